Source: an optimization exercise on an open RTL-to-GDS flow (aim: small area, a short achievable clock period and few clock cycles per item). Production flows keep margins and buffers that such runs may drop.
At most, simulation tests tie the RTL to the original design; equivalence was not proved.
Order is by start time. A run may have started before the one above it ended, and the first run may already hold edits.
Not every run is shown, and edits may drop behaviour that the tests do not exercise.
No functional check of the RTL was part of runs 2, 9, 10 and 14.
The clock port is modelled as an ideal driver; clocking choices that lean on that would not hold on a real chip.

==> design.v <==
module ntt_processer (
    input clk,
    input rst,
    input start,
    input [1:0] mode,  
    input is_add_or_sub,
    input [9:0] ram_r_start_offset_A,
    input [9:0] ram_r_start_offset_B,
    input [9:0] ram_w_start_offset,
    input [95:0] ram_rdata,
    output reg last_cycle,
    output reg ram_wen,
    output [9:0] ram_raddr,
    output [9:0] ram_waddr,
    output reg [95:0] ram_wdata,
    output reg NTT_finish
);
parameter WAIT_COMMAND_AND_FRST_CYCLE = 2'd0;
parameter PROCESSING = 2'd1;
parameter LAST_CYCLE = 2'd2;
reg [1:0] st, nst;  
reg [7:0] cycle_cnt, ncnt;
reg [2:0] stage;
reg in_buf_pre_load;
reg in_buf_load;
reg bu_type;
reg [9:0] ram_r_start_offset;
reg buf_wen;
reg [95:0] BP_in_data;
reg [4:0] buf_raddr;
wire [6:0] coef_addr;
wire [4:0] ag_raddr_out, ag_waddr_out;
wire [23:0] coef_rom_out;
wire [95:0] buf_rdata, buf_wdata;
wire [95:0] BP_out_data;
reg [1:0] mode_reg;
reg is_add_or_sub_reg;
reg [9:0] ram_r_start_offset_A_reg;
reg [9:0] ram_r_start_offset_B_reg;
reg [9:0] ram_w_start_offset_reg;
addr_generator AG (
    .clk(clk),
    .rst(rst),
    .mode(start ? mode : mode_reg),
    .cycle_cnt(cycle_cnt),
    .stage(stage),
    .coef_addr(coef_addr),
    .raddr(ag_raddr_out),
    .waddr(ag_waddr_out)
);
BU_processor BP (
    .clk(clk),
    .rst(rst),
    .op_mode(start ? mode : mode_reg),  
    .stage(stage), 
    .in_buf_pre_load(in_buf_pre_load),
    .in_buf_load(in_buf_load),
    .bu_type(bu_type), 
    .in_data(BP_in_data),
    .in_coef(coef_rom_out),
    .out_data(BP_out_data)
);
twiddle_factor ROM (
    .clk(clk),
    .addr(coef_addr),
    .dout(coef_rom_out)
);
assign buf_wdata = BP_out_data; 
buf_96x32 ntt_buf (
    .clk(clk),
    .rst(rst),
    .wen(buf_wen),
    .raddr(buf_raddr),
    .waddr(ag_waddr_out),
    .din(buf_wdata),
    .dout(buf_rdata)
);
assign ram_raddr = ram_r_start_offset + ag_raddr_out;
assign ram_waddr = mode == 2'd0 || mode == 2'd1 ? ram_w_start_offset_reg + ag_waddr_out : ram_w_start_offset_reg + buf_raddr;
always @(posedge clk or posedge rst) begin
    if(rst) begin
        st <= WAIT_COMMAND_AND_FRST_CYCLE;
        cycle_cnt <= 8'd0;
    end
    else begin
        st <= nst;
        cycle_cnt <= ncnt;
    end
end
always @(*) begin
    case (st)
        WAIT_COMMAND_AND_FRST_CYCLE : begin
            stage = 3'd0;
            if(start) begin
                nst = PROCESSING;
                ncnt = cycle_cnt + 1;
            end
            else begin
                nst = st;
                ncnt = 8'd0;
            end
        end 
        PROCESSING : begin
            ncnt = cycle_cnt + 1;
            case(mode_reg)
            2'd0, 2'd1: begin
                nst = cycle_cnt == 8'd228 ? LAST_CYCLE : PROCESSING;
                stage = cycle_cnt[7:5];
            end
            2'd2: begin
                nst = cycle_cnt == 8'd138 ? LAST_CYCLE : PROCESSING;
                stage = { 1'b0, ~cycle_cnt[1], cycle_cnt[0] };  
            end
            2'd3: begin
                nst = cycle_cnt == 8'd66 ? LAST_CYCLE : PROCESSING;
                stage = { 2'b0, cycle_cnt[0] };
            end
            endcase
        end 
        LAST_CYCLE : begin
            nst = LAST_CYCLE;
            ncnt = 8'd0;
            stage = 3'd0;
        end 
        default: begin
            nst = WAIT_COMMAND_AND_FRST_CYCLE;
            stage = 3'd0;
            ncnt = 8'd0;
        end
    endcase
end
always @(*) begin
    case (st)
        WAIT_COMMAND_AND_FRST_CYCLE : begin
            in_buf_pre_load = mode == 2'd2 || mode == 2'd3;
            in_buf_load = 1'b0;
            bu_type = mode == 2'd3 ? is_add_or_sub : 1'b0;
            ram_r_start_offset = ram_r_start_offset_A;
            last_cycle = 1'b0;
            ram_wen = 1'b0;
            buf_wen = 1'b0;
            BP_in_data = ram_rdata;
            ram_wdata = 0;
            buf_raddr = 0;
            NTT_finish = 1'd0;
        end 
        PROCESSING : begin
            last_cycle = 1'b0;
            NTT_finish = 1'd0;
            case(mode_reg)
            2'd0, 2'd1: begin
                in_buf_pre_load = 1'b0;
                in_buf_load = 1'b0;
                bu_type = cycle_cnt[0];
                ram_r_start_offset = ram_r_start_offset_A_reg;
                ram_wen = cycle_cnt > 8'd197;
                buf_wen = cycle_cnt > 8'd5 && cycle_cnt <= 8'd197;
                BP_in_data = stage == 3'd0 ? ram_rdata : buf_rdata;
                ram_wdata = BP_out_data;
                buf_raddr = ag_raddr_out;
            end
            2'd2: begin
                in_buf_pre_load = cycle_cnt[1:0] == 2'd0;
                in_buf_load = cycle_cnt[1:0] == 2'd1;
                bu_type = 1'b0;
                ram_r_start_offset = cycle_cnt[0] ? ram_r_start_offset_B_reg : ram_r_start_offset_A_reg;
                ram_wen = cycle_cnt > 8'd107;
                buf_wen = cycle_cnt > 8'd12 && cycle_cnt[1:0] == 2'd3;
                BP_in_data = ram_rdata;
                ram_wdata = buf_rdata;
                buf_raddr = cycle_cnt - 8'd108;
            end
            2'd3: begin
                in_buf_pre_load = ~cycle_cnt[0];
                in_buf_load = cycle_cnt[0];
                bu_type = is_add_or_sub_reg;
                ram_r_start_offset = cycle_cnt[0] ? ram_r_start_offset_B_reg : ram_r_start_offset_A_reg;
                ram_wen = cycle_cnt > 8'd35;
                buf_wen = cycle_cnt > 8'd3 && cycle_cnt[0];
                BP_in_data = ram_rdata;
                ram_wdata = buf_rdata;
                buf_raddr = cycle_cnt - 8'd36;
            end
            endcase
        end 
        LAST_CYCLE : begin
            in_buf_pre_load = 1'b0;
            in_buf_load = 1'b0;
            bu_type = 1'b0;
            ram_r_start_offset = ram_w_start_offset_reg;
            last_cycle = 1'b1;
            ram_wen = 1'b1;
            buf_wen = 1'b0;
            BP_in_data = ram_rdata;
            ram_wdata = BP_out_data;
            buf_raddr = 5'd31;
            NTT_finish = 1'd1;
        end 
        default: begin
            in_buf_pre_load = 1'b0;
            in_buf_load = 1'b0;
            bu_type = 1'b0;
            ram_r_start_offset = ram_r_start_offset_A;
            last_cycle = 1'b0;
            ram_wen = 1'b0;
            buf_wen = 1'b0;
            BP_in_data = ram_rdata;
            ram_wdata = 0;
            buf_raddr = 0;
            NTT_finish = 1'd0;
        end
    endcase
end
always @(posedge clk or posedge rst) begin
    if(rst) begin
        mode_reg <= 0;
        is_add_or_sub_reg <= 0;
        ram_r_start_offset_A_reg <= 0;
        ram_r_start_offset_B_reg <= 0;
        ram_w_start_offset_reg <= 0;
    end
    else begin
        if(start) begin
            mode_reg <= mode;
            is_add_or_sub_reg <= is_add_or_sub;
            ram_r_start_offset_A_reg <= ram_r_start_offset_A;
            ram_r_start_offset_B_reg <= ram_r_start_offset_B;
            ram_w_start_offset_reg <= ram_w_start_offset;
        end
    end
end
endmodule
module addr_generator (
    input clk,
    input rst,
    input [1:0] mode,
    input [7:0] cycle_cnt,
    input [2:0] stage,
    output reg [6:0] coef_addr,
    output reg [4:0] raddr,
    output reg [4:0] waddr
);
reg [4:0] stage_offset;
reg [4:0] raddr_offset;
reg [6:0] coef_addr_offset;
reg [6:0] coef_addr_cnt;
wire [7:0] cycle_cnt_sub_2;
assign cycle_cnt_sub_2 = cycle_cnt - 2;
reg [4:0] waddr_shift_reg [5:0];
always @(*) begin
    case(mode)
    2'd0: begin
        case(stage)
        3'd0: stage_offset = 5'd16;
        3'd1: stage_offset = 5'd8;
        3'd2: stage_offset = 5'd4;
        3'd3: stage_offset = 5'd2;
        default: stage_offset = 5'd1;
        endcase
    end
    2'd1: begin
        case(stage)
        3'd5: stage_offset = 5'd16;
        3'd4: stage_offset = 5'd8;
        3'd3: stage_offset = 5'd4;
        3'd2: stage_offset = 5'd2;
        default: stage_offset = 5'd1;
        endcase
    end
    default: begin  
        stage_offset = 5'd0;
    end
    endcase
end
always @(*) begin
    case(mode)
    2'd0: begin
        coef_addr_offset = 7'd1 << stage;
        coef_addr_cnt = stage == 3'd6 ? {cycle_cnt[4:0], 1'b0} : (cycle_cnt[4:0] >> (3'd5-stage));
    end
    2'd1: begin
        coef_addr_offset = 7'd1 << (3'd7 - stage);
        coef_addr_cnt = stage == 3'd0 ? {cycle_cnt[4:0], 1'b0} + 6'd2 :
                        stage == 3'd1 || stage == 3'd6 ? (cycle_cnt[4:0] >> (stage-1)) + 6'd1 :
                        { (cycle_cnt[4:0] >> (stage)), 1'b0 } + (cycle_cnt[0] ? 6'd2 : 6'd1);
    end
    2'd2: begin
        coef_addr_offset = 7'd64;
        coef_addr_cnt = { cycle_cnt_sub_2[7:2], 1'b0 };
    end
    2'd3: begin
        coef_addr_offset = 7'd0;
        coef_addr_cnt = 7'd0;
    end
    endcase
end
always @(*) begin
    case(mode)
    2'd0: begin
        case(stage)
        3'd0: raddr_offset = 5'd0;
        3'd1: raddr_offset = { 1'b0, cycle_cnt[4], 3'b0 } ;  
        3'd2: raddr_offset = { 1'b0, cycle_cnt[4:3], 2'b0 } ;  
        3'd3: raddr_offset = { 1'b0, cycle_cnt[4:2], 1'b0 } ;  
        default: raddr_offset = { 1'd0, cycle_cnt[4:1] };
        endcase
    end
    2'd1: begin
        case(stage)
        3'd5: raddr_offset = 5'd0;
        3'd4: raddr_offset = { 1'b0, cycle_cnt[4], 3'b0 } ;  
        3'd3: raddr_offset = { 1'b0, cycle_cnt[4:3], 2'b0 } ;  
        3'd2: raddr_offset = { 1'b0, cycle_cnt[4:2], 1'b0 } ;  
        default: raddr_offset = { 1'd0, cycle_cnt[4:1] };
        endcase        
    end
    2'd2: begin
        raddr_offset = cycle_cnt[7:2];
    end
    2'd3: begin
        raddr_offset = cycle_cnt[6:1];
    end
    endcase
end
always @(*) begin
    case(mode)
    2'd0, 
    2'd1: begin
        raddr = raddr_offset + cycle_cnt[4:1] + (cycle_cnt[0] ? stage_offset : 5'd0);
    end
    default: begin  
        raddr = raddr_offset;
    end
    endcase
end
always @(*) begin
    case(mode)
    2'd0: begin
       coef_addr = coef_addr_offset + coef_addr_cnt;
    end
    2'd1: begin
       coef_addr = coef_addr_offset - coef_addr_cnt;
    end
    2'd2: begin
        coef_addr = coef_addr_offset + coef_addr_cnt;
    end
    2'd3: begin
        coef_addr = 0;
    end
    endcase
end
integer i;
always @(posedge clk or posedge rst) begin
    if(rst) begin
        for(i=0; i<6; i=i+1) waddr_shift_reg[i] <= 0;
    end
    else begin
        case(mode)
        2'd0, 
        2'd1: begin
        waddr_shift_reg[0] <= raddr;
        for(i=1; i<6; i=i+1) waddr_shift_reg[i] <= waddr_shift_reg[i-1];
        end
        endcase
    end
end
always @(*) begin
    case(mode)
    2'd0, 
    2'd1: begin
       waddr = waddr_shift_reg[5];
    end
    2'd2: begin
       waddr = cycle_cnt[7:2] - 3;
    end
    2'd3: begin
       waddr = cycle_cnt[7:1] - 2;
    end
    endcase
end
endmodule
module BU_processor (
    input clk,
    input rst,
    input [1:0] op_mode, 
    input [2:0] stage, 
    input in_buf_pre_load,
    input in_buf_load,
    input bu_type, 
    input [95:0] in_data,
    input [23:0] in_coef,
    output [95:0] out_data
);
integer i;
wire [11:0] in_data_split [7:0];
wire [11:0] in_coef_split [1:0];
reg [11:0] out_data_split [7:0];
wire [11:0] in_coef_split_neg [1:0];
reg [11:0] in_buf_a_pre [7:0];  
reg [11:0] in_buf_a [7:0];  
reg [11:0] in_buf_b [7:0];  
reg [11:0] out_buf [7:0];  
reg [2:0] stage_prop [8:0];  
reg type_prop [5:0];  
reg [11:0] bu_0_in_1, bu_0_in_2, bu_0_coef;
wire [1:0] bu_0_mode;
wire [11:0] bu_0_out_1, bu_0_out_2;
BU bu_0 (
    .clk(clk),
    .rst(rst),
    .u_in(bu_0_in_1),
    .t_in(bu_0_in_2),
    .coef(bu_0_coef),
    .mode(bu_0_mode),
    .U_out(bu_0_out_1),
    .T_out(bu_0_out_2)
);
reg [11:0] bu_1_in_1, bu_1_in_2, bu_1_coef;
wire [1:0] bu_1_mode;
wire [11:0] bu_1_out_1, bu_1_out_2;
BU bu_1 (
    .clk(clk),
    .rst(rst),
    .u_in(bu_1_in_1),
    .t_in(bu_1_in_2),
    .coef(bu_1_coef),
    .mode(bu_1_mode),
    .U_out(bu_1_out_1),
    .T_out(bu_1_out_2)
);
reg [11:0] bu_2_in_1, bu_2_in_2, bu_2_coef;
wire [1:0] bu_2_mode;
wire [11:0] bu_2_out_1, bu_2_out_2;
BU bu_2 (
    .clk(clk),
    .rst(rst),
    .u_in(bu_2_in_1),
    .t_in(bu_2_in_2),
    .coef(bu_2_coef),
    .mode(bu_2_mode),
    .U_out(bu_2_out_1),
    .T_out(bu_2_out_2)
);
reg [11:0] bu_3_in_1, bu_3_in_2, bu_3_coef;
wire [1:0] bu_3_mode;
wire [11:0] bu_3_out_1, bu_3_out_2;
BU bu_3 (
    .clk(clk),
    .rst(rst),
    .u_in(bu_3_in_1),
    .t_in(bu_3_in_2),
    .coef(bu_3_coef),
    .mode(bu_3_mode),
    .U_out(bu_3_out_1),
    .T_out(bu_3_out_2)
);
reg [11:0] mult_a0, mult_a1, mult_b0, mult_b1, mult_coef;
wire [11:0] mul_reduce_in_1, mul_reduce_in_2;
wire [11:0] mul_reduce_out;
mul_reduce MR (
    .clk(clk),
    .rst(rst),
    .in1(mul_reduce_in_1),
    .in2(mul_reduce_in_2),
    .res(mul_reduce_out)
);
assign mul_reduce_in_1 = op_mode == 2'd2 ? mult_a1 : 12'd0;
assign mul_reduce_in_2 = op_mode == 2'd2 ? mult_coef : 12'd0;
assign in_data_split[0] = in_data[11:00];
assign in_data_split[1] = in_data[23:12];
assign in_data_split[2] = in_data[35:24];
assign in_data_split[3] = in_data[47:36];
assign in_data_split[4] = in_data[59:48];
assign in_data_split[5] = in_data[71:60];
assign in_data_split[6] = in_data[83:72];
assign in_data_split[7] = in_data[95:84];
assign in_coef_split[0] = in_coef[11:00];
assign in_coef_split[1] = in_coef[23:12];
assign in_coef_split_neg[0] = 12'd3329 - in_coef[11:00];
assign in_coef_split_neg[1] = 12'd3329 - in_coef[23:12];
assign out_data = { out_data_split[7], out_data_split[6], out_data_split[5], out_data_split[4],
                    out_data_split[3], out_data_split[2], out_data_split[1], out_data_split[0] };
assign bu_0_mode = op_mode;
assign bu_1_mode = op_mode;
assign bu_2_mode = op_mode == 2'd2 ? 2'd0 : op_mode;
assign bu_3_mode = op_mode == 2'd2 ? 2'd0 : op_mode;
always @(*) begin
    case(op_mode)
    2'd0 : begin
        bu_0_in_1 = in_data_split[0];
        bu_0_in_2 = in_data_split[2];
        bu_1_in_1 = in_data_split[1];
        bu_1_in_2 = in_data_split[3];
        bu_2_in_1 = in_data_split[4];
        bu_2_in_2 = in_data_split[6];
        bu_3_in_1 = in_data_split[5];
        bu_3_in_2 = in_data_split[7];
        bu_0_coef = in_coef_split[0];
        bu_1_coef = in_coef_split[0];
        bu_2_coef = stage == 3'd6 ? in_coef_split[1] : in_coef_split[0];
        bu_3_coef = stage == 3'd6 ? in_coef_split[1] : in_coef_split[0];
    end
    2'd1: begin
        bu_0_in_1 = in_data_split[0];
        bu_0_in_2 = stage == 3'd0 ? in_data_split[2] : in_data_split[4];
        bu_1_in_1 = in_data_split[1];
        bu_1_in_2 = stage == 3'd0 ? in_data_split[3] : in_data_split[5];
        bu_2_in_1 = stage == 3'd0 ? in_data_split[4] : in_data_split[2];
        bu_2_in_2 = in_data_split[6];
        bu_3_in_1 = stage == 3'd0 ? in_data_split[5] : in_data_split[3];
        bu_3_in_2 = in_data_split[7];
        bu_0_coef = stage == 3'd0 ? in_coef_split_neg[1] : in_coef_split_neg[0];
        bu_1_coef = stage == 3'd0 ? in_coef_split_neg[1] : in_coef_split_neg[0];
        bu_2_coef = in_coef_split_neg[0];
        bu_3_coef = in_coef_split_neg[0];
    end
    2'd2: begin
        bu_0_in_1 = mult_b1;  
        bu_0_in_2 = mult_b0;  
        bu_0_coef = mult_a0;  
        bu_1_in_1 = mult_a0;  
        bu_1_in_2 = mult_b0;  
        bu_1_coef = mult_a1;  
        bu_2_in_1 = bu_0_out_2;  
        bu_2_in_2 = mul_reduce_out;  
        bu_2_coef = bu_0_out_1;  
        bu_3_in_1 = bu_1_out_2;  
        bu_3_in_2 = bu_0_out_1;  
        bu_3_coef = bu_1_out_1;  
    end
    default: begin  
        bu_0_in_1 = stage[0] ? in_buf_a[4] : in_buf_a[0];
        bu_0_in_2 = stage[0] ? in_buf_b[4] : in_buf_b[0];
        bu_1_in_1 = stage[0] ? in_buf_a[5] : in_buf_a[1];
        bu_1_in_2 = stage[0] ? in_buf_b[5] : in_buf_b[1];
        bu_2_in_1 = stage[0] ? in_buf_a[6] : in_buf_a[2];
        bu_2_in_2 = stage[0] ? in_buf_b[6] : in_buf_b[2];
        bu_3_in_1 = stage[0] ? in_buf_a[7] : in_buf_a[3];
        bu_3_in_2 = stage[0] ? in_buf_b[7] : in_buf_b[3];
        bu_0_coef = 12'd0;
        bu_1_coef = 12'd0;
        bu_2_coef = 12'd0;
        bu_3_coef = 12'd0;
    end
    endcase
end
always @(*) begin
    if(op_mode == 2'd2) begin
        case(stage[1:0])
        2'd0: begin
            mult_a0 = in_buf_a[0];
            mult_b0 = in_buf_b[0];
            mult_a1 = in_buf_a[1];
            mult_b1 = in_buf_b[1];
            mult_coef = in_coef_split[0];
        end
        2'd1: begin
            mult_a0 = in_buf_a[2];
            mult_b0 = in_buf_b[2];
            mult_a1 = in_buf_a[3];
            mult_b1 = in_buf_b[3];
            mult_coef = in_coef_split_neg[0];
        end
        2'd2: begin
            mult_a0 = in_buf_a[4];
            mult_b0 = in_buf_b[4];
            mult_a1 = in_buf_a[5];
            mult_b1 = in_buf_b[5];
            mult_coef = in_coef_split[1];
        end
        2'd3: begin
            mult_a0 = in_buf_a[6];
            mult_b0 = in_buf_b[6];
            mult_a1 = in_buf_a[7];
            mult_b1 = in_buf_b[7];
            mult_coef = in_coef_split_neg[1];
        end
        endcase 
    end
    else begin
        mult_a0 = 12'd0;
        mult_b0 = 12'd0;
        mult_a1 = 12'd0;
        mult_b1 = 12'd0;
        mult_coef = 12'd0;
    end
end
always @(posedge clk or posedge rst) begin
    if(rst) begin
        for(i=0; i<6; i=i+1) stage_prop[0] <= 0;
        for(i=0; i<9; i=i+1) type_prop[0] <= 0;
    end
    else begin
        stage_prop[0] <= stage;
        type_prop[0] <= bu_type;
        for(i=1; i<6; i=i+1) begin
            stage_prop[i] <= stage_prop[i-1];
            type_prop[i] <= type_prop[i-1];
        end
        for(i=6; i<9; i=i+1) begin
            stage_prop[i] <= stage_prop[i-1];
        end
    end
end
always @(posedge clk) begin
    if(rst) begin
        for(i=0; i<8; i=i+1) out_buf[i] <= 0;
    end
    else begin
        case(op_mode)
        2'd0: begin
            if(stage_prop[4] == 3'd5) begin
                out_buf[0] <= bu_0_out_1;
                out_buf[1] <= bu_1_out_1;
                out_buf[2] <= bu_2_out_1;
                out_buf[3] <= bu_3_out_1;
                out_buf[4] <= bu_0_out_2;
                out_buf[5] <= bu_1_out_2;
                out_buf[6] <= bu_2_out_2;
                out_buf[7] <= bu_3_out_2;
            end
            else if(stage_prop[4] == 3'd6) begin
                out_buf[0] <= bu_0_out_1;
                out_buf[1] <= bu_1_out_1;
                out_buf[2] <= bu_0_out_2;
                out_buf[3] <= bu_1_out_2;
                out_buf[4] <= bu_2_out_1;
                out_buf[5] <= bu_3_out_1;
                out_buf[6] <= bu_2_out_2;
                out_buf[7] <= bu_3_out_2;
            end
            else begin 
                if(type_prop[4] == 1'b0) begin 
                    out_buf[0] <= bu_0_out_2;
                    out_buf[1] <= bu_1_out_2;
                    out_buf[2] <= bu_2_out_2;
                    out_buf[3] <= bu_3_out_2;
                    out_buf[4] <= bu_0_out_1;
                    out_buf[5] <= bu_1_out_1;
                    out_buf[6] <= bu_2_out_1;
                    out_buf[7] <= bu_3_out_1;
                end
                else begin
                    out_buf[4] <= bu_0_out_2;
                    out_buf[5] <= bu_1_out_2;
                    out_buf[6] <= bu_2_out_2;
                    out_buf[7] <= bu_3_out_2;
                end
            end
        end
        2'd1: begin
            if(stage_prop[4] == 3'd0 || stage_prop[4] == 3'd6) begin
                out_buf[0] <= bu_0_out_1;
                out_buf[1] <= bu_1_out_1;
                out_buf[2] <= bu_0_out_2;
                out_buf[3] <= bu_1_out_2;
                out_buf[4] <= bu_2_out_1;
                out_buf[5] <= bu_3_out_1;
                out_buf[6] <= bu_2_out_2;
                out_buf[7] <= bu_3_out_2;
            end
            else begin 
                if(type_prop[4] == 1'b0) begin 
                    out_buf[0] <= bu_2_out_1;
                    out_buf[1] <= bu_3_out_1;
                    out_buf[2] <= bu_2_out_2;
                    out_buf[3] <= bu_3_out_2;
                    out_buf[4] <= bu_0_out_1;
                    out_buf[5] <= bu_1_out_1;
                    out_buf[6] <= bu_0_out_2;
                    out_buf[7] <= bu_1_out_2;
                end
                else begin
                    out_buf[4] <= bu_2_out_1;
                    out_buf[5] <= bu_3_out_1;
                    out_buf[6] <= bu_2_out_2;
                    out_buf[7] <= bu_3_out_2;
                end
            end
        end
        2'd2: begin
            case(stage_prop[8][1:0]) 
            2'd0: begin
                out_buf[0] <= bu_2_out_1;
                out_buf[1] <= bu_3_out_1;
            end
            2'd1: begin
                out_buf[2] <= bu_2_out_1;
                out_buf[3] <= bu_3_out_1;            
            end
            2'd2: begin
                out_buf[4] <= bu_2_out_1;
                out_buf[5] <= bu_3_out_1;            
            end
            2'd3: begin
                out_buf[6] <= bu_2_out_1;
                out_buf[7] <= bu_3_out_1;            
            end
            endcase
        end
        default: begin  
            if(type_prop[0]) begin  
                if(stage_prop[0][0]) begin
                    out_buf[4] <= bu_0_out_2;
                    out_buf[5] <= bu_1_out_2;
                    out_buf[6] <= bu_2_out_2;
                    out_buf[7] <= bu_3_out_2;    
                end
                else begin
                    out_buf[0] <= bu_0_out_2;
                    out_buf[1] <= bu_1_out_2;
                    out_buf[2] <= bu_2_out_2;
                    out_buf[3] <= bu_3_out_2;   
                end 
            end
            else begin  
                if(stage_prop[0][0]) begin
                    out_buf[4] <= bu_0_out_1;
                    out_buf[5] <= bu_1_out_1;
                    out_buf[6] <= bu_2_out_1;
                    out_buf[7] <= bu_3_out_1;    
                end
                else begin
                    out_buf[0] <= bu_0_out_1;
                    out_buf[1] <= bu_1_out_1;
                    out_buf[2] <= bu_2_out_1;
                    out_buf[3] <= bu_3_out_1;    
                end
            end
        end
        endcase
    end
end
always @(*) begin
    case(op_mode)
    2'd0: begin
        if(stage_prop[5] == 3'd5 || stage_prop[5] == 3'd6) begin
            for(i=0; i<8; i=i+1) out_data_split[i] = out_buf[i];
        end
        else begin 
            if(type_prop[5] == 1'b0) begin 
                out_data_split[0] = out_buf[4];
                out_data_split[1] = out_buf[5];
                out_data_split[2] = out_buf[6];
                out_data_split[3] = out_buf[7];
                out_data_split[4] = bu_0_out_1;
                out_data_split[5] = bu_1_out_1;
                out_data_split[6] = bu_2_out_1;
                out_data_split[7] = bu_3_out_1;
            end
            else begin
                for(i=0; i<8; i=i+1) out_data_split[i] = out_buf[i];
            end
        end
    end
    2'd1: begin
        if(stage_prop[5] == 3'd0 || stage_prop[5] == 3'd6) begin
            for(i=0; i<8; i=i+1) out_data_split[i] = out_buf[i];
        end
        else begin 
            if(type_prop[5] == 1'b0) begin 
                out_data_split[0] = out_buf[4];
                out_data_split[1] = out_buf[5];
                out_data_split[2] = out_buf[6];
                out_data_split[3] = out_buf[7];
                out_data_split[4] = bu_0_out_1;
                out_data_split[5] = bu_1_out_1;
                out_data_split[6] = bu_0_out_2;
                out_data_split[7] = bu_1_out_2;
            end
            else begin
                for(i=0; i<8; i=i+1) out_data_split[i] = out_buf[i];
            end
        end        
    end
    default: begin  
        for(i=0; i<8; i=i+1) out_data_split[i] = out_buf[i];
    end
    endcase
end
always @(posedge clk or posedge rst) begin
    if(rst) begin
        for(i=0; i<8; i=i+1) in_buf_a_pre[i] <= 0;
    end
    else begin
        if(in_buf_pre_load) begin
            for(i=0; i<8; i=i+1) in_buf_a_pre[i] <= in_data_split[i];
        end
    end
end
always @(posedge clk) begin
    if(rst) begin
        for(i=0; i<8; i=i+1) in_buf_a[i] <= 0;
        for(i=0; i<8; i=i+1) in_buf_b[i] <= 0;
    end
    else begin
        if(in_buf_load) begin
            for(i=0; i<8; i=i+1) begin
                in_buf_a[i] <= in_buf_a_pre[i];
                in_buf_b[i] <= in_data_split[i];
            end
        end
    end
end
endmodule
module BU (
    input clk,
    input rst,
    input [11:0] u_in,
    input [11:0] t_in,
    input [11:0] coef,
    input [1:0] mode,
    output [11:0] U_out,
    output [11:0] T_out
);
wire [11:0] slice_A_u_in;
wire [11:0] slice_A_t_in;
wire [11:0] slice_A_coef_in;
wire [11:0] slice_A_U_out;
wire [11:0] slice_A_T_out;
reg [11:0] slice_A_shift_regs [0:3];
mul_reduce mul_red_A (
    .clk(clk),
    .rst(rst),
    .in1(slice_A_t_in),
    .in2(slice_A_coef_in),
    .res(slice_A_T_out)
);
always @(posedge clk) begin
    slice_A_shift_regs[0] <= slice_A_u_in;
    slice_A_shift_regs[1] <= slice_A_shift_regs[0];
    slice_A_shift_regs[2] <= slice_A_shift_regs[1];
    slice_A_shift_regs[3] <= slice_A_shift_regs[2];
end
assign slice_A_U_out = slice_A_shift_regs[3];
wire [11:0] slice_B_u_in;
wire [11:0] slice_B_t_in;
wire [11:0] slice_B_U_out;
wire [11:0] slice_B_T_out;
reg [11:0] slice_B_u_in_reg;
reg [11:0] slice_B_t_in_reg;
add_div2 add_B (
    .in1(slice_B_u_in_reg),
    .in2(slice_B_t_in_reg),
    .mode(mode),
    .res(slice_B_U_out)
);
sub_div2 sub_B (
    .in1(slice_B_u_in_reg),
    .in2(slice_B_t_in_reg),
    .mode(mode),
    .res(slice_B_T_out)
);
always @(posedge clk or posedge rst) begin
    if(rst) begin
        slice_B_u_in_reg <= 0;
        slice_B_t_in_reg <= 0;
    end
    else begin
        slice_B_u_in_reg <= slice_B_u_in;
        slice_B_t_in_reg <= slice_B_t_in;
    end
end
reg [11:0] coef_reg;
always @(posedge clk) begin
    if(rst) coef_reg <= 0;
    else coef_reg <= coef;
end
assign slice_A_u_in = mode == 2'd1 || mode == 2'd3 ? slice_B_U_out : u_in;
assign slice_A_t_in = mode == 2'd1 || mode == 2'd3 ? slice_B_T_out : t_in;
assign slice_A_coef_in = mode == 2'd1 || mode == 2'd3 ? coef_reg : coef;
assign slice_B_u_in = mode == 2'd1 || mode == 2'd3 ? u_in : slice_A_U_out;
assign slice_B_t_in = mode == 2'd1 || mode == 2'd3 ? t_in : slice_A_T_out;
assign U_out = mode == 2'd0 || mode == 2'd3 ? slice_B_U_out : slice_A_U_out;
assign T_out = mode == 2'd0 || mode == 2'd3 ? slice_B_T_out : slice_A_T_out;
endmodule
module mul_reduce (
    input clk,
    input rst,
    input [11:0] in1,
    input [11:0] in2,
    output [11:0] res
);
reg [11:0] in1_reg;
reg [11:0] in2_reg;
always @(posedge clk or posedge rst) begin
    if(rst) begin
        in1_reg <= 0;
        in2_reg <= 0;
    end
    else begin
        in1_reg <= in1;
        in2_reg <= in2;
    end
end
wire [23:0] prod;
assign prod = in1_reg * in2_reg;
reg [23:0] prod_reg;
always @(posedge clk or posedge rst) begin
    if(rst) prod_reg <= 0;
    else prod_reg <= prod;
end
reduce mod (
    .clk(clk),
    .rst(rst),
    .c(prod_reg),
    .r(res)
);
endmodule
module reduce (
    input clk,
    input rst,
    input [23:0] c,
    output [11:0] r
);
wire [7:0] c0;
wire [15:0] c1;
wire [13:0] d_1;
wire [13:0] d1_sum;
wire [12:0] Q_1;
assign c0 = c[7:0];
assign c1 = c[23:8];
assign d_1 = c1[15:3] + c1[15:5];  
assign d1_sum = d_1 - d_1[13:6];
assign Q_1 = d1_sum[13:1];
reg [7:0] c0_reg;
reg [5:0] c1_reg;
reg [12:0] Q_1_reg;
always @(posedge clk or posedge rst) begin
    if(rst) begin
        Q_1_reg <= 0;
        c1_reg <= 0;
        c0_reg <= 0;
    end
    else begin
        Q_1_reg <= Q_1;
        c1_reg <= c1[5:0];
        c0_reg <= c0;
    end
end
wire [5:0] s_1;
wire [5:0] s_2;
wire [5:0] r_1;
wire [13:0] r1c0;
assign s_1[5:3] = c1_reg[5:3] - Q_1_reg[2:0];
assign s_1[2:0] = c1_reg[2:0];
assign s_2[5:2] = Q_1_reg[5:2] + Q_1_reg[3:0];
assign s_2[1:0] = Q_1_reg[1:0];
assign r_1 = s_1 - s_2;
assign r1c0 = {r_1, c0_reg};
wire [13:0] R;
reg [13:0] R_reg;
assign R = r1c0 - Q_1_reg;
always @(posedge clk or posedge rst) begin
    if(rst) R_reg = 0;
    else R_reg <= R;
end
assign r = R_reg[13] | (R_reg[12:0] >= 13'd3329) ? 
                       (R_reg[11:0] + (R_reg[13] ? 12'd3329 : -12'd3329))
                     : R_reg[11:0];
endmodule
module add_div2 (
    input [11:0] in1,
    input [11:0] in2,
    input [1:0] mode,
    output [11:0] res
);
wire [12:0] add_result;
wire [11:0] reduced_add_result;
assign add_result = in1 + in2;
assign reduced_add_result = add_result >= 13'd3329 ? add_result - 12'd3329 : add_result;
assign res = mode == 2'd1 ?  (reduced_add_result[0]  ? reduced_add_result[11:1] + 12'd1665 : reduced_add_result[11:1] )
            : reduced_add_result;
endmodule
module sub_div2 (
    input [11:0] in1,
    input [11:0] in2,
    input [1:0] mode,
    output [11:0] res
);
wire [12:0] sub_result;
wire [11:0] reduced_sub_result;
assign sub_result = in1 - in2;
assign reduced_sub_result = sub_result[12]  ? sub_result + 12'd3329 : sub_result;
assign res = mode == 2'd1 ?  (reduced_sub_result[0]  ? reduced_sub_result[11:1] + 12'd1665 : reduced_sub_result[11:1] )
            : reduced_sub_result;
endmodule
module twiddle_factor(
    input clk,
    input [6:0] addr,
    output [23:0] dout
);
function [11:0] rom;
    input [6:0] a;
    begin
        case(a)
        7'd0: rom = 12'h001;
        7'd1: rom = 12'h6c1;
        7'd2: rom = 12'ha14;
        7'd3: rom = 12'hcd9;
        7'd4: rom = 12'ha52;
        7'd5: rom = 12'h276;
        7'd6: rom = 12'h769;
        7'd7: rom = 12'h350;
        7'd8: rom = 12'h426;
        7'd9: rom = 12'h77f;
        7'd10: rom = 12'h0c1;
        7'd11: rom = 12'h31d;
        7'd12: rom = 12'hae2;
        7'd13: rom = 12'hcbc;
        7'd14: rom = 12'h239;
        7'd15: rom = 12'h6d2;
        7'd16: rom = 12'h128;
        7'd17: rom = 12'h98f;
        7'd18: rom = 12'h53b;
        7'd19: rom = 12'h5c4;
        7'd20: rom = 12'hbe6;
        7'd21: rom = 12'h038;
        7'd22: rom = 12'h8c0;
        7'd23: rom = 12'h535;
        7'd24: rom = 12'h592;
        7'd25: rom = 12'h82e;
        7'd26: rom = 12'h217;
        7'd27: rom = 12'hb42;
        7'd28: rom = 12'h959;
        7'd29: rom = 12'hb3f;
        7'd30: rom = 12'h7b6;
        7'd31: rom = 12'h335;
        7'd32: rom = 12'h121;
        7'd33: rom = 12'h14b;
        7'd34: rom = 12'hcb5;
        7'd35: rom = 12'h6dc;
        7'd36: rom = 12'h4ad;
        7'd37: rom = 12'h900;
        7'd38: rom = 12'h8e5;
        7'd39: rom = 12'h807;
        7'd40: rom = 12'h28a;
        7'd41: rom = 12'h7b9;
        7'd42: rom = 12'h9d1;
        7'd43: rom = 12'h278;
        7'd44: rom = 12'hb31;
        7'd45: rom = 12'h021;
        7'd46: rom = 12'h528;
        7'd47: rom = 12'h77b;
        7'd48: rom = 12'h90f;
        7'd49: rom = 12'h59b;
        7'd50: rom = 12'h327;
        7'd51: rom = 12'h1c4;
        7'd52: rom = 12'h59e;
        7'd53: rom = 12'hb34;
        7'd54: rom = 12'h5fe;
        7'd55: rom = 12'h962;
        7'd56: rom = 12'ha57;
        7'd57: rom = 12'ha39;
        7'd58: rom = 12'h5c9;
        7'd59: rom = 12'h288;
        7'd60: rom = 12'h9aa;
        7'd61: rom = 12'hc26;
        7'd62: rom = 12'h4cb;
        7'd63: rom = 12'h38e;
        7'd64: rom = 12'h011;
        7'd65: rom = 12'hac9;
        7'd66: rom = 12'h247;
        7'd67: rom = 12'ha59;
        7'd68: rom = 12'h665;
        7'd69: rom = 12'h2d3;
        7'd70: rom = 12'h8f0;
        7'd71: rom = 12'h44c;
        7'd72: rom = 12'h581;
        7'd73: rom = 12'ha66;
        7'd74: rom = 12'hcd1;
        7'd75: rom = 12'h0e9;
        7'd76: rom = 12'h2f4;
        7'd77: rom = 12'h86c;
        7'd78: rom = 12'hbc7;
        7'd79: rom = 12'hbea;
        7'd80: rom = 12'h6a7;
        7'd81: rom = 12'h673;
        7'd82: rom = 12'hae5;
        7'd83: rom = 12'h6fd;
        7'd84: rom = 12'h737;
        7'd85: rom = 12'h3b8;
        7'd86: rom = 12'h5b5;
        7'd87: rom = 12'ha7f;
        7'd88: rom = 12'h3ab;
        7'd89: rom = 12'h904;
        7'd90: rom = 12'h985;
        7'd91: rom = 12'h954;
        7'd92: rom = 12'h2dd;
        7'd93: rom = 12'h921;
        7'd94: rom = 12'h10c;
        7'd95: rom = 12'h281;
        7'd96: rom = 12'h630;
        7'd97: rom = 12'h8fa;
        7'd98: rom = 12'h7f5;
        7'd99: rom = 12'hc94;
        7'd100: rom = 12'h177;
        7'd101: rom = 12'h9f5;
        7'd102: rom = 12'h82a;
        7'd103: rom = 12'h66d;
        7'd104: rom = 12'h427;
        7'd105: rom = 12'h13f;
        7'd106: rom = 12'had5;
        7'd107: rom = 12'h2f5;
        7'd108: rom = 12'h833;
        7'd109: rom = 12'h231;
        7'd110: rom = 12'h9a2;
        7'd111: rom = 12'ha22;
        7'd112: rom = 12'haf4;
        7'd113: rom = 12'h444;
        7'd114: rom = 12'h193;
        7'd115: rom = 12'h402;
        7'd116: rom = 12'h477;
        7'd117: rom = 12'h866;
        7'd118: rom = 12'had7;
        7'd119: rom = 12'h376;
        7'd120: rom = 12'h6ba;
        7'd121: rom = 12'h4bc;
        7'd122: rom = 12'h752;
        7'd123: rom = 12'h405;
        7'd124: rom = 12'h83e;
        7'd125: rom = 12'hb77;
        7'd126: rom = 12'h375;
        7'd127: rom = 12'h86a;
        endcase
    end
endfunction
wire [6:0] addr_p1 = addr + 7'd1;
assign dout = {rom(addr_p1), rom(addr)};
endmodule
module buf_96x32 (
    input clk,
    input rst,
    input wen,
    input [4:0] raddr,
    input [4:0] waddr,
    input [95:0] din,
    output reg [95:0] dout
);
reg [95:0] data [0:31];
always @(*) begin
    dout = data[raddr];
end
integer i;
always@(posedge clk) begin
    if(rst) begin
        for(i=0; i<32; i=i+1) data[i] <= 0;
    end
    else begin
        if(wen) data[waddr] <= din;
    end
end
endmodule
==> run.sh <==
#!/bin/bash
# synth_recipe.tcl (not shown) runs the flow's synth.tcl, then flattens the netlist and writes it again
# the make line also repeats each setting of config.mk as NAME=value (left out here)
make -C /OpenROAD-flow-scripts/flow DESIGN_CONFIG=/design/flow/config.mk WORK_HOME=/design/flow/orfs CLKGATE_MAP_FILE= SYNTH_SCRIPT=/design/flow/synth_recipe.tcl finish
==> config.mk <==
export PLATFORM = sky130hd
export DESIGN_NAME = ntt_processer
export DESIGN_NICKNAME = ntt_processer
export VERILOG_FILES = /design/flow/design.v
export SDC_FILE = /design/flow/constraint.sdc
export NUM_CORES = 8
export LEC_CHECK = 0
export CAP_MARGIN = 30
export CORE_MARGIN = 2
export CORE_UTILIZATION = 40
export PLACE_DENSITY = 0.6
export SLEW_MARGIN = 30
==> constraint.sdc <==
create_clock -name core_clock -period 13.0 [get_ports {clk}]
set_input_delay 2.6000 -clock core_clock [delete_from_list [all_inputs] [get_ports {clk}]]
set_output_delay 2.6000 -clock core_clock [all_outputs]
set_load 0.01 [all_outputs]
==> summary.md, run 1 <==
| Metric | Value |
|---|---|
| Outcome | `complete, no violations` |
| Area share of the largest cell type after synthesis | `38.6%` |
| Vias in the first global route | `189,000` |
| Largest fanout on the critical path | `21` |
| Clock skew | `131 ps` |
| Sink Count | `4,340` |
| Post-synthesis instance total | `22,900` |
| Worst Path Arrival | `10,170 ps` |
| Slew @ Worst Pin | `1220 ps` |
| CP Data Required Time | `10,400 ps` |
| RSZ-0062 raised after global routing | `no` |
| Share of layout cells above drive strength 1 | `12.8%` |
| Commonest cells post-synth | `nor2_1, edfxtp_1, nand2_1` |
| Most Crowded Layer GR | `met2` |
| Register name with the most flops | `ntt_buf.data` |
| Vias per cell | `6.35` |
| Global Route Usage Sum | `35.1%` |
| Post-route ant nets | `0` |
| Final Hold Fails | `0` |
| Die X | `780 um` |
| Largest net degree at the start of global routing | `168` |
| Root Driver | `clkbuf_16` |
| Vias | `198,000` |
| Core area | `0.602 mm^2` |
| Post-CTS setup buffers | `0` |
| Start of the worst register-to-register path | `st[1]` |
| Ranking of synthesized cells by area | `edfxtp_1, dfrtp_1, nor2_1` |
| Max reg flops | `3,072` |
| Nets | `24,200` |
| CTS max path bufs | `4` |
| Max_cap viols | `0` |
| Endpoints failing setup | `0` |
| Area delta synth->final | `13.1%` |
| Die height | `780 um` |
| Seq/Total Area, Yosys | `50.4%` |
| Crit path kind | `input pin to output pin` |
| Placed wire-length estimate | `717,000 um` |
| Worst setup path start | `mode[0]` |
| First-pass GRT wire length | `1,510,000 um` |
| TritonCTS clock tree | `done` |
| H-tree Lvls | `5` |
| Synth Flop Type | `edfxtp_1` |
| Tcrit/Tclk final | `98.2%` |
| Setup Total Neg Slack | `0 ps` |
| Yosys top cell by area | `edfxtp_1` |
| Final wirelength | `1,100,000 um` |
| Cts bufs inserted | `449` |
| GR Util met3 | `11.6%` |
| Pins over their slew limit | `0` |
| Register bit total from synthesis | `4,340` |
| Clock latency on the worst-skew pair | `1180 ps` |
| Wire per inst | `35.2 um` |
| FMAX | `78.3 MHz` |
| Initial antenna violation count | `113` |
| Max_slew headroom | `18.4%` |
| Hold path startpoint | `BP.bu_3.slice_A_shift_regs[2][6]` |
| Minimum clock period | `12,770 ps` |
| Crit path launch type | `input pin` |
| Area after DPL | `0.258 mm^2` |
| Core Rows | `285` |
| Yosys warning total | `17` |
| Die Area | `0.609 mm^2` |
| Port bufs | `250` |
| Initial drt markers | `32,900` |
| Type of the most critical hold path | `flop to flop` |
| Synthesized area | `0.241 mm^2` |
| Gpl congestion | `1.06` |
| Placed instance count | `30,300` |
| Fin cells | `31,300` |
| Count leader, synth | `nor2_1` |
| Syn nets | `24,300` |
| Post-route cell area | `0.273 mm^2` |
| Starting Density | `40.1%` |
| Netlist cell types | `123` |
| Synth Area per Inst | `10.5 um^2` |
| DRC | `0` |
| I/O pins | `251` |
| Fraction of registers with async set/reset | `16.5%` |
| M1 GR Usage | `41.7%` |
| Total congestion overflow | `0` |
| CP endpoint kind | `output pin` |
| Drt first pass iters | `9` |
| EDFF count, synth | `3,098` |
| Met2 usage | `51.9%` |
| Clock-pin slew on the worst setup and hold paths | `70 ps` |
## stage by stage
stage | hold WS, ps | setup slack [ps] | util, %
6_report | 266 | 232 | 45.3
2_1_floorplan | 310 | -1480 | -
4_1_cts | 255 | 89.3 | 45.3
5_1_grt | 278 | 24.0 | 45.3
3_3_place_gp | 310 | -138 | 42.8
3_5_place_dp | 312 | 118 | 42.8
## worst paths after layout
check / to / slack (ps) / cells past startpoint
setup / recovery: ram_wdata[27] / 230 / 27
hold / removal: BP.bu_3.slice_A_shift_regs[3][6] / 270 / 0
setup reg to reg: BP.bu_1.mul_red_A.in2_reg[3] / 1310 / 38
hold reg to reg: BP.bu_3.slice_A_shift_regs[3][6] / 270 / 0
max in group asynchronous: BP.bu_3.mul_red_A.prod_reg[21] / 8300 / 5
min in group asynchronous: BP.type_prop[0] / 1810 / 2
## cells in the final DEF (no fill, tap or decap), drive strengths merged, types with 98 or more instances in the layout
| cell | count |
|---|---|
| a211oi | 173 |
| a21o | 184 |
| a21oi | 1184 |
| a221oi | 138 |
| a22oi | 123 |
| a31oi | 204 |
| and2 | 412 |
| buf | 1001 |
| clkbuf | 576 |
| clkdlybuf4s50 | 244 |
| clkinv | 180 |
| dfrtp | 714 |
| dfxtp | 528 |
| diode | 98 |
| edfxtp | 3098 |
| fa | 551 |
| ha | 750 |
| inv | 1093 |
| mux2 | 111 |
| mux2i | 260 |
| mux4 | 691 |
| nand2 | 2455 |
| nand2b | 294 |
| nand3 | 379 |
| nor2 | 4280 |
| nor3 | 218 |
| o211ai | 147 |
| o21ai | 938 |
| o221ai | 117 |
| xnor2 | 393 |
| xor2 | 172 |
## critical path, stage by stage
cell,delay (ps)
clkdlybuf4s50_1,520
mux2i_4,420
inv_8,150
ha_4,280
nand3_1,150
a31oi_1,110
o31ai_1,280
fa_1,470
inv_1,70
ha_1,180
inv_1,70
fa_1,460
o21ai_0,120
o211ai_1,140
a21oi_1,200
buf_4,270
o21a_4,340
buf_12,230
buf_12,220
mux4_2,520
mux4_2,460
nor2_1,170
nor2_2,190
a21oi_1,640
buf_4,230
nor2_1,50
clkdlybuf4s50_1,520
## logic make-up after synthesis
group / synth area share, %
xor gates and xnor gates: 2.10
muxes: 8.06
DFF: 50.4
buffers and inverters: 4.60
AOI/OAI and AO/OA: 11.6
adders and majority gates: 8.47
and+or+nand+nor: 14.8
## final cells by class
class                   count  area, um^2
fillers                 55500      329000
flip-flops and latches   4340      121000
multi-input cells       15600      111000
clock buffers             576       12300
repair buffers           1245       11600
well taps                8036       10100
inverters                1083        4090
clock inverters           241        2400
diodes                     98         245
## metal layers
| metal | up-vias | wire [um] |
|---|---|---|
| met4 | 62 | 112000 |
| met5 | - | 528 |
| li1 | 80600 | - |
| met2 | 15400 | 468000 |
| met3 | 4012 | 148000 |
| met1 | 98400 | 373000 |
## timing repair
action                     in CTS  in global routing
setup endpoints to repair       0                  6
gates resized for setup         0                  7
hold buffers                    0                  0
Testbench counts, summed over its fixed seeds: cycles 30,808, ops 192.
Power of run 1 is not shown: the default activity estimate is doubtful for this run.
==> run 2: changes to the inputs <==
==> design.v (replaced) <==
module ntt_processer (
    input clk,
    input rst,
    input start,
    input [1:0] mode,  
    input is_add_or_sub,
    input [9:0] ram_r_start_offset_A,
    input [9:0] ram_r_start_offset_B,
    input [9:0] ram_w_start_offset,
    input [95:0] ram_rdata,
    output last_cycle,
    output ram_wen,
    output [9:0] ram_raddr,
    output [9:0] ram_waddr,
    output [95:0] ram_wdata,
    output NTT_finish
);
localparam IDLE = 2'd0, RUN = 2'd1, DONE = 2'd2;
reg [1:0] st;
reg [7:0] cnt;
reg       wen_r, fin_r;
reg [1:0] md;
reg       sub_r;
wire [4:0] offA = ram_r_start_offset_A[9:5];
wire [4:0] offB = ram_r_start_offset_B[9:5];
wire [4:0] offW = ram_w_start_offset[9:5];
wire m_ntt  = (md == 2'd0);
wire m_intt = (md == 2'd1);
wire m_nt   = ~md[1];
wire m_mult = (md == 2'd2);
wire m_as   = (md == 2'd3);
function [4:0] ins;
    input [4:0] p;
    input [2:0] k;
    begin
        case (k)
        3'd1:    ins = {p[4:2], p[0], p[1]};
        3'd2:    ins = {p[4:3], p[0], p[2:1]};
        3'd3:    ins = {p[4], p[0], p[3:1]};
        3'd4:    ins = {p[0], p[4:1]};
        default: ins = p;
        endcase
    end
endfunction
function [2:0] pairbit;
    input       intt;
    input [2:0] pass;
    begin
        if (pass > 3'd4) pairbit = 3'd0;
        else pairbit = intt ? pass : 3'd4 - pass;
    end
endfunction
reg        wen_n, fin_n;
reg  [4:0] wad_n;
always @(posedge clk or posedge rst) begin
    if (rst) begin
        st    <= IDLE;
        cnt   <= 8'd0;
        wen_r <= 1'b0;
        fin_r <= 1'b0;
    end else begin
        case (st)
        IDLE: if (start) begin
            st  <= RUN;
            cnt <= 8'd1;
        end
        RUN: begin
            cnt   <= cnt + 8'd1;
            wen_r <= wen_n;
            if (fin_n) begin
                fin_r <= 1'b1;
                st    <= DONE;
            end
        end
        default: wen_r <= 1'b0;
        endcase
    end
end
always @(posedge clk) begin
    if (st == IDLE) begin
        md    <= mode;
        sub_r <= is_add_or_sub;
    end
end
wire [7:0] wpos  = cnt - 8'd7;
wire [7:0] mpos  = cnt - 8'd14;
wire [7:0] apos  = cnt - 8'd8;
always @(*) begin
    case (md)
    2'd2: begin
        wen_n = (cnt >= 8'd14) && (cnt <= 8'd138) && (cnt[1:0] == 2'd2);
        fin_n = (cnt == 8'd138);
        wad_n = mpos[6:2];
    end
    2'd3: begin
        wen_n = (cnt >= 8'd8) && (cnt <= 8'd70) && !cnt[0];
        fin_n = (cnt == 8'd70);
        wad_n = apos[5:1];
    end
    default: begin
        wen_n = (cnt >= 8'd7) && (cnt <= 8'd230);
        fin_n = (cnt == 8'd230);
        wad_n = ins(wpos[4:0], pairbit(md[0], wpos[7:5]));
    end
    endcase
end
reg [9:0] waddr_r;
always @(posedge clk) waddr_r <= {offW, wad_n};
assign ram_wen    = wen_r;
assign NTT_finish = fin_r;
assign last_cycle = fin_r;
assign ram_waddr  = waddr_r;
wire [2:0] pass = cnt[7:5];
wire [4:0] pos  = cnt[4:0];
wire [4:0] xa   = ins(pos, pairbit(md[0], pass));
wire [7:0] tpos = cnt - 8'd6;
reg [9:0] raddr_r;
reg       ysel_r, f_r;           
reg [5:0] row_r;
reg       sel0_r, sel1_r;
reg [4:0] rb_n, ro_n;
reg [5:0] row_n;
reg       sel0_n, sel1_n;
always @(*) begin
    case (md)
    2'd2: begin
        ro_n = cnt[6:2];
        rb_n = (cnt[1:0] == 2'd0) ? offA : offB;
    end
    2'd3: begin
        ro_n = cnt[5:1];
        rb_n = cnt[0] ? offB : offA;
    end
    default: begin
        ro_n = xa;
        rb_n = (pass == 3'd0) ? offA : offW;
    end
    endcase
    sel0_n = 1'b1;
    sel1_n = 1'b0;
    row_n  = 6'd0;
    if (m_mult) begin
        row_n  = {1'b1, tpos[6:2]};
        sel1_n = tpos[1];
    end else if (m_intt) begin
        case (pass)
        3'd0: row_n = {1'b1, ~xa};
        3'd1: row_n = {2'b01, ~xa[4:1]};
        3'd2: row_n = {3'b001, ~xa[4:2]};
        3'd3: row_n = {4'b0001, ~xa[4:3]};
        3'd4: row_n = {5'b00001, ~xa[4]};
        3'd5: row_n = 6'd1;
        default: begin row_n = 6'd0; sel1_n = 1'b1; end
        endcase
    end else begin
        case (pass)
        3'd0: begin row_n = 6'd0; sel1_n = 1'b1; end
        3'd1: begin row_n = 6'd1; sel0_n = xa[4]; sel1_n = xa[4]; end
        3'd2: begin row_n = {5'd1, xa[4]}; sel0_n = xa[3]; sel1_n = xa[3]; end
        3'd3: begin row_n = {4'd1, xa[4:3]}; sel0_n = xa[2]; sel1_n = xa[2]; end
        3'd4: begin row_n = {3'd1, xa[4:2]}; sel0_n = xa[1]; sel1_n = xa[1]; end
        3'd5: begin row_n = {2'd1, xa[4:1]}; sel0_n = xa[0]; sel1_n = xa[0]; end
        default: begin row_n = {1'b1, xa}; sel0_n = 1'b0; sel1_n = 1'b1; end
        endcase
    end
end
always @(posedge clk) begin
    if (st == IDLE) begin
        raddr_r <= {offA, 5'd0};
        ysel_r  <= 1'b0;
        f_r     <= 1'b0;
        row_r   <= (mode == 2'd1) ? 6'd63 : 6'd0;
        sel0_r  <= 1'b1;
        sel1_r  <= (mode != 2'd1);
    end else begin
        raddr_r <= {rb_n, ro_n};
        ysel_r  <= (pass <= 3'd4) & pos[0];
        f_r     <= pass[0];
        row_r   <= row_n;
        sel0_r  <= sel0_n;
        sel1_r  <= sel1_n;
    end
end
assign ram_raddr = raddr_r;
wire [23:0] rom_q;
twiddle_rom ROM (.row(row_r), .dout(rom_q));
wire [11:0] tw0 = sel0_r ? rom_q[23:12] : rom_q[11:0];
wire [11:0] tw1 = sel1_r ? rom_q[23:12] : rom_q[11:0];
wire [95:0] rd = ram_rdata;
reg  [95:0] RA;
reg  [71:0] RB;
wire ld_a  = m_mult ? (cnt[1:0] == 2'd1) : cnt[0];
wire bsel  = m_mult ? (cnt[1:0] == 2'd2) : !cnt[0];
always @(posedge clk) begin
    if (ld_a) RA <= rd;
    else if (m_mult) RA <= {24'd0, RA[95:24]};
    else RA <= {48'd0, RA[95:48]};
    if (m_mult) RB <= bsel ? rd[95:24] : {24'd0, RB[71:24]};
    else if (bsel) RB <= {24'd0, rd[95:48]};
end
reg [47:0] a_r, b_r;
reg [11:0] tw_r0, tw_r1;
reg        ysel0, f0;
always @(posedge clk) begin
    if (m_nt) begin
        a_r[11:0]  <= rd[11:0];
        b_r[11:0]  <= f_r ? rd[59:48] : rd[35:24];
        a_r[23:12] <= rd[23:12];
        b_r[23:12] <= f_r ? rd[71:60] : rd[47:36];
        a_r[35:24] <= f_r ? rd[35:24] : rd[59:48];
        b_r[35:24] <= rd[83:72];
        a_r[47:36] <= f_r ? rd[47:36] : rd[71:60];
        b_r[47:36] <= rd[95:84];
    end else begin
        a_r <= RA[47:0];
        b_r <= bsel ? rd[47:0] : RB[47:0];
    end
    tw_r0 <= m_as ? 12'd1 : tw0;
    tw_r1 <= m_as ? 12'd1 : tw1;
    ysel0 <= ysel_r;
    f0    <= f_r;
end
wire [47:0] sum_w, dif_w, r_w, u4_w;
reg  [47:0] x1, y1, u1, u2, u3, u4;
reg  [71:0] pl, ph;
reg  [59:0] s3;
reg  [47:0] r4;
genvar k;
generate
for (k = 0; k < 4; k = k + 1) begin : U
    wire [11:0] ak = a_r[12*k +: 12];
    wire [11:0] bk = b_r[12*k +: 12];
    wire [11:0] twk = (k < 2) ? tw_r0 : tw_r1;
    wire        pre = m_intt | (m_mult & (k < 2));
    wire [11:0] blk_a = !pre ? u4[12*k +: 12] : (m_mult && k == 1) ? a_r[11:0]  : bk;
    wire [11:0] blk_b = !pre ? r4[12*k +: 12] : (m_mult && k == 0) ? b_r[23:12] : ak;
    wire [11:0] bsum, bdif;
    modblk B (.a(blk_a), .b(blk_b), .half(m_intt), .sum(bsum), .dif(bdif));
    assign sum_w[12*k +: 12] = bsum;
    assign dif_w[12*k +: 12] = bdif;
    always @(posedge clk) begin
        if (m_mult) begin
            if (k == 0) begin x1[11:0] <= ak; y1[11:0] <= bk; end
            if (k == 1) begin x1[23:12] <= ak; y1[23:12] <= bk; end
            if (k == 2) begin x1[35:24] <= sum_w[23:12]; y1[35:24] <= sum_w[11:0]; end
            if (k == 3) begin x1[47:36] <= r4[23:12]; y1[47:36] <= tw1; u1[47:36] <= r4[11:0]; end
        end else begin
            x1[12*k +: 12] <= m_intt ? bdif : bk;
            y1[12*k +: 12] <= twk;
            u1[12*k +: 12] <= m_intt ? bsum : ak;
        end
    end
    always @(posedge clk) begin
        pl[18*k +: 18] <= x1[12*k +: 12] * y1[12*k +: 6];
        ph[18*k +: 18] <= x1[12*k +: 12] * y1[12*k+6 +: 6];
        u2[12*k +: 12] <= u1[12*k +: 12];
    end
    wire [14:0] sa;
    reduce_a RA_ (.pl(pl[18*k +: 18]), .ph(ph[18*k +: 18]), .s(sa));
    always @(posedge clk) begin
        s3[15*k +: 15] <= sa;
        u3[12*k +: 12] <= u2[12*k +: 12];
    end
    wire [11:0] rb;
    reduce_b RB_ (.s(s3[15*k +: 15]), .r(rb));
    always @(posedge clk) begin
        r4[12*k +: 12] <= rb;
        u4[12*k +: 12] <= u3[12*k +: 12];
    end
end
endgenerate
wire [47:0] Uo = m_intt ? u4 : sum_w;
wire [47:0] To = m_intt ? r4 : dif_w;
reg ysel1, ysel2, ysel3, ysel4, f1, f2, f3, f4;
always @(posedge clk) begin
    ysel1 <= ysel0; ysel2 <= ysel1; ysel3 <= ysel2; ysel4 <= ysel3;
    f1 <= f0; f2 <= f1; f3 <= f2; f4 <= f3;
end
wire [11:0] c1;
modsub3 KS (.r3(r4[35:24]), .r1(r4[11:0]), .r2(r4[23:12]), .c(c1));
wire [11:0] c0 = cnt[0] ? sum_w[47:36] : dif_w[47:36];
reg [47:0] HU, HT;
reg        hf;
reg [95:0] WD;
function [95:0] place;
    input        f;
    input [47:0] F0;
    input [47:0] F1;
    begin
        if (f) place = {F1, F0};
        else   place = {F1[47:24], F0[47:24], F1[23:0], F0[23:0]};
    end
endfunction
always @(posedge clk) begin
    if (m_mult) begin
        HU <= {HU[35:0], c1};
        WD <= {HU[47:36], c0, WD[95:24]};
    end else if (m_as) begin
        WD <= {(sub_r ? To : Uo), WD[95:48]};
    end else if (ysel4) begin
        HU <= HT;
        HT <= To;
        WD <= place(hf, HU, Uo);
    end else begin
        HU <= Uo;
        HT <= To;
        hf <= f4;
        WD <= place(hf, HU, HT);
    end
end
assign ram_wdata = WD;
endmodule
module modblk (
    input  [11:0] a,
    input  [11:0] b,
    input         half,
    output [11:0] sum,
    output [11:0] dif
);
wire [11:0] ah = half ? {1'b0, a[11:1]} : a;
wire [11:0] bh = half ? {1'b0, b[11:1]} : b;
wire a1 = half & a[0];
wire b1 = half & b[0];
wire [12:0] cs = (a1 & b1) ? 13'd3330 : (a1 | b1) ? 13'd1665 : 13'd0;
wire [13:0] s0 = {2'b0, ah} + {2'b0, bh} + {1'b0, cs};
wire [13:0] s1 = s0 - 14'd3329;
assign sum = s1[13] ? s0[11:0] : s1[11:0];
wire [13:0] cd = (a1 & ~b1) ? 14'd1665 : (~a1 & b1) ? -14'd1665 : 14'd0;
wire [13:0] d0 = {2'b0, ah} - {2'b0, bh} + cd;
wire [13:0] d1 = d0 + 14'd3329;
assign dif = d0[13] ? d1[11:0] : d0[11:0];
endmodule
module modsub3 (
    input  [11:0] r3,
    input  [11:0] r1,
    input  [11:0] r2,
    output [11:0] c
);
wire [13:0] z  = {2'b0, r3} - {2'b0, r1} - {2'b0, r2};
wire [13:0] z1 = z + 14'd3329;
wire [13:0] z2 = z + 14'd6658;
assign c = !z[13] ? z[11:0] : (!z1[13] ? z1[11:0] : z2[11:0]);
endmodule
module reduce_a (input [17:0] pl, input [17:0] ph, output [14:0] s);
function [11:0] t6;
    input [5:0] x;
    begin
        case (x)
        6'd0: t6 = 12'd0;
        6'd1: t6 = 12'd767;
        6'd2: t6 = 12'd1534;
        6'd3: t6 = 12'd2301;
        6'd4: t6 = 12'd3068;
        6'd5: t6 = 12'd506;
        6'd6: t6 = 12'd1273;
        6'd7: t6 = 12'd2040;
        6'd8: t6 = 12'd2807;
        6'd9: t6 = 12'd245;
        6'd10: t6 = 12'd1012;
        6'd11: t6 = 12'd1779;
        6'd12: t6 = 12'd2546;
        6'd13: t6 = 12'd3313;
        6'd14: t6 = 12'd751;
        6'd15: t6 = 12'd1518;
        6'd16: t6 = 12'd2285;
        6'd17: t6 = 12'd3052;
        6'd18: t6 = 12'd490;
        6'd19: t6 = 12'd1257;
        6'd20: t6 = 12'd2024;
        6'd21: t6 = 12'd2791;
        6'd22: t6 = 12'd229;
        6'd23: t6 = 12'd996;
        6'd24: t6 = 12'd1763;
        6'd25: t6 = 12'd2530;
        6'd26: t6 = 12'd3297;
        6'd27: t6 = 12'd735;
        6'd28: t6 = 12'd1502;
        6'd29: t6 = 12'd2269;
        6'd30: t6 = 12'd3036;
        6'd31: t6 = 12'd474;
        6'd32: t6 = 12'd1241;
        6'd33: t6 = 12'd2008;
        6'd34: t6 = 12'd2775;
        6'd35: t6 = 12'd213;
        6'd36: t6 = 12'd980;
        6'd37: t6 = 12'd1747;
        6'd38: t6 = 12'd2514;
        6'd39: t6 = 12'd3281;
        6'd40: t6 = 12'd719;
        6'd41: t6 = 12'd1486;
        6'd42: t6 = 12'd2253;
        6'd43: t6 = 12'd3020;
        6'd44: t6 = 12'd458;
        6'd45: t6 = 12'd1225;
        6'd46: t6 = 12'd1992;
        6'd47: t6 = 12'd2759;
        6'd48: t6 = 12'd197;
        6'd49: t6 = 12'd964;
        6'd50: t6 = 12'd1731;
        6'd51: t6 = 12'd2498;
        default: t6 = 12'd0;
        endcase
    end
endfunction
function [11:0] t12;
    input [3:0] x;
    begin
        case (x)
        4'd0: t12 = 12'd0;
        4'd1: t12 = 12'd767;
        4'd2: t12 = 12'd1534;
        4'd3: t12 = 12'd2301;
        4'd4: t12 = 12'd3068;
        4'd5: t12 = 12'd506;
        4'd6: t12 = 12'd1273;
        4'd7: t12 = 12'd2040;
        4'd8: t12 = 12'd2807;
        4'd9: t12 = 12'd245;
        4'd10: t12 = 12'd1012;
        4'd11: t12 = 12'd1779;
        4'd12: t12 = 12'd2546;
        4'd13: t12 = 12'd3313;
        4'd14: t12 = 12'd751;
        4'd15: t12 = 12'd1518;
        default: t12 = 12'd0;
        endcase
    end
endfunction
function [11:0] t16;
    input [3:0] x;
    begin
        case (x)
        4'd0: t16 = 12'd0;
        4'd1: t16 = 12'd2285;
        4'd2: t16 = 12'd1241;
        4'd3: t16 = 12'd197;
        4'd4: t16 = 12'd2482;
        4'd5: t16 = 12'd1438;
        4'd6: t16 = 12'd394;
        4'd7: t16 = 12'd2679;
        4'd8: t16 = 12'd1635;
        4'd9: t16 = 12'd591;
        4'd10: t16 = 12'd2876;
        4'd11: t16 = 12'd1832;
        4'd12: t16 = 12'd788;
        4'd13: t16 = 12'd3073;
        4'd14: t16 = 12'd2029;
        4'd15: t16 = 12'd985;
        default: t16 = 12'd0;
        endcase
    end
endfunction
function [11:0] t20;
    input [3:0] x;
    begin
        case (x)
        4'd0: t20 = 12'd0;
        4'd1: t20 = 12'd3270;
        4'd2: t20 = 12'd3211;
        4'd3: t20 = 12'd3152;
        4'd4: t20 = 12'd3093;
        4'd5: t20 = 12'd3034;
        4'd6: t20 = 12'd2975;
        4'd7: t20 = 12'd2916;
        4'd8: t20 = 12'd2857;
        4'd9: t20 = 12'd2798;
        4'd10: t20 = 12'd2739;
        default: t20 = 12'd0;
        endcase
    end
endfunction
assign s = {3'd0, pl[11:0]} + {3'd0, ph[5:0], 6'd0} + {3'd0, t6(pl[17:12])} + {3'd0, t12(ph[9:6])} + {3'd0, t16(ph[13:10])} + {3'd0, t20(ph[17:14])};
endmodule
module reduce_b (input [14:0] s, output [11:0] r);
function [11:0] t3;
    input [2:0] x;
    begin
        case (x)
        3'd0: t3 = 12'd0;
        3'd1: t3 = 12'd767;
        3'd2: t3 = 12'd1534;
        3'd3: t3 = 12'd2301;
        3'd4: t3 = 12'd3068;
        3'd5: t3 = 12'd506;
        default: t3 = 12'd0;
        endcase
    end
endfunction
wire [12:0] v = {1'b0, s[11:0]} + {1'b0, t3(s[14:12])};
wire [13:0] v1 = {1'b0, v} - 14'd3329;
wire [13:0] v2 = {1'b0, v} - 14'd6658;
assign r = !v2[13] ? v2[11:0] : (!v1[13] ? v1[11:0] : v[11:0]);
endmodule
module twiddle_rom (input [5:0] row, output reg [23:0] dout);
always @(*) begin
    case (row)
    6'd0: dout = {12'd1729, 12'd1};
    6'd1: dout = {12'd3289, 12'd2580};
    6'd2: dout = {12'd630, 12'd2642};
    6'd3: dout = {12'd848, 12'd1897};
    6'd4: dout = {12'd1919, 12'd1062};
    6'd5: dout = {12'd797, 12'd193};
    6'd6: dout = {12'd3260, 12'd2786};
    6'd7: dout = {12'd1746, 12'd569};
    6'd8: dout = {12'd2447, 12'd296};
    6'd9: dout = {12'd1476, 12'd1339};
    6'd10: dout = {12'd56, 12'd3046};
    6'd11: dout = {12'd1333, 12'd2240};
    6'd12: dout = {12'd2094, 12'd1426};
    6'd13: dout = {12'd2882, 12'd535};
    6'd14: dout = {12'd2879, 12'd2393};
    6'd15: dout = {12'd821, 12'd1974};
    6'd16: dout = {12'd331, 12'd289};
    6'd17: dout = {12'd1756, 12'd3253};
    6'd18: dout = {12'd2304, 12'd1197};
    6'd19: dout = {12'd2055, 12'd2277};
    6'd20: dout = {12'd1977, 12'd650};
    6'd21: dout = {12'd632, 12'd2513};
    6'd22: dout = {12'd33, 12'd2865};
    6'd23: dout = {12'd1915, 12'd1320};
    6'd24: dout = {12'd1435, 12'd2319};
    6'd25: dout = {12'd452, 12'd807};
    6'd26: dout = {12'd2868, 12'd1438};
    6'd27: dout = {12'd2402, 12'd1534};
    6'd28: dout = {12'd2617, 12'd2647};
    6'd29: dout = {12'd648, 12'd1481};
    6'd30: dout = {12'd3110, 12'd2474};
    6'd31: dout = {12'd910, 12'd1227};
    6'd32: dout = {12'd2761, 12'd17};
    6'd33: dout = {12'd2649, 12'd583};
    6'd34: dout = {12'd723, 12'd1637};
    6'd35: dout = {12'd1100, 12'd2288};
    6'd36: dout = {12'd2662, 12'd1409};
    6'd37: dout = {12'd233, 12'd3281};
    6'd38: dout = {12'd2156, 12'd756};
    6'd39: dout = {12'd3050, 12'd3015};
    6'd40: dout = {12'd1651, 12'd1703};
    6'd41: dout = {12'd1789, 12'd2789};
    6'd42: dout = {12'd952, 12'd1847};
    6'd43: dout = {12'd2687, 12'd1461};
    6'd44: dout = {12'd2308, 12'd939};
    6'd45: dout = {12'd2388, 12'd2437};
    6'd46: dout = {12'd2337, 12'd733};
    6'd47: dout = {12'd641, 12'd268};
    6'd48: dout = {12'd2298, 12'd1584};
    6'd49: dout = {12'd3220, 12'd2037};
    6'd50: dout = {12'd2549, 12'd375};
    6'd51: dout = {12'd1645, 12'd2090};
    6'd52: dout = {12'd319, 12'd1063};
    6'd53: dout = {12'd757, 12'd2773};
    6'd54: dout = {12'd561, 12'd2099};
    6'd55: dout = {12'd2594, 12'd2466};
    6'd56: dout = {12'd1092, 12'd2804};
    6'd57: dout = {12'd1026, 12'd403};
    6'd58: dout = {12'd2150, 12'd1143};
    6'd59: dout = {12'd886, 12'd2775};
    6'd60: dout = {12'd1212, 12'd1722};
    6'd61: dout = {12'd1029, 12'd1874};
    6'd62: dout = {12'd2935, 12'd2110};
    6'd63: dout = {12'd2154, 12'd885};
    default: dout = 24'd0;
    endcase
end
endmodule
==> run 2 against run 1 <==
  * Still clean on timing, DRC and antenna
  * Global-route usage shrank 7.8 points
  * Worst setup slack improved by 3800 ps
  * Via count shrank 62%
  * First-iteration DRC count fell by 77%
  * Critical endpoint is now WD[41]
  * Highest routed layer unchanged
==> summary.md, run 2 <==
| Metric | Value |
|---|---|
| Outcome | `complete, no violations` |
| Fin cells | `13,400` |
| Initial drt markers | `7,681` |
| Start of the worst register-to-register path | `md[0]` |
| CP endpoint kind | `flop` |
| Register bit total from synthesis | `1,198` |
| Tcrit/Tclk final | `69.3%` |
| I/O pins | `251` |
| Seq/Total Area, Yosys | `29.0%` |
| Die height | `479 um` |
| Final Hold Fails | `0` |
| Post-route cell area | `0.101 mm^2` |
| Synthesized area | `0.0902 mm^2` |
| Minimum clock period | `9010 ps` |
| Clock skew | `46.3 ps` |
| Synth Flop Type | `dfxtp_1` |
| Drt first pass iters | `8` |
| Root Driver | `clkbuf_16` |
| Vias per cell | `5.70` |
| Most frequent cells in the layout | `nand2_1, dfxtp_1, inv_1, ha_1, nor2_1` |
| Clock-pin slew on the worst setup and hold paths | `70 ps` |
| Vias in the first global route | `73,400` |
| Vias | `76,300` |
| CP delay by family, top | `compound AO/OA/AOI/OAI gates` |
| Worst Path Arrival | `9620 ps` |
| TritonCTS clock tree | `done` |
| Fraction of registers with async set/reset | `1.00%` |
| Largest net degree at the start of global routing | `127` |
| Endpoints failing setup | `0` |
| Reg2Reg Setup Slack | `3990 ps` |
| Crit path kind | `flop to flop` |
| First-pass GRT wire length | `474,000 um` |
| Reg2Reg Depth | `27` |
| Max_slew headroom | `26.8%` |
| Sink Count | `1,198` |
| Commonest cells post-synth | `nand2_1, dfxtp_1, inv_1` |
| Core Rows | `174` |
| Top Registers | `RA: 96 flops, WD: 96 flops, RB: 72 flops` |
| Wire per inst | `23.9 um` |
| Type of the most critical hold path | `flop to flop` |
| R2r endpoint | `WD[41]` |
| Critical Path Max Stage Delay | `830 ps` |
| Ranking of synthesized cells by area | `dfxtp_1, fa_1, ha_1` |
| Yosys warning total | `4` |
| Die Area | `0.229 mm^2` |
| Hold_ws | `318 ps` |
| Cts hold-fix bufs | `0` |
| CP Data Required Time | `13,620 ps` |
| Post-route ant nets | `0` |
| Total congestion overflow | `0` |
| Starting Density | `40.2%` |
| Yosys top cell by area | `dfxtp_1` |
| Post-CTS setup buffers | `0` |
| CTS resizes | `0` |
| Cell mode on critical path | `a21oi_1` |
| Placed instance count | `13,100` |
| Slowest-stage cell, CP | `a31oi_1` |
| Largest fanout on the critical path | `126` |
| Worst Hold End | `u4[17]` |
| Max_cap viols | `0` |
| Most common cell after layout, fill and taps aside | `nand2_1` |
| Hold Crit Depth | `0` |
| CTS max path bufs | `3` |
| Port bufs | `235` |
| Gpl congestion | `1.02` |
| Clock latency on the worst-skew pair | `840 ps` |
| Setup Total Neg Slack | `0 ps` |
| Global Route Usage Sum | `27.3%` |
| Crit path launch type | `flop` |
| Count leader, synth | `nand2_1` |
| Fill cells | `21,600` |
| CP Buf/Inv Count | `5` |
| Area delta synth->final | `11.5%` |
| Initial antenna violation count | `36` |
| Die X | `479 um` |
| Nets | `11,600` |
| H-tree Lvls | `4` |
| Core area | `0.224 mm^2` |
| Share of layout cells above drive strength 1 | `6.56%` |
| Hold path startpoint | `u3[17]` |
| DRC | `0` |
| Placed wire-length estimate | `247,000 um` |
| RSZ-0062 raised after global routing | `no` |
| Synth Area per Inst | `8.78 um^2` |
| EDFF count, synth | `208` |
| Area share of the largest cell type after synthesis | `21.7%` |
| Syn nets | `11,700` |
| Pins over their slew limit | `0` |
| Area after DPL | `0.0954 mm^2` |
| Post-synthesis instance total | `10,300` |
| Final wirelength | `320,000 um` |
| FMAX | `111 MHz` |
| Slew @ Worst Pin | `1090 ps` |
| Netlist cell types | `116` |
| Cts bufs inserted | `139` |
run 2: stage by stage:
stage          setup slack, ps  util, %
6_report                  3990     44.8
5_1_grt                   3600     44.8
4_1_cts                   4280     44.7
3_5_place_dp              4310     42.5
3_3_place_gp              4450     42.5
2_1_floorplan             5000        -
run 2: layout make-up:
type	instances	area [um^2]	share of cell area (%)
Multi-Input combinational cell	7694	59200	58.9
Inverter	861	3240	3.22
Clock inverter	64	917	0.912
Tap cell	2992	3740	3.72
Sequential cell	1198	26100	26.0
Antenna cell	32	80.1	0.0796
Timing Repair Buffer	334	3170	3.15
Clock buffer	194	4080	4.05
run 2: worst reg2reg max path, cell delays in order (launching register included):
cell	delay (ps)
edfxtp_1	370
buf_4	270
inv_1	220
ha_4	400
buf_4	540
buf_12	500
nand2_1	160
a21oi_1	410
a21oi_1	130
mux2i_1	340
ha_1	380
inv_1	190
nor2_1	70
nor2_1	150
xnor2_1	100
ha_1	420
and4b_1	260
a311o_1	260
a211o_2	360
a41oi_1	240
xor2_1	310
nand3b_1	150
o311a_4	180
a21oi_1	670
nor3_1	130
xor2_1	660
nand2_1	110
a31oi_1	830
run 2: cells by family after synthesis:
family	count (synthesis)	share of synthesized area, %
compound gates	2464	17.4
xor+xnor	520	5.10
fa+ha+maj	1256	21.6
buf+inv	1380	5.77
flops	1198	29.0
mux	567	6.80
simple gates	2887	14.4
run 2: worst max-delay path by stage:
stage          start     end  slack (ps)  cells after the start
2_1_floorplan  md[1]  HU[19]        5000                     37
3_3_place_gp   md[1]  WD[61]        4450                     27
3_5_place_dp   md[0]  WD[61]        4310                     28
4_1_cts        md[0]   HU[7]        4280                     28
5_1_grt        md[0]  WD[41]        3600                     27
6_report       md[0]  WD[41]        3990                     27
run 2: per-layer routing:
metal	routed length, um	share of wire (%)	global-route usage, %
met5	117	0.037	0
met4	21900	6.8	16.2
met3	23800	7.4	4.93
met2	140000	44	42.2
met1	134000	42	35.7
Power of run 2 is not shown: default switching activity piles up to over one toggle a cycle in this logic, so the estimate is an artifact.
==> run 3: changes to the inputs <==
==> design.v (replaced) <==
module ntt_processer (
    input clk,
    input rst,
    input start,
    input [1:0] mode,  
    input is_add_or_sub,
    input [9:0] ram_r_start_offset_A,
    input [9:0] ram_r_start_offset_B,
    input [9:0] ram_w_start_offset,
    input [95:0] ram_rdata,
    output last_cycle,
    output ram_wen,
    output [9:0] ram_raddr,
    output [9:0] ram_waddr,
    output [95:0] ram_wdata,
    output NTT_finish
);
localparam IDLE = 2'd0, RUN = 2'd1, DONE = 2'd2;
reg [1:0] st;
reg [7:0] cnt;
reg       wen_r, fin_r;
reg [1:0] md;
reg       sub_r;
wire [4:0] offA = ram_r_start_offset_A[9:5];
wire [4:0] offB = ram_r_start_offset_B[9:5];
wire [4:0] offW = ram_w_start_offset[9:5];
reg m_ntt, m_intt, m_nt, m_mult, m_as, m_post01, m_post23;
function [4:0] ins;
    input [4:0] p;
    input [2:0] k;
    begin
        case (k)
        3'd1:    ins = {p[4:2], p[0], p[1]};
        3'd2:    ins = {p[4:3], p[0], p[2:1]};
        3'd3:    ins = {p[4], p[0], p[3:1]};
        3'd4:    ins = {p[0], p[4:1]};
        default: ins = p;
        endcase
    end
endfunction
function [2:0] pairbit;
    input       intt;
    input [2:0] pass;
    begin
        if (pass > 3'd4) pairbit = 3'd0;
        else pairbit = intt ? pass : 3'd4 - pass;
    end
endfunction
reg        wen_n, fin_n;
reg  [4:0] wad_n;
always @(posedge clk or posedge rst) begin
    if (rst) begin
        st    <= IDLE;
        cnt   <= 8'd0;
        wen_r <= 1'b0;
        fin_r <= 1'b0;
    end else begin
        case (st)
        IDLE: if (start) begin
            st  <= RUN;
            cnt <= 8'd1;
        end
        RUN: begin
            cnt   <= cnt + 8'd1;
            wen_r <= wen_n;
            if (fin_n) begin
                fin_r <= 1'b1;
                st    <= DONE;
            end
        end
        default: wen_r <= 1'b0;
        endcase
    end
end
always @(posedge clk) begin
    if (st == IDLE) begin
        md      <= mode;
        sub_r   <= is_add_or_sub;
        m_ntt   <= (mode == 2'd0);
        m_intt  <= (mode == 2'd1);
        m_nt    <= ~mode[1];
        m_mult  <= (mode == 2'd2);
        m_as    <= (mode == 2'd3);
        m_post01 <= (mode == 2'd0) | (mode == 2'd3);
        m_post23 <= (mode != 2'd1);
    end
end
wire [7:0] wpos  = cnt - 8'd8;
wire [7:0] mpos  = cnt - 8'd15;
wire [7:0] apos  = cnt - 8'd9;
always @(*) begin
    case (md)
    2'd2: begin
        wen_n = (cnt >= 8'd15) && (cnt <= 8'd139) && (cnt[1:0] == 2'd3);
        fin_n = (cnt == 8'd139);
        wad_n = mpos[6:2];
    end
    2'd3: begin
        wen_n = (cnt >= 8'd9) && (cnt <= 8'd71) && cnt[0];
        fin_n = (cnt == 8'd71);
        wad_n = apos[5:1];
    end
    default: begin
        wen_n = (cnt >= 8'd8) && (cnt <= 8'd231);
        fin_n = (cnt == 8'd231);
        wad_n = ins(wpos[4:0], pairbit(md[0], wpos[7:5]));
    end
    endcase
end
reg [9:0] waddr_r;
always @(posedge clk) waddr_r <= {offW, wad_n};
assign ram_wen    = wen_r;
assign NTT_finish = fin_r;
assign last_cycle = fin_r;
assign ram_waddr  = waddr_r;
wire [2:0] pass = cnt[7:5];
wire [4:0] pos  = cnt[4:0];
wire [4:0] xa   = ins(pos, pairbit(md[0], pass));
wire [7:0] tpos = cnt - 8'd6;
reg [9:0] raddr_r;
reg       ysel_r, f_r;           
reg [5:0] row_r;
reg       sel0_r, sel1_r;
reg [4:0] rb_n, ro_n;
reg [5:0] row_n;
reg       sel0_n, sel1_n;
always @(*) begin
    case (md)
    2'd2: begin
        ro_n = cnt[6:2];
        rb_n = (cnt[1:0] == 2'd0) ? offA : offB;
    end
    2'd3: begin
        ro_n = cnt[5:1];
        rb_n = cnt[0] ? offB : offA;
    end
    default: begin
        ro_n = xa;
        rb_n = (pass == 3'd0) ? offA : offW;
    end
    endcase
    sel0_n = 1'b1;
    sel1_n = 1'b0;
    row_n  = 6'd0;
    if (m_mult) begin
        row_n  = {1'b1, tpos[6:2]};
        sel1_n = tpos[1];
    end else if (m_intt) begin
        case (pass)
        3'd0: row_n = {1'b1, ~xa};
        3'd1: row_n = {2'b01, ~xa[4:1]};
        3'd2: row_n = {3'b001, ~xa[4:2]};
        3'd3: row_n = {4'b0001, ~xa[4:3]};
        3'd4: row_n = {5'b00001, ~xa[4]};
        3'd5: row_n = 6'd1;
        default: begin row_n = 6'd0; sel1_n = 1'b1; end
        endcase
    end else begin
        case (pass)
        3'd0: begin row_n = 6'd0; sel1_n = 1'b1; end
        3'd1: begin row_n = 6'd1; sel0_n = xa[4]; sel1_n = xa[4]; end
        3'd2: begin row_n = {5'd1, xa[4]}; sel0_n = xa[3]; sel1_n = xa[3]; end
        3'd3: begin row_n = {4'd1, xa[4:3]}; sel0_n = xa[2]; sel1_n = xa[2]; end
        3'd4: begin row_n = {3'd1, xa[4:2]}; sel0_n = xa[1]; sel1_n = xa[1]; end
        3'd5: begin row_n = {2'd1, xa[4:1]}; sel0_n = xa[0]; sel1_n = xa[0]; end
        default: begin row_n = {1'b1, xa}; sel0_n = 1'b0; sel1_n = 1'b1; end
        endcase
    end
end
always @(posedge clk) begin
    if (st == IDLE) begin
        raddr_r <= {offA, 5'd0};
        ysel_r  <= 1'b0;
        f_r     <= 1'b0;
        row_r   <= (mode == 2'd1) ? 6'd63 : 6'd0;
        sel0_r  <= 1'b1;
        sel1_r  <= (mode != 2'd1);
    end else begin
        raddr_r <= {rb_n, ro_n};
        ysel_r  <= (pass <= 3'd4) & pos[0];
        f_r     <= pass[0];
        row_r   <= row_n;
        sel0_r  <= sel0_n;
        sel1_r  <= sel1_n;
    end
end
assign ram_raddr = raddr_r;
wire [23:0] rom_q;
twiddle_rom ROM (.row(row_r), .dout(rom_q));
wire [11:0] tw0 = sel0_r ? rom_q[23:12] : rom_q[11:0];
wire [11:0] tw1 = sel1_r ? rom_q[23:12] : rom_q[11:0];
wire [95:0] rd = ram_rdata;
reg  [95:0] RA;
reg  [71:0] RB;
wire ld_a  = m_mult ? (cnt[1:0] == 2'd1) : cnt[0];
wire bsel  = m_mult ? (cnt[1:0] == 2'd2) : !cnt[0];
always @(posedge clk) begin
    if (ld_a) RA <= rd;
    else if (m_mult) RA <= {24'd0, RA[95:24]};
    else RA <= {48'd0, RA[95:48]};
    if (m_mult) RB <= bsel ? rd[95:24] : {24'd0, RB[71:24]};
    else RB <= {24'd0, rd[95:48]};
end
reg [47:0] a_r, b_r;
reg [11:0] tw_r0, tw_r1;
reg        ysel0, f0;
always @(posedge clk) begin
    if (m_nt) begin
        a_r[11:0]  <= rd[11:0];
        b_r[11:0]  <= f_r ? rd[59:48] : rd[35:24];
        a_r[23:12] <= rd[23:12];
        b_r[23:12] <= f_r ? rd[71:60] : rd[47:36];
        a_r[35:24] <= f_r ? rd[35:24] : rd[59:48];
        b_r[35:24] <= rd[83:72];
        a_r[47:36] <= f_r ? rd[47:36] : rd[71:60];
        b_r[47:36] <= rd[95:84];
    end else begin
        a_r <= RA[47:0];
        b_r <= bsel ? rd[47:0] : RB[47:0];
    end
    tw_r0 <= m_as ? 12'd1 : tw0;
    tw_r1 <= m_as ? 12'd1 : tw1;
    ysel0 <= ysel_r;
    f0    <= f_r;
end
wire [47:0] sum_w, dif_w, uh_w;
reg  [47:0] x1, y1, u1, u2, u3, u4;
reg  [71:0] pl, ph;
reg  [59:0] s3;
reg  [47:0] r4;
wire [11:0] tw0h, tw1h;
modhalf H0 (.x(tw_r0), .h(tw0h));
modhalf H1 (.x(tw_r1), .h(tw1h));
genvar k;
generate
for (k = 0; k < 4; k = k + 1) begin : U
    wire [11:0] ak = a_r[12*k +: 12];
    wire [11:0] bk = b_r[12*k +: 12];
    wire [11:0] twk = (k < 2) ? (m_intt ? tw0h : tw_r0) : (m_intt ? tw1h : tw_r1);
    wire        post = (k < 2) ? m_post01 : m_post23;
    wire [11:0] blk_a = post ? u4[12*k +: 12] : (m_mult && k == 1) ? a_r[11:0]  : bk;
    wire [11:0] blk_b = post ? r4[12*k +: 12] : (m_mult && k == 0) ? b_r[23:12] : ak;
    wire [11:0] bsum, bdif;
    modblk B (.a(blk_a), .b(blk_b), .sum(bsum), .dif(bdif));
    assign sum_w[12*k +: 12] = bsum;
    assign dif_w[12*k +: 12] = bdif;
    wire [11:0] uh;
    modhalf HU_ (.x(u4[12*k +: 12]), .h(uh));
    assign uh_w[12*k +: 12] = uh;
    wire [11:0] x1n, y1n, u1n;
    if (k == 0) begin
        assign x1n = m_mult ? ak : m_intt ? bdif : bk;
        assign y1n = m_mult ? bk : twk;
        assign u1n = m_intt ? bsum : ak;
    end else if (k == 1) begin
        assign x1n = m_mult ? ak : m_intt ? bdif : bk;
        assign y1n = m_mult ? bk : twk;
        assign u1n = m_intt ? bsum : ak;
    end else if (k == 2) begin
        assign x1n = m_mult ? sum_w[23:12] : m_intt ? bdif : bk;
        assign y1n = m_mult ? sum_w[11:0] : twk;
        assign u1n = m_intt ? bsum : ak;
    end else begin
        assign x1n = m_mult ? r4[23:12] : m_intt ? bdif : bk;
        assign y1n = m_mult ? tw1 : twk;
        assign u1n = m_mult ? r4[11:0] : m_intt ? bsum : ak;
    end
    always @(posedge clk) begin
        x1[12*k +: 12] <= x1n;
        y1[12*k +: 12] <= y1n;
        u1[12*k +: 12] <= u1n;
    end
    always @(posedge clk) begin
        pl[18*k +: 18] <= x1[12*k +: 12] * y1[12*k +: 6];
        ph[18*k +: 18] <= x1[12*k +: 12] * y1[12*k+6 +: 6];
        u2[12*k +: 12] <= u1[12*k +: 12];
    end
    wire [14:0] sa;
    reduce_a RA_ (.pl(pl[18*k +: 18]), .ph(ph[18*k +: 18]), .s(sa));
    always @(posedge clk) begin
        s3[15*k +: 15] <= sa;
        u3[12*k +: 12] <= u2[12*k +: 12];
    end
    wire [11:0] rb;
    reduce_b RB_ (.s(s3[15*k +: 15]), .r(rb));
    always @(posedge clk) begin
        r4[12*k +: 12] <= rb;
        u4[12*k +: 12] <= u3[12*k +: 12];
    end
end
endgenerate
wire [47:0] Uo = m_intt ? uh_w : sum_w;
wire [47:0] To = m_intt ? r4 : dif_w;
reg  [47:0] RU, RT;
always @(posedge clk) begin
    RU <= Uo;
    RT <= To;
end
reg ysel1, ysel2, ysel3, ysel4, ysel5, f1, f2, f3, f4, f5;
always @(posedge clk) begin
    ysel1 <= ysel0; ysel2 <= ysel1; ysel3 <= ysel2; ysel4 <= ysel3; ysel5 <= ysel4;
    f1 <= f0; f2 <= f1; f3 <= f2; f4 <= f3; f5 <= f4;
end
wire [11:0] c1;
modsub3 KS (.r3(r4[35:24]), .r1(r4[11:0]), .r2(r4[23:12]), .c(c1));
reg  [11:0] c1r;
always @(posedge clk) c1r <= c1;
wire [11:0] c0 = cnt[0] ? RT[47:36] : RU[47:36];
reg [47:0] HU, HT;
reg        hf;
reg [95:0] WD;
function [95:0] place;
    input        f;
    input [47:0] F0;
    input [47:0] F1;
    begin
        if (f) place = {F1, F0};
        else   place = {F1[47:24], F0[47:24], F1[23:0], F0[23:0]};
    end
endfunction
always @(posedge clk) begin
    hf <= ysel5 ? hf : f5;
    if (m_mult) begin
        HU <= {HU[35:0], c1r};
        HT <= RT;
        WD <= {HU[47:36], c0, WD[95:24]};
    end else if (m_as) begin
        HU <= RU;
        HT <= RT;
        WD <= {(sub_r ? RT : RU), WD[95:48]};
    end else if (ysel5) begin
        HU <= HT;
        HT <= RT;
        WD <= place(hf, HU, RU);
    end else begin
        HU <= RU;
        HT <= RT;
        WD <= place(hf, HU, HT);
    end
end
assign ram_wdata = WD;
endmodule
module modblk (
    input  [11:0] a,
    input  [11:0] b,
    output [11:0] sum,
    output [11:0] dif
);
localparam [12:0] KS = 13'd767;
wire [12:0] a13 = {1'b0, a};
wire [12:0] b13 = {1'b0, b};
wire [12:0] s1  = a13 + b13;
wire [12:0] ks_s = a13 ^ b13 ^ KS;
wire [12:0] ks_c = (a13 & b13) | (a13 & KS) | (b13 & KS);
wire [12:0] s2  = ks_s + {ks_c[11:0], 1'b0};
assign sum = s2[12] ? s2[11:0] : s1[11:0];
localparam [12:0] KD = 13'd3330;
wire [12:0] nb  = ~b13;
wire [12:0] d1  = a13 + nb + 13'd1;
wire [12:0] kd_s = a13 ^ nb ^ KD;
wire [12:0] kd_c = (a13 & nb) | (a13 & KD) | (nb & KD);
wire [12:0] d2  = kd_s + {kd_c[11:0], 1'b0};
assign dif = d1[12] ? d2[11:0] : d1[11:0];
endmodule
module modhalf (
    input  [11:0] x,
    output [11:0] h
);
assign h = {1'b0, x[11:1]} + (x[0] ? 12'd1665 : 12'd0);
endmodule
module modsub3 (
    input  [11:0] r3,
    input  [11:0] r1,
    input  [11:0] r2,
    output [11:0] c
);
wire [13:0] z  = {2'b0, r3} - {2'b0, r1} - {2'b0, r2};
wire [13:0] z1 = z + 14'd3329;
wire [13:0] z2 = z + 14'd6658;
assign c = !z[13] ? z[11:0] : (!z1[13] ? z1[11:0] : z2[11:0]);
endmodule
module reduce_a (input [17:0] pl, input [17:0] ph, output [14:0] s);
wire [11:0] t6;
wire [63:0] t6_c0 = 64'hb4b5a5ad2d696b4a;
assign t6[0] = t6_c0[pl[17:12]];
wire [63:0] t6_c1 = 64'h926c93649b24d926;
assign t6[1] = t6_c1[pl[17:12]];
wire [63:0] t6_c2 = 64'h71e38f1c78e3c71e;
assign t6[2] = t6_c2[pl[17:12]];
wire [63:0] t6_c3 = 64'h0fe07f03f81fc0fe;
assign t6[3] = t6_c3[pl[17:12]];
wire [63:0] t6_c4 = 64'hffe000fff8003ffe;
assign t6[4] = t6_c4[pl[17:12]];
wire [63:0] t6_c5 = 64'hffe0000007fffffe;
assign t6[5] = t6_c5[pl[17:12]];
wire [63:0] t6_c6 = 64'h001ffffffffffffe;
assign t6[6] = t6_c6[pl[17:12]];
wire [63:0] t6_c7 = 64'hfffffffffffffffe;
assign t6[7] = t6_c7[pl[17:12]];
wire [63:0] t6_c8 = 64'h4b4a5a52d29694b4;
assign t6[8] = t6_c8[pl[17:12]];
wire [63:0] t6_c9 = 64'hd926c93649b24d92;
assign t6[9] = t6_c9[pl[17:12]];
wire [63:0] t6_c10 = 64'h8c5462a31518a8c4;
assign t6[10] = t6_c10[pl[17:12]];
wire [63:0] t6_c11 = 64'h11988cc466233118;
assign t6[11] = t6_c11[pl[17:12]];
wire [11:0] t12;
wire [15:0] t12_c0 = 16'h6b4a;
assign t12[0] = t12_c0[ph[9:6]];
wire [15:0] t12_c1 = 16'hd926;
assign t12[1] = t12_c1[ph[9:6]];
wire [15:0] t12_c2 = 16'hc71e;
assign t12[2] = t12_c2[ph[9:6]];
wire [15:0] t12_c3 = 16'hc0fe;
assign t12[3] = t12_c3[ph[9:6]];
wire [15:0] t12_c4 = 16'h3ffe;
assign t12[4] = t12_c4[ph[9:6]];
wire [15:0] t12_c5 = 16'hfffe;
assign t12[5] = t12_c5[ph[9:6]];
wire [15:0] t12_c6 = 16'hfffe;
assign t12[6] = t12_c6[ph[9:6]];
wire [15:0] t12_c7 = 16'hfffe;
assign t12[7] = t12_c7[ph[9:6]];
wire [15:0] t12_c8 = 16'h94b4;
assign t12[8] = t12_c8[ph[9:6]];
wire [15:0] t12_c9 = 16'h4d92;
assign t12[9] = t12_c9[ph[9:6]];
wire [15:0] t12_c10 = 16'ha8c4;
assign t12[10] = t12_c10[ph[9:6]];
wire [15:0] t12_c11 = 16'h3118;
assign t12[11] = t12_c11[ph[9:6]];
wire [11:0] t16;
wire [15:0] t16_c0 = 16'he38e;
assign t16[0] = t16_c0[ph[13:10]];
wire [15:0] t16_c1 = 16'h03f0;
assign t16[1] = t16_c1[ph[13:10]];
wire [15:0] t16_c2 = 16'h56aa;
assign t16[2] = t16_c2[ph[13:10]];
wire [15:0] t16_c3 = 16'hce66;
assign t16[3] = t16_c3[ph[13:10]];
wire [15:0] t16_c4 = 16'h94b4;
assign t16[4] = t16_c4[ph[13:10]];
wire [15:0] t16_c5 = 16'h4d92;
assign t16[5] = t16_c5[ph[13:10]];
wire [15:0] t16_c6 = 16'hc38e;
assign t16[6] = t16_c6[ph[13:10]];
wire [15:0] t16_c7 = 16'hc07e;
assign t16[7] = t16_c7[ph[13:10]];
wire [15:0] t16_c8 = 16'hdc70;
assign t16[8] = t16_c8[ph[13:10]];
wire [15:0] t16_c9 = 16'hdf80;
assign t16[9] = t16_c9[ph[13:10]];
wire [15:0] t16_c10 = 16'h6924;
assign t16[10] = t16_c10[ph[13:10]];
wire [15:0] t16_c11 = 16'h2492;
assign t16[11] = t16_c11[ph[13:10]];
wire [11:0] t20;
wire [15:0] t20_c0 = 16'h5554;
assign t20[0] = t20_c0[ph[17:14]];
wire [15:0] t20_c1 = 16'h6666;
assign t20[1] = t20_c1[ph[17:14]];
wire [15:0] t20_c2 = 16'hd2d2;
assign t20[2] = t20_c2[ph[17:14]];
wire [15:0] t20_c3 = 16'h9b64;
assign t20[3] = t20_c3[ph[17:14]];
wire [15:0] t20_c4 = 16'h1c78;
assign t20[4] = t20_c4[ph[17:14]];
wire [15:0] t20_c5 = 16'h1f80;
assign t20[5] = t20_c5[ph[17:14]];
wire [15:0] t20_c6 = 16'h4aaa;
assign t20[6] = t20_c6[ph[17:14]];
wire [15:0] t20_c7 = 16'hc666;
assign t20[7] = t20_c7[ph[17:14]];
wire [15:0] t20_c8 = 16'hc1e0;
assign t20[8] = t20_c8[ph[17:14]];
wire [15:0] t20_c9 = 16'h3fe0;
assign t20[9] = t20_c9[ph[17:14]];
wire [15:0] t20_c10 = 16'h001e;
assign t20[10] = t20_c10[ph[17:14]];
wire [15:0] t20_c11 = 16'hfffe;
assign t20[11] = t20_c11[ph[17:14]];
assign s = {3'd0, pl[11:0]} + {3'd0, ph[5:0], 6'd0} + {3'd0, t6} + {3'd0, t12} + {3'd0, t16} + {3'd0, t20};
endmodule
module reduce_b (input [14:0] s, output [11:0] r);
wire [12:0] t3;
wire [7:0] t3_c0 = 8'h4a;
assign t3[0] = t3_c0[s[14:12]];
wire [7:0] t3_c1 = 8'h26;
assign t3[1] = t3_c1[s[14:12]];
wire [7:0] t3_c2 = 8'h1e;
assign t3[2] = t3_c2[s[14:12]];
wire [7:0] t3_c3 = 8'hfe;
assign t3[3] = t3_c3[s[14:12]];
wire [7:0] t3_c4 = 8'hfe;
assign t3[4] = t3_c4[s[14:12]];
wire [7:0] t3_c5 = 8'hfe;
assign t3[5] = t3_c5[s[14:12]];
wire [7:0] t3_c6 = 8'hfe;
assign t3[6] = t3_c6[s[14:12]];
wire [7:0] t3_c7 = 8'hfe;
assign t3[7] = t3_c7[s[14:12]];
wire [7:0] t3_c8 = 8'hb4;
assign t3[8] = t3_c8[s[14:12]];
wire [7:0] t3_c9 = 8'h92;
assign t3[9] = t3_c9[s[14:12]];
wire [7:0] t3_c10 = 8'hc4;
assign t3[10] = t3_c10[s[14:12]];
wire [7:0] t3_c11 = 8'h18;
assign t3[11] = t3_c11[s[14:12]];
wire [7:0] t3_c12 = 8'h00;
assign t3[12] = t3_c12[s[14:12]];
wire [13:0] t3q;
wire [7:0] t3q_c0 = 8'hb5;
assign t3q[0] = t3q_c0[s[14:12]];
wire [7:0] t3q_c1 = 8'h93;
assign t3q[1] = t3q_c1[s[14:12]];
wire [7:0] t3q_c2 = 8'h8f;
assign t3q[2] = t3q_c2[s[14:12]];
wire [7:0] t3q_c3 = 8'h7f;
assign t3q[3] = t3q_c3[s[14:12]];
wire [7:0] t3q_c4 = 8'hff;
assign t3q[4] = t3q_c4[s[14:12]];
wire [7:0] t3q_c5 = 8'hff;
assign t3q[5] = t3q_c5[s[14:12]];
wire [7:0] t3q_c6 = 8'hff;
assign t3q[6] = t3q_c6[s[14:12]];
wire [7:0] t3q_c7 = 8'hff;
assign t3q[7] = t3q_c7[s[14:12]];
wire [7:0] t3q_c8 = 8'h4a;
assign t3q[8] = t3q_c8[s[14:12]];
wire [7:0] t3q_c9 = 8'hd9;
assign t3q[9] = t3q_c9[s[14:12]];
wire [7:0] t3q_c10 = 8'h72;
assign t3q[10] = t3q_c10[s[14:12]];
wire [7:0] t3q_c11 = 8'h9c;
assign t3q[11] = t3q_c11[s[14:12]];
wire [7:0] t3q_c12 = 8'hff;
assign t3q[12] = t3q_c12[s[14:12]];
wire [7:0] t3q_c13 = 8'hff;
assign t3q[13] = t3q_c13[s[14:12]];
wire [13:0] t3qq;
wire [7:0] t3qq_c0 = 8'h4a;
assign t3qq[0] = t3qq_c0[s[14:12]];
wire [7:0] t3qq_c1 = 8'hd9;
assign t3qq[1] = t3qq_c1[s[14:12]];
wire [7:0] t3qq_c2 = 8'hc7;
assign t3qq[2] = t3qq_c2[s[14:12]];
wire [7:0] t3qq_c3 = 8'h3f;
assign t3qq[3] = t3qq_c3[s[14:12]];
wire [7:0] t3qq_c4 = 8'hff;
assign t3qq[4] = t3qq_c4[s[14:12]];
wire [7:0] t3qq_c5 = 8'hff;
assign t3qq[5] = t3qq_c5[s[14:12]];
wire [7:0] t3qq_c6 = 8'hff;
assign t3qq[6] = t3qq_c6[s[14:12]];
wire [7:0] t3qq_c7 = 8'hff;
assign t3qq[7] = t3qq_c7[s[14:12]];
wire [7:0] t3qq_c8 = 8'hb5;
assign t3qq[8] = t3qq_c8[s[14:12]];
wire [7:0] t3qq_c9 = 8'h6c;
assign t3qq[9] = t3qq_c9[s[14:12]];
wire [7:0] t3qq_c10 = 8'ha9;
assign t3qq[10] = t3qq_c10[s[14:12]];
wire [7:0] t3qq_c11 = 8'hce;
assign t3qq[11] = t3qq_c11[s[14:12]];
wire [7:0] t3qq_c12 = 8'h10;
assign t3qq[12] = t3qq_c12[s[14:12]];
wire [7:0] t3qq_c13 = 8'hff;
assign t3qq[13] = t3qq_c13[s[14:12]];
wire [12:0] c0 = {1'b0, s[11:0]} + t3;
wire [13:0] c1 = {2'b0, s[11:0]} + t3q;
wire [13:0] c2 = {2'b0, s[11:0]} + t3qq;
assign r = !c2[13] ? c2[11:0] : (!c1[13] ? c1[11:0] : c0[11:0]);
endmodule
module twiddle_rom (input [5:0] row, output [23:0] dout);
wire [23:0] t;
wire [63:0] t_c0 = 64'h8e767fb7b36f62a9;
assign t[0] = t_c0[row];
wire [63:0] t_c1 = 64'h7edc1582df10b654;
assign t[1] = t_c1[row];
wire [63:0] t_c2 = 64'hcd36efc61f0ea412;
assign t[2] = t_c2[row];
wire [63:0] t_c3 = 64'h5008d000ed944388;
assign t[3] = t_c3[row];
wire [63:0] t_c4 = 64'hff674c691c62f286;
assign t[4] = t_c4[row];
wire [63:0] t_c5 = 64'hd5df1f4c4acf87d8;
assign t[5] = t_c5[row];
wire [63:0] t_c6 = 64'had2642eeb8284c6c;
assign t[6] = t_c6[row];
wire [63:0] t_c7 = 64'h1ba27bf8ec3e9c60;
assign t[7] = t_c7[row];
wire [63:0] t_c8 = 64'ha286bc906fe1d708;
assign t[8] = t_c8[row];
wire [63:0] t_c9 = 64'hb92357c61250a4ce;
assign t[9] = t_c9[row];
wire [63:0] t_c10 = 64'h34130d34ac869218;
assign t[10] = t_c10[row];
wire [63:0] t_c11 = 64'h49e822a8516a4c46;
assign t[11] = t_c11[row];
wire [63:0] t_c12 = 64'h607ccb2711d9c933;
assign t[12] = t_c12[row];
wire [63:0] t_c13 = 64'hce910994c9897194;
assign t[13] = t_c13[row];
wire [63:0] t_c14 = 64'h7d3e3a58c60adb74;
assign t[14] = t_c14[row];
wire [63:0] t_c15 = 64'h90190eebb1b35572;
assign t[15] = t_c15[row];
wire [63:0] t_c16 = 64'h58772f0615b2ccfe;
assign t[16] = t_c16[row];
wire [63:0] t_c17 = 64'hdcfd4ff05cf0dc54;
assign t[17] = t_c17[row];
wire [63:0] t_c18 = 64'hcd2d2bff0aa3229f;
assign t[18] = t_c18[row];
wire [63:0] t_c19 = 64'h102786a5a31203c3;
assign t[19] = t_c19[row];
wire [63:0] t_c20 = 64'h481474808f95eb38;
assign t[20] = t_c20[row];
wire [63:0] t_c21 = 64'h48e88f97b4b2e0bd;
assign t[21] = t_c21[row];
wire [63:0] t_c22 = 64'h330a030841920ad3;
assign t[22] = t_c22[row];
wire [63:0] t_c23 = 64'hc48778d35c0c7142;
assign t[23] = t_c23[row];
assign dout = t;
endmodule
==> run 3 against run 2 <==
  * Still clean
  * Cell area rose by 0.17%
  * Die area increased by 1.0%
  * Via count shrank 2.1%
  * Maximum frequency rose by 46%
  * Cell count rose by 1.9%
  * Worst setup slack improved by 2800 ps
  * Critical endpoint is now x1[6]
  * Critical path depth decreased by 11
  * Non-clock buffer count fell by 36
  * Hold slack got worse by 0.81 ps
  * Critical path type unchanged
  * Utilization fell by 0.40 points
  * Largest cell class unchanged
  * Global-route usage is 2.8 points lower
  * Clock-buffer cell count shrank 6
==> summary.md, run 3 <==
| Metric | Value |
|---|---|
| Outcome | `complete, no violations` |
| Fill cells | `22,000` |
| Synth Flop Type | `dfxtp_1` |
| Fraction of registers with async set/reset | `1.01%` |
| Cts hold-fix bufs | `0` |
| Area after DPL | `0.0958 mm^2` |
| Post-CTS setup buffers | `0` |
| RSZ-0062 raised after global routing | `no` |
| Post-synthesis instance total | `10,600` |
| Crit path kind | `flop to flop` |
| Top Registers | `RA: 96 flops, WD: 96 flops` |
| Die Area | `0.232 mm^2` |
| Starting Density | `40.2%` |
| Synthesized area | `0.0911 mm^2` |
| H-tree Lvls | `4` |
| Register bit total from synthesis | `1,192` |
| Initial antenna violation count | `36` |
| EDFF count, synth | `10` |
| Slowest-stage cell, CP | `mux2i_1` |
| Ranking of synthesized cells by area | `dfxtp_1, ha_1, fa_1` |
| Count leader, synth | `dfxtp_1` |
| First-pass GRT wire length | `437,000 um` |
| Global Route Usage Sum | `24.5%` |
| Sink Count | `1,192` |
| Final wirelength | `291,000 um` |
| Port bufs | `235` |
| Most frequent cells in the layout | `nand2_1, dfxtp_1, inv_1, ha_1, a21oi_1` |
| Clock-pin slew on the worst setup and hold paths | `60 ps` |
| Placed instance count | `13,400` |
| Yosys top cell by area | `dfxtp_1` |
| Slew @ Worst Pin | `1250 ps` |
| Vias | `74,600` |
| Most common cell after layout, fill and taps aside | `nand2_1` |
| Clock latency on the worst-skew pair | `800 ps` |
| Tcrit/Tclk final | `47.6%` |
| Core area | `0.227 mm^2` |
| Nets | `12,000` |
| Max_cap viols | `0` |
| Vias in the first global route | `71,700` |
| Gpl congestion | `0.966` |
| CTS resizes | `0` |
| FMAX | `162 MHz` |
| Setup Total Neg Slack | `0 ps` |
| Netlist cell types | `104` |
| Commonest cells post-synth | `dfxtp_1, nand2_1, inv_1` |
| Type of the most critical hold path | `flop to flop` |
| Area delta synth->final | `10.5%` |
| Crit path launch type | `flop` |
| CP endpoint kind | `flop` |
| Die height | `481 um` |
| CP Data Required Time | `13,570 ps` |
| Cells along the critical path | `buf_4 > buf_12 > mux2i_1 > o21a_1 > ha_1 > inv_1 > fa_1 > o211ai_1 > o221ai_1 > o31ai_1 > a21o_1 > a21o_1 > mux2i_1 > nor2_1 > a21oi_1 > o21ai_0` |
| Largest net degree at the start of global routing | `278` |
| Drt first pass iters | `7` |
| Initial drt markers | `6,809` |
| Largest fanout on the critical path | `160` |
| Hold_ws | `318 ps` |
| Cts bufs inserted | `138` |
| Wire per inst | `21.3 um` |
| Syn nets | `12,100` |
| Placed wire-length estimate | `229,000 um` |
| Total congestion overflow | `0` |
| Critical Path Max Stage Delay | `900 ps` |
| Synth Area per Inst | `8.59 um^2` |
| Root Driver | `clkbuf_16` |
| DRC | `0` |
| Final Hold Fails | `0` |
| Die X | `481 um` |
| Minimum clock period | `6190 ps` |
| Post-route ant nets | `0` |
| Core Rows | `175` |
| Endpoints failing setup | `0` |
| Seq/Total Area, Yosys | `26.4%` |
| Share of layout cells above drive strength 1 | `4.80%` |
| Worst Path Arrival | `6760 ps` |
| Area share of the largest cell type after synthesis | `25.7%` |
| I/O pins | `251` |
| Max_slew headroom | `16.2%` |
| Post-route cell area | `0.101 mm^2` |
| Clock skew | `53.4 ps` |
| CTS max path bufs | `3` |
| TritonCTS clock tree | `done` |
| Pins over their slew limit | `0` |
| Vias per cell | `5.48` |
| Yosys warning total | `1` |
| Fin cells | `13,600` |
run 3: cell count changes after synthesis, sizes merged, moves of 49 or more:
cell | before | now
nand2 | 1220 | 1167
mux2i | 368 | 583
nor2 | 746 | 650
ha | 758 | 868
inv | 857 | 1023
dfxtp | 978 | 1170
o21ai | 592 | 696
clkbuf | 426 | 493
o22ai | 75 | 18
o21bai | 117 | 68
mux2 | 181 | 84
edfxtp | 208 | 10
run 3: layout make-up:
cell class | count | area [um^2] | area share (%)
diodes | 22 | 55.1 | 0.0546
clock buffers | 188 | 3880 | 3.85
clock inverters | 66 | 1000 | 0.992
inverters | 1033 | 3880 | 3.85
multi-input cells | 7819 | 61200 | 60.8
flip-flops and latches | 1192 | 24000 | 23.9
well taps | 3009 | 3760 | 3.74
repair buffers | 298 | 2920 | 2.90
run 3: logic make-up (layout without fill, tap and decap cells):
family,count (synthesis),in the layout,share of synthesized area (%)
xor gates and xnor gates,514,514,4.96
buffers and inverters,1600,1585,6.61
adders and majority gates,1407,1407,23.7
AOI/OAI and AO/OA,2445,2445,16.7
and+or+nand+nor,2770,2770,13.8
DFF,1192,1192,26.4
other,0,22,0
muxes,683,683,7.84
run 3: metrics by stage:
| stage | setup WS (ps) | utilization [%] |
|---|---|---|
| after floorplan | 8220 | - |
| after global placement | 7030 | 42.2 |
| after detailed placement | 6960 | 42.2 |
| after CTS | 6920 | 44.4 |
| after global routing | 6460 | 44.4 |
| final | 6810 | 44.4 |
run 3: worst paths after layout:
check                       start     end  slack [ps]  depth (start not counted)
min reg2reg                u2[35]  u3[35]         320                          0
min                        u2[35]  u3[35]         320                          0
max reg2reg                m_mult   x1[6]        6810                         16
max                        m_mult   x1[6]        6810                         16
min in group asynchronous     rst   fin_r        2130                          2
max in group asynchronous     rst  cnt[0]       10500                          2
run 3: critical path, delay by kind of cell (launching register included):
kind / cells / cell delay [ps]
and+or+nand+nor: 1 / 70
buffers and inverters: 3 / 1420
DFF: 1 / 360
AOI/OAI and AO/OA: 8 / 2230
muxes: 2 / 1170
adders and majority gates: 2 / 620
run 3: routing by layer:
metal | vias to the layer above | global-route usage, % | part of all wire, %
met5 | - | 0 | 0.033
met4 | 16 | 8.43 | 3.5
met3 | 356 | 4.03 | 6.8
met2 | 2341 | 38.0 | 44
met1 | 36300 | 34.4 | 45
li1 | 35600 | - | -
Testbench counts for the RTL of run 3, summed over its fixed seeds: cycles 31,352, ops 192.
Power of run 3 is left out for the same reason.
==> run 4: changes to the inputs <==
--- a/design.v
+++ b/design.v
@@ -25,5 +25,5 @@
 wire [4:0] offB = ram_r_start_offset_B[9:5];
 wire [4:0] offW = ram_w_start_offset[9:5];
-reg m_ntt, m_intt, m_nt, m_mult, m_as, m_post01, m_post23;
+reg m_intt, m_nt, m_mult, m_as, m_post01, m_post23;
 function [4:0] ins;
     input [4:0] p;
@@ -75,34 +75,42 @@
 always @(posedge clk) begin
     if (st == IDLE) begin
-        md      <= mode;
-        sub_r   <= is_add_or_sub;
-        m_ntt   <= (mode == 2'd0);
-        m_intt  <= (mode == 2'd1);
-        m_nt    <= ~mode[1];
-        m_mult  <= (mode == 2'd2);
-        m_as    <= (mode == 2'd3);
+        md       <= mode;
+        sub_r    <= is_add_or_sub;
+        m_intt   <= (mode == 2'd1);
+        m_nt     <= ~mode[1];
+        m_mult   <= (mode == 2'd2);
+        m_as     <= (mode == 2'd3);
         m_post01 <= (mode == 2'd0) | (mode == 2'd3);
         m_post23 <= (mode != 2'd1);
     end
 end
-wire [7:0] wpos  = cnt - 8'd8;
-wire [7:0] mpos  = cnt - 8'd15;
-wire [7:0] apos  = cnt - 8'd9;
+reg [7:0] wc;
+always @(posedge clk) begin
+    if (st == IDLE)
+        case (mode)
+        2'd0:    wc <= 8'd248;    
+        2'd1:    wc <= 8'd249;    
+        2'd2:    wc <= 8'd240;    
+        default: wc <= 8'd247;    
+        endcase
+    else
+        wc <= wc + 8'd1;
+end
 always @(*) begin
     case (md)
     2'd2: begin
-        wen_n = (cnt >= 8'd15) && (cnt <= 8'd139) && (cnt[1:0] == 2'd3);
-        fin_n = (cnt == 8'd139);
-        wad_n = mpos[6:2];
+        wen_n = (wc <= 8'd124) && (wc[1:0] == 2'd0);
+        fin_n = (wc == 8'd124);
+        wad_n = wc[6:2];
     end
     2'd3: begin
-        wen_n = (cnt >= 8'd9) && (cnt <= 8'd71) && cnt[0];
-        fin_n = (cnt == 8'd71);
-        wad_n = apos[5:1];
+        wen_n = (wc <= 8'd62) && !wc[0];
+        fin_n = (wc == 8'd62);
+        wad_n = wc[5:1];
     end
     default: begin
-        wen_n = (cnt >= 8'd8) && (cnt <= 8'd231);
-        fin_n = (cnt == 8'd231);
-        wad_n = ins(wpos[4:0], pairbit(md[0], wpos[7:5]));
+        wen_n = (wc <= 8'd223);
+        fin_n = (wc == 8'd223);
+        wad_n = ins(wc[4:0], pairbit(md[0], wc[7:5]));
     end
     endcase
@@ -117,5 +125,5 @@
 wire [4:0] pos  = cnt[4:0];
 wire [4:0] xa   = ins(pos, pairbit(md[0], pass));
-wire [7:0] tpos = cnt - 8'd6;
+wire [7:0] tpos = cnt - 8'd7;
 reg [9:0] raddr_r;
 reg       ysel_r, f_r;           
@@ -143,8 +151,8 @@
     sel1_n = 1'b0;
     row_n  = 6'd0;
-    if (m_mult) begin
+    if (md == 2'd2) begin
         row_n  = {1'b1, tpos[6:2]};
         sel1_n = tpos[1];
-    end else if (m_intt) begin
+    end else if (md == 2'd1) begin
         case (pass)
         3'd0: row_n = {1'b1, ~xa};
@@ -202,4 +210,9 @@
     else RB <= {24'd0, rd[95:48]};
 end
+wire [47:0] pu = f_r ? {rd[47:36], rd[35:24], rd[23:12], rd[11:0]}
+                     : {rd[71:60], rd[59:48], rd[23:12], rd[11:0]};
+wire [47:0] pv = f_r ? {rd[95:84], rd[83:72], rd[71:60], rd[59:48]}
+                     : {rd[95:84], rd[83:72], rd[47:36], rd[35:24]};
+wire [47:0] bsrc = bsel ? rd[47:0] : RB[47:0];
 reg [47:0] a_r, b_r;
 reg [11:0] tw_r0, tw_r1;
@@ -207,15 +220,9 @@
 always @(posedge clk) begin
     if (m_nt) begin
-        a_r[11:0]  <= rd[11:0];
-        b_r[11:0]  <= f_r ? rd[59:48] : rd[35:24];
-        a_r[23:12] <= rd[23:12];
-        b_r[23:12] <= f_r ? rd[71:60] : rd[47:36];
-        a_r[35:24] <= f_r ? rd[35:24] : rd[59:48];
-        b_r[35:24] <= rd[83:72];
-        a_r[47:36] <= f_r ? rd[47:36] : rd[71:60];
-        b_r[47:36] <= rd[95:84];
+        a_r <= pu;
+        b_r <= pv;
     end else begin
         a_r <= RA[47:0];
-        b_r <= bsel ? rd[47:0] : RB[47:0];
+        b_r <= bsrc;
     end
     tw_r0 <= m_as ? 12'd1 : tw0;
@@ -224,45 +231,41 @@
     f0    <= f_r;
 end
-wire [47:0] sum_w, dif_w, uh_w;
-reg  [47:0] x1, y1, u1, u2, u3, u4;
-reg  [71:0] pl, ph;
-reg  [59:0] s3;
-reg  [47:0] r4;
 wire [11:0] tw0h, tw1h;
 modhalf H0 (.x(tw_r0), .h(tw0h));
 modhalf H1 (.x(tw_r1), .h(tw1h));
+wire [47:0] sum_w, dif_w, redb_w, uh_w;
+reg  [47:0] BA, BB;
+reg  [47:0] x1, y1, u1, u2, u3, u3b;
+reg  [71:0] pl, ph;
+reg  [59:0] sa3, ca3, s3b;
+reg  [23:0] r01;
 genvar k;
 generate
 for (k = 0; k < 4; k = k + 1) begin : U
-    wire [11:0] ak = a_r[12*k +: 12];
-    wire [11:0] bk = b_r[12*k +: 12];
+    wire [11:0] ak  = a_r[12*k +: 12];
+    wire [11:0] bk  = b_r[12*k +: 12];
     wire [11:0] twk = (k < 2) ? (m_intt ? tw0h : tw_r0) : (m_intt ? tw1h : tw_r1);
     wire        post = (k < 2) ? m_post01 : m_post23;
-    wire [11:0] blk_a = post ? u4[12*k +: 12] : (m_mult && k == 1) ? a_r[11:0]  : bk;
-    wire [11:0] blk_b = post ? r4[12*k +: 12] : (m_mult && k == 0) ? b_r[23:12] : ak;
     wire [11:0] bsum, bdif;
-    modblk B (.a(blk_a), .b(blk_b), .sum(bsum), .dif(bdif));
+    modblk B (.a(BA[12*k +: 12]), .b(BB[12*k +: 12]), .sum(bsum), .dif(bdif));
     assign sum_w[12*k +: 12] = bsum;
     assign dif_w[12*k +: 12] = bdif;
-    wire [11:0] uh;
-    modhalf HU_ (.x(u4[12*k +: 12]), .h(uh));
-    assign uh_w[12*k +: 12] = uh;
     wire [11:0] x1n, y1n, u1n;
     if (k == 0) begin
-        assign x1n = m_mult ? ak : m_intt ? bdif : bk;
-        assign y1n = m_mult ? bk : twk;
+        assign x1n = m_mult ? BA[23:12] : m_intt ? bdif : bk;    
+        assign y1n = m_mult ? BA[11:0]  : twk;                   
         assign u1n = m_intt ? bsum : ak;
     end else if (k == 1) begin
-        assign x1n = m_mult ? ak : m_intt ? bdif : bk;
-        assign y1n = m_mult ? bk : twk;
+        assign x1n = m_mult ? BB[23:12] : m_intt ? bdif : bk;    
+        assign y1n = m_mult ? BB[11:0]  : twk;                   
         assign u1n = m_intt ? bsum : ak;
     end else if (k == 2) begin
-        assign x1n = m_mult ? sum_w[23:12] : m_intt ? bdif : bk;
-        assign y1n = m_mult ? sum_w[11:0] : twk;
+        assign x1n = m_mult ? sum_w[23:12] : m_intt ? bdif : bk;  
+        assign y1n = m_mult ? sum_w[11:0]  : twk;                 
         assign u1n = m_intt ? bsum : ak;
     end else begin
-        assign x1n = m_mult ? r4[23:12] : m_intt ? bdif : bk;
-        assign y1n = m_mult ? tw1 : twk;
-        assign u1n = m_mult ? r4[11:0] : m_intt ? bsum : ak;
+        assign x1n = m_mult ? r01[23:12] : m_intt ? bdif : bk;    
+        assign y1n = m_mult ? tw1 : twk;                          
+        assign u1n = m_mult ? r01[11:0] : m_intt ? bsum : ak;     
     end
     always @(posedge clk) begin
@@ -276,34 +279,62 @@
         u2[12*k +: 12] <= u1[12*k +: 12];
     end
-    wire [14:0] sa;
-    reduce_a RA_ (.pl(pl[18*k +: 18]), .ph(ph[18*k +: 18]), .s(sa));
+    wire [14:0] sa, ca;
+    reduce_a RA_ (.pl(pl[18*k +: 18]), .ph(ph[18*k +: 18]), .sa(sa), .ca(ca));
     always @(posedge clk) begin
-        s3[15*k +: 15] <= sa;
-        u3[12*k +: 12] <= u2[12*k +: 12];
+        sa3[15*k +: 15] <= sa;
+        ca3[15*k +: 15] <= ca;
+        u3[12*k +: 12]  <= u2[12*k +: 12];
     end
-    wire [11:0] rb;
-    reduce_b RB_ (.s(s3[15*k +: 15]), .r(rb));
     always @(posedge clk) begin
-        r4[12*k +: 12] <= rb;
-        u4[12*k +: 12] <= u3[12*k +: 12];
+        s3b[15*k +: 15] <= sa3[15*k +: 15] + ca3[15*k +: 15];
+        u3b[12*k +: 12] <= u3[12*k +: 12];
     end
+    wire [11:0] rb;
+    reduce_b RB_ (.s(s3b[15*k +: 15]), .r(rb));
+    assign redb_w[12*k +: 12] = rb;
+    wire [11:0] uh;
+    modhalf HU_ (.x(u3b[12*k +: 12]), .h(uh));
+    assign uh_w[12*k +: 12] = uh;
 end
 endgenerate
-wire [47:0] Uo = m_intt ? uh_w : sum_w;
-wire [47:0] To = m_intt ? r4 : dif_w;
-reg  [47:0] RU, RT;
 always @(posedge clk) begin
-    RU <= Uo;
-    RT <= To;
+    if (m_post01) begin
+        BA[23:0] <= u3b[23:0];
+        BB[23:0] <= redb_w[23:0];
+    end else if (m_mult) begin
+        BA[11:0]  <= bsrc[11:0];
+        BB[11:0]  <= bsrc[23:12];
+        BA[23:12] <= RA[11:0];
+        BB[23:12] <= RA[23:12];
+    end else begin
+        BA[23:0] <= pv[23:0];
+        BB[23:0] <= pu[23:0];
+    end
+    if (m_post23) begin
+        BA[47:24] <= u3b[47:24];
+        BB[47:24] <= redb_w[47:24];
+    end else begin
+        BA[47:24] <= pv[47:24];
+        BB[47:24] <= pu[47:24];
+    end
+    r01 <= redb_w[23:0];
+end
+reg [47:0] RU, RT;
+always @(posedge clk) begin
+    RU <= m_intt ? uh_w : sum_w;
+    RT <= m_intt ? redb_w : dif_w;
 end
-reg ysel1, ysel2, ysel3, ysel4, ysel5, f1, f2, f3, f4, f5;
+reg ysel1, ysel2, ysel3, ysel4, ysel5, yselR, f1, f2, f3, f4, f5, fR;
 always @(posedge clk) begin
     ysel1 <= ysel0; ysel2 <= ysel1; ysel3 <= ysel2; ysel4 <= ysel3; ysel5 <= ysel4;
     f1 <= f0; f2 <= f1; f3 <= f2; f4 <= f3; f5 <= f4;
+    yselR <= m_intt ? ysel4 : ysel5;
+    fR    <= m_intt ? f4 : f5;
 end
-wire [11:0] c1;
-modsub3 KS (.r3(r4[35:24]), .r1(r4[11:0]), .r2(r4[23:12]), .c(c1));
-reg  [11:0] c1r;
-always @(posedge clk) c1r <= c1;
+reg  [13:0] c1raw;
+always @(posedge clk) c1raw <= {2'b0, BB[35:24]} - {2'b0, r01[11:0]} - {2'b0, r01[23:12]};
+wire [13:0] c1a = c1raw + 14'd3329;
+wire [13:0] c1b = c1raw + 14'd6658;
+wire [11:0] c1  = !c1raw[13] ? c1raw[11:0] : (!c1a[13] ? c1a[11:0] : c1b[11:0]);
 wire [11:0] c0 = cnt[0] ? RT[47:36] : RU[47:36];
 reg [47:0] HU, HT;
@@ -320,14 +351,14 @@
 endfunction
 always @(posedge clk) begin
-    hf <= ysel5 ? hf : f5;
+    hf <= yselR ? hf : fR;
     if (m_mult) begin
-        HU <= {HU[35:0], c1r};
-        HT <= RT;
-        WD <= {HU[47:36], c0, WD[95:24]};
+        HU <= {HU[35:0], c1};
+        HT <= {HT[35:0], HU[47:36]};
+        WD <= {HT[11:0], c0, WD[95:24]};
     end else if (m_as) begin
         HU <= RU;
         HT <= RT;
         WD <= {(sub_r ? RT : RU), WD[95:48]};
-    end else if (ysel5) begin
+    end else if (yselR) begin
         HU <= HT;
         HT <= RT;
@@ -380,5 +411,5 @@
 assign c = !z[13] ? z[11:0] : (!z1[13] ? z1[11:0] : z2[11:0]);
 endmodule
-module reduce_a (input [17:0] pl, input [17:0] ph, output [14:0] s);
+module reduce_a (input [17:0] pl, input [17:0] ph, output [14:0] sa, output [14:0] ca);
 wire [11:0] t6;
 wire [63:0] t6_c0 = 64'hb4b5a5ad2d696b4a;
@@ -481,5 +512,18 @@
 wire [15:0] t20_c11 = 16'hfffe;
 assign t20[11] = t20_c11[ph[17:14]];
-assign s = {3'd0, pl[11:0]} + {3'd0, ph[5:0], 6'd0} + {3'd0, t6} + {3'd0, t12} + {3'd0, t16} + {3'd0, t20};
+wire [14:0] o0 = {3'd0, pl[11:0]};
+wire [14:0] o1 = {3'd0, ph[5:0], 6'd0};
+wire [14:0] o2 = {3'd0, t6};
+wire [14:0] o3 = {3'd0, t12};
+wire [14:0] o4 = {3'd0, t16};
+wire [14:0] o5 = {3'd0, t20};
+wire [14:0] s1 = o0 ^ o1 ^ o2;
+wire [14:0] c1 = {(o0[13:0] & o1[13:0]) | (o0[13:0] & o2[13:0]) | (o1[13:0] & o2[13:0]), 1'b0};
+wire [14:0] s2 = o3 ^ o4 ^ o5;
+wire [14:0] c2 = {(o3[13:0] & o4[13:0]) | (o3[13:0] & o5[13:0]) | (o4[13:0] & o5[13:0]), 1'b0};
+wire [14:0] s3 = s1 ^ c1 ^ s2;
+wire [14:0] c3 = {(s1[13:0] & c1[13:0]) | (s1[13:0] & s2[13:0]) | (c1[13:0] & s2[13:0]), 1'b0};
+assign sa = s3 ^ c3 ^ c2;
+assign ca = {(s3[13:0] & c3[13:0]) | (s3[13:0] & c2[13:0]) | (c3[13:0] & c2[13:0]), 1'b0};
 endmodule
 module reduce_b (input [14:0] s, output [11:0] r);
==> run 4 against run 3 <==
  * Synthesized cell count up 4.5%
  * First-iteration DRC count rose by 4.5%
  * Clock skew decreased by 9.5 ps
  * Sequential share of layout area up 1.9 points
  * Register-to-register slack improved by 1300 ps
  * Critical path depth down 3
  * Die area grew 6.7%
  * Cell count increased by 5.3%
  * Critical path type unchanged
  * Critical endpoint is now RU[5]
  * Largest cell class unchanged
==> summary.md, run 4 <==
| Metric | Value |
|---|---|
| Cells along the critical path | `inv_1 > ha_1 > inv_1 > ha_1 > o21ai_0 > o21a_1 > o311ai_0 > o31ai_1 > xnor2_1 > buf_4 > mux2i_1 > nor2_1 > a21oi_1` |
| FMAX | `205 MHz` |
| Seq/Total Area, Yosys | `28.5%` |
| Post-Synth Adder-Cell Area | `22.2%` |
| Area after DPL | `0.102 mm^2` |
| Drt first pass iters | `8` |
| Synth Area per Inst | `8.77 um^2` |
| Share of layout cells above drive strength 1 | `5.83%` |
| Most common cell after layout, fill and taps aside | `dfxtp_1` |
| Sink Count | `1,376` |
| Syn nets | `12,600` |
| Post-CTS setup buffers | `0` |
| RSZ-0062 raised after global routing | `no` |
| Post-layout util | `44.4%` |
| Port bufs | `235` |
| Root Driver | `clkbuf_16` |
| Largest net degree at the start of global routing | `176` |
| Area delta synth->final | `10.8%` |
| Ranking of synthesized cells by area | `dfxtp_1, fa_1, ha_1` |
| First-pass GRT wire length | `473,000 um` |
| Multi-input logic area | `0.0630 mm^2` |
| Vias | `78,200` |
| Netlist cell types | `94` |
| Tcrit/Tclk final | `37.5%` |
| Die height | `497 um` |
| Type of the most critical hold path | `flop to flop` |
| Total congestion overflow | `0` |
| Gpl congestion | `0.911` |
| Initial drt markers | `7,115` |
| DRC | `0` |
| Post-route ant nets | `0` |
| Hold_ws | `315 ps` |
| Slew @ Worst Pin | `1120 ps` |
| Wire per inst | `22.0 um` |
| Initial antenna violation count | `96` |
| Post-synthesis instance total | `11,100` |
| Setup Total Neg Slack | `0 ps` |
| CTS max path bufs | `3` |
| CP Buf/Inv Count | `3` |
| Synthesized area | `0.0973 mm^2` |
| Starting Density | `40.1%` |
| Clock skew | `43.8 ps` |
| Hold path startpoint | `u1[11]` |
| Synth Flop Type | `dfxtp_1` |
| Reg2Reg Setup Slack | `8120 ps` |
| R2r endpoint | `RU[5]` |
| Global Route Usage Sum | `24.9%` |
| Fraction of registers with async set/reset | `0.872%` |
| Worst Hold End | `u2[11]` |
| Main combinational cell family by area after synthesis | `adder cells` |
| Endpoints failing setup | `0` |
| Placed wire-length estimate | `251,000 um` |
| Yosys warning total | `1` |
| Post-route cell area | `0.108 mm^2` |
| Clock latency on the worst-skew pair | `830 ps` |
| I/O pins | `251` |
| Critical Path Max Stage Delay | `720 ps` |
| Fill cells | `23,500` |
| Crit path kind | `flop to flop` |
| Core area | `0.243 mm^2` |
| Vias per cell | `5.45` |
| Minimum clock period | `4880 ps` |
| Die X | `497 um` |
| Max_slew headroom | `24.8%` |
| Pins over their slew limit | `0` |
| Worst Path Arrival | `5520 ps` |
| Outcome | `complete, no violations` |
| Count leader, synth | `dfxtp_1` |
| Cts bufs inserted | `156` |
| Compound-gate portion of the synthesized area | `15.9%` |
| Mux cell area share after synthesis | `8.49%` |
| CP Data Required Time | `13,640 ps` |
| Vias in the first global route | `75,200` |
| Area share of the largest cell type after synthesis | `27.9%` |
| Clock-pin slew on the worst setup and hold paths | `60 ps` |
| EDFF count, synth | `10` |
| Register Area | `0.0277 mm^2` |
| Cts hold-fix bufs | `0` |
| Reg2Reg Depth | `13` |
| CP delay by family, top | `compound AO/OA/AOI/OAI gates` |
| Simple-Gate Fraction of Synth Area | `13.9%` |
| H-tree Lvls | `4` |
| TritonCTS clock tree | `done` |
| Max_cap viols | `0` |
| Final wirelength | `316,000 um` |
| Final Hold Fails | `0` |
| Crit path launch type | `flop` |
| Core Rows | `181` |
| Register bit total from synthesis | `1,376` |
| Slowest-stage cell, CP | `mux2i_1` |
| Die Area | `0.247 mm^2` |
| Largest fanout on the critical path | `21` |
| Nets | `12,500` |
| XOR/XNOR Fraction of Synth Area | `4.29%` |
| Start of the worst register-to-register path | `BA[4]` |
| Worst path depth | `13` |
| Commonest cells post-synth | `dfxtp_1, inv_1, nand2_1` |
| Yosys top cell by area | `dfxtp_1` |
| Most frequent cells in the layout | `dfxtp_1, inv_1, nand2_1, ha_1, o21ai_0` |
| Hold Crit Depth | `0` |
| CP endpoint kind | `flop` |
| CTS resizes | `0` |
| Top Registers | `RA: 96 flops, WD: 96 flops` |
## run 4: cell count changes after synthesis, sizes merged, moves of 37 or more
cell / change
mux2: +91
and2: +269
o21ai: +72
nand2: -312
dfxtp: +184
a211oi: +50
ha: -37
inv: +150
nor3: +49
## run 4: per-stage QoR
step | setup slack (ps) | cells
final | 8120 | 14300
after global routing | 7880 | 14300
after CTS | 8210 | 14300
after detailed placement | 8240 | 14000
after global placement | 8060 | 14000
after floorplan | 8870 | 11100
## run 4: routing by layer
layer  up-vias  global-route usage [%]  wire length, um
met2      2482                    37.8           137000
met4        76                    9.08            11200
li1      37200                       -                -
met5         -                       0              517
met1     37900                    34.5           143000
met3       468                    5.38            24100
## run 4: cells by family (layout without fill, tap and decap cells)
group,after synthesis,after routing
multiplexers,768,768
AND/OR/NAND/NOR,2808,2808
adder cells (fa/ha/maj),1389,1389
other,0,35
buffers and inverters,1757,1778
XOR/XNOR,476,476
flip-flops,1376,1376
AO/OA/AOI/OAI,2517,2517
## run 4: cell type report
cell class | count | area share [%]
multi-input cells | 7958 | 58.5
flip-flops and latches | 1376 | 25.7
clock buffers | 212 | 4.16
inverters | 1181 | 4.12
well taps | 3202 | 3.72
repair buffers | 312 | 2.76
clock inverters | 73 | 0.952
diodes | 35 | 0.0813
## run 4: how the worst max path moves through the flow
stage                     slack, ps            end    from
after floorplan                8870         ph[35]  y1[18]
after detailed placement       8240         RU[18]  BA[14]
after global placement         8060         RU[33]  BB[29]
after CTS                      8210  ram_wdata[95]  WD[95]
final                          8120          RU[5]   BA[4]
after global routing           7880         RU[18]  BA[14]
Testbench counts for the RTL of run 4, summed over its fixed seeds: cycles 31,576, ops 192.
Power of run 4 is left out for the same reason.
==> run 5: changes to the inputs <==
==> flow/run.sh (new file) <==
#!/bin/bash
# Layout flow: the standard ORFS flow (standard.sh), with one extra step
# after clock tree synthesis (flow/post_cts.tcl, run through ORFS's
# POST_CTS_TCL hook) that repairs setup timing against a tighter target than
# the clock period, so that the achieved period shrinks.  Constraints and
# clock period are unchanged.  Each tool's output is logged in this folder.
set -euo pipefail
export POST_CTS_TCL="$PWD/flow/post_cts.tcl"
bash standard.sh > standard.log 2>&1
==> flow/post_cts.tcl (new file) <==
# Sourced by ORFS cts.tcl (POST_CTS_TCL) after its own timing repair.
# Repair setup timing as if the required slack were 9 ns of the 13 ns period
# (a ~4 ns target): sizes up gates, buffers and swaps pins; the design's
# logic and registers are unchanged.
puts "post_cts: extra setup repair"
report_worst_slack -max
report_design_area
repair_timing -setup -setup_margin 9 -repair_tns 100 -skip_gate_cloning
set result [catch { detailed_placement } msg]
if { $result != 0 } {
  error "post_cts: detailed placement failed: $msg"
}
check_placement -verbose
estimate_parasitics -placement
report_worst_slack -max
report_design_area
==> standard.sh (new file) <==
#!/bin/bash
# synth_recipe.tcl (not shown) runs the flow's synth.tcl, then flattens the netlist and writes it again
# the make line also repeats each setting of config.mk as NAME=value (left out here)
make -C /OpenROAD-flow-scripts/flow DESIGN_CONFIG=/design/flow/config.mk WORK_HOME=/design/flow/orfs CLKGATE_MAP_FILE= SYNTH_SCRIPT=/design/flow/synth_recipe.tcl "${@:-finish}"
removed: run.sh
==> run 5 against run 4 <==
  * Area after synthesis unchanged
  * Still clean
  * Die area unchanged
  * Register-to-register slack improved by 700 ps
  * Worst setup slack improved by 700 ps
  * Utilization is 0.54 points higher
  * Global-route usage is 0.21 points higher
==> summary.md, run 5 <==
| Metric | Value |
|---|---|
| Port bufs | `235` |
| Vias in the first global route | `75,900` |
| Core Rows | `181` |
| Fin cells | `14,400` |
| Die height | `497 um` |
| Largest fanout on the critical path | `15` |
| Share of layout cells above drive strength 1 | `9.15%` |
| I/O pins | `251` |
| Syn nets | `12,600` |
| Commonest cells post-synth | `dfxtp_1, inv_1, nand2_1` |
| Count leader, synth | `dfxtp_1` |
| RSZ-0062 raised after global routing | `no` |
| Wire per inst | `22.2 um` |
| Clock latency on the worst-skew pair | `830 ps` |
| Max_slew headroom | `33.7%` |
| Global Route Usage Sum | `25.1%` |
| Placed instance count | `14,000` |
| Crit path launch type | `flop` |
| Largest net degree at the start of global routing | `176` |
| Yosys top cell by area | `dfxtp_1` |
| Drt first pass iters | `6` |
| Placed wire-length estimate | `251,000 um` |
| Tcrit/Tclk final | `32.1%` |
| DRC | `0` |
| Most common cell after layout, fill and taps aside | `dfxtp_1` |
| Fill cells | `23,400` |
| Outcome | `complete, no violations` |
| Setup Total Neg Slack | `0 ps` |
| Nets | `12,600` |
| GR Util met3 | `5.23%` |
| Yosys warning total | `1` |
| Minimum clock period | `4180 ps` |
| Gpl congestion | `0.911` |
| Synth Flop Type | `dfxtp_1` |
| Final wirelength | `319,000 um` |
| Die Area | `0.247 mm^2` |
| Area share of the largest cell type after synthesis | `27.9%` |
| M1 GR Usage | `34.9%` |
| Die X | `497 um` |
| Endpoints failing setup | `0` |
| Post-synthesis instance total | `11,100` |
| Pins over their slew limit | `0` |
| Fraction of registers with async set/reset | `0.872%` |
| Slew @ Worst Pin | `995 ps` |
| Synth Area per Inst | `8.77 um^2` |
| Initial antenna violation count | `90` |
| Type of the most critical hold path | `flop to flop` |
| Netlist cell types | `94` |
| Final Hold Fails | `0` |
| Max_cap viols | `0` |
| Post-route ant nets | `0` |
| CP endpoint kind | `flop` |
| Vias | `78,500` |
| FMAX | `240 MHz` |
| Sink Count | `1,376` |
| Most frequent cells in the layout | `dfxtp_1, inv_1, nand2_1, ha_1, o21ai_0` |
| CP Data Required Time | `13,650 ps` |
| Top Registers | `RA: 96 flops, WD: 96 flops` |
| First-pass GRT wire length | `478,000 um` |
| Starting Density | `40.1%` |
| Synthesized area | `0.0973 mm^2` |
| Met2 usage | `38.3%` |
| Total congestion overflow | `0` |
| Area delta synth->final | `12.2%` |
| Worst Path Arrival | `4820 ps` |
| Initial drt markers | `7,078` |
| Most Crowded Layer GR | `met2` |
| Crit path kind | `flop to flop` |
| Register bit total from synthesis | `1,376` |
| Core area | `0.243 mm^2` |
| Ranking of synthesized cells by area | `dfxtp_1, fa_1, ha_1` |
| TritonCTS clock tree | `done` |
| Clock skew | `42.9 ps` |
| Vias per cell | `5.46` |
| Seq/Total Area, Yosys | `28.5%` |
| EDFF count, synth | `10` |
| Clock-pin slew on the worst setup and hold paths | `60 ps` |
## run 5: metal layers
layer | wire [um] | vias to the layer above
met5 | 532 | -
met4 | 11000 | 76
met3 | 23900 | 478
met1 | 145000 | 38200
li1 | - | 37400
met2 | 139000 | 2414
## run 5: worst paths after layout
kind,from,endpoint,slack [ps],cells after the start
min reg2reg,u1[11],u2[11],310,0
max reg2reg,BB[26],RU[31],8820,14
max in group asynchronous,rst,cnt[5],10490,2
min in group asynchronous,rst,fin_r,2140,2
max,BB[26],RU[31],8820,14
min,u1[11],u2[11],310,0
## run 5: critical path, cell delays in order (launching register included)
cell,delay (ps)
dfxtp_1,460
inv_1,110
ha_2,460
inv_1,160
ha_1,320
a211oi_1,350
o21a_1,240
nor3_1,90
a2111oi_2,290
buf_4,180
a21oi_1,70
xor2_1,120
buf_4,270
mux2i_1,180
mux2i_2,690
## run 5: logic make-up after synthesis
logic type               share of synthesized area (%)
AO/OA/AOI/OAI                                     15.9
XOR/XNOR                                          4.29
adder cells (fa/ha/maj)                           22.2
buffers and inverters                             6.82
flip-flops                                        28.5
multiplexers                                      8.49
AND/OR/NAND/NOR                                   13.9
## run 5: cell type report
type / instances / area, um^2 / area share [%]
timing repair buffer: 358 / 3270 / 3.00
sequential: 1376 / 28000 / 25.7
clock inverter: 73 / 1030 / 0.940
multi-input combinational: 7958 / 63800 / 58.5
inverter: 1181 / 4440 / 4.07
tap: 3202 / 4010 / 3.67
antenna: 34 / 85.1 / 0.0780
clock buffer: 212 / 4490 / 4.11
## run 5: metrics by stage
| step | hold slack (ps) | setup slack (ps) | area [um^2] | utilization [%] |
|---|---|---|---|---|
| floorplan | 310 | 8870 | 97300 | - |
| global placement | 310 | 8060 | 102000 | 42.1 |
| detailed placement | 312 | 8240 | 102000 | 42.1 |
| global route | 312 | 8610 | 109000 | 45.0 |
| finish | 314 | 8820 | 109000 | 45.0 |
Power of run 5 is left out for the same reason.
==> run 6: changes to the inputs <==
--- a/design.v
+++ b/design.v
@@ -238,4 +238,5 @@
 reg  [47:0] x1, y1, u1, u2, u3, u3b;
 reg  [71:0] pl, ph;
+reg  [3:0]  n2;
 reg  [59:0] sa3, ca3, s3b;
 reg  [23:0] r01;
@@ -274,11 +275,15 @@
         u1[12*k +: 12] <= u1n;
     end
+    wire [17:0] pln, phn;
+    wire        n2n;
+    booth_mul M (.x(x1[12*k +: 12]), .y(y1[12*k +: 12]), .pl(pln), .ph(phn), .n2(n2n));
     always @(posedge clk) begin
-        pl[18*k +: 18] <= x1[12*k +: 12] * y1[12*k +: 6];
-        ph[18*k +: 18] <= x1[12*k +: 12] * y1[12*k+6 +: 6];
+        pl[18*k +: 18] <= pln;
+        ph[18*k +: 18] <= phn;
+        n2[k]          <= n2n;
         u2[12*k +: 12] <= u1[12*k +: 12];
     end
     wire [14:0] sa, ca;
-    reduce_a RA_ (.pl(pl[18*k +: 18]), .ph(ph[18*k +: 18]), .sa(sa), .ca(ca));
+    reduce_a RA_ (.pl(pl[18*k +: 18]), .ph(ph[18*k +: 18]), .n2(n2[k]), .sa(sa), .ca(ca));
     always @(posedge clk) begin
         sa3[15*k +: 15] <= sa;
@@ -411,29 +416,69 @@
 assign c = !z[13] ? z[11:0] : (!z1[13] ? z1[11:0] : z2[11:0]);
 endmodule
-module reduce_a (input [17:0] pl, input [17:0] ph, output [14:0] sa, output [14:0] ca);
+module booth_mul (
+    input  [11:0] x,
+    input  [11:0] y,
+    output [17:0] pl,
+    output [17:0] ph,
+    output        n2
+);
+wire [12:0] ye = {y, 1'b0};
+wire [5:0]  neg;
+wire [17:0] row [0:5];
+genvar i;
+generate
+for (i = 0; i < 6; i = i + 1) begin : D
+    wire b2 = ye[2*i+2];
+    wire b1 = ye[2*i+1];
+    wire b0 = ye[2*i];
+    wire one = b1 ^ b0;
+    wire two = (b2 & ~b1 & ~b0) | (~b2 & b1 & b0);
+    assign neg[i] = b2 & ~(b1 & b0);
+    wire [12:0] m = one ? {1'b0, x} : two ? {x, 1'b0} : 13'd0;
+    assign row[i] = neg[i] ? ~{5'd0, m} : {5'd0, m};
+end
+endgenerate
+wire [17:0] la = row[0];
+wire [17:0] lb = {row[1][15:0], 1'b0, neg[0]};
+wire [17:0] lc = {row[2][13:0], 1'b0, neg[1], 2'b00};
+wire [17:0] ls = la ^ lb ^ lc;
+wire [17:0] lk = {(la[16:0] & lb[16:0]) | (la[16:0] & lc[16:0]) | (lb[16:0] & lc[16:0]), 1'b0};
+assign pl = ls + lk;
+wire [17:0] ha = row[3];
+wire [17:0] hb = {row[4][15:0], 1'b0, neg[3]};
+wire [17:0] hc = {row[5][13:0], 1'b0, neg[4], 2'b00};
+wire [17:0] hd = {(y[11] ? {x} : 12'd0), 1'b0, neg[5], 4'b0000};
+wire [17:0] hs1 = ha ^ hb ^ hc;
+wire [17:0] hk1 = {(ha[16:0] & hb[16:0]) | (ha[16:0] & hc[16:0]) | (hb[16:0] & hc[16:0]), 1'b0};
+wire [17:0] hs2 = hs1 ^ hk1 ^ hd;
+wire [17:0] hk2 = {(hs1[16:0] & hk1[16:0]) | (hs1[16:0] & hd[16:0]) | (hk1[16:0] & hd[16:0]), 1'b0};
+assign ph = hs2 + hk2;
+assign n2 = neg[2];
+endmodule
+module reduce_a (input [17:0] pl, input [17:0] ph, input n2, output [14:0] sa, output [14:0] ca);
 wire [11:0] t6;
-wire [63:0] t6_c0 = 64'hb4b5a5ad2d696b4a;
+wire [63:0] t6_c0 = 64'h5a52d2962d696b4a;
 assign t6[0] = t6_c0[pl[17:12]];
-wire [63:0] t6_c1 = 64'h926c93649b24d926;
+wire [63:0] t6_c1 = 64'hc93649b29b24d926;
 assign t6[1] = t6_c1[pl[17:12]];
-wire [63:0] t6_c2 = 64'h71e38f1c78e3c71e;
+wire [63:0] t6_c2 = 64'h38f1c78e78e3c71e;
 assign t6[2] = t6_c2[pl[17:12]];
-wire [63:0] t6_c3 = 64'h0fe07f03f81fc0fe;
+wire [63:0] t6_c3 = 64'h07f03f81f81fc0fe;
 assign t6[3] = t6_c3[pl[17:12]];
-wire [63:0] t6_c4 = 64'hffe000fff8003ffe;
+wire [63:0] t6_c4 = 64'h000fff80f8003ffe;
 assign t6[4] = t6_c4[pl[17:12]];
-wire [63:0] t6_c5 = 64'hffe0000007fffffe;
+wire [63:0] t6_c5 = 64'h0000007f07fffffe;
 assign t6[5] = t6_c5[pl[17:12]];
-wire [63:0] t6_c6 = 64'h001ffffffffffffe;
+wire [63:0] t6_c6 = 64'h00000000fffffffe;
 assign t6[6] = t6_c6[pl[17:12]];
-wire [63:0] t6_c7 = 64'hfffffffffffffffe;
+wire [63:0] t6_c7 = 64'h00000000fffffffe;
 assign t6[7] = t6_c7[pl[17:12]];
-wire [63:0] t6_c8 = 64'h4b4a5a52d29694b4;
+wire [63:0] t6_c8 = 64'h5a52d296d29694b4;
 assign t6[8] = t6_c8[pl[17:12]];
-wire [63:0] t6_c9 = 64'hd926c93649b24d92;
+wire [63:0] t6_c9 = 64'hc93649b249b24d92;
 assign t6[9] = t6_c9[pl[17:12]];
-wire [63:0] t6_c10 = 64'h8c5462a31518a8c4;
+wire [63:0] t6_c10 = 64'h62a315181518a8c4;
 assign t6[10] = t6_c10[pl[17:12]];
-wire [63:0] t6_c11 = 64'h11988cc466233118;
+wire [63:0] t6_c11 = 64'h8cc4662366233118;
 assign t6[11] = t6_c11[pl[17:12]];
 wire [11:0] t12;
@@ -513,5 +558,5 @@
 assign t20[11] = t20_c11[ph[17:14]];
 wire [14:0] o0 = {3'd0, pl[11:0]};
-wire [14:0] o1 = {3'd0, ph[5:0], 6'd0};
+wire [14:0] o1 = {3'd0, ph[5:0], 1'b0, n2, 4'd0};
 wire [14:0] o2 = {3'd0, t6};
 wire [14:0] o3 = {3'd0, t12};
==> run 6 against run 5 <==
  * First-iteration DRC count shrank 3.5%
  * Clock-buffer cell count down 13
  * Maximum frequency fell by 1.2%
  * Utilization grew 1.2 points
  * Die area shrank 2.4%
  * Register-to-register slack worse by 50 ps
  * Worst setup slack worse by 52 ps
  * Critical endpoint is now x1[35]
==> summary.md, run 6 <==
| Metric | Value |
|---|---|
| Multi-input logic area | `0.0629 mm^2` |
| Sink Count | `1,380` |
| Vias per cell | `5.51` |
| Ranking of synthesized cells by area | `dfxtp_1, ha_1, fa_1` |
| Post-Synth Adder-Cell Area | `18.5%` |
| Initial antenna violation count | `76` |
| Setup Total Neg Slack | `0 ps` |
| Post-route ant nets | `0` |
| Outcome | `complete, no violations` |
| Slew @ Worst Pin | `1030 ps` |
| First-pass GRT wire length | `474,000 um` |
| Seq/Total Area, Yosys | `29.3%` |
| Placed instance count | `13,900` |
| Share of layout cells above drive strength 1 | `10.6%` |
| Final wirelength | `317,000 um` |
| DRC | `0` |
| R2r endpoint | `x1[35]` |
| Wire per inst | `22.1 um` |
| Worst Hold End | `u3b[15]` |
| Synth Area per Inst | `8.62 um^2` |
| Largest net degree at the start of global routing | `227` |
| Post-synthesis instance total | `11,000` |
| Clock-pin slew on the worst setup and hold paths | `70 ps` |
| Area delta synth->final | `14.7%` |
| Starting Density | `40.3%` |
| Top Registers | `RA: 96 flops, WD: 96 flops` |
| EDFF count, synth | `10` |
| Largest fanout on the critical path | `6` |
| Die Area | `0.241 mm^2` |
| Nets | `12,300` |
| Hold path startpoint | `u3[15]` |
| Die height | `491 um` |
| Reg2Reg Setup Slack | `8770 ps` |
| Max_cap viols | `0` |
| Reg2Reg Depth | `14` |
| Yosys warning total | `2` |
| Pins over their slew limit | `0` |
| Start of the worst register-to-register path | `BB[25]` |
| Netlist cell types | `97` |
| Type of the most critical hold path | `flop to flop` |
| CP endpoint kind | `flop` |
| Post-route cell area | `0.109 mm^2` |
| Endpoints failing setup | `0` |
| Placed wire-length estimate | `243,000 um` |
| Area share of the largest cell type after synthesis | `28.6%` |
| Compound-gate portion of the synthesized area | `18.6%` |
| Count leader, synth | `dfxtp_1` |
| Register Area | `0.0279 mm^2` |
| Final Hold Fails | `0` |
| Yosys top cell by area | `dfxtp_1` |
| Mux cell area share after synthesis | `8.26%` |
| Main combinational cell family by area after synthesis | `compound AO/OA/AOI/OAI gates` |
| RSZ-0062 raised after global routing | `no` |
| Hold Crit Depth | `0` |
| FMAX | `237 MHz` |
| Synthesized area | `0.0949 mm^2` |
| Max_slew headroom | `31.1%` |
| I/O pins | `251` |
| Register bit total from synthesis | `1,380` |
| Drt first pass iters | `7` |
| Gpl congestion | `0.941` |
| Fraction of registers with async set/reset | `0.870%` |
| Core Rows | `178` |
| Tcrit/Tclk final | `32.5%` |
| Area after DPL | `0.0997 mm^2` |
| Minimum clock period | `4230 ps` |
| Port bufs | `235` |
| Synth Flop Type | `dfxtp_1` |
| Commonest cells post-synth | `dfxtp_1, inv_1, nand2_1` |
| Fin cells | `14,400` |
| Worst Path Arrival | `4870 ps` |
| Syn nets | `12,300` |
| Vias | `79,000` |
| Crit path kind | `flop to flop` |
| Core area | `0.236 mm^2` |
| Clock latency on the worst-skew pair | `840 ps` |
| Fill cells | `22,700` |
| Global Route Usage Sum | `25.3%` |
| Crit path launch type | `flop` |
| Most frequent cells in the layout | `dfxtp_1, inv_1, nand2_1, o21ai_0, ha_1` |
| XOR/XNOR Fraction of Synth Area | `7.10%` |
| Die X | `491 um` |
| TritonCTS clock tree | `done` |
| Vias in the first global route | `75,700` |
| Total congestion overflow | `0` |
| Simple-Gate Fraction of Synth Area | `11.6%` |
| Initial drt markers | `6,832` |
| Clock skew | `57.0 ps` |
| CP Data Required Time | `13,640 ps` |
| Most common cell after layout, fill and taps aside | `dfxtp_1` |
## run 6: cell count changes in the layout (fill, tap and decap cells not counted), sizes merged, moves of 53 or more
cell / before / now
xnor2: 343 / 584
buf: 133 / 252
a22oi: 39 / 256
fa: 558 / 386
and2: 519 / 56
inv: 1183 / 1030
xor2: 133 / 186
nor2: 677 / 755
## run 6: metrics by stage
step | worst slack [ps] | utilization, % | hold slack, ps
floorplan | 8410 | - | 310
global placement | 7530 | 42.3 | 310
detailed placement | 7570 | 42.3 | 312
global route | 8590 | 46.2 | 309
finish | 8770 | 46.2 | 297
## run 6: critical path, cell delays in order (launching register included)
cell       delay (ps)
dfxtp_4           420
inv_1             110
ha_1              360
ha_1              200
inv_1              70
fa_1              450
o21bai_1          150
a21o_1            180
a21oi_1            90
o21ai_0           390
a2111oi_0         230
nor3b_1           380
o41ai_1           110
a2111oi_1         760
a21oi_1           150
## run 6: final cells by class
class / count / area share, %
Sequential cell: 1380 / 25.7
Clock inverter: 85 / 1.15
Multi-Input combinational cell: 7978 / 57.7
Tap cell: 3150 / 3.62
Inverter: 1033 / 3.62
Clock buffer: 199 / 3.99
Antenna cell: 44 / 0.101
Timing Repair Buffer: 481 / 4.13
## run 6: cells by family after synthesis
logic type | after synthesis
compound gates | 2830
xor+xnor | 770
fa+ha+maj | 1174
buf+inv | 1649
flops | 1380
mux | 749
simple gates | 2455
## run 6: how the worst max path moves through the flow
stage / startpoint / end / slack [ps] / depth (start not counted)
global route: y1[21] / ph[34] / 8590 / 19
global placement: s3b[27] / RT[17] / 7530 / 13
finish: BB[25] / x1[35] / 8770 / 14
floorplan: y1[21] / ph[34] / 8410 / 18
detailed placement: y1[19] / ph[34] / 7570 / 17
## run 6: routing by layer
| metal | track usage (%) | wire length, um | up-vias |
|---|---|---|---|
| met2 | 40.9 | 146000 | 2504 |
| met4 | 11.1 | 14800 | 42 |
| met3 | 3.91 | 20000 | 504 |
| met5 | 0 | 264 | - |
| met1 | 33.4 | 136000 | 38100 |
| li1 | - | - | 37800 |
Testbench counts for the RTL of run 6, summed over its fixed seeds: cycles 31,576, ops 192.
Power of run 6 is left out for the same reason.
==> run 7: changes to the inputs <==
--- a/design.v
+++ b/design.v
@@ -89,8 +89,7 @@
     if (st == IDLE)
         case (mode)
-        2'd0:    wc <= 8'd248;    
-        2'd1:    wc <= 8'd249;    
         2'd2:    wc <= 8'd240;    
-        default: wc <= 8'd247;    
+        2'd3:    wc <= 8'd248;    
+        default: wc <= 8'd249;    
         endcase
     else
@@ -215,17 +214,9 @@
                      : {rd[95:84], rd[83:72], rd[47:36], rd[35:24]};
 wire [47:0] bsrc = bsel ? rd[47:0] : RB[47:0];
-reg [47:0] a_r, b_r;
 reg [11:0] tw_r0, tw_r1;
 reg        ysel0, f0;
 always @(posedge clk) begin
-    if (m_nt) begin
-        a_r <= pu;
-        b_r <= pv;
-    end else begin
-        a_r <= RA[47:0];
-        b_r <= bsrc;
-    end
-    tw_r0 <= m_as ? 12'd1 : tw0;
-    tw_r1 <= m_as ? 12'd1 : tw1;
+    tw_r0 <= tw0;
+    tw_r1 <= tw1;
     ysel0 <= ysel_r;
     f0    <= f_r;
@@ -236,5 +227,6 @@
 wire [47:0] sum_w, dif_w, redb_w, uh_w;
 reg  [47:0] BA, BB;
-reg  [47:0] x1, y1, u1, u2, u3, u3b;
+reg  [47:0] x1, u1, u2, u3, u3b;
+reg  [75:0] y1;                  
 reg  [71:0] pl, ph;
 reg  [3:0]  n2;
@@ -244,7 +236,7 @@
 generate
 for (k = 0; k < 4; k = k + 1) begin : U
-    wire [11:0] ak  = a_r[12*k +: 12];
-    wire [11:0] bk  = b_r[12*k +: 12];
-    wire [11:0] twk = (k < 2) ? (m_intt ? tw0h : tw_r0) : (m_intt ? tw1h : tw_r1);
+    wire [11:0] ak  = m_as ? RA[12*k +: 12]   : pu[12*k +: 12];
+    wire [11:0] bk  = m_as ? bsrc[12*k +: 12] : pv[12*k +: 12];
+    wire [11:0] twk = m_as ? 12'd1 : (k < 2) ? (m_intt ? tw0h : tw0) : (m_intt ? tw1h : tw1);
     wire        post = (k < 2) ? m_post01 : m_post23;
     wire [11:0] bsum, bdif;
@@ -270,12 +262,14 @@
         assign u1n = m_mult ? r01[11:0] : m_intt ? bsum : ak;     
     end
+    wire [18:0] y1e;
+    booth_enc E (.y(y1n), .e(y1e));
     always @(posedge clk) begin
         x1[12*k +: 12] <= x1n;
-        y1[12*k +: 12] <= y1n;
+        y1[19*k +: 19] <= y1e;
         u1[12*k +: 12] <= u1n;
     end
     wire [17:0] pln, phn;
     wire        n2n;
-    booth_mul M (.x(x1[12*k +: 12]), .y(y1[12*k +: 12]), .pl(pln), .ph(phn), .n2(n2n));
+    booth_mul M (.x(x1[12*k +: 12]), .e(y1[19*k +: 19]), .pl(pln), .ph(phn), .n2(n2n));
     always @(posedge clk) begin
         pl[18*k +: 18] <= pln;
@@ -330,10 +324,10 @@
     RT <= m_intt ? redb_w : dif_w;
 end
-reg ysel1, ysel2, ysel3, ysel4, ysel5, yselR, f1, f2, f3, f4, f5, fR;
+reg ysel1, ysel2, ysel3, ysel4, yselR, f1, f2, f3, f4, fR;
 always @(posedge clk) begin
-    ysel1 <= ysel0; ysel2 <= ysel1; ysel3 <= ysel2; ysel4 <= ysel3; ysel5 <= ysel4;
-    f1 <= f0; f2 <= f1; f3 <= f2; f4 <= f3; f5 <= f4;
-    yselR <= m_intt ? ysel4 : ysel5;
-    fR    <= m_intt ? f4 : f5;
+    ysel1 <= ysel0; ysel2 <= ysel1; ysel3 <= ysel2; ysel4 <= ysel3;
+    f1 <= f0; f2 <= f1; f3 <= f2; f4 <= f3;
+    yselR <= ysel4;
+    fR    <= f4;
 end
 reg  [13:0] c1raw;
@@ -416,12 +410,29 @@
 assign c = !z[13] ? z[11:0] : (!z1[13] ? z1[11:0] : z2[11:0]);
 endmodule
+module booth_enc (
+    input  [11:0] y,
+    output [18:0] e
+);
+wire [12:0] ye = {y, 1'b0};
+genvar i;
+generate
+for (i = 0; i < 6; i = i + 1) begin : D
+    wire b2 = ye[2*i+2];
+    wire b1 = ye[2*i+1];
+    wire b0 = ye[2*i];
+    assign e[3*i]   = b1 ^ b0;                                   
+    assign e[3*i+1] = (b2 & ~b1 & ~b0) | (~b2 & b1 & b0);        
+    assign e[3*i+2] = b2 & ~(b1 & b0);                           
+end
+endgenerate
+assign e[18] = y[11];
+endmodule
 module booth_mul (
     input  [11:0] x,
-    input  [11:0] y,
+    input  [18:0] e,
     output [17:0] pl,
     output [17:0] ph,
     output        n2
 );
-wire [12:0] ye = {y, 1'b0};
 wire [5:0]  neg;
 wire [17:0] row [0:5];
@@ -429,10 +440,7 @@
 generate
 for (i = 0; i < 6; i = i + 1) begin : D
-    wire b2 = ye[2*i+2];
-    wire b1 = ye[2*i+1];
-    wire b0 = ye[2*i];
-    wire one = b1 ^ b0;
-    wire two = (b2 & ~b1 & ~b0) | (~b2 & b1 & b0);
-    assign neg[i] = b2 & ~(b1 & b0);
+    wire one = e[3*i];
+    wire two = e[3*i+1];
+    assign neg[i] = e[3*i+2];
     wire [12:0] m = one ? {1'b0, x} : two ? {x, 1'b0} : 13'd0;
     assign row[i] = neg[i] ? ~{5'd0, m} : {5'd0, m};
@@ -448,5 +456,5 @@
 wire [17:0] hb = {row[4][15:0], 1'b0, neg[3]};
 wire [17:0] hc = {row[5][13:0], 1'b0, neg[4], 2'b00};
-wire [17:0] hd = {(y[11] ? {x} : 12'd0), 1'b0, neg[5], 4'b0000};
+wire [17:0] hd = {(e[18] ? x : 12'd0), 1'b0, neg[5], 4'b0000};
 wire [17:0] hs1 = ha ^ hb ^ hc;
 wire [17:0] hk1 = {(ha[16:0] & hb[16:0]) | (ha[16:0] & hc[16:0]) | (hb[16:0] & hc[16:0]), 1'b0};
==> flow/run.sh (replaced) <==
#!/bin/bash
# Layout flow: the standard ORFS flow (standard.sh), with two extra
# setup-repair steps run through ORFS's own hooks: flow/post_cts.tcl after
# clock tree synthesis (POST_CTS_TCL) and flow/post_grt.tcl after global
# routing (POST_GLOBAL_ROUTE_TCL).  They repair setup timing against a
# tighter target than the clock period, so that the achieved period shrinks.
# Synthesis, constraints and clock period are unchanged.  Each tool's output
# is logged in this folder (standard.log; ORFS's per-step logs under orfs/).
set -euo pipefail
export POST_CTS_TCL="$PWD/flow/post_cts.tcl"
export POST_GLOBAL_ROUTE_TCL="$PWD/flow/post_grt.tcl"
bash standard.sh > standard.log 2>&1
==> flow/post_grt.tcl (new file) <==
# Sourced by ORFS global_route.tcl (POST_GLOBAL_ROUTE_TCL) before it writes
# the global-routed design: one more setup repair against the ~4 ns target,
# now with global-routing parasitics, then the incremental global route and
# legalisation that ORFS itself uses after a repair.
puts "post_grt: extra setup repair"
estimate_parasitics -global_routing
report_worst_slack -max
report_design_area
repair_timing -setup -setup_margin 9 -repair_tns 100 -skip_gate_cloning
global_route -start_incremental
detailed_placement
global_route -end_incremental
estimate_parasitics -global_routing
repair_timing -hold
global_route -start_incremental
detailed_placement
global_route -end_incremental
check_placement -verbose
estimate_parasitics -global_routing
report_worst_slack -max
report_worst_slack -min
report_design_area
==> run 7 against run 6 <==
  * Hold slack got worse by 3.9 ps
  * Utilization decreased by 0.50 points
  * Flip-flop and latch count decreased by 71
  * Via count increased by 2.5%
  * Sequential share of layout area decreased by 0.78 points
  * Cell count increased by 0.66%
==> summary.md, run 7 <==
| Metric | Value |
|---|---|
| Top sig layer | `met5` |
| Multi-input logic area | `0.0637 mm^2` |
| Sink Count | `1,309` |
| CP Data Required Time | `13,680 ps` |
| Reg2Reg Setup Slack | `9030 ps` |
| First-pass GRT wire length | `483,000 um` |
| Register Area | `0.0267 mm^2` |
| Core area | `0.235 mm^2` |
| Max_slew headroom | `26.7%` |
| DRC | `0` |
| Netlist cell types | `99` |
| Ranking of synthesized cells by area | `dfxtp_1, ha_1, fa_1` |
| Yosys warning total | `2` |
| Total congestion overflow | `0` |
| Post-route ant nets | `0` |
| Setup Total Neg Slack | `0 ps` |
| EDFF count, synth | `9` |
| Gpl congestion | `0.981` |
| I/O pins | `251` |
| Initial drt markers | `7,973` |
| Area delta synth->final | `13.8%` |
| Placed wire-length estimate | `255,000 um` |
| Register bit total from synthesis | `1,309` |
| Initial antenna violation count | `46` |
| Endpoints failing setup | `0` |
| Global Route Usage Sum | `26.1%` |
| Largest fanout on the critical path | `5` |
| Fill cells | `22,700` |
| Drt first pass iters | `6` |
| Wire per inst | `22.8 um` |
| CP endpoint kind | `flop` |
| TritonCTS clock tree | `done` |
| Crit path kind | `input pin to flop` |
| Tcrit/Tclk final | `31.6%` |
| Largest net degree at the start of global routing | `209` |
| Slowest-stage cell, CP | `clkdlybuf4s50_1` |
| Outcome | `complete, no violations` |
| Die height | `490 um` |
| Clock skew | `54.6 ps` |
| Post-synthesis instance total | `11,200` |
| Starting Density | `40.2%` |
| Wl on met1 | `146,000 um` |
| Crit path launch type | `input pin` |
| FMAX | `244 MHz` |
| Cells along the critical path | `clkdlybuf4s50_1 > mux2_2 > nor2_1 > a311oi_1 > a211oi_1 > a21oi_1` |
| Top Registers | `RA: 96 flops, WD: 96 flops, y1: 76 flops` |
| Minimum clock period | `4100 ps` |
| Final wirelength | `329,000 um` |
| Vias | `81,000` |
| Met3 routed WL | `26,600 um` |
| Synth Area per Inst | `8.46 um^2` |
| Slew @ Worst Pin | `1100 ps` |
| Core Rows | `178` |
| Max_cap viols | `0` |
| Port bufs | `235` |
| Synthesized area | `0.0945 mm^2` |
| Pins over their slew limit | `0` |
| Vias in the first global route | `76,500` |
| Type of the most critical hold path | `flop to flop` |
| Clock latency on the worst-skew pair | `840 ps` |
| Syn nets | `12,500` |
| Clock-pin slew on the worst setup and hold paths | `60 ps` |
| Vias per cell | `5.61` |
| Die Area | `0.240 mm^2` |
| Synth Flop Type | `dfxtp_1` |
| Most common cell after layout, fill and taps aside | `nand2_1` |
| Fraction of registers with async set/reset | `0.917%` |
| Yosys top cell by area | `dfxtp_1` |
| Die X | `490 um` |
| Area share of the largest cell type after synthesis | `27.3%` |
| Count leader, synth | `dfxtp_1` |
| Commonest cells post-synth | `dfxtp_1, nand2_1, inv_1` |
| Critical Path Max Stage Delay | `700 ps` |
| Final Hold Fails | `0` |
| Nets | `12,500` |
| Share of layout cells above drive strength 1 | `11.6%` |
| Seq/Total Area, Yosys | `27.9%` |
| CP Buf/Inv Count | `1` |
| Most frequent cells in the layout | `nand2_1, dfxtp_1, inv_1, ha_1, nor2_1` |
| WL met2 | `141,000 um` |
| CP delay by family, top | `compound AO/OA/AOI/OAI gates` |
| Worst Path Arrival | `4780 ps` |
## run 7: changes by cell type after synthesis, sizes merged, moves of 30 or more
cell    before   now
nand2      891  1202
a311oi      21    70
a21oi      783   751
dfxtp     1358  1288
mux2i      571   488
a22oi      256   153
a211oi     190   155
xnor2      584   614
## run 7: final timing paths
path / from / endpoint / depth (start not counted)
min reg2reg: u1[35] / u2[35] / 0
min in group asynchronous: rst / st[1] / 2
max: ram_rdata[64] / x1[16] / 6
max in group asynchronous: rst / cnt[2] / 2
min: u1[35] / u2[35] / 0
max reg2reg: BA[5] / y1[53] / 14
## run 7: logic make-up after synthesis
logic type	after synthesis	synth area share, %
buffers and inverters	1634	6.56
XOR/XNOR	801	7.42
multiplexers	700	8.00
adder cells (fa/ha/maj)	1184	18.7
AO/OA/AOI/OAI	2748	18.3
AND/OR/NAND/NOR	2800	13.1
flip-flops	1309	27.9
## run 7: final cells by class
class	count	share of cell area, %
multi-input cells	8233	59.3
repair buffers	460	3.83
flip-flops and latches	1309	24.9
inverters	1007	3.56
diodes	21	0.0489
clock inverters	73	0.995
well taps	3150	3.67
clock buffers	191	3.78
## run 7: routing by layer
| metal | up-vias | GRT usage [%] |
|---|---|---|
| met2 | 3178 | 39.3 |
| met5 | - | 0 |
| met3 | 532 | 5.02 |
| met1 | 39100 | 36.2 |
| met4 | 22 | 11.4 |
| li1 | 38200 | - |
## run 7: metrics by stage
step           hold WS (ps)  setup slack (ps)  cells  cell area, um^2  utilization [%]
2_1_floorplan           310              8610  11200            94500                -
3_3_place_gp            310              7680  14000            99200             42.2
3_5_place_dp            312              7650  14000            99300             42.2
6_report                293              8900  14400           108000             45.7
Testbench counts for the RTL of run 7, summed over its fixed seeds: cycles 31,480, ops 192.
Power of run 7 is left out for the same reason.
==> run 8: changes to the inputs <==
--- a/config.mk
+++ b/config.mk
@@ -8,5 +8,7 @@
 export CAP_MARGIN = 30
 export CORE_MARGIN = 2
-export CORE_UTILIZATION = 40
-export PLACE_DENSITY = 0.6
+export CORE_UTILIZATION = 65
+export CTS_CLUSTER_DIAMETER = 80
+export CTS_CLUSTER_SIZE = 20
+export PLACE_DENSITY = 0.8
 export SLEW_MARGIN = 30
==> run 8 against run 7 <==
  * Via count increased by 1.1%
  * First-iteration DRC count up 21%
  * Sequential share of layout area up 0.81 points
  * Area after synthesis unchanged
  * Register-to-register slack got worse by 130 ps
==> summary.md, run 8 <==
| Metric | Value |
|---|---|
| Endpoints failing setup | `0` |
| Wire per inst | `23.1 um` |
| Largest net degree at the start of global routing | `262` |
| TritonCTS clock tree | `done` |
| Type of the most critical hold path | `flop to flop` |
| Yosys warning total | `2` |
| Share of layout cells above drive strength 1 | `9.64%` |
| Yosys top cell by area | `dfxtp_1` |
| CP Data Required Time | `13,590 ps` |
| Initial antenna violation count | `25` |
| Area delta synth->final | `9.95%` |
| Synth Flop Type | `dfxtp_1` |
| Syn nets | `12,500` |
| Starting Density | `65.6%` |
| Final wirelength | `302,000 um` |
| Post-route ant nets | `0` |
| Top Registers | `RA: 96 flops, WD: 96 flops, y1: 76 flops` |
| Vias per cell | `6.29` |
| Core Rows | `139` |
| Worst Path Arrival | `4850 ps` |
| Area share of the largest cell type after synthesis | `27.3%` |
| Count leader, synth | `dfxtp_1` |
| Tcrit/Tclk final | `32.8%` |
| Most common cell after layout, fill and taps aside | `nand2_1` |
| I/O pins | `251` |
| Sink Count | `1,309` |
| Pins over their slew limit | `0` |
| Register Area | `0.0267 mm^2` |
| Worst setup path start | `ram_rdata[56]` |
| Core area | `0.144 mm^2` |
| Placed wire-length estimate | `228,000 um` |
| Gpl congestion | `1.02` |
| Drt first pass iters | `8` |
| Die Area | `0.148 mm^2` |
| Minimum clock period | `4260 ps` |
| Commonest cells post-synth | `dfxtp_1, nand2_1, inv_1` |
| Post-layout util | `72.2%` |
| Synthesized area | `0.0945 mm^2` |
| DRC | `0` |
| Global Route Usage Sum | `39.0%` |
| Setup Total Neg Slack | `0 ps` |
| Final Hold Fails | `0` |
| Slew @ Worst Pin | `1100 ps` |
| Die X | `385 um` |
| FMAX | `235 MHz` |
| Multi-input logic area | `0.0637 mm^2` |
| Clock skew | `53.5 ps` |
| EDFF count, synth | `9` |
| Vias in the first global route | `76,000` |
| Ranking of synthesized cells by area | `dfxtp_1, ha_1, fa_1` |
| Total congestion overflow | `0` |
| Initial drt markers | `9,639` |
| Max_cap viols | `0` |
| Register bit total from synthesis | `1,309` |
| Crit path kind | `input pin to flop` |
| Start of the worst register-to-register path | `BB[13]` |
| Placed instance count | `12,800` |
| Hold path startpoint | `u2[45]` |
| Netlist cell types | `99` |
| Clock-pin slew on the worst setup and hold paths | `90 ps` |
| Most frequent cells in the layout | `nand2_1, dfxtp_1, inv_1, ha_1, nor2_1` |
| Fill cells | `11,100` |
| First-pass GRT wire length | `449,000 um` |
| Post-synthesis instance total | `11,200` |
| Vias | `81,900` |
| Seq/Total Area, Yosys | `27.9%` |
| Crit path launch type | `input pin` |
| Outcome | `complete, no violations` |
| Nets | `12,400` |
| Die height | `385 um` |
| Port bufs | `235` |
| CP endpoint kind | `flop` |
| Fraction of registers with async set/reset | `0.917%` |
| Largest fanout on the critical path | `5` |
| Fin cells | `13,000` |
| Synth Area per Inst | `8.46 um^2` |
| Clock latency on the worst-skew pair | `750 ps` |
| Max_slew headroom | `26.7%` |
-- run 8: cell types whose count changed in the layout (fill, tap and decap cells not counted), sizes merged --
cell and delta:
clkinv -31, buf -65, diode -15, dlymetal6s2s +88, clkinvlp -8, inv +13, bufinv -14, clkbuf -130
-- run 8: worst paths after layout --
| kind | end | depth (start not counted) | slack (ps) |
|---|---|---|---|
| setup reg to reg | RU[23] | 14 | 8900 |
| min in group asynchronous | fin_r | 2 | 2190 |
| hold reg to reg | u3[45] | 0 | 320 |
| max in group asynchronous | cnt[5] | 2 | 10470 |
| setup / recovery | x1[8] | 6 | 8740 |
| hold / removal | u3[45] | 0 | 320 |
-- run 8: kinds of logic after synthesis --
kind of cell	share of synthesized area (%)
and+or+nand+nor	13.1
adders and majority gates	18.7
muxes	8.00
DFF	27.9
buffers and inverters	6.56
xor gates and xnor gates	7.42
AOI/OAI and AO/OA	18.3
-- run 8: critical path, stage by stage --
cell and delay, ps:
clkdlybuf4s50_1 640, mux2_2 300, nor2_1 60, a311oi_1 700, a211oi_2 190, a21oi_1 350
-- run 8: layer usage --
metal	GRT usage, %	vias up	wire, um	share of wire, %
met5	0	-	86	0.029
met4	18.2	12	17500	5.8
met3	6.85	789	30200	10
met2	60.0	4216	132000	44
met1	53.2	39000	122000	40
li1	-	37900	-	-
-- run 8: metrics by stage --
| stage | setup slack (ps) | hold WS (ps) | area [um^2] |
|---|---|---|---|
| floorplan | 8610 | 310 | 94500 |
| detailed placement | 7890 | 312 | 97500 |
| finish | 8740 | 322 | 104000 |
| global placement | 7970 | 310 | 97500 |
-- run 8: final cells by class --
cell class | instances | share of cell area (%)
tap | 1903 | 2.29
sequential | 1309 | 25.7
timing repair buffer | 445 | 4.28
inverter | 1007 | 3.68
clock buffer | 99 | 2.28
clock inverter | 33 | 0.442
antenna | 6 | 0.0144
multi-input combinational | 8233 | 61.3
Power of run 8 is left out for the same reason.
==> run 9: changes to the inputs <==
--- a/design.v
+++ b/design.v
@@ -199,13 +199,12 @@
 wire [95:0] rd = ram_rdata;
 reg  [95:0] RA;
-reg  [71:0] RB;
+reg  [47:0] RB;
 wire ld_a  = m_mult ? (cnt[1:0] == 2'd1) : cnt[0];
-wire bsel  = m_mult ? (cnt[1:0] == 2'd2) : !cnt[0];
+wire bsel  = !cnt[0];         
 always @(posedge clk) begin
     if (ld_a) RA <= rd;
     else if (m_mult) RA <= {24'd0, RA[95:24]};
     else RA <= {48'd0, RA[95:48]};
-    if (m_mult) RB <= bsel ? rd[95:24] : {24'd0, RB[71:24]};
-    else RB <= {24'd0, rd[95:48]};
+    RB <= m_mult ? {24'd0, rd[95:72]} : rd[95:48];
 end
 wire [47:0] pu = f_r ? {rd[47:36], rd[35:24], rd[23:12], rd[11:0]}
@@ -213,5 +212,7 @@
 wire [47:0] pv = f_r ? {rd[95:84], rd[83:72], rd[71:60], rd[59:48]}
                      : {rd[95:84], rd[83:72], rd[47:36], rd[35:24]};
-wire [47:0] bsrc = bsel ? rd[47:0] : RB[47:0];
+wire [47:0] bsrc = !m_mult ? (bsel ? rd[47:0] : RB)
+                  : {24'd0, (cnt[1:0] == 2'd2) ? rd[23:0] : (cnt[1:0] == 2'd3) ? rd[47:24] :
+                            (cnt[1:0] == 2'd0) ? rd[71:48] : RB[23:0]};
 reg [11:0] tw_r0, tw_r1;
 reg        ysel0, f0;
--- a/config.mk
+++ b/config.mk
@@ -8,7 +8,7 @@
 export CAP_MARGIN = 30
 export CORE_MARGIN = 2
-export CORE_UTILIZATION = 65
+export CORE_UTILIZATION = 55
 export CTS_CLUSTER_DIAMETER = 80
 export CTS_CLUSTER_SIZE = 20
-export PLACE_DENSITY = 0.8
+export PLACE_DENSITY = 0.7
 export SLEW_MARGIN = 30
==> run 9 against run 8 <==
  * Critical path type is now flop to flop
  * First-iteration DRC count fell by 15%
  * Hold slack got worse by 6.6 ps
  * Via count fell by 3.3%
  * Global-route usage fell by 6.0 points
  * Utilization fell by 11 points
  * Die area rose by 17%
  * Area after synthesis fell by 0.76%
  * Cell count rose by 2.2%
  * Clock skew fell by 21 ps
  * Register-to-register slack improved by 120 ps
  * Clock-buffer cell count fell by 2
  * Critical path depth rose by 9
==> summary.md, run 9 <==
| Metric | Value |
|---|---|
| Final wirelength | `298,000 um` |
| Commonest cells post-synth | `dfxtp_1, nand2_1, inv_1` |
| Reg2Reg Depth | `15` |
| Cell mode on critical path | `buf_4` |
| Initial antenna violation count | `62` |
| Most frequent cells in the layout | `nand2_1, dfxtp_1, inv_1, o21ai_0, ha_1` |
| Count leader, synth | `dfxtp_1` |
| Core Rows | `151` |
| FMAX | `251 MHz` |
| Seq/Total Area, Yosys | `27.6%` |
| Vias | `79,300` |
| Starting Density | `55.3%` |
| Register bit total from synthesis | `1,285` |
| Global Route Usage Sum | `33.0%` |
| Worst Hold End | `u3b[22]` |
| Vias in the first global route | `74,100` |
| Crit path launch type | `flop` |
| Synth Flop Type | `dfxtp_1` |
| Wire per inst | `22.4 um` |
| Cells along the critical path | `buf_6 > clkinvlp_4 > ha_4 > buf_4 > or3_1 > a311o_1 > o21ai_1 > mux2i_1 > a221o_1 > o211ai_1 > buf_4 > o31a_1 > buf_4 > inv_1 > ha_1` |
| Post-synthesis instance total | `11,100` |
| Worst Path Arrival | `4620 ps` |
| Yosys warning total | `2` |
| Max_cap viols | `0` |
| Reg2Reg Setup Slack | `9020 ps` |
| Type of the most critical hold path | `flop to flop` |
| I/O pins | `251` |
| Minimum clock period | `3980 ps` |
| Start of the worst register-to-register path | `row_r[0]` |
| Netlist cell types | `99` |
| Slew @ Worst Pin | `1090 ps` |
| Total congestion overflow | `0` |
| Largest fanout on the critical path | `18` |
| Syn nets | `12,400` |
| Area share of the largest cell type after synthesis | `27.0%` |
| Yosys top cell by area | `dfxtp_1` |
| CP Data Required Time | `13,640 ps` |
| Slowest-stage cell, CP | `a221o_1` |
| First-pass GRT wire length | `447,000 um` |
| Max_slew headroom | `27.3%` |
| Drt first pass iters | `8` |
| Nets | `12,300` |
| TritonCTS clock tree | `done` |
| Synth Area per Inst | `8.44 um^2` |
| Core area | `0.169 mm^2` |
| DRC | `0` |
| Placed wire-length estimate | `227,000 um` |
| Sink Count | `1,285` |
| Die height | `417 um` |
| Crit path kind | `flop to flop` |
| Port bufs | `235` |
| Fraction of registers with async set/reset | `0.934%` |
| Clock latency on the worst-skew pair | `760 ps` |
| EDFF count, synth | `9` |
| Clock-pin slew on the worst setup and hold paths | `90 ps` |
| Initial drt markers | `8,184` |
| Final Hold Fails | `0` |
| Hold Crit Depth | `0` |
| Top Registers | `RA: 96 flops, WD: 96 flops, y1: 76 flops` |
| Gpl congestion | `0.987` |
| Outcome | `complete, no violations` |
| CP endpoint kind | `flop` |
| Setup Total Neg Slack | `0 ps` |
| Hold path startpoint | `u3[22]` |
| Clock skew | `32.5 ps` |
| Tcrit/Tclk final | `30.6%` |
| Most common cell after layout, fill and taps aside | `nand2_1` |
| Die Area | `0.174 mm^2` |
| Synthesized area | `0.0938 mm^2` |
| Vias per cell | `5.95` |
| Area delta synth->final | `9.93%` |
| Largest net degree at the start of global routing | `264` |
| Post-route ant nets | `0` |
| Ranking of synthesized cells by area | `dfxtp_1, ha_1, fa_1` |
| Endpoints failing setup | `0` |
| Share of layout cells above drive strength 1 | `9.24%` |
| Critical Path Max Stage Delay | `530 ps` |
| Pins over their slew limit | `0` |
| Die X | `417 um` |
| R2r endpoint | `y1[47]` |
run 9: cell count changes after synthesis, moves of 16 or more:
cell	previous run	this run
a311oi_1	70	18
mux2_2	185	207
and3_1	90	64
a21oi_1	751	721
dfxtp_1	1288	1264
o21ai_0	781	855
o211ai_1	65	100
buf_1	89	73
a211oi_1	153	182
nor2_1	757	721
run 9: area by class of cell:
cell class / count / area, um^2
sequential: 1285 / 26200
tap: 2218 / 2780
fill: 14800 / 66400
multi-input combinational: 8212 / 63300
antenna: 49 / 123
inverter: 1000 / 3780
timing repair buffer: 419 / 4200
clock inverter: 36 / 468
clock buffer: 97 / 2290
run 9: how the worst max path moves through the flow:
| stage | start | to |
|---|---|---|
| after floorplan | y1[30] | ph[34] |
| after global placement | s3b[27] | RT[20] |
| after detailed placement | y1[11] | ph[16] |
| final | row_r[0] | y1[47] |
run 9: critical path, delay by kind of cell (launching register included):
| family | cells | cell delay, ps |
|---|---|---|
| AOI/OAI and AO/OA | 5 | 1540 |
| DFF | 1 | 340 |
| muxes | 1 | 130 |
| adders and majority gates | 2 | 470 |
| and+or+nand+nor | 1 | 380 |
| buffers and inverters | 6 | 950 |
run 9: kinds of logic after synthesis:
family          Yosys count  synth area share, %
buf+inv                1610                 6.52
xor+xnor                796                 7.43
compound gates         2769                 18.4
flops                  1285                 27.6
fa+ha+maj              1185                 18.9
mux                     714                 8.23
simple gates           2748                 12.9
run 9: through the flow:
step           hold slack [ps]  utilization, %  instance area, um^2  std cells  worst slack [ps]
2_1_floorplan              310               -                93800      11100              8580
3_5_place_dp               312            57.3                97200      13000              7980
3_3_place_gp               310            57.3                97200      13000              8010
6_report                   316            60.8               103000      13300              9020
run 9: layer usage:
metal	global-route usage, %	up-vias	part of all wire, %
li1	-	37700	-
met1	46.0	37800	44
met2	50.4	3164	43
met3	3.88	567	7.4
met4	16.9	4	5.5
met5	0	-	0.011
Power of run 9 is left out for the same reason.
==> run 10: changes to the inputs <==
--- a/config.mk
+++ b/config.mk
@@ -8,7 +8,7 @@
 export CAP_MARGIN = 30
 export CORE_MARGIN = 2
-export CORE_UTILIZATION = 55
+export CORE_UTILIZATION = 40
 export CTS_CLUSTER_DIAMETER = 80
 export CTS_CLUSTER_SIZE = 20
-export PLACE_DENSITY = 0.7
+export PLACE_DENSITY = 0.6
 export SLEW_MARGIN = 30
==> run 10 against run 9 <==
  * Worst setup slack worse by 52 ps
  * Critical endpoint is now x1[10]
  * First-iteration DRC count down 18%
  * Hold slack worse by 18 ps
  * Largest cell class unchanged
  * Cell area up 1.2%
  * Flip-flop and latch count unchanged
  * Synthesized cell count unchanged
==> summary.md, run 10 <==
| Metric | Value |
|---|---|
| Reg2Reg Setup Slack | `8970 ps` |
| Max_slew headroom | `25.6%` |
| Die Area | `0.238 mm^2` |
| Type of the most critical hold path | `flop to flop` |
| Vias | `78,400` |
| Nets | `12,300` |
| Vias per cell | `5.50` |
| Fill cells | `22,600` |
| Drt first pass iters | `9` |
| Slowest-stage cell, CP | `mux2i_2` |
| Hold Crit Depth | `0` |
| Initial drt markers | `6,748` |
| FMAX | `248 MHz` |
| Clock latency on the worst-skew pair | `790 ps` |
| CP delay by family, top | `compound AO/OA/AOI/OAI gates` |
| EDFF count, synth | `9` |
| Gpl congestion | `0.965` |
| Starting Density | `40.3%` |
| Reg2Reg Depth | `10` |
| DRC | `0` |
| Post-synthesis instance total | `11,100` |
| Initial antenna violation count | `68` |
| Yosys top cell by area | `dfxtp_1` |
| Count leader, synth | `dfxtp_1` |
| Cell mode on critical path | `o31a_1` |
| Slew @ Worst Pin | `1100 ps` |
| Sink Count | `1,285` |
| First-pass GRT wire length | `454,000 um` |
| Largest fanout on the critical path | `21` |
| CP Data Required Time | `13,530 ps` |
| Synth Area per Inst | `8.44 um^2` |
| Start of the worst register-to-register path | `BA[0]` |
| Die height | `488 um` |
| Placed wire-length estimate | `234,000 um` |
| Port bufs | `235` |
| Max_cap viols | `0` |
| Post-route ant nets | `0` |
| Multi-input logic area | `0.0632 mm^2` |
| Vias in the first global route | `74,000` |
| Crit path launch type | `flop` |
| Setup Total Neg Slack | `0 ps` |
| Most common cell after layout, fill and taps aside | `nand2_1` |
| Hold path startpoint | `u1[11]` |
| Commonest cells post-synth | `dfxtp_1, nand2_1, inv_1` |
| Core area | `0.233 mm^2` |
| I/O pins | `251` |
| Register bit total from synthesis | `1,285` |
| Pins over their slew limit | `0` |
| Syn nets | `12,400` |
| Endpoints failing setup | `0` |
| Worst Path Arrival | `4560 ps` |
| TritonCTS clock tree | `done` |
| Fraction of registers with async set/reset | `0.934%` |
| Tcrit/Tclk final | `31.0%` |
| Area share of the largest cell type after synthesis | `27.0%` |
| Register Area | `0.0262 mm^2` |
| Worst Hold End | `u2[11]` |
| Largest net degree at the start of global routing | `180` |
| Yosys warning total | `2` |
| Synth Flop Type | `dfxtp_1` |
| Critical Path Max Stage Delay | `620 ps` |
| Synthesized area | `0.0938 mm^2` |
| Final Hold Fails | `0` |
| Netlist cell types | `99` |
| Die X | `488 um` |
| Cells along the critical path | `inv_1 > ha_1 > fa_1 > o31a_1 > o31a_1 > o31ai_2 > a221o_1 > a31o_4 > mux2i_2 > o21ai_0` |
| CP Buf/Inv Count | `1` |
| Share of layout cells above drive strength 1 | `9.53%` |
| R2r endpoint | `x1[10]` |
| Crit path kind | `flop to flop` |
| Clock skew | `69.7 ps` |
| Minimum clock period | `4030 ps` |
| Final wirelength | `304,000 um` |
| Most frequent cells in the layout | `nand2_1, dfxtp_1, inv_1, o21ai_0, ha_1` |
| Outcome | `complete, no violations` |
| Area delta synth->final | `11.3%` |
| Core Rows | `177` |
| Ranking of synthesized cells by area | `dfxtp_1, ha_1, fa_1` |
| CP endpoint kind | `flop` |
| Top Registers | `RA: 96 flops, WD: 96 flops, y1: 76 flops` |
| Total congestion overflow | `0` |
| Global Route Usage Sum | `24.5%` |
| Seq/Total Area, Yosys | `27.6%` |
| Wire per inst | `21.4 um` |
| Clock-pin slew on the worst setup and hold paths | `90 ps` |
[run 10: cell counts after synthesis]
No cell type changed its count.
[run 10: worst max path at each step]
stage / from / end / slack [ps] / depth (start not counted)
after global placement: y1[12] / ph[16] / 7990 / 16
after detailed placement: y1[12] / ph[16] / 7880 / 16
after floorplan: y1[30] / ph[34] / 8580 / 16
final: BA[0] / x1[10] / 8970 / 10
[run 10: cell type report]
cell class                 instances  area share [%]
antenna                           53           0.127
inverter                        1000            3.63
multi-input combinational       8212            60.6
clock inverter                    43           0.624
tap                             3132            3.75
clock buffer                     100            2.25
sequential                      1285            25.1
timing repair buffer             415            3.93
[run 10: through the flow]
stage | hold WS, ps | cells | worst slack (ps) | cell area [um^2] | util (%)
2_1_floorplan | 310 | 11100 | 8580 | 93800 | -
3_3_place_gp | 310 | 13900 | 7990 | 98300 | 42.2
3_5_place_dp | 312 | 13900 | 7880 | 98300 | 42.2
6_report | 298 | 14200 | 8970 | 104000 | 44.8
[run 10: cell families after synthesis]
| kind of cell | synth area share, % |
|---|---|
| simple gates | 12.9 |
| mux | 8.23 |
| flops | 27.6 |
| buf+inv | 6.52 |
| fa+ha+maj | 18.9 |
| compound gates | 18.4 |
| xor+xnor | 7.43 |
[run 10: routing by layer]
metal,global-route usage [%],wire length [um]
met5,0,25
met4,11.3,14800
met3,2.72,18700
met2,38.4,135000
met1,33.9,136000
Power of run 10 is left out for the same reason.
==> run 11: changes to the inputs <==
--- a/design.v
+++ b/design.v
@@ -81,6 +81,6 @@
         m_mult   <= (mode == 2'd2);
         m_as     <= (mode == 2'd3);
-        m_post01 <= (mode == 2'd0) | (mode == 2'd3);
-        m_post23 <= (mode != 2'd1);
+        m_post01 <= (mode == 2'd0);
+        m_post23 <= (mode == 2'd0) | (mode == 2'd2);
     end
 end
@@ -90,5 +90,5 @@
         case (mode)
         2'd2:    wc <= 8'd240;    
-        2'd3:    wc <= 8'd248;    
+        2'd3:    wc <= 8'd252;    
         default: wc <= 8'd249;    
         endcase
@@ -237,7 +237,7 @@
 generate
 for (k = 0; k < 4; k = k + 1) begin : U
-    wire [11:0] ak  = m_as ? RA[12*k +: 12]   : pu[12*k +: 12];
-    wire [11:0] bk  = m_as ? bsrc[12*k +: 12] : pv[12*k +: 12];
-    wire [11:0] twk = m_as ? 12'd1 : (k < 2) ? (m_intt ? tw0h : tw0) : (m_intt ? tw1h : tw1);
+    wire [11:0] ak  = pu[12*k +: 12];
+    wire [11:0] bk  = pv[12*k +: 12];
+    wire [11:0] twk = (k < 2) ? (m_intt ? tw0h : tw0) : (m_intt ? tw1h : tw1);
     wire        post = (k < 2) ? m_post01 : m_post23;
     wire [11:0] bsum, bdif;
@@ -307,4 +307,7 @@
         BA[23:12] <= RA[11:0];
         BB[23:12] <= RA[23:12];
+    end else if (m_as) begin
+        BA[23:0] <= RA[23:0];
+        BB[23:0] <= bsrc[23:0];
     end else begin
         BA[23:0] <= pv[23:0];
@@ -314,4 +317,7 @@
         BA[47:24] <= u3b[47:24];
         BB[47:24] <= redb_w[47:24];
+    end else if (m_as) begin
+        BA[47:24] <= RA[47:24];
+        BB[47:24] <= bsrc[47:24];
     end else begin
         BA[47:24] <= pv[47:24];
==> run 11 against run 10 <==
  * Still clean on timing, DRC and antenna
  * Non-clock buffer count grew 22
  * Critical path depth grew 1
  * Hold slack gained 1.8 ps
  * Maximum frequency grew 0.75%
  * Area after synthesis shrank 0.46%
==> summary.md, run 11 <==
| Metric | Value |
|---|---|
| Count leader, synth | `dfxtp_1` |
| Multi-input logic area | `0.0627 mm^2` |
| Wire per inst | `22.5 um` |
| Cell mode on critical path | `mux4_2` |
| Fraction of registers with async set/reset | `0.934%` |
| Tcrit/Tclk final | `30.8%` |
| Pins over their slew limit | `0` |
| Commonest cells post-synth | `dfxtp_1, nand2_1, inv_1` |
| Max_slew headroom | `30.2%` |
| Most Crowded Layer GR | `met2` |
| Core Rows | `177` |
| Worst setup path start | `row_r[1]` |
| Area delta synth->final | `11.5%` |
| M1 GR Usage | `34.8%` |
| Cells along the critical path | `buf_12 > clkinvlp_4 > ha_4 > inv_1 > ha_2 > or2_2 > mux4_2 > mux4_2 > o211ai_1 > o21a_2 > mux2i_1` |
| Drt first pass iters | `6` |
| Fill cells | `22,400` |
| Initial antenna violation count | `94` |
| Max_cap viols | `0` |
| Hold path startpoint | `u3[16]` |
| Largest net degree at the start of global routing | `156` |
| Post-route ant nets | `0` |
| Largest fanout on the critical path | `22` |
| Die Area | `0.237 mm^2` |
| Core area | `0.232 mm^2` |
| I/O pins | `251` |
| FMAX | `250 MHz` |
| Post-route worst setup slack | `9000 ps` |
| Die height | `487 um` |
| CP Data Required Time | `13,720 ps` |
| Met2 usage | `39.9%` |
| Type of the most critical hold path | `flop to flop` |
| Sink Count | `1,285` |
| Syn nets | `12,300` |
| Global Route Usage Sum | `25.6%` |
| DRC | `0` |
| Slew @ Worst Pin | `1050 ps` |
| Outcome | `complete, no violations` |
| Final wirelength | `316,000 um` |
| Yosys top cell by area | `dfxtp_1` |
| Register bit total from synthesis | `1,285` |
| Gpl congestion | `0.977` |
| TritonCTS clock tree | `done` |
| Post-synthesis instance total | `11,000` |
| Slowest-stage cell, CP | `o211ai_1` |
| Worst Path Arrival | `4720 ps` |
| Placed wire-length estimate | `246,000 um` |
| Synth Area per Inst | `8.50 um^2` |
| EDFF count, synth | `9` |
| Clock latency on the worst-skew pair | `800 ps` |
| Synth Flop Type | `dfxtp_1` |
| Start of the worst register-to-register path | `row_r[1]` |
| Most common cell after layout, fill and taps aside | `nand2_1` |
| Port bufs | `235` |
| Vias in the first global route | `74,200` |
| Minimum clock period | `4000 ps` |
| GR Util met3 | `5.46%` |
| Starting Density | `40.2%` |
| Pre-CTS setup slack | `7940 ps` |
| Seq/Total Area, Yosys | `27.7%` |
| Endpoints failing setup | `0` |
| First-pass GRT wire length | `468,000 um` |
| Ranking of synthesized cells by area | `dfxtp_1, ha_1, fa_1` |
| Crit path kind | `flop to flop` |
| Crit path launch type | `flop` |
| Share of layout cells above drive strength 1 | `10.1%` |
| Total congestion overflow | `0` |
| CP endpoint kind | `flop` |
| Yosys warning total | `2` |
| Die X | `487 um` |
| Synthesized area | `0.0934 mm^2` |
| Most frequent cells in the layout | `nand2_1, dfxtp_1, inv_1, o21ai_0, ha_1` |
| Area share of the largest cell type after synthesis | `27.1%` |
| Setup Total Neg Slack | `0 ps` |
| Register Area | `0.0263 mm^2` |
| Clock-pin slew on the worst setup and hold paths | `80 ps` |
| Final Hold Fails | `0` |
| Vias | `78,600` |
| Initial drt markers | `7,483` |
| Critical Path Max Stage Delay | `780 ps` |
| Nets | `12,200` |
| Netlist cell types | `101` |
| Clock skew | `59.0 ps` |
| Top Registers | `RA: 96 flops, WD: 96 flops, y1: 76 flops` |
| Vias per cell | `5.60` |
-- run 11: kinds of logic (layout without fill, tap and decap cells) --
kind of cell	after synthesis	after routing	synth area share (%)
AOI/OAI and AO/OA	2693	2693	18.0
xor gates and xnor gates	803	803	7.54
adders and majority gates	1180	1180	18.9
buffers and inverters	1644	1636	6.68
DFF	1285	1285	27.7
muxes	747	747	8.60
other	0	37	0
and+or+nand+nor	2630	2630	12.5
-- run 11: cell type report --
class,instances,area share [%]
multi-input cells,8053,60.2
flip-flops and latches,1285,25.2
repair buffers,437,3.87
inverters,1039,3.77
well taps,3043,3.66
clock buffers,111,2.46
clock inverters,49,0.697
diodes,37,0.0889
-- run 11: worst paths after layout --
| check | end | slack [ps] | depth (start not counted) |
|---|---|---|---|
| hold / removal | u3b[16] | 300 | 0 |
| max in group asynchronous | cnt[0] | 10480 | 2 |
| hold reg to reg | u3b[16] | 300 | 0 |
| setup reg to reg | y1[54] | 9000 | 11 |
| setup / recovery | y1[54] | 9000 | 11 |
| min in group asynchronous | fin_r | 2130 | 2 |
-- run 11: critical path: cells and delay by family (launching register included) --
| kind | cells | cell delay (ps) |
|---|---|---|
| AO/OA/AOI/OAI | 2 | 1140 |
| multiplexers | 3 | 1260 |
| flip-flops | 1 | 330 |
| buffers and inverters | 3 | 380 |
| AND/OR/NAND/NOR | 1 | 340 |
| adder cells (fa/ha/maj) | 2 | 460 |
-- run 11: through the flow --
stage | std cells | cell area (um^2) | hold slack, ps | utilization, %
3_5_place_dp | 13700 | 97900 | 312 | 42.1
6_report | 14100 | 104000 | 300 | 44.8
2_1_floorplan | 11000 | 93400 | 310 | -
3_3_place_gp | 13700 | 97800 | 310 | 42.1
-- run 11: routing by layer --
layer	share of wire [%]	up-vias
met5	0.12	-
met4	3.9	60
met3	8.5	517
met2	44	2792
met1	43	38000
li1	-	37300
Testbench counts for the RTL of run 11, summed over its fixed seeds: cycles 31,288, ops 192.
Power of run 11 is left out for the same reason.
==> run 12: changes to the inputs <==
--- a/design.v
+++ b/design.v
@@ -203,8 +203,9 @@
 wire bsel  = !cnt[0];         
 always @(posedge clk) begin
-    if (ld_a) RA <= rd;
-    else if (m_mult) RA <= {24'd0, RA[95:24]};
-    else RA <= {48'd0, RA[95:48]};
-    RB <= m_mult ? {24'd0, rd[95:72]} : rd[95:48];
+    RA[95:72] <= rd[95:72];
+    RA[71:48] <= ld_a ? rd[71:48] : RA[95:72];
+    RA[47:24] <= ld_a ? rd[47:24] : m_mult ? RA[71:48] : RA[95:72];
+    RA[23:0]  <= ld_a ? rd[23:0]  : m_mult ? RA[47:24] : RA[71:48];
+    RB <= rd[95:48];
 end
 wire [47:0] pu = f_r ? {rd[47:36], rd[35:24], rd[23:12], rd[11:0]}
@@ -214,5 +215,5 @@
 wire [47:0] bsrc = !m_mult ? (bsel ? rd[47:0] : RB)
                   : {24'd0, (cnt[1:0] == 2'd2) ? rd[23:0] : (cnt[1:0] == 2'd3) ? rd[47:24] :
-                            (cnt[1:0] == 2'd0) ? rd[71:48] : RB[23:0]};
+                            (cnt[1:0] == 2'd0) ? rd[71:48] : RB[47:24]};
 reg [11:0] tw_r0, tw_r1;
 reg        ysel0, f0;
==> run 12 against run 11 <==
  * Still clean
  * Area after synthesis is 2.0% lower
  * Utilization is 0.45 points higher
  * Cell area is 1.1% lower
  * Hold slack better by 5.2 ps
  * First-iteration DRC count is 4.5% lower
  * Clock skew is 12 ps lower
  * Sequential share of layout area is 0.21 points lower
  * Clock-buffer cell count is 10 lower
  * Via count is 2.4% lower
  * Critical path depth is 1 lower
  * Flip-flop and latch count is 24 lower
  * Worst setup slack worse by 1.1 ps
  * Critical path type unchanged
  * Highest routed layer unchanged
==> summary.md, run 12 <==
| Metric | Value |
|---|---|
| Ranking of synthesized cells by area | `dfxtp_1, ha_1, fa_1` |
| Vias | `76,800` |
| Drt first pass iters | `6` |
| TritonCTS clock tree | `done` |
| Clock latency on the worst-skew pair | `780 ps` |
| Most frequent cells in the layout | `dfxtp_1, nand2_1, inv_1, nor2_1, ha_1` |
| DRC | `0` |
| Core area | `0.227 mm^2` |
| Setup Total Neg Slack | `0 ps` |
| Largest net degree at the start of global routing | `252` |
| Max reg flops | `96` |
| Wire per inst | `22.4 um` |
| CP endpoint kind | `flop` |
| Max_slew headroom | `26.2%` |
| Synthesized area | `0.0915 mm^2` |
| Syn nets | `12,100` |
| Seq/Total Area, Yosys | `27.8%` |
| Slew @ Worst Pin | `1080 ps` |
| Gpl congestion | `0.977` |
| Reg2Reg Depth | `10` |
| Netlist cell types | `108` |
| Final wirelength | `309,000 um` |
| Total congestion overflow | `0` |
| Area share of the largest cell type after synthesis | `27.1%` |
| Vias per cell | `5.55` |
| Clock-pin slew on the worst setup and hold paths | `80 ps` |
| Starting Density | `40.2%` |
| Sink Count | `1,261` |
| Multi-input logic area | `0.0621 mm^2` |
| Top Registers | `WD: 96 flops, y1: 76 flops, RA: 73 flops` |
| Synth Area per Inst | `8.49 um^2` |
| Post-route ant nets | `0` |
| Most common cell after layout, fill and taps aside | `dfxtp_1` |
| Largest fanout on the critical path | `21` |
| Commonest cells post-synth | `dfxtp_1, nand2_1, inv_1` |
| R2r endpoint | `y1[34]` |
| Register Area | `0.0258 mm^2` |
| Register name with the most flops | `WD` |
| Post-route worst setup slack | `9000 ps` |
| Endpoints failing setup | `0` |
| Fraction of registers with async set/reset | `0.952%` |
| Final Hold Fails | `0` |
| Post-layout util | `45.3%` |
| Core Rows | `175` |
| Reg2Reg Setup Slack | `9000 ps` |
| Fill cells | `21,900` |
| Die Area | `0.233 mm^2` |
| Initial antenna violation count | `80` |
| Area delta synth->final | `12.6%` |
| EDFF count, synth | `9` |
| Initial drt markers | `7,147` |
| First-pass GRT wire length | `457,000 um` |
| Placed wire-length estimate | `238,000 um` |
| Count leader, synth | `dfxtp_1` |
| Pins over their slew limit | `0` |
| Critical Path Max Stage Delay | `590 ps` |
| CP Data Required Time | `13,620 ps` |
| I/O pins | `251` |
| Yosys top cell by area | `dfxtp_1` |
| Global Route Usage Sum | `25.6%` |
| Hold Crit Depth | `0` |
| Vias in the first global route | `72,100` |
| Worst Path Arrival | `4620 ps` |
| Cell mode on critical path | `ha_1` |
| Crit path kind | `flop to flop` |
| Start of the worst register-to-register path | `row_r[1]` |
| Clock skew | `47.2 ps` |
| Slowest-stage cell, CP | `ha_1` |
| Tcrit/Tclk final | `30.8%` |
| Type of the most critical hold path | `flop to flop` |
| Post-synthesis instance total | `10,800` |
| Die X | `482 um` |
| Register bit total from synthesis | `1,261` |
| Worst Hold End | `u3[1]` |
| Hold path startpoint | `u2[1]` |
| Die height | `482 um` |
| Max_cap viols | `0` |
| Pre-CTS setup slack | `7930 ps` |
| Yosys warning total | `2` |
| Minimum clock period | `4000 ps` |
| Port bufs | `235` |
| Nets | `12,100` |
| Share of layout cells above drive strength 1 | `10.8%` |
| Crit path launch type | `flop` |
| Synth Flop Type | `dfxtp_1` |
| Cells along the critical path | `buf_4 > ha_1 > and2_0 > nor3_1 > a31o_1 > mux4_2 > mux2i_1 > a211oi_4 > a21oi_1 > ha_1` |
| Outcome | `complete, no violations` |
| FMAX | `250 MHz` |
## run 12: changes by cell type in the layout (fill, tap and decap cells not counted), sizes merged, moves of 21 or more
cell / change
a21oi: +80
and3: -21
clkbuf: -27
dfxtp: -24
dlymetal6s2s: +23
nand2: -43
nand3: -25
nor2: +78
o21ai: -43
xor2: +28
## run 12: cells by family (layout without fill, tap and decap cells)
family,after synthesis,after routing,share of synthesized area [%]
XOR/XNOR,819,819,7.85
buffers and inverters,1619,1638,6.73
multiplexers,744,744,8.61
AND/OR/NAND/NOR,2498,2498,11.8
other,0,28,0
flip-flops,1261,1261,27.8
adder cells (fa/ha/maj),1179,1179,19.3
AO/OA/AOI/OAI,2655,2655,18.0
## run 12: metrics by stage
step / instances / cell area [um^2] / hold WS [ps]
6_report: 13800 / 103000 / 305
3_5_place_dp: 13500 / 95900 / 312
2_1_floorplan: 10800 / 91500 / 310
3_3_place_gp: 13500 / 95900 / 310
## run 12: final cells by class
| cell class | count | area share [%] |
|---|---|---|
| diodes | 28 | 0.0680 |
| flip-flops and latches | 1261 | 25.0 |
| clock buffers | 101 | 2.34 |
| repair buffers | 463 | 4.36 |
| multi-input cells | 7895 | 60.2 |
| well taps | 3009 | 3.65 |
| clock inverters | 46 | 0.570 |
| inverters | 1028 | 3.77 |
## run 12: how the worst max path moves through the flow
stage              from  endpoint  cells past startpoint
6_report       row_r[1]    y1[34]                     10
3_5_place_dp    s3b[43]    RT[35]                     13
3_3_place_gp    s3b[43]    RT[30]                     13
2_1_floorplan    y1[11]    ph[17]                     17
## run 12: routing by layer
metal / wire (um) / up-vias / global-route usage (%)
met5: 559 / - / 0
li1: - / 36500 / -
met1: 138000 / 37000 / 35.7
met4: 8960 / 82 / 7.02
met2: 134000 / 2714 / 39.2
met3: 27400 / 469 / 6.18
## run 12: worst max-delay path, delay by kind of cell, from the launching register on
family / cells / cell delay (ps)
muxes: 2 / 840
DFF: 1 / 310
AOI/OAI and AO/OA: 3 / 850
and+or+nand+nor: 2 / 660
buffers and inverters: 1 / 280
adders and majority gates: 2 / 920
Testbench counts for the RTL of run 12, summed over its fixed seeds: cycles 31,288, ops 192.
Power of run 12 is left out for the same reason.
==> run 13: changes to the inputs <==
==> flow/post_cts.tcl (replaced) <==
# Sourced by ORFS cts.tcl (POST_CTS_TCL) after its own timing repair.
# Repair setup timing as if the required slack were 9.2 ns of the 13 ns period
# (a ~3.8 ns target): sizes up gates, buffers and swaps pins; the design's
# logic and registers are unchanged.
puts "post_cts: extra setup repair"
report_worst_slack -max
report_design_area
repair_timing -setup -setup_margin 9.2 -repair_tns 100 -skip_gate_cloning
set result [catch { detailed_placement } msg]
if { $result != 0 } {
  error "post_cts: detailed placement failed: $msg"
}
check_placement -verbose
estimate_parasitics -placement
report_worst_slack -max
report_design_area
--- a/flow/post_grt.tcl
+++ b/flow/post_grt.tcl
@@ -1,4 +1,4 @@
 # Sourced by ORFS global_route.tcl (POST_GLOBAL_ROUTE_TCL) before it writes
-# the global-routed design: one more setup repair against the ~4 ns target,
+# the global-routed design: one more setup repair against the ~3.8 ns target,
 # now with global-routing parasitics, then the incremental global route and
 # legalisation that ORFS itself uses after a repair.
@@ -7,5 +7,5 @@
 report_worst_slack -max
 report_design_area
-repair_timing -setup -setup_margin 9 -repair_tns 100 -skip_gate_cloning
+repair_timing -setup -setup_margin 9.2 -repair_tns 100 -skip_gate_cloning
 global_route -start_incremental
 detailed_placement
==> run 13 against run 12 <==
  * Maximum frequency grew 1.9%
  * Global-route usage is 0.24 points higher
  * Hold slack better by 5.7 ps
  * Via count is 1.7% higher
  * Die area did not move
  * Still clean on timing, DRC and antenna
  * First-iteration DRC count grew 4.8%
  * Register-to-register slack better by 90 ps
  * Largest cell class unchanged
  * Synthesized cell count unchanged
  * Cell area grew 2.8%
  * Critical path depth decreased by 9
==> summary.md, run 13 <==
| Metric | Value |
|---|---|
| Slew @ Worst Pin | `1070 ps` |
| Hold_ws | `311 ps` |
| R2r endpoint | `ph[52]` |
| Max_slew headroom | `28.2%` |
| First-pass GRT wire length | `461,000 um` |
| Multi-input logic area | `0.0631 mm^2` |
| Final Hold Fails | `0` |
| Vias | `78,000` |
| CP delay by family, top | `flip-flops` |
| Register name with the most flops | `WD` |
| Core Rows | `175` |
| Gpl congestion | `0.977` |
| EDFF count, synth | `9` |
| Synthesized area | `0.0915 mm^2` |
| Area share of the largest cell type after synthesis | `27.1%` |
| Max reg flops | `96` |
| Initial drt markers | `7,490` |
| Fill cells | `21,700` |
| Reg2Reg Setup Slack | `9090 ps` |
| Vias per cell | `5.57` |
| Hold path startpoint | `u2[1]` |
| Nets | `12,200` |
| CP Buf/Inv Count | `1` |
| Yosys top cell by area | `dfxtp_1` |
| Global Route Usage Sum | `25.8%` |
| Crit path launch type | `flop` |
| Crit path kind | `flop to output pin` |
| Worst Path Arrival | `1320 ps` |
| Type of the most critical hold path | `flop to flop` |
| Register Area | `0.0260 mm^2` |
| Wire per inst | `22.4 um` |
| Yosys warning total | `2` |
| Clock latency on the worst-skew pair | `780 ps` |
| Initial antenna violation count | `81` |
| Die Area | `0.233 mm^2` |
| Die X | `482 um` |
| Sink Count | `1,261` |
| Core area | `0.227 mm^2` |
| Worst Hold End | `u3[1]` |
| Final wirelength | `314,000 um` |
| Pre-CTS setup slack | `7930 ps` |
| Placed wire-length estimate | `238,000 um` |
| Max_cap viols | `0` |
| Commonest cells post-synth | `dfxtp_1, nand2_1, inv_1` |
| Endpoints failing setup | `0` |
| Clock-pin slew on the worst setup and hold paths | `80 ps` |
| Most common cell after layout, fill and taps aside | `nand2_1` |
| Netlist cell types | `108` |
| Synth Area per Inst | `8.49 um^2` |
| Hold Crit Depth | `0` |
| Count leader, synth | `dfxtp_1` |
| Worst path depth | `1` |
| Share of layout cells above drive strength 1 | `15.8%` |
| I/O pins | `251` |
| Total congestion overflow | `0` |
| CP Data Required Time | `10,400 ps` |
| Clock skew | `47.2 ps` |
| Pins over their slew limit | `0` |
| Most frequent cells in the layout | `nand2_1, dfxtp_1, inv_1, nor2_1, ha_1` |
| FMAX | `255 MHz` |
| Ranking of synthesized cells by area | `dfxtp_1, ha_1, fa_1` |
| Drt first pass iters | `6` |
| DRC | `0` |
| Area delta synth->final | `15.7%` |
| Tcrit/Tclk final | `30.2%` |
| Critical Path Max Stage Delay | `420 ps` |
| Slowest-stage cell, CP | `dfrtp_1` |
| Post-synthesis instance total | `10,800` |
| Syn nets | `12,100` |
| Post-route ant nets | `0` |
| Seq/Total Area, Yosys | `27.8%` |
| Start of the worst register-to-register path | `y1[48]` |
| Vias in the first global route | `72,700` |
| TritonCTS clock tree | `done` |
| Register bit total from synthesis | `1,261` |
| Outcome | `complete, no violations` |
| Synth Flop Type | `dfxtp_1` |
| Largest fanout on the critical path | `3` |
| Port bufs | `235` |
| Top Registers | `WD: 96 flops, y1: 76 flops, RA: 73 flops` |
| Minimum clock period | `3920 ps` |
| Cells along the critical path | `clkbuf_2` |
| CP endpoint kind | `output pin` |
| Fraction of registers with async set/reset | `0.952%` |
| Post-route worst setup slack | `9080 ps` |
| Post-layout util | `46.5%` |
| Die height | `482 um` |
| Largest net degree at the start of global routing | `252` |
| Reg2Reg Depth | `17` |
| Setup Total Neg Slack | `0 ps` |
| Starting Density | `40.2%` |
## run 13: area by class of cell
| type | instances | share of cell area [%] |
|---|---|---|
| well taps | 3009 | 3.56 |
| diodes | 40 | 0.0946 |
| repair buffers | 642 | 5.63 |
| inverters | 1028 | 3.69 |
| flip-flops and latches | 1261 | 24.6 |
| clock buffers | 101 | 2.28 |
| multi-input cells | 7895 | 59.6 |
| clock inverters | 46 | 0.554 |
## run 13: cells by family after synthesis
family / synth area share [%]
multiplexers: 8.61
AND/OR/NAND/NOR: 11.8
flip-flops: 27.8
buffers and inverters: 6.73
adder cells (fa/ha/maj): 19.3
XOR/XNOR: 7.85
AO/OA/AOI/OAI: 18.0
## run 13: worst reg2reg max path, delay by kind of cell (launching register included)
kind	cells	cell delay [ps]
and+or+nand+nor	1	130
xor gates and xnor gates	2	260
DFF	1	350
AOI/OAI and AO/OA	10	1750
buffers and inverters	1	50
adders and majority gates	3	1260
## run 13: metal layers
layer	GRT usage, %	wire length [um]
met4	6.97	9140
met5	0	481
met1	36.1	140000
met2	39.7	137000
met3	6.04	27700
## run 13: worst max-delay path by stage
stage,startpoint,to
2_1_floorplan,y1[11],ph[17]
3_3_place_gp,s3b[43],RT[30]
3_5_place_dp,s3b[43],RT[35]
6_report,fin_r,NTT_finish
## run 13: through the flow
step / cells / area (um^2)
6_report: 14000 / 106000
3_5_place_dp: 13500 / 95900
3_3_place_gp: 13500 / 95900
2_1_floorplan: 10800 / 91500
Power of run 13 is left out for the same reason.
==> run 14: changes to the inputs <==
--- a/design.v
+++ b/design.v
@@ -233,5 +233,5 @@
 reg  [71:0] pl, ph;
 reg  [3:0]  n2;
-reg  [59:0] sa3, ca3, s3b;
+reg  [55:0] sa3, ca3, s3b;
 reg  [23:0] r01;
 genvar k;
@@ -280,17 +280,17 @@
         u2[12*k +: 12] <= u1[12*k +: 12];
     end
-    wire [14:0] sa, ca;
+    wire [13:0] sa, ca;
     reduce_a RA_ (.pl(pl[18*k +: 18]), .ph(ph[18*k +: 18]), .n2(n2[k]), .sa(sa), .ca(ca));
     always @(posedge clk) begin
-        sa3[15*k +: 15] <= sa;
-        ca3[15*k +: 15] <= ca;
+        sa3[14*k +: 14] <= sa;
+        ca3[14*k +: 14] <= ca;
         u3[12*k +: 12]  <= u2[12*k +: 12];
     end
     always @(posedge clk) begin
-        s3b[15*k +: 15] <= sa3[15*k +: 15] + ca3[15*k +: 15];
+        s3b[14*k +: 14] <= sa3[14*k +: 14] + ca3[14*k +: 14];
         u3b[12*k +: 12] <= u3[12*k +: 12];
     end
     wire [11:0] rb;
-    reduce_b RB_ (.s(s3b[15*k +: 15]), .r(rb));
+    reduce_b RB_ (.s(s3b[14*k +: 14]), .r(rb));
     assign redb_w[12*k +: 12] = rb;
     wire [11:0] uh;
@@ -472,210 +472,150 @@
 assign n2 = neg[2];
 endmodule
-module reduce_a (input [17:0] pl, input [17:0] ph, input n2, output [14:0] sa, output [14:0] ca);
-wire [11:0] t6;
-wire [63:0] t6_c0 = 64'h5a52d2962d696b4a;
-assign t6[0] = t6_c0[pl[17:12]];
-wire [63:0] t6_c1 = 64'hc93649b29b24d926;
-assign t6[1] = t6_c1[pl[17:12]];
-wire [63:0] t6_c2 = 64'h38f1c78e78e3c71e;
-assign t6[2] = t6_c2[pl[17:12]];
-wire [63:0] t6_c3 = 64'h07f03f81f81fc0fe;
-assign t6[3] = t6_c3[pl[17:12]];
-wire [63:0] t6_c4 = 64'h000fff80f8003ffe;
-assign t6[4] = t6_c4[pl[17:12]];
-wire [63:0] t6_c5 = 64'h0000007f07fffffe;
-assign t6[5] = t6_c5[pl[17:12]];
-wire [63:0] t6_c6 = 64'h00000000fffffffe;
-assign t6[6] = t6_c6[pl[17:12]];
-wire [63:0] t6_c7 = 64'h00000000fffffffe;
-assign t6[7] = t6_c7[pl[17:12]];
-wire [63:0] t6_c8 = 64'h5a52d296d29694b4;
-assign t6[8] = t6_c8[pl[17:12]];
-wire [63:0] t6_c9 = 64'hc93649b249b24d92;
-assign t6[9] = t6_c9[pl[17:12]];
-wire [63:0] t6_c10 = 64'h62a315181518a8c4;
-assign t6[10] = t6_c10[pl[17:12]];
-wire [63:0] t6_c11 = 64'h8cc4662366233118;
-assign t6[11] = t6_c11[pl[17:12]];
+module reduce_a (input [17:0] pl, input [17:0] ph, input n2, output [13:0] sa, output [13:0] ca);
+wire [23:0] p = {{6{pl[17]}}, pl} + {ph, 6'd0};
 wire [11:0] t12;
-wire [15:0] t12_c0 = 16'h6b4a;
-assign t12[0] = t12_c0[ph[9:6]];
-wire [15:0] t12_c1 = 16'hd926;
-assign t12[1] = t12_c1[ph[9:6]];
-wire [15:0] t12_c2 = 16'hc71e;
-assign t12[2] = t12_c2[ph[9:6]];
-wire [15:0] t12_c3 = 16'hc0fe;
-assign t12[3] = t12_c3[ph[9:6]];
-wire [15:0] t12_c4 = 16'h3ffe;
-assign t12[4] = t12_c4[ph[9:6]];
-wire [15:0] t12_c5 = 16'hfffe;
-assign t12[5] = t12_c5[ph[9:6]];
-wire [15:0] t12_c6 = 16'hfffe;
-assign t12[6] = t12_c6[ph[9:6]];
-wire [15:0] t12_c7 = 16'hfffe;
-assign t12[7] = t12_c7[ph[9:6]];
-wire [15:0] t12_c8 = 16'h94b4;
-assign t12[8] = t12_c8[ph[9:6]];
-wire [15:0] t12_c9 = 16'h4d92;
-assign t12[9] = t12_c9[ph[9:6]];
-wire [15:0] t12_c10 = 16'ha8c4;
-assign t12[10] = t12_c10[ph[9:6]];
-wire [15:0] t12_c11 = 16'h3118;
-assign t12[11] = t12_c11[ph[9:6]];
+wire [31:0] t12_c0 = 32'h6b4a6b4a;
+assign t12[0] = t12_c0[{n2, p[15:12]}];
+wire [31:0] t12_c1 = 32'hd926d926;
+assign t12[1] = t12_c1[{n2, p[15:12]}];
+wire [31:0] t12_c2 = 32'hc71ec71e;
+assign t12[2] = t12_c2[{n2, p[15:12]}];
+wire [31:0] t12_c3 = 32'hc0fec0fe;
+assign t12[3] = t12_c3[{n2, p[15:12]}];
+wire [31:0] t12_c4 = 32'hc0013ffe;
+assign t12[4] = t12_c4[{n2, p[15:12]}];
+wire [31:0] t12_c5 = 32'hc000fffe;
+assign t12[5] = t12_c5[{n2, p[15:12]}];
+wire [31:0] t12_c6 = 32'hc000fffe;
+assign t12[6] = t12_c6[{n2, p[15:12]}];
+wire [31:0] t12_c7 = 32'hc000fffe;
+assign t12[7] = t12_c7[{n2, p[15:12]}];
+wire [31:0] t12_c8 = 32'hab4a94b4;
+assign t12[8] = t12_c8[{n2, p[15:12]}];
+wire [31:0] t12_c9 = 32'h59264d92;
+assign t12[9] = t12_c9[{n2, p[15:12]}];
+wire [31:0] t12_c10 = 32'hac54a8c4;
+assign t12[10] = t12_c10[{n2, p[15:12]}];
+wire [31:0] t12_c11 = 32'h31983118;
+assign t12[11] = t12_c11[{n2, p[15:12]}];
 wire [11:0] t16;
 wire [15:0] t16_c0 = 16'he38e;
-assign t16[0] = t16_c0[ph[13:10]];
+assign t16[0] = t16_c0[p[19:16]];
 wire [15:0] t16_c1 = 16'h03f0;
-assign t16[1] = t16_c1[ph[13:10]];
+assign t16[1] = t16_c1[p[19:16]];
 wire [15:0] t16_c2 = 16'h56aa;
-assign t16[2] = t16_c2[ph[13:10]];
+assign t16[2] = t16_c2[p[19:16]];
 wire [15:0] t16_c3 = 16'hce66;
-assign t16[3] = t16_c3[ph[13:10]];
+assign t16[3] = t16_c3[p[19:16]];
 wire [15:0] t16_c4 = 16'h94b4;
-assign t16[4] = t16_c4[ph[13:10]];
+assign t16[4] = t16_c4[p[19:16]];
 wire [15:0] t16_c5 = 16'h4d92;
-assign t16[5] = t16_c5[ph[13:10]];
+assign t16[5] = t16_c5[p[19:16]];
 wire [15:0] t16_c6 = 16'hc38e;
-assign t16[6] = t16_c6[ph[13:10]];
+assign t16[6] = t16_c6[p[19:16]];
 wire [15:0] t16_c7 = 16'hc07e;
-assign t16[7] = t16_c7[ph[13:10]];
+assign t16[7] = t16_c7[p[19:16]];
 wire [15:0] t16_c8 = 16'hdc70;
-assign t16[8] = t16_c8[ph[13:10]];
+assign t16[8] = t16_c8[p[19:16]];
 wire [15:0] t16_c9 = 16'hdf80;
-assign t16[9] = t16_c9[ph[13:10]];
+assign t16[9] = t16_c9[p[19:16]];
 wire [15:0] t16_c10 = 16'h6924;
-assign t16[10] = t16_c10[ph[13:10]];
+assign t16[10] = t16_c10[p[19:16]];
 wire [15:0] t16_c11 = 16'h2492;
-assign t16[11] = t16_c11[ph[13:10]];
+assign t16[11] = t16_c11[p[19:16]];
 wire [11:0] t20;
-wire [15:0] t20_c0 = 16'h5554;
-assign t20[0] = t20_c0[ph[17:14]];
-wire [15:0] t20_c1 = 16'h6666;
-assign t20[1] = t20_c1[ph[17:14]];
-wire [15:0] t20_c2 = 16'hd2d2;
-assign t20[2] = t20_c2[ph[17:14]];
+wire [15:0] t20_c0 = 16'h9554;
+assign t20[0] = t20_c0[p[23:20]];
+wire [15:0] t20_c1 = 16'ha666;
+assign t20[1] = t20_c1[p[23:20]];
+wire [15:0] t20_c2 = 16'h12d2;
+assign t20[2] = t20_c2[p[23:20]];
 wire [15:0] t20_c3 = 16'h9b64;
-assign t20[3] = t20_c3[ph[17:14]];
-wire [15:0] t20_c4 = 16'h1c78;
-assign t20[4] = t20_c4[ph[17:14]];
-wire [15:0] t20_c5 = 16'h1f80;
-assign t20[5] = t20_c5[ph[17:14]];
-wire [15:0] t20_c6 = 16'h4aaa;
-assign t20[6] = t20_c6[ph[17:14]];
-wire [15:0] t20_c7 = 16'hc666;
-assign t20[7] = t20_c7[ph[17:14]];
-wire [15:0] t20_c8 = 16'hc1e0;
-assign t20[8] = t20_c8[ph[17:14]];
+assign t20[3] = t20_c3[p[23:20]];
+wire [15:0] t20_c4 = 16'h9c78;
+assign t20[4] = t20_c4[p[23:20]];
+wire [15:0] t20_c5 = 16'h9f80;
+assign t20[5] = t20_c5[p[23:20]];
+wire [15:0] t20_c6 = 16'h0aaa;
+assign t20[6] = t20_c6[p[23:20]];
+wire [15:0] t20_c7 = 16'h0666;
+assign t20[7] = t20_c7[p[23:20]];
+wire [15:0] t20_c8 = 16'h01e0;
+assign t20[8] = t20_c8[p[23:20]];
 wire [15:0] t20_c9 = 16'h3fe0;
-assign t20[9] = t20_c9[ph[17:14]];
+assign t20[9] = t20_c9[p[23:20]];
 wire [15:0] t20_c10 = 16'h001e;
-assign t20[10] = t20_c10[ph[17:14]];
-wire [15:0] t20_c11 = 16'hfffe;
-assign t20[11] = t20_c11[ph[17:14]];
-wire [14:0] o0 = {3'd0, pl[11:0]};
-wire [14:0] o1 = {3'd0, ph[5:0], 1'b0, n2, 4'd0};
-wire [14:0] o2 = {3'd0, t6};
-wire [14:0] o3 = {3'd0, t12};
-wire [14:0] o4 = {3'd0, t16};
-wire [14:0] o5 = {3'd0, t20};
-wire [14:0] s1 = o0 ^ o1 ^ o2;
-wire [14:0] c1 = {(o0[13:0] & o1[13:0]) | (o0[13:0] & o2[13:0]) | (o1[13:0] & o2[13:0]), 1'b0};
-wire [14:0] s2 = o3 ^ o4 ^ o5;
-wire [14:0] c2 = {(o3[13:0] & o4[13:0]) | (o3[13:0] & o5[13:0]) | (o4[13:0] & o5[13:0]), 1'b0};
-wire [14:0] s3 = s1 ^ c1 ^ s2;
-wire [14:0] c3 = {(s1[13:0] & c1[13:0]) | (s1[13:0] & s2[13:0]) | (c1[13:0] & s2[13:0]), 1'b0};
-assign sa = s3 ^ c3 ^ c2;
-assign ca = {(s3[13:0] & c3[13:0]) | (s3[13:0] & c2[13:0]) | (c3[13:0] & c2[13:0]), 1'b0};
+assign t20[10] = t20_c10[p[23:20]];
+wire [15:0] t20_c11 = 16'h3ffe;
+assign t20[11] = t20_c11[p[23:20]];
+wire [13:0] o0 = {2'd0, p[11:0]};
+wire [13:0] o1 = {2'd0, t12};
+wire [13:0] o2 = {2'd0, t16};
+wire [13:0] o3 = {2'd0, t20};
+wire [13:0] s1 = o0 ^ o1 ^ o2;
+wire [13:0] c1 = {(o0[12:0] & o1[12:0]) | (o0[12:0] & o2[12:0]) | (o1[12:0] & o2[12:0]), 1'b0};
+assign sa = s1 ^ c1 ^ o3;
+assign ca = {(s1[12:0] & c1[12:0]) | (s1[12:0] & o3[12:0]) | (c1[12:0] & o3[12:0]), 1'b0};
 endmodule
-module reduce_b (input [14:0] s, output [11:0] r);
+module reduce_b (input [13:0] s, output [11:0] r);
 wire [12:0] t3;
-wire [7:0] t3_c0 = 8'h4a;
-assign t3[0] = t3_c0[s[14:12]];
-wire [7:0] t3_c1 = 8'h26;
-assign t3[1] = t3_c1[s[14:12]];
-wire [7:0] t3_c2 = 8'h1e;
-assign t3[2] = t3_c2[s[14:12]];
-wire [7:0] t3_c3 = 8'hfe;
-assign t3[3] = t3_c3[s[14:12]];
-wire [7:0] t3_c4 = 8'hfe;
-assign t3[4] = t3_c4[s[14:12]];
-wire [7:0] t3_c5 = 8'hfe;
-assign t3[5] = t3_c5[s[14:12]];
-wire [7:0] t3_c6 = 8'hfe;
-assign t3[6] = t3_c6[s[14:12]];
-wire [7:0] t3_c7 = 8'hfe;
-assign t3[7] = t3_c7[s[14:12]];
-wire [7:0] t3_c8 = 8'hb4;
-assign t3[8] = t3_c8[s[14:12]];
-wire [7:0] t3_c9 = 8'h92;
-assign t3[9] = t3_c9[s[14:12]];
-wire [7:0] t3_c10 = 8'hc4;
-assign t3[10] = t3_c10[s[14:12]];
-wire [7:0] t3_c11 = 8'h18;
-assign t3[11] = t3_c11[s[14:12]];
-wire [7:0] t3_c12 = 8'h00;
-assign t3[12] = t3_c12[s[14:12]];
+wire [3:0] t3_c0 = 4'ha;
+assign t3[0] = t3_c0[s[13:12]];
+wire [3:0] t3_c1 = 4'h6;
+assign t3[1] = t3_c1[s[13:12]];
+wire [3:0] t3_c2 = 4'he;
+assign t3[2] = t3_c2[s[13:12]];
+wire [3:0] t3_c3 = 4'he;
+assign t3[3] = t3_c3[s[13:12]];
+wire [3:0] t3_c4 = 4'he;
+assign t3[4] = t3_c4[s[13:12]];
+wire [3:0] t3_c5 = 4'he;
+assign t3[5] = t3_c5[s[13:12]];
+wire [3:0] t3_c6 = 4'he;
+assign t3[6] = t3_c6[s[13:12]];
+wire [3:0] t3_c7 = 4'he;
+assign t3[7] = t3_c7[s[13:12]];
+wire [3:0] t3_c8 = 4'h4;
+assign t3[8] = t3_c8[s[13:12]];
+wire [3:0] t3_c9 = 4'h2;
+assign t3[9] = t3_c9[s[13:12]];
+wire [3:0] t3_c10 = 4'h4;
+assign t3[10] = t3_c10[s[13:12]];
+wire [3:0] t3_c11 = 4'h8;
+assign t3[11] = t3_c11[s[13:12]];
+wire [3:0] t3_c12 = 4'h0;
+assign t3[12] = t3_c12[s[13:12]];
 wire [13:0] t3q;
-wire [7:0] t3q_c0 = 8'hb5;
-assign t3q[0] = t3q_c0[s[14:12]];
-wire [7:0] t3q_c1 = 8'h93;
-assign t3q[1] = t3q_c1[s[14:12]];
-wire [7:0] t3q_c2 = 8'h8f;
-assign t3q[2] = t3q_c2[s[14:12]];
-wire [7:0] t3q_c3 = 8'h7f;
-assign t3q[3] = t3q_c3[s[14:12]];
-wire [7:0] t3q_c4 = 8'hff;
-assign t3q[4] = t3q_c4[s[14:12]];
-wire [7:0] t3q_c5 = 8'hff;
-assign t3q[5] = t3q_c5[s[14:12]];
-wire [7:0] t3q_c6 = 8'hff;
-assign t3q[6] = t3q_c6[s[14:12]];
-wire [7:0] t3q_c7 = 8'hff;
-assign t3q[7] = t3q_c7[s[14:12]];
-wire [7:0] t3q_c8 = 8'h4a;
-assign t3q[8] = t3q_c8[s[14:12]];
-wire [7:0] t3q_c9 = 8'hd9;
-assign t3q[9] = t3q_c9[s[14:12]];
-wire [7:0] t3q_c10 = 8'h72;
-assign t3q[10] = t3q_c10[s[14:12]];
-wire [7:0] t3q_c11 = 8'h9c;
-assign t3q[11] = t3q_c11[s[14:12]];
-wire [7:0] t3q_c12 = 8'hff;
-assign t3q[12] = t3q_c12[s[14:12]];
-wire [7:0] t3q_c13 = 8'hff;
-assign t3q[13] = t3q_c13[s[14:12]];
-wire [13:0] t3qq;
-wire [7:0] t3qq_c0 = 8'h4a;
-assign t3qq[0] = t3qq_c0[s[14:12]];
-wire [7:0] t3qq_c1 = 8'hd9;
-assign t3qq[1] = t3qq_c1[s[14:12]];
-wire [7:0] t3qq_c2 = 8'hc7;
-assign t3qq[2] = t3qq_c2[s[14:12]];
-wire [7:0] t3qq_c3 = 8'h3f;
-assign t3qq[3] = t3qq_c3[s[14:12]];
-wire [7:0] t3qq_c4 = 8'hff;
-assign t3qq[4] = t3qq_c4[s[14:12]];
-wire [7:0] t3qq_c5 = 8'hff;
-assign t3qq[5] = t3qq_c5[s[14:12]];
-wire [7:0] t3qq_c6 = 8'hff;
-assign t3qq[6] = t3qq_c6[s[14:12]];
-wire [7:0] t3qq_c7 = 8'hff;
-assign t3qq[7] = t3qq_c7[s[14:12]];
-wire [7:0] t3qq_c8 = 8'hb5;
-assign t3qq[8] = t3qq_c8[s[14:12]];
-wire [7:0] t3qq_c9 = 8'h6c;
-assign t3qq[9] = t3qq_c9[s[14:12]];
-wire [7:0] t3qq_c10 = 8'ha9;
-assign t3qq[10] = t3qq_c10[s[14:12]];
-wire [7:0] t3qq_c11 = 8'hce;
-assign t3qq[11] = t3qq_c11[s[14:12]];
-wire [7:0] t3qq_c12 = 8'h10;
-assign t3qq[12] = t3qq_c12[s[14:12]];
-wire [7:0] t3qq_c13 = 8'hff;
-assign t3qq[13] = t3qq_c13[s[14:12]];
+wire [3:0] t3q_c0 = 4'h5;
+assign t3q[0] = t3q_c0[s[13:12]];
+wire [3:0] t3q_c1 = 4'h3;
+assign t3q[1] = t3q_c1[s[13:12]];
+wire [3:0] t3q_c2 = 4'hf;
+assign t3q[2] = t3q_c2[s[13:12]];
+wire [3:0] t3q_c3 = 4'hf;
+assign t3q[3] = t3q_c3[s[13:12]];
+wire [3:0] t3q_c4 = 4'hf;
+assign t3q[4] = t3q_c4[s[13:12]];
+wire [3:0] t3q_c5 = 4'hf;
+assign t3q[5] = t3q_c5[s[13:12]];
+wire [3:0] t3q_c6 = 4'hf;
+assign t3q[6] = t3q_c6[s[13:12]];
+wire [3:0] t3q_c7 = 4'hf;
+assign t3q[7] = t3q_c7[s[13:12]];
+wire [3:0] t3q_c8 = 4'ha;
+assign t3q[8] = t3q_c8[s[13:12]];
+wire [3:0] t3q_c9 = 4'h9;
+assign t3q[9] = t3q_c9[s[13:12]];
+wire [3:0] t3q_c10 = 4'h2;
+assign t3q[10] = t3q_c10[s[13:12]];
+wire [3:0] t3q_c11 = 4'hc;
+assign t3q[11] = t3q_c11[s[13:12]];
+wire [3:0] t3q_c12 = 4'hf;
+assign t3q[12] = t3q_c12[s[13:12]];
+wire [3:0] t3q_c13 = 4'hf;
+assign t3q[13] = t3q_c13[s[13:12]];
 wire [12:0] c0 = {1'b0, s[11:0]} + t3;
 wire [13:0] c1 = {2'b0, s[11:0]} + t3q;
-wire [13:0] c2 = {2'b0, s[11:0]} + t3qq;
-assign r = !c2[13] ? c2[11:0] : (!c1[13] ? c1[11:0] : c0[11:0]);
+assign r = !c1[13] ? c1[11:0] : c0[11:0];
 endmodule
 module twiddle_rom (input [5:0] row, output [23:0] dout);
==> flow/post_cts.tcl (replaced) <==
# Sourced by ORFS cts.tcl (POST_CTS_TCL) after its own timing repair.
# Repair setup timing as if the required slack were 9 ns of the 13 ns period
# (a ~4 ns target): sizes up gates, buffers and swaps pins; the design's
# logic and registers are unchanged.
puts "post_cts: extra setup repair"
report_worst_slack -max
report_design_area
repair_timing -setup -setup_margin 9 -repair_tns 100 -skip_gate_cloning
set result [catch { detailed_placement } msg]
if { $result != 0 } {
  error "post_cts: detailed placement failed: $msg"
}
check_placement -verbose
estimate_parasitics -placement
report_worst_slack -max
report_design_area
--- a/flow/post_grt.tcl
+++ b/flow/post_grt.tcl
@@ -1,4 +1,4 @@
 # Sourced by ORFS global_route.tcl (POST_GLOBAL_ROUTE_TCL) before it writes
-# the global-routed design: one more setup repair against the ~3.8 ns target,
+# the global-routed design: one more setup repair against the ~4 ns target,
 # now with global-routing parasitics, then the incremental global route and
 # legalisation that ORFS itself uses after a repair.
@@ -7,5 +7,5 @@
 report_worst_slack -max
 report_design_area
-repair_timing -setup -setup_margin 9.2 -repair_tns 100 -skip_gate_cloning
+repair_timing -setup -setup_margin 9 -repair_tns 100 -skip_gate_cloning
 global_route -start_incremental
 detailed_placement
==> run 14 against run 13 <==
  * Still clean
  * Register-to-register slack worse by 170 ps
  * Via count is 4.9% lower
  * Global-route usage is 0.78 points lower
  * Synthesized cell count is 5.6% lower
  * Maximum frequency is 3.9% lower
  * Clock skew is 37 ps higher
  * Utilization is 0.47 points lower
  * Flip-flop and latch count is 4 lower
  * Routed wire length is 6.6% lower
  * Critical path depth is 13 higher
  * Clock-buffer cell count is 5 higher
  * Critical endpoint is now sa3[10]
  * Largest cell class unchanged
  * Highest routed layer unchanged
==> summary.md, run 14 <==
| Metric | Value |
|---|---|
| XOR/XNOR Fraction of Synth Area | `8.44%` |
| Mux cell area share after synthesis | `9.79%` |
| Port bufs | `235` |
| Ranking of synthesized cells by area | `dfxtp_1, ha_1, fa_1` |
| Post-synthesis instance total | `10,200` |
| Outcome | `complete, no violations` |
| Drt first pass iters | `9` |
| Nets | `11,500` |
| Minimum clock period | `4080 ps` |
| Max_cap viols | `0` |
| Wire per inst | `22.0 um` |
| Crit path kind | `flop to flop` |
| Clock latency on the worst-skew pair | `780 ps` |
| Largest net degree at the start of global routing | `185` |
| Placed wire-length estimate | `225,000 um` |
| Post-Synth Adder-Cell Area | `18.3%` |
| Yosys top cell by area | `dfxtp_1` |
| Vias in the first global route | `70,100` |
| Synth Area per Inst | `8.70 um^2` |
| Max_slew headroom | `29.2%` |
| Worst Path Arrival | `4700 ps` |
| Setup Total Neg Slack | `0 ps` |
| EDFF count, synth | `9` |
| Area share of the largest cell type after synthesis | `28.0%` |
| Top Registers | `WD: 96 flops, y1: 76 flops, RA: 73 flops` |
| TritonCTS clock tree | `done` |
| Type of the most critical hold path | `flop to flop` |
| Syn nets | `11,400` |
| CP Data Required Time | `13,620 ps` |
| Most frequent cells in the layout | `dfxtp_1, nand2_1, inv_1, ha_1, nor2_1` |
| Register name with the most flops | `WD` |
| Core area | `0.220 mm^2` |
| Compound-gate portion of the synthesized area | `16.8%` |
| DRC | `0` |
| Tcrit/Tclk final | `31.4%` |
| Seq/Total Area, Yosys | `28.6%` |
| Main combinational cell family by area after synthesis | `adder cells` |
| Register bit total from synthesis | `1,257` |
| Vias | `74,200` |
| GR Util met3 | `4.28%` |
| Area delta synth->final | `14.4%` |
| Final Hold Fails | `0` |
| Met2 usage | `39.0%` |
| CP endpoint kind | `flop` |
| Count leader, synth | `dfxtp_1` |
| Post-route ant nets | `0` |
| Fill cells | `21,100` |
| I/O pins | `251` |
| Crit path launch type | `flop` |
| Final wirelength | `293,000 um` |
| Fraction of registers with async set/reset | `0.955%` |
| Die X | `474 um` |
| Die height | `474 um` |
| Synth Flop Type | `dfxtp_1` |
| Largest fanout on the critical path | `14` |
| Core Rows | `172` |
| FMAX | `245 MHz` |
| Die Area | `0.225 mm^2` |
| Most common cell after layout, fill and taps aside | `dfxtp_1` |
| Synthesized area | `0.0885 mm^2` |
| Total congestion overflow | `0` |
| Most Crowded Layer GR | `met2` |
| Commonest cells post-synth | `dfxtp_1, nand2_1, inv_1` |
| Global Route Usage Sum | `25.0%` |
| Clock skew | `84.0 ps` |
| Clock-pin slew on the worst setup and hold paths | `80 ps` |
| Endpoints failing setup | `0` |
| Yosys warning total | `2` |
| Share of layout cells above drive strength 1 | `12.8%` |
| Pins over their slew limit | `0` |
| Gpl congestion | `0.979` |
| M1 GR Usage | `34.3%` |
| Vias per cell | `5.56` |
| Initial antenna violation count | `70` |
| Max reg flops | `96` |
| Starting Density | `40.3%` |
| First-pass GRT wire length | `434,000 um` |
| Simple-Gate Fraction of Synth Area | `12.0%` |
| Slew @ Worst Pin | `1060 ps` |
| Initial drt markers | `7,045` |
| Netlist cell types | `115` |
| Sink Count | `1,257` |
[run 14: area by class of cell]
cell class	count	area, um^2	share of cell area (%)
multi-input combinational	7528	60400	59.7
tap	2958	3700	3.66
clock inverter	42	549	0.543
antenna	37	92.6	0.0915
inverter	877	3350	3.31
timing repair buffer	538	5120	5.06
clock buffer	106	2360	2.34
sequential	1257	25600	25.3
[run 14: stage by stage]
stage	instances	area (um^2)	worst slack [ps]	utilization, %	hold slack (ps)
6_report	13300	101000	8920	46.1	322
3_5_place_dp	12900	93100	7750	42.4	312
3_3_place_gp	12900	93000	7780	42.3	310
2_1_floorplan	10200	88500	8580	-	310
[run 14: path summary, 6_finish.rpt]
check	cells past startpoint	slack, ps	end	startpoint
worst max register to register	14	8920	sa3[10]	ph[0]
worst min register to register	0	320	u3[4]	u2[4]
worst max-delay path	14	8920	sa3[10]	ph[0]
worst min-delay path	0	320	u3[4]	u2[4]
min in group asynchronous	2	2150	wen_r	rst
max in group asynchronous	2	10460	cnt[0]	rst
[run 14: critical path, stage by stage, from the launching register on]
cell      delay (ps)
dfxtp_2          340
ha_4             170
inv_4             50
fa_2             230
nor2b_4           50
o31a_1           270
o211ai_1         260
nor2b_2          410
xor2_4           370
and2_1           230
nor2_1            60
mux4_2           480
fa_1             520
inv_1             60
fa_1             470
[run 14: cell families after synthesis]
logic type | after synthesis
simple gates | 2401
compound gates | 2379
buf+inv | 1384
flops | 1257
fa+ha+maj | 1110
xor+xnor | 843
mux | 795
[run 14: routing by layer]
layer	share of wire, %	vias to the layer above
met5	0.072	-
met4	4.5	34
met1	44	35800
met3	8.1	502
met2	44	2905
li1	-	35000
Power of run 14 is left out for the same reason.
==> run 15: changes to the inputs <==
--- a/design.v
+++ b/design.v
@@ -234,4 +234,5 @@
 reg  [3:0]  n2;
 reg  [55:0] sa3, ca3, s3b;
+reg  [15:0] pt3;
 reg  [23:0] r01;
 genvar k;
@@ -281,12 +282,16 @@
     end
     wire [13:0] sa, ca;
-    reduce_a RA_ (.pl(pl[18*k +: 18]), .ph(ph[18*k +: 18]), .n2(n2[k]), .sa(sa), .ca(ca));
+    wire [3:0]  pt;
+    reduce_a RA_ (.pl(pl[18*k +: 18]), .ph(ph[18*k +: 18]), .n2(n2[k]), .sa(sa), .ca(ca), .ptop(pt));
     always @(posedge clk) begin
         sa3[14*k +: 14] <= sa;
         ca3[14*k +: 14] <= ca;
+        pt3[4*k +: 4]   <= pt;
         u3[12*k +: 12]  <= u2[12*k +: 12];
     end
+    wire [13:0] sc;
+    reduce_c RC_ (.sa(sa3[14*k +: 14]), .ca(ca3[14*k +: 14]), .ptop(pt3[4*k +: 4]), .s(sc));
     always @(posedge clk) begin
-        s3b[14*k +: 14] <= sa3[14*k +: 14] + ca3[14*k +: 14];
+        s3b[14*k +: 14] <= sc;
         u3b[12*k +: 12] <= u3[12*k +: 12];
     end
@@ -472,5 +477,6 @@
 assign n2 = neg[2];
 endmodule
-module reduce_a (input [17:0] pl, input [17:0] ph, input n2, output [13:0] sa, output [13:0] ca);
+module reduce_a (input [17:0] pl, input [17:0] ph, input n2,
+                 output [13:0] sa, output [13:0] ca, output [3:0] ptop);
 wire [23:0] p = {{6{pl[17]}}, pl} + {ph, 6'd0};
 wire [11:0] t12;
@@ -524,37 +530,41 @@
 wire [15:0] t16_c11 = 16'h2492;
 assign t16[11] = t16_c11[p[19:16]];
+wire [13:0] o0 = {2'd0, p[11:0]};
+wire [13:0] o1 = {2'd0, t12};
+wire [13:0] o2 = {2'd0, t16};
+assign sa = o0 ^ o1 ^ o2;
+assign ca = {(o0[12:0] & o1[12:0]) | (o0[12:0] & o2[12:0]) | (o1[12:0] & o2[12:0]), 1'b0};
+assign ptop = p[23:20];
+endmodule
+module reduce_c (input [13:0] sa, input [13:0] ca, input [3:0] ptop, output [13:0] s);
 wire [11:0] t20;
 wire [15:0] t20_c0 = 16'h9554;
-assign t20[0] = t20_c0[p[23:20]];
+assign t20[0] = t20_c0[ptop];
 wire [15:0] t20_c1 = 16'ha666;
-assign t20[1] = t20_c1[p[23:20]];
+assign t20[1] = t20_c1[ptop];
 wire [15:0] t20_c2 = 16'h12d2;
-assign t20[2] = t20_c2[p[23:20]];
+assign t20[2] = t20_c2[ptop];
 wire [15:0] t20_c3 = 16'h9b64;
-assign t20[3] = t20_c3[p[23:20]];
+assign t20[3] = t20_c3[ptop];
 wire [15:0] t20_c4 = 16'h9c78;
-assign t20[4] = t20_c4[p[23:20]];
+assign t20[4] = t20_c4[ptop];
 wire [15:0] t20_c5 = 16'h9f80;
-assign t20[5] = t20_c5[p[23:20]];
+assign t20[5] = t20_c5[ptop];
 wire [15:0] t20_c6 = 16'h0aaa;
-assign t20[6] = t20_c6[p[23:20]];
+assign t20[6] = t20_c6[ptop];
 wire [15:0] t20_c7 = 16'h0666;
-assign t20[7] = t20_c7[p[23:20]];
+assign t20[7] = t20_c7[ptop];
 wire [15:0] t20_c8 = 16'h01e0;
-assign t20[8] = t20_c8[p[23:20]];
+assign t20[8] = t20_c8[ptop];
 wire [15:0] t20_c9 = 16'h3fe0;
-assign t20[9] = t20_c9[p[23:20]];
+assign t20[9] = t20_c9[ptop];
 wire [15:0] t20_c10 = 16'h001e;
-assign t20[10] = t20_c10[p[23:20]];
+assign t20[10] = t20_c10[ptop];
 wire [15:0] t20_c11 = 16'h3ffe;
-assign t20[11] = t20_c11[p[23:20]];
-wire [13:0] o0 = {2'd0, p[11:0]};
-wire [13:0] o1 = {2'd0, t12};
-wire [13:0] o2 = {2'd0, t16};
+assign t20[11] = t20_c11[ptop];
 wire [13:0] o3 = {2'd0, t20};
-wire [13:0] s1 = o0 ^ o1 ^ o2;
-wire [13:0] c1 = {(o0[12:0] & o1[12:0]) | (o0[12:0] & o2[12:0]) | (o1[12:0] & o2[12:0]), 1'b0};
-assign sa = s1 ^ c1 ^ o3;
-assign ca = {(s1[12:0] & c1[12:0]) | (s1[12:0] & o3[12:0]) | (c1[12:0] & o3[12:0]), 1'b0};
+wire [13:0] s2 = sa ^ ca ^ o3;
+wire [13:0] c2 = {(sa[12:0] & ca[12:0]) | (sa[12:0] & o3[12:0]) | (ca[12:0] & o3[12:0]), 1'b0};
+assign s = s2 + c2;
 endmodule
 module reduce_b (input [13:0] s, output [11:0] r);
==> run 15 against run 14 <==
  * Clock-buffer cell count down 8
  * Utilization down 0.82 points
  * Sequential share of layout area grew 0.77 points
  * Largest cell class unchanged
  * Flip-flop and latch count grew 12
  * Highest routed layer unchanged
  * Die area shrank 0.14%
  * First-iteration DRC count shrank 6.4%
  * Via count decreased by 1.3%
==> summary.md, run 15 <==
| Metric | Value |
|---|---|
| Register name with the most flops | `WD` |
| Vias | `73,200` |
| Tcrit/Tclk final | `31.3%` |
| Minimum clock period | `4070 ps` |
| Slowest-stage cell, CP | `dfrtp_1` |
| EDFF count, synth | `9` |
| Max_slew headroom | `29.4%` |
| Max reg flops | `96` |
| Slew @ Worst Pin | `1030 ps` |
| Seq/Total Area, Yosys | `28.9%` |
| Area delta synth->final | `12.4%` |
| Total congestion overflow | `0` |
| Area after DPL | `0.0930 mm^2` |
| Largest fanout on the critical path | `2` |
| I/O pins | `251` |
| Cell mode on critical path | `buf_6` |
| Crit path kind | `flop to output pin` |
| Die height | `474 um` |
| Vias per cell | `5.53` |
| Vias in the first global route | `69,100` |
| TritonCTS clock tree | `done` |
| Core Rows | `172` |
| Global Route Usage Sum | `24.9%` |
| Post-route cell area | `0.0993 mm^2` |
| Clock latency on the worst-skew pair | `820 ps` |
| DRC | `0` |
| Placed wire-length estimate | `226,000 um` |
| Pins over their slew limit | `0` |
| Worst Path Arrival | `1470 ps` |
| Cells along the critical path | `buf_6 > buf_6` |
| Netlist cell types | `101` |
| Share of layout cells above drive strength 1 | `10.8%` |
| CP endpoint kind | `output pin` |
| Die Area | `0.225 mm^2` |
| Initial drt markers | `6,596` |
| Synth Area per Inst | `8.63 um^2` |
| Starting Density | `40.2%` |
| Post-synthesis instance total | `10,200` |
| Count leader, synth | `dfxtp_1` |
| Gpl congestion | `0.978` |
| Fraction of registers with async set/reset | `0.946%` |
| Yosys warning total | `2` |
| Initial antenna violation count | `76` |
| CP Data Required Time | `10,400 ps` |
| Die X | `474 um` |
| FMAX | `245 MHz` |
| Outcome | `complete, no violations` |
| Wire per inst | `22.0 um` |
| Top Registers | `WD: 96 flops, y1: 76 flops, RA: 73 flops` |
| Yosys top cell by area | `dfxtp_1` |
| Port bufs | `235` |
| Syn nets | `11,500` |
| Synth Flop Type | `dfxtp_1` |
| Fill cells | `21,300` |
| Synthesized area | `0.0883 mm^2` |
| Final wirelength | `291,000 um` |
| Critical Path Max Stage Delay | `410 ps` |
| Post-route ant nets | `0` |
| Setup Total Neg Slack | `0 ps` |
| Most common cell after layout, fill and taps aside | `dfxtp_1` |
| Type of the most critical hold path | `flop to flop` |
| Clock-pin slew on the worst setup and hold paths | `90 ps` |
| Endpoints failing setup | `0` |
| Nets | `11,500` |
| Register bit total from synthesis | `1,269` |
| Clock skew | `97.9 ps` |
| Crit path launch type | `flop` |
| Sink Count | `1,269` |
| Commonest cells post-synth | `dfxtp_1, nand2_1, inv_1` |
| Most frequent cells in the layout | `dfxtp_1, nand2_1, inv_1, ha_1, o21ai_0` |
| First-pass GRT wire length | `430,000 um` |
| Largest net degree at the start of global routing | `180` |
| Core area | `0.220 mm^2` |
| Drt first pass iters | `8` |
| Max_cap viols | `0` |
| Ranking of synthesized cells by area | `dfxtp_1, ha_1, fa_1` |
| Area share of the largest cell type after synthesis | `28.3%` |
| Final Hold Fails | `0` |
-- run 15: changes by cell type after synthesis, moves of 15 or more --
cell | before | now
a221oi_1 | 35 | 19
inv_1 | 856 | 946
and3_1 | 61 | 46
a31oi_1 | 47 | 79
xor2_1 | 232 | 206
nand2_1 | 986 | 1033
nor2_1 | 698 | 679
mux2i_1 | 569 | 543
xnor2_1 | 602 | 643
or3_1 | 36 | 21
a22oi_1 | 152 | 123
a211oi_1 | 144 | 116
-- run 15: worst paths after layout --
path                        start    endpoint  slack [ps]  depth (start not counted)
min in group asynchronous     rst      cnt[5]        2110                          2
max in group asynchronous     rst      cnt[0]       10500                          2
setup / recovery            fin_r  last_cycle        8930                          2
hold / removal              u2[0]       u3[0]         240                          0
hold reg to reg             u2[0]       u3[0]         240                          0
setup reg to reg           y1[34]      ph[33]        9000                         15
-- run 15: cell type report --
| class | instances | area, um^2 | share of cell area, % |
|---|---|---|---|
| clock buffer | 98 | 2380 | 2.39 |
| multi-input combinational | 7488 | 58700 | 59.1 |
| inverter | 966 | 3670 | 3.69 |
| clock inverter | 54 | 785 | 0.790 |
| antenna | 30 | 75.1 | 0.0756 |
| sequential | 1269 | 25900 | 26.1 |
| timing repair buffer | 455 | 4160 | 4.19 |
| tap | 2871 | 3590 | 3.62 |
-- run 15: per-layer routing --
layer  track usage, %  part of all wire [%]
met1             34.3                    44
met2             38.1                    43
met3             5.10                   8.6
met4             9.37                   4.0
met5                0                  0.13
-- run 15: worst max-delay path: cells and delay by family, from the launching register on --
family / cells / cell delay [ps]
DFF: 1 / 410
buffers and inverters: 2 / 240
-- run 15: cell families after synthesis --
| kind of cell | after synthesis | share of synthesized area [%] |
|---|---|---|
| buf+inv | 1478 | 6.38 |
| flops | 1269 | 28.9 |
| simple gates | 2378 | 11.7 |
| compound gates | 2380 | 16.7 |
| mux | 758 | 9.25 |
| xor+xnor | 857 | 8.59 |
| fa+ha+maj | 1115 | 18.4 |
-- run 15: per-stage QoR --
| stage | worst slack, ps | hold WS (ps) | cells | util (%) |
|---|---|---|---|---|
| 2_1_floorplan | 8520 | 310 | 10200 | - |
| 3_3_place_gp | 8010 | 309 | 12900 | 42.3 |
| 3_5_place_dp | 7940 | 312 | 12900 | 42.4 |
| 6_report | 8930 | 242 | 13200 | 45.2 |
Testbench counts for the RTL of run 15, summed over its fixed seeds: cycles 31,288, ops 192.
Power of run 15 is left out for the same reason.

==> static timing again, ports no longer ideal <==
How much do the figures lean on ideal ports? The routed layouts below were timed once more, with nothing changed but the port constraints. Step 1: set_driving_cell puts a clkbuf_16 on clk and a buf_2 on each other input, an assumption about the parent block. Step 2 also shifts input and output timing later by t, the mid clock arrival at the registers, as if the neighbouring blocks saw the same clock. Slacks: no drivers / after step 1 / after step 2; pairs: no drivers / after step 1.
run | shift t [ns] | setup slack, ns | hold slack, ns | worst setup path at the end | worst slew at a driven data input, ns
run 1 | 1.226 | 0.232 / 0.188 / 0.188 | 0.266 / 0.266 / 0.266 | input to output | 0.38
run 2 | 0.911 | 3.991 / 3.991 / 3.991 | 0.318 / 0.318 / 0.318 | register to register | 0.11
run 3 | 0.871 | 6.812 / 6.812 / 6.812 | 0.318 / 0.318 / 0.318 | register to register | 0.32
run 4 | 0.904 | 8.120 / 8.120 / 8.120 | 0.315 / 0.315 / 0.315 | register to register | 0.29
run 5 | 0.903 | 8.825 / 8.752 / 8.294 | 0.314 / 0.314 / 0.314 | input to register | 0.32
run 6 | 0.906 | 8.773 / 8.773 / 8.274 | 0.297 / 0.297 / 0.297 | input to register | 0.26
run 7 | 0.892 | 8.895 / 8.938 / 8.060 | 0.293 / 0.293 / 0.293 | input to register | 0.22
run 8 | 0.812 | 8.739 / 8.805 / 7.993 | 0.322 / 0.322 / 0.322 | input to register | 0.08
run 9 | 0.826 | 9.022 / 8.954 / 8.159 | 0.316 / 0.316 / 0.316 | input to register | 0.22
run 10 | 0.855 | 8.970 / 8.917 / 8.063 | 0.298 / 0.298 / 0.298 | input to register | 0.24
run 11 | 0.868 | 9.000 / 8.939 / 8.125 | 0.300 / 0.300 / 0.300 | input to register | 0.25
run 12 | 0.842 | 8.999 / 8.956 / 8.193 | 0.305 / 0.305 / 0.305 | input to register | 0.26
run 13 | 0.843 | 9.075 / 8.987 / 8.319 | 0.311 / 0.311 / 0.311 | input to register | 0.28
run 14 | 0.824 | 8.916 / 8.859 / 8.269 | 0.322 / 0.322 / 0.322 | input to register | 0.25
run 15 | 0.862 | 8.925 / 8.832 / 8.133 | 0.242 / 0.242 / 0.242 | input to register | 0.26
After both steps setup and hold are still met in every run listed. The setup slack of run 10, which loses most, moves by -0.053 ns with the drivers and by -0.907 ns with both steps.
